Source: an optimization exercise on an open RTL-to-GDS flow (aim: small area). Production flows keep margins and buffers that such runs may drop.
Where RTL was checked, it was by simulation tests only, not by an equivalence proof against the original.
Runs are listed by start time; runs that overlapped did not see each other's results, and the first one shown may already differ from the original design.
Some runs may be left out. An edit can pass the tests and still lose a function that they never use.
For runs 7 and 8, only the layout was checked, not whether the RTL still works.
The clock cells of runs 6 to 16 and 18 to 22 come from the design's own scripts or RTL, not from TritonCTS.
No driver is modelled on the clock port, so clock power and skew are understated where the tree is cut down; a real chip needs a root buffer or a tree.

<file path="flow/design.v">
module debouncing #(
    parameter integer THRESHOLD = 100
)(
    input  wire clk,
    input  wire reset,
    input  wire btn,
    output reg  transmit
);
    reg ff1, ff2;
    reg [31:0] count;
    always @(posedge clk) begin
        if (reset) begin
            ff1 <= 1'b0;
            ff2 <= 1'b0;
        end else begin
            ff1 <= btn;
            ff2 <= ff1;
        end
    end
    always @(posedge clk) begin
        if (reset) begin
            count <= 0;
            transmit <= 1'b0;
        end else begin
            if (ff2) begin
                if (count < THRESHOLD) count <= count + 1;
            end else begin
                if (count > 0) count <= count - 1;
            end
            if (count >= THRESHOLD) transmit <= 1'b1;
            else transmit <= 1'b0;
        end
    end
endmodule
module transmitter #(
    parameter integer CLK_FREQ  = 1000000,
    parameter integer BAUD_RATE = 9600
)(
    input  wire        clk,
    input  wire        reset,
    input  wire [7:0]  data_in,
    input  wire        transmit,
    output reg         txd,
    output reg         tx_done
);
    localparam integer BAUD_COUNT = CLK_FREQ / BAUD_RATE;
    reg state;
    reg [15:0] baudcnt;
    reg [3:0] bits_sent;
    reg [9:0] shift_reg;
    always @(posedge clk) begin
        if (reset) begin
            state <= 0;
            baudcnt <= 0;
            bits_sent <= 0;
            shift_reg <= 10'h3FF;
            txd <= 1'b1;
            tx_done <= 1'b0;
        end else begin
            tx_done <= 1'b0;
            if (state == 1'b0) begin
                if (transmit) begin
                    baudcnt <= 0;
                    bits_sent <= 0;
                    shift_reg <= {1'b1, data_in, 1'b0};
                    state <= 1'b1;
                end
            end else begin
                if (baudcnt < BAUD_COUNT - 1)
                    baudcnt <= baudcnt + 1;
                else begin
                    baudcnt <= 0;
                    txd <= shift_reg[0];
                    shift_reg <= {1'b1, shift_reg[9:1]};
                    bits_sent <= bits_sent + 1;
                    if (bits_sent + 1 >= 10) begin
                        tx_done <= 1'b1;
                        state <= 1'b0;
                        txd <= 1'b1;
                    end
                end
            end
        end
    end
endmodule
module receiver #(
    parameter integer CLK_FREQ   = 1000000,
    parameter integer BAUD_RATE  = 9600,
    parameter integer DIV_SAMPLE = 4
)(
    input  wire       clk,
    input  wire       rst,
    input  wire       rxd,
    output wire [7:0] rxddata,
    output reg        data_ready
);
    localparam integer DIV_COUNTER = CLK_FREQ / (BAUD_RATE * DIV_SAMPLE);
    localparam integer MID_SAMPLE  = DIV_SAMPLE / 2;
    localparam integer DIV_BIT     = 10;
    reg [13:0] baudcnt;
    reg [1:0] samplecnt;
    reg [3:0] bitcnt;
    reg [9:0] rxshift;
    reg state;
    assign rxddata = rxshift[8:1];
    always @(posedge clk) begin
        if (rst) begin
            state <= 1'b0;
            baudcnt <= 0;
            samplecnt <= 0;
            bitcnt <= 0;
            rxshift <= 10'h3FF;
            data_ready <= 1'b0;
        end else begin
            data_ready <= 1'b0;
            if (baudcnt < DIV_COUNTER - 1) begin
                baudcnt <= baudcnt + 1;
            end else begin
                baudcnt <= 0;
                if (state == 1'b0) begin
                    samplecnt <= 0;
                    bitcnt <= 0;
                    if (~rxd) begin
                        state <= 1'b1;
                    end
                end else begin
                    if (samplecnt == MID_SAMPLE - 1) begin
                        rxshift <= {rxd, rxshift[9:1]};
                    end
                    if (samplecnt < DIV_SAMPLE - 1) begin
                        samplecnt <= samplecnt + 1;
                    end else begin
                        samplecnt <= 0;
                        bitcnt <= bitcnt + 1;
                        if (bitcnt + 1 >= DIV_BIT) begin
                            data_ready <= 1'b1;
                            state <= 1'b0;
                        end
                    end
                end
            end
        end
    end
endmodule
module shared_mem #(
    parameter integer WIDTH = 8,
    parameter integer DEPTH = 16,
    parameter integer ADDR_WIDTH = 4
)(
    input  wire clk,
    input  wire we,
    input  wire [ADDR_WIDTH-1:0] waddr,
    input  wire [WIDTH-1:0] wdata,
    input  wire re,
    input  wire [ADDR_WIDTH-1:0] raddr,
    output reg  [WIDTH-1:0] rdata
);
    reg [WIDTH-1:0] mem [0:DEPTH-1];
    always @(posedge clk) begin
        if (we) mem[waddr] <= wdata;
        if (re) rdata <= mem[raddr];
    end
endmodule
module topmodule #(
    parameter integer CLK_FREQ = 1000000,
    parameter integer BAUD_RATE = 9600,
    parameter integer DB_THRES = 100
)(
    input  wire [7:0] data_in,
    input  wire clk,
    input  wire btn,
    input  wire reset,
    output wire txd,
    output wire [7:0] mem_out_data,
    output wire [3:0] mem_wr_addr,
    output wire tx_done_dbg,
    output wire rx_ready_dbg,
    output wire [7:0] rx_byte_dbg
);
    wire transmit_db;
    wire tx_done;
    wire [7:0] rx_byte;
    wire rx_ready;
    reg [3:0] write_addr;
    reg mem_we, mem_re;
    wire [7:0] mem_rdata;
    debouncing #(.THRESHOLD(DB_THRES)) DB (
        .clk(clk), .reset(reset), .btn(btn), .transmit(transmit_db)
    );
    transmitter #(.CLK_FREQ(CLK_FREQ), .BAUD_RATE(BAUD_RATE)) TX (
        .clk(clk), .reset(reset), .data_in(data_in),
        .transmit(transmit_db), .txd(txd), .tx_done(tx_done)
    );
    receiver #(.CLK_FREQ(CLK_FREQ), .BAUD_RATE(BAUD_RATE)) RX (
        .clk(clk), .rst(reset), .rxd(txd), .rxddata(rx_byte), .data_ready(rx_ready)
    );
    shared_mem #(.WIDTH(8), .DEPTH(16), .ADDR_WIDTH(4)) MEM (
        .clk(clk), .we(mem_we), .waddr(write_addr), .wdata(data_in),
        .re(mem_re), .raddr(write_addr), .rdata(mem_rdata)
    );
    always @(posedge clk) begin
        if (reset) begin
            write_addr <= 0;
            mem_we <= 1'b0;
            mem_re <= 1'b0;
        end else begin
            mem_we <= 1'b0;
            mem_re <= 1'b0;
            if (tx_done) begin
                mem_we <= 1'b1;
                write_addr <= write_addr + 1;
            end
            if (rx_ready) begin
                mem_re <= 1'b1;
            end
        end
    end
    assign mem_out_data = mem_rdata;
    assign mem_wr_addr = write_addr;
    assign tx_done_dbg = tx_done;
    assign rx_ready_dbg = rx_ready;
    assign rx_byte_dbg = rx_byte;
endmodule
</file>
<file path="flow/run.sh">
#!/bin/bash
# synth_recipe.tcl (not shown) runs the flow's synth.tcl, then flattens the netlist and writes it again
# the make line also repeats each setting of config.mk as NAME=value (left out here)
make -C /OpenROAD-flow-scripts/flow DESIGN_CONFIG=/design/flow/config.mk WORK_HOME=/design/flow/orfs CLKGATE_MAP_FILE= SYNTH_SCRIPT=/design/flow/synth_recipe.tcl finish
</file>
<file path="flow/config.mk">
export PLATFORM = sky130hd
export DESIGN_NAME = topmodule
export DESIGN_NICKNAME = topmodule
export VERILOG_FILES = /design/flow/design.v
export SDC_FILE = /design/flow/constraint.sdc
export NUM_CORES = 4
export LEC_CHECK = 0
export CAP_MARGIN = 20
export CORE_MARGIN = 2
export CORE_UTILIZATION = 40
export SLEW_MARGIN = 20
</file>
<file path="flow/constraint.sdc">
create_clock -name core_clock -period 10.0 [get_ports {clk}]
set_input_delay 2.0000 -clock core_clock [delete_from_list [all_inputs] [get_ports {clk}]]
set_output_delay 2.0000 -clock core_clock [all_outputs]
set_load 0.01 [all_outputs]
</file>
==> flow_summary.json, run 1 <==
{
  "ios": 34,
  "via_per_inst": 5.43,
  "skew_ns": 0.00870,
  "clkLatencyLatePin_ns": 0.52,
  "ctsHoldBuffers": 0,
  "synth_top_family_by_area": "simple AND/OR/NAND/NOR gates",
  "wl_um": 22300,
  "htree_levels": 1,
  "period_share_pct": 41.2,
  "fill_cells": 2417,
  "post_cts_buffers": 0,
  "drv_slew": 0,
  "fin_nets": 996,
  "synth_top_area_share_pct": 37.4,
  "cts_max_path_buffers": 3,
  "cts_resized": 0,
  "synth_mux_area_share_pct": 10.0,
  "final.setup.worst_slack_ns": 5.88,
  "relSlewSlack_pct": 38.8,
  "multiInputGateArea_um2": 4500,
  "critPathBufInv": 1,
  "synth_top_area_cell": "edfxtp_1",
  "avgSynthCellArea_um2": 12.0,
  "grt_pass1_vias": 6906,
  "tns_ns": 0,
  "yosys-top-cells-area": "edfxtp_1 (37%), dfxtp_1 (19%), mux4_2 (8.2%)",
  "start_kind": "flip-flop",
  "netlist_area_um2": 10900,
  "largest_reg_flops": 128,
  "path_max_fanout": 17,
  "synth_compound_area_share_pct": 10.2,
  "path_clk_slew_ns": 0.06,
  "max_freq_ghz": 0.243,
  "hpwl_um": 14400,
  "start_util_pct": 40.7,
  "cts_made_buffers": 25,
  "synth.most_common_cell": "edfxtp_1",
  "numPortBuffers": 33,
  "synth_cells": 910,
  "rsz0062_at_grt": "no",
  "row_count": 60,
  "hp-class": "reg -> reg",
  "critPathMaxStageDelay_ns": 0.91,
  "tightest_slew_ns": 0.917,
  "ys_seq_area_share_pct": 56.4,
  "critPathRequiredTime_ns": 8.00,
  "worstSetupPathType": "reg -> out",
  "setup_viol": 0,
  "fin_util_pct": 46.3,
  "synth_edf_count": 136,
  "dieWidth_um": 169,
  "ys_types": 65,
  "core_area_um2": 26900,
  "post-place-ws_ns": 6.04,
  "critPathSlowestCell": "dfxtp_1",
  "grt_max_degree": 61,
  "dr_total_vias": 7054,
  "die_y_um": 169,
  "place.gp.congestion": 0.823,
  "seqCellArea_um2": 6170,
  "grt.overflow.total": 0,
  "drc": 0,
  "endpoint_kind": "output port",
  "clock_sinks": 240,
  "fin_crit_ns": 4.12,
  "ys_ff_latch": 240,
  "ant_nets": 0,
  "crit_arrival_ns": 2.12,
  "synthAdderAreaFrac_pct": 5.11,
  "wire_per_inst_um": 17.1,
  "synth_ff_type": "edfxtp_1",
  "largest-register": "MEM.mem",
  "antenna_found_initial": 0,
  "detailedRoute.firstPassIterationCount": 5,
  "async_reset_ff_share_pct": 0,
  "cts_tree": "built",
  "hold_viol": 0,
  "dieArea_um2": 28700,
  "reg_top3": "MEM.mem x128, DB.count x32, TX.baudcnt x16",
  "cpLargestDelayFamily": "flip-flops",
  "root_buffer": "clkbuf_16",
  "final_layout_size_suffix_gt1_share_pct": 10.5,
  "drtIter0Drc": 435,
  "grt_pass1_wl_um": 36800,
  "outcome": "no timing/DRC/antenna violations",
  "area_delta_synth_final_pct": 13.8,
  "yosysWarningCount": 5,
  "ys_top_cells_by_count": "edfxtp_1 (136), dfxtp_1 (104), nor2_1 (85)",
  "synthSimpleGateAreaFrac_pct": 13.8,
  "path_cells": "clkdlybuf4s50_1",
  "synth_xor_area_share_pct": 1.76,
  "grt_usage_pct": 15.9,
  "antennaDiodeCount": 0,
  "drv_cap": 0
}
-- logic make-up after synthesis --
group                    count (synthesis)
AND/OR/NAND/NOR                        304
flip-flops                             240
AO/OA/AOI/OAI                          170
buffers and inverters                   70
multiplexers                            59
adder cells (fa/ha/maj)                 44
XOR/XNOR                                22
other                                    1
-- stage by stage --
step / cell area [um2] / cells / hold slack [ns]
2_1_floorplan: 11000 / 918 / 0.414
3_3_place_gp: 11600 / 1255 / 0.442
3_5_place_dp: 11600 / 1255 / 0.452
4_1_cts: 12400 / 1300 / 0.467
5_1_grt: 12400 / 1300 / 0.481
6_report: 12400 / 1300 / 0.464
-- layer usage --
| metal | global-route usage (%) | vias up | share of wire [%] |
|---|---|---|---|
| met4 | 3.83 | 0 | 1.7 |
| li1 | - | 3474 | - |
| met1 | 22.2 | 3438 | 48 |
| met3 | 2.36 | 31 | 3.8 |
| met2 | 26.2 | 111 | 47 |
| met5 | 0 | - | 0 |
-- worst paths after layout --
kind / startpoint / endpoint / slack, ns / cells after the start
setup / recovery: write_addr[3] / mem_wr_addr[3] / 5.88 / 1
hold / removal: DB.ff1 / DB.ff2 / 0.46 / 1
setup reg to reg: DB.ff2 / DB.count[26] / 6.40 / 10
hold reg to reg: DB.ff1 / DB.ff2 / 0.46 / 1
-- layout by cell type (no fill, tap or decap), drive strengths merged, types with 6 or more instances in the layout --
master           n
xor2             9
ha              43
edfxtp         136
nand2           70
dfxtp          104
and2            12
xnor2           13
a21oi           57
nor2b           10
nor3            23
buf             12
o21ai           21
conb             9
nand2b           6
a21o            15
clkbuf          30
o31ai            8
mux2i           18
inv             23
nor4            11
clkinv           8
nor2            85
clkdlybuf4s50   32
mux4            40
nand3           30
or3              7
and3            19
o211ai          12
o21a             8
-- layout make-up --
type	instances	share of cell area [%]
clock buffer	30	5.34
clock inverter	15	1.49
inverter	22	0.664
multi-input combinational	608	36.2
sequential	240	49.6
tap	341	3.43
timing repair buffer	44	3.28
Power of run 1 is not shown: the default activity estimate is doubtful for this run.
==> run 2: changes to the inputs <==
==> flow/design.v (replaced) <==
module debouncing #(
    parameter integer THRESHOLD = 100
)(
    input  wire clk,
    input  wire reset,
    input  wire btn,
    output reg  transmit
);
    reg ff1, ff2;
    reg [6:0] count;
    wire at_top = (count == THRESHOLD[6:0]);
    wire at_bot = (count == 7'd0);
    always @(posedge clk) begin
        if (reset) begin
            ff1 <= 1'b0;
            ff2 <= 1'b0;
            count <= 7'd0;
            transmit <= 1'b0;
        end else begin
            ff1 <= btn;
            ff2 <= ff1;
            if (ff2) begin
                if (!at_top) count <= count + 7'd1;
            end else begin
                if (!at_bot) count <= count - 7'd1;
            end
            transmit <= at_top;
        end
    end
endmodule
module transmitter #(
    parameter integer CLK_FREQ  = 1000000,
    parameter integer BAUD_RATE = 9600
)(
    input  wire        clk,
    input  wire        reset,
    input  wire [7:0]  data_in,
    input  wire        transmit,
    output wire        txd,
    output wire        tx_done,
    output wire        mem_we      
);
    localparam integer BAUD_COUNT = CLK_FREQ / BAUD_RATE;
    localparam [3:0] S_DONE = 4'd0, S_IDLE_WE = 4'd1, S_IDLE = 4'd2,
                     S_PRE_WE = 4'd5, S_PRE = 4'd6, S_START = 4'd7;
    reg [3:0] st;
    reg [6:0] baudcnt;
    reg [7:0] data;
    wire active  = st[3] | st[2];
    wire baud_end = (baudcnt == BAUD_COUNT - 1);
    wire idle    = ~st[3] & ~st[2];
    always @(posedge clk) begin
        baudcnt <= (active & ~baud_end) ? baudcnt + 7'd1 : 7'd0;
        if (idle & transmit) data <= data_in;
    end
    always @(posedge clk) begin
        if (reset) begin
            st <= S_IDLE;
        end else begin
            if (idle) begin
                if (st == S_DONE) st <= transmit ? S_PRE_WE : S_IDLE_WE;
                else              st <= transmit ? S_PRE    : S_IDLE;
            end else if (st == S_PRE_WE || baud_end) begin
                st <= st + 4'd1;
            end
        end
    end
    assign txd     = st[3] ? data[st[2:0]] : (st != S_START);
    assign tx_done = (st == S_DONE);
    assign mem_we  = (st == S_IDLE_WE) | (st == S_PRE_WE);
endmodule
module receiver #(
    parameter integer CLK_FREQ   = 1000000,
    parameter integer BAUD_RATE  = 9600,
    parameter integer DIV_SAMPLE = 4
)(
    input  wire       clk,
    input  wire       rst,
    input  wire       rxd,
    output wire [7:0] rxddata,
    output wire       data_ready,
    output wire       mem_re       
);
    localparam integer DIV_COUNTER = CLK_FREQ / (BAUD_RATE * DIV_SAMPLE);
    localparam [5:0] S_READY = 6'd40, S_RE = 6'd41, S_IDLE = 6'd63;
    reg [4:0] baudcnt;
    reg [5:0] st;
    reg [9:1] rxshift;
    wire tick   = (baudcnt == DIV_COUNTER - 1);
    wire idle   = (st == S_IDLE);
    wire active = (st < 6'd40);
    assign rxddata = rxshift[8:1];
    always @(posedge clk) begin
        if (rst) begin
            baudcnt <= 5'd0;
            st <= S_IDLE;
            rxshift <= 9'h1FF;
        end else begin
            baudcnt <= tick ? 5'd0 : baudcnt + 5'd1;
            if (st == S_RE)
                st <= S_IDLE;
            else if (st == S_READY || (tick & active) || (tick & idle & ~rxd))
                st <= st + 6'd1;
            if (tick & active & (st[1:0] == 2'd1))
                rxshift <= {rxd, rxshift[9:2]};
        end
    end
    assign data_ready = (st == S_READY);
    assign mem_re     = (st == S_RE);
endmodule
module shared_mem #(
    parameter integer WIDTH = 8
)(
    input  wire clk,
    input  wire we,
    input  wire [WIDTH-1:0] wdata,
    input  wire re,
    output reg  [WIDTH-1:0] rdata
);
    reg [WIDTH-1:0] last;
    always @(posedge clk) begin
        if (we) last <= wdata;
        if (re) rdata <= last;
    end
endmodule
module topmodule #(
    parameter integer CLK_FREQ = 1000000,
    parameter integer BAUD_RATE = 9600,
    parameter integer DB_THRES = 100
)(
    input  wire [7:0] data_in,
    input  wire clk,
    input  wire btn,
    input  wire reset,
    output wire txd,
    output wire [7:0] mem_out_data,
    output wire [3:0] mem_wr_addr,
    output wire tx_done_dbg,
    output wire rx_ready_dbg,
    output wire [7:0] rx_byte_dbg
);
    wire transmit_db;
    wire tx_done;
    wire rx_ready;
    wire mem_we, mem_re;
    reg [3:0] write_addr;
    debouncing #(.THRESHOLD(DB_THRES)) DB (
        .clk(clk), .reset(reset), .btn(btn), .transmit(transmit_db)
    );
    transmitter #(.CLK_FREQ(CLK_FREQ), .BAUD_RATE(BAUD_RATE)) TX (
        .clk(clk), .reset(reset), .data_in(data_in),
        .transmit(transmit_db), .txd(txd), .tx_done(tx_done), .mem_we(mem_we)
    );
    receiver #(.CLK_FREQ(CLK_FREQ), .BAUD_RATE(BAUD_RATE)) RX (
        .clk(clk), .rst(reset), .rxd(txd), .rxddata(rx_byte_dbg),
        .data_ready(rx_ready), .mem_re(mem_re)
    );
    shared_mem #(.WIDTH(8)) MEM (
        .clk(clk), .we(mem_we), .wdata(data_in), .re(mem_re), .rdata(mem_out_data)
    );
    always @(posedge clk) begin
        if (reset) write_addr <= 4'd0;
        else if (tx_done) write_addr <= write_addr + 4'd1;
    end
    assign mem_wr_addr = write_addr;
    assign tx_done_dbg = tx_done;
    assign rx_ready_dbg = rx_ready;
endmodule
==> flow_summary.json, run 2 <==
{
  "rsz0062_at_grt": "no",
  "max_freq_ghz": 0.235,
  "drv_slew": 0,
  "final_common_cell": "dfxtp_1",
  "post-place-ws_ns": 6.09,
  "critPathBufInv": 1,
  "tightest_slew_ns": 0.839,
  "hp-class": "reg -> reg",
  "drtIter0Drc": 106,
  "place.gp.congestion": 0.766,
  "tns_ns": 0,
  "path_clk_slew_ns": 0.08,
  "use_met1_pct": 17.1,
  "relSlewSlack_pct": 43.9,
  "async_reset_ff_share_pct": 0,
  "grt_use_met2_pct": 20.6,
  "drv_cap": 0,
  "dieWidth_um": 91.8,
  "synth_edf_count": 24,
  "path_max_fanout": 10,
  "synth.most_common_cell": "dfxtp_1",
  "grt.met3_usage_pct": 4.52,
  "synth_cells": 291,
  "grt_pass1_wl_um": 8950,
  "grt_max_degree": 33,
  "root_buffer": "clkbuf_8",
  "outcome": "no timing/DRC/antenna violations",
  "ctsHoldBuffers": 0,
  "numPortBuffers": 33,
  "seqCellArea_um2": 1620,
  "worstSetupPathType": "reg -> out",
  "fin_crit_ns": 4.26,
  "via_per_inst": 4.89,
  "final.setup.worst_slack_ns": 5.74,
  "netlist_area_um2": 3080,
  "setup_viol": 0,
  "die_y_um": 91.8,
  "critPathMaxStageDelay_ns": 0.58,
  "wl_um": 5110,
  "largest_reg_flops": 9,
  "ios": 34,
  "wire_per_inst_um": 11.9,
  "critPathRequiredTime_ns": 8.00,
  "area_delta_synth_final_pct": 18.3,
  "ys_seq_area_share_pct": 52.6,
  "clock_sinks": 69,
  "skew_ns": 0.00900,
  "clkLatencyLatePin_ns": 0.34,
  "cts_resized": 0,
  "final_layout_size_suffix_gt1_share_pct": 8.28,
  "grt_usage_pct": 13.5,
  "start_kind": "flip-flop",
  "post_cts_buffers": 0,
  "largest-register": "RX.rxshift",
  "grt.overflow.total": 0,
  "drc": 0,
  "crit_arrival_ns": 2.26,
  "hpwl_um": 3560,
  "synth_ff_type": "dfxtp_1",
  "antennaDiodeCount": 0,
  "ant_nets": 0,
  "critPathSlowestCell": "dfxtp_1",
  "final_cells": 428,
  "yosys-top-cells-area": "dfxtp_1 (29%), edfxtp_1 (23%), ha_1 (6.1%)",
  "hold_slack_ns": 0.414,
  "avgSynthCellArea_um2": 10.6,
  "antenna_found_initial": 0,
  "hold_viol": 0,
  "fill_cells": 720,
  "yosysWarningCount": 5,
  "row_count": 32,
  "synth_top_area_cell": "dfxtp_1",
  "detailedRoute.firstPassIterationCount": 4,
  "dp.cells": 412,
  "ys_ff_latch": 69,
  "dr_total_vias": 2091,
  "synth_top_area_share_pct": 29.2,
  "start_util_pct": 40.5,
  "htree_levels": 3,
  "endpoint_kind": "output port",
  "grt_pass1_vias": 1973,
  "layout_common_cells": "dfxtp_1 (45), nor2_1 (36), clkdlybuf4s50_1 (33)",
  "core_area_um2": 7610,
  "cts_made_buffers": 9,
  "cts_tree": "built",
  "cts_max_path_buffers": 2,
  "dieArea_um2": 8430,
  "cpLargestDelayFamily": "flip-flops",
  "ys_top_cells_by_count": "dfxtp_1 (45), nor2_1 (36), edfxtp_1 (24)",
  "multiInputGateArea_um2": 1300,
  "ys_types": 47,
  "grt-busiest-layer": "met2",
  "period_share_pct": 42.6,
  "fin_nets": 348,
  "path_cells": "mux2i_1, a22oi_1, nand3_1, a21oi_1, clkdlybuf4s50_1"
}
[run 2: cell count changes after synthesis, moves of 15 or more]
cell	delta
edfxtp_1	-112
mux4_2	-40
nand2_1	-66
ha_1	-28
nor3_1	-16
a21oi_1	-47
clkbuf_1	-28
nor2_1	-49
and3_1	-15
dfxtp_1	-59
[run 2: cells by family after synthesis]
group | count (synthesis) | share of synthesized area [%]
and+or+nand+nor | 97 | 16.3
DFF | 69 | 52.6
buffers and inverters | 33 | 5.19
muxes | 11 | 3.61
adders and majority gates | 16 | 6.74
AOI/OAI and AO/OA | 52 | 11.9
xor gates and xnor gates | 13 | 3.69
[run 2: final timing paths]
| kind | startpoint | end | slack [ns] | cells after the start |
|---|---|---|---|---|
| max | TX.st[2] | txd | 5.74 | 5 |
| min | MEM.last[3] | MEM.rdata[3] | 0.41 | 0 |
| max reg2reg | DB.ff2 | DB.count[6] | 7.74 | 7 |
| min reg2reg | MEM.last[3] | MEM.rdata[3] | 0.41 | 0 |
[run 2: routing by layer]
metal  vias up  part of all wire [%]
li1       1080                     -
met1       970                    49
met2        33                    45
met3         8                   4.0
met4         0                   2.0
met5         -                     0
[run 2: per-stage QoR]
step	utilization [%]	cell area, um2
2_1_floorplan	-	3080
3_3_place_gp	45.4	3460
3_5_place_dp	45.4	3460
4_1_cts	47.9	3650
5_1_grt	47.9	3650
6_report	47.9	3650
[run 2: cell type report]
type | instances | area share, %
Timing Repair Buffer | 34 | 9.26
Inverter | 18 | 1.85
Tap cell | 102 | 3.50
Clock inverter | 6 | 1.75
Multi-Input combinational cell | 189 | 35.7
Sequential cell | 69 | 44.5
Clock buffer | 10 | 3.50
Power of run 2 is not shown: the default activity estimate is doubtful for this run.
==> run 3: changes to the inputs <==
==> flow/flow/run.sh (new file) <==
#!/bin/bash
# Standard ORFS layout, with smaller port buffers and no CTS dummy loads.
cp standard.sh standard_sh_copy.txt
export BUFFER_PORTS_ARGS="-buffer_cell sky130_fd_sc_hd__buf_1"
export CTS_ARGS="-sink_clustering_enable -repair_clock_nets -dont_use_dummy_load"
bash standard.sh > standard.log 2>&1
==> flow/standard.sh (new file) <==
#!/bin/bash
# synth_recipe.tcl (not shown) runs the flow's synth.tcl, then flattens the netlist and writes it again
# the make line also repeats each setting of config.mk as NAME=value (left out here)
make -C /OpenROAD-flow-scripts/flow DESIGN_CONFIG=/design/flow/config.mk WORK_HOME=/design/flow/orfs CLKGATE_MAP_FILE= SYNTH_SCRIPT=/design/flow/synth_recipe.tcl "${@:-finish}"
removed: flow/run.sh
==> flow_summary.json, run 3 <==
{
  "numPortBuffers": 33,
  "synth_cells": 291,
  "critPathBufInv": 1,
  "grt_pass1_wl_um": 8670,
  "synth.most_common_cell": "dfxtp_1",
  "hp-class": "reg -> reg",
  "via_per_inst": 4.90,
  "rsz0062_at_grt": "no",
  "ys_top_cells_by_count": "dfxtp_1 (45), nor2_1 (36), edfxtp_1 (24)",
  "synth_top_area_cell": "dfxtp_1",
  "largest_reg_flops": 9,
  "tightest_slew_ns": 0.936,
  "async_reset_ff_share_pct": 0,
  "min-delay-start": "MEM.last[0]",
  "clkLatencyLatePin_ns": 0.35,
  "ys_ff_latch": 69,
  "startpoint": "TX.st[2]",
  "final_layout_size_suffix_gt1_share_pct": 6.58,
  "ios": 34,
  "drv_slew": 0,
  "cts_tree": "built",
  "synth_ff_type": "dfxtp_1",
  "path_clk_slew_ns": 0.08,
  "netlist_area_um2": 3080,
  "outcome": "no timing/DRC/antenna violations",
  "crit_arrival_ns": 1.87,
  "dr_total_vias": 2063,
  "yosysWarningCount": 5,
  "endpoint_kind": "output port",
  "layout_common_cells": "dfxtp_1 (45), nor2_1 (36), buf_1 (33)",
  "fin_util_pct": 44.3,
  "setup_viol": 0,
  "max_freq_ghz": 0.259,
  "rr_endpoint": "DB.count[6]",
  "hpwl_um": 3500,
  "path_max_fanout": 10,
  "hold_viol": 0,
  "die_y_um": 91.8,
  "critPathRequiredTime_ns": 8.00,
  "antennaDiodeCount": 0,
  "htree_levels": 3,
  "row_count": 32,
  "ant_nets": 0,
  "synth_top_area_share_pct": 29.2,
  "ys_seq_area_share_pct": 52.6,
  "period_share_pct": 38.7,
  "skew_ns": 0.0216,
  "critPathSlowestCell": "dfxtp_1",
  "r2r_start": "DB.ff2",
  "cts_made_buffers": 9,
  "drv_cap": 0,
  "regToRegSetupSlack_ns": 7.73,
  "grt_pass1_vias": 1998,
  "antenna_found_initial": 0,
  "core_area_um2": 7610,
  "wire_per_inst_um": 11.8,
  "place.gp.congestion": 0.773,
  "dieArea_um2": 8430,
  "rr_worst_depth": 7,
  "grt_usage_pct": 13.0,
  "largest-register": "RX.rxshift",
  "critPathMaxStageDelay_ns": 0.59,
  "cts_resized": 0,
  "fin_nets": 348,
  "area_delta_synth_final_pct": 9.42,
  "wl_um": 4970,
  "drtIter0Drc": 117,
  "grt.overflow.total": 0,
  "detailedRoute.firstPassIterationCount": 4,
  "cts_max_path_buffers": 2,
  "worstSetupPathType": "reg -> out",
  "clock_sinks": 69,
  "cpLargestDelayFamily": "flip-flops",
  "start_kind": "flip-flop",
  "ys_types": 47,
  "grt_max_degree": 33,
  "path_cells": "mux2i_1, a22oi_1, nand3_1, a21oi_1, buf_1",
  "yosys-top-cells-area": "dfxtp_1 (29%), edfxtp_1 (23%), ha_1 (6.1%)",
  "relSlewSlack_pct": 37.5,
  "root_buffer": "clkbuf_8",
  "dieWidth_um": 91.8,
  "final_common_cell": "dfxtp_1",
  "synth_edf_count": 24,
  "avgSynthCellArea_um2": 10.6,
  "start_util_pct": 40.5,
  "min_delay_worst_endpoint": "MEM.rdata[0]",
  "post_cts_buffers": 0,
  "fin_crit_ns": 3.87,
  "ctsHoldBuffers": 0,
  "drc": 0,
  "tns_ns": 0,
  "hold_depth": 0
}
-- run 3: cell counts after synthesis --
Identical to the previous run, type by type.
-- run 3: layout make-up --
type	count	area [um2]
inverters	18	67.6
fillers	737	4230
well taps	102	128
repair buffers	34	131
clock buffers	9	124
multi-input cells	189	1300
flip-flops and latches	69	1620
-- run 3: kinds of logic after synthesis --
family	share of synthesized area, %
AO/OA/AOI/OAI	11.9
XOR/XNOR	3.69
adder cells (fa/ha/maj)	6.74
buffers and inverters	5.19
flip-flops	52.6
multiplexers	3.61
AND/OR/NAND/NOR	16.3
-- run 3: per-stage QoR --
step | cell area, um2 | instances | hold WS, ns | setup slack, ns
2_1_floorplan | 3080 | 291 | 0.400 | 6.84
3_3_place_gp | 3250 | 412 | 0.401 | 6.52
3_5_place_dp | 3250 | 412 | 0.405 | 6.50
4_1_cts | 3370 | 421 | 0.422 | 6.12
5_1_grt | 3370 | 421 | 0.433 | 6.00
6_report | 3370 | 421 | 0.421 | 6.13
-- run 3: worst max path at each step --
stage / to / slack (ns) / cells past startpoint
3_3_place_gp: txd / 6.52 / 5
3_5_place_dp: txd / 6.50 / 5
5_1_grt: txd / 6.00 / 5
6_report: txd / 6.13 / 5
4_1_cts: txd / 6.12 / 5
2_1_floorplan: txd / 6.84 / 5
-- run 3: layer usage --
layer | wire (um) | vias up | GRT usage (%) | share of wire (%)
li1 | - | 1074 | - | -
met1 | 2360 | 944 | 15.3 | 47
met5 | 0 | - | 0 | 0
met2 | 2300 | 35 | 21.3 | 46
met4 | 108 | 0 | 6.84 | 2.2
met3 | 206 | 10 | 4.03 | 4.1
Power of run 3 is not shown: the default activity estimate is doubtful for this run.
==> run 4: changes to the inputs <==
==> flow/flow/run.sh (replaced) <==
#!/bin/bash
export BUFFER_PORTS_ARGS="-buffer_cell sky130_fd_sc_hd__buf_1"
export CTS_ARGS="-sink_clustering_enable -repair_clock_nets -dont_use_dummy_load -sink_clustering_size 100 -sink_clustering_max_diameter 500 -buf_list sky130_fd_sc_hd__clkbuf_16 -root_buf sky130_fd_sc_hd__clkbuf_16"
bash standard.sh > standard.log 2>&1
==> flow_summary.json, run 4 <==
{
  "outcome": "no timing/DRC/antenna violations",
  "grt.overflow.total": 0,
  "hold_depth": 0,
  "clock_sinks": 69,
  "path_clk_slew_ns": 0.06,
  "largest_reg_flops": 9,
  "drc": 0,
  "final_layout_size_suffix_gt1_share_pct": 6.58,
  "layout_common_cells": "dfxtp_1 (45), nor2_1 (36), buf_1 (33)",
  "drv_cap": 0,
  "regToRegSetupSlack_ns": 7.73,
  "worstSetupPathType": "reg -> out",
  "start_kind": "flip-flop",
  "cts_resized": 0,
  "rr_endpoint": "DB.count[6]",
  "rsz0062_at_grt": "no",
  "rr_worst_depth": 7,
  "ys_seq_area_share_pct": 52.6,
  "post_cts_buffers": 0,
  "setup_viol": 0,
  "grt_usage_pct": 13.1,
  "dieArea_um2": 8430,
  "yosysWarningCount": 5,
  "synth_cells": 291,
  "dieWidth_um": 91.8,
  "antennaDiodeCount": 0,
  "fin_crit_ns": 3.84,
  "hp-class": "reg -> reg",
  "critPathRequiredTime_ns": 8.00,
  "wire_per_inst_um": 11.8,
  "core_area_um2": 7610,
  "hold_viol": 0,
  "period_share_pct": 38.4,
  "htree_levels": 3,
  "row_count": 32,
  "via_per_inst": 4.90,
  "critPathSlowestCell": "dfxtp_1",
  "die_y_um": 91.8,
  "stdcell_area_um2": 3470,
  "min-delay-start": "MEM.last[0]",
  "dr_total_vias": 2063,
  "synth_ff_type": "dfxtp_1",
  "crit_arrival_ns": 1.84,
  "yosys-top-cells-area": "dfxtp_1 (29%), edfxtp_1 (23%), ha_1 (6.1%)",
  "synth_top_area_cell": "dfxtp_1",
  "drv_slew": 0,
  "grt_pass1_wl_um": 8710,
  "final_common_cell": "dfxtp_1",
  "netlist_area_um2": 3080,
  "max_freq_ghz": 0.260,
  "critPathBufInv": 1,
  "async_reset_ff_share_pct": 0,
  "skew_ns": 0.0156,
  "final_cells": 421,
  "drtIter0Drc": 137,
  "area_delta_synth_final_pct": 12.7,
  "grt_max_degree": 33,
  "place.gp.congestion": 0.773,
  "clkLatencyLatePin_ns": 0.33,
  "start_util_pct": 40.5,
  "r2r_start": "DB.ff2",
  "ant_nets": 0,
  "cpLargestDelayFamily": "flip-flops",
  "ys_ff_latch": 69,
  "cts_made_buffers": 9,
  "dpl_cell_area_um2": 3250,
  "path_cells": "mux2i_1, a22oi_1, nand3_1, a21oi_1, buf_1",
  "tns_ns": 0,
  "hpwl_um": 3500,
  "relSlewSlack_pct": 36.1,
  "tightest_slew_ns": 0.956,
  "detailedRoute.firstPassIterationCount": 4,
  "dp.cells": 412,
  "fin_nets": 348,
  "synth_top_area_share_pct": 29.2,
  "ys_top_cells_by_count": "dfxtp_1 (45), nor2_1 (36), edfxtp_1 (24)",
  "grt_pass1_vias": 2012,
  "cts_tree": "built",
  "root_buffer": "clkbuf_16",
  "critPathMaxStageDelay_ns": 0.58,
  "min_delay_worst_endpoint": "MEM.rdata[0]",
  "ys_types": 47,
  "synth_edf_count": 24,
  "largest-register": "RX.rxshift",
  "path_max_fanout": 10,
  "wl_um": 4970,
  "cts_max_path_buffers": 2,
  "antenna_found_initial": 0,
  "avgSynthCellArea_um2": 10.6,
  "ios": 34,
  "synth.most_common_cell": "dfxtp_1",
  "ctsHoldBuffers": 0,
  "endpoint_kind": "output port",
  "numPortBuffers": 33
}
[run 4: cell counts after synthesis]
Identical to the previous run, type by type.
[run 4: worst max-delay path by stage]
stage / end / slack (ns) / cells after the start / start
after floorplan: txd / 6.84 / 5 / TX.st[2]
after global placement: txd / 6.52 / 5 / TX.st[2]
after detailed placement: txd / 6.50 / 5 / TX.st[2]
after CTS: txd / 6.14 / 5 / TX.st[2]
after global routing: txd / 6.03 / 5 / TX.st[2]
final: txd / 6.16 / 5 / TX.st[2]
[run 4: routing by layer]
| metal | track usage (%) | vias to the layer above | share of wire, % |
|---|---|---|---|
| met2 | 21.4 | 33 | 47 |
| met1 | 15.7 | 949 | 47 |
| li1 | - | 1072 | - |
| met5 | 0 | - | 0 |
| met4 | 6.72 | 0 | 1.9 |
| met3 | 3.78 | 9 | 3.8 |
[run 4: cell type report]
type	count	area, um2
Fill cell	729	4130
Sequential cell	69	1620
Multi-Input combinational cell	189	1300
Clock buffer	9	225
Timing Repair Buffer	34	131
Tap cell	102	128
Inverter	18	67.6
[run 4: kinds of logic after synthesis]
group           share of synthesized area [%]
simple gates                             16.3
flops                                    52.6
compound gates                           11.9
buf+inv                                  5.19
fa+ha+maj                                6.74
xor+xnor                                 3.69
mux                                      3.61
[run 4: stage by stage]
stage | util (%) | hold slack (ns) | worst slack, ns
floorplan | - | 0.400 | 6.84
CTS | 45.7 | 0.418 | 6.14
global placement | 42.7 | 0.401 | 6.52
global route | 45.7 | 0.426 | 6.03
finish | 45.7 | 0.418 | 6.16
detailed placement | 42.7 | 0.405 | 6.50
Power of run 4 is not shown: the default activity estimate is doubtful for this run.
==> run 5: changes to the inputs <==
==> flow/flow/run.sh (replaced) <==
#!/bin/bash
export BUFFER_PORTS_ARGS="-buffer_cell sky130_fd_sc_hd__buf_1"
export CTS_ARGS="-sink_clustering_enable -repair_clock_nets -dont_use_dummy_load -sink_clustering_size 100 -sink_clustering_max_diameter 500 -sink_buffer_max_cap_derate 1.0 -buf_list sky130_fd_sc_hd__clkbuf_8 -root_buf sky130_fd_sc_hd__clkbuf_8"
bash standard.sh > standard.log 2>&1
==> flow_summary.json, run 5 <==
{
  "wl_um": 4970,
  "skew_ns": 0.0216,
  "period_share_pct": 38.7,
  "max_freq_ghz": 0.259,
  "ios": 34,
  "tightest_slew_ns": 0.936,
  "start_kind": "flip-flop",
  "cts_resized": 0,
  "grt.overflow.total": 0,
  "htree_levels": 3,
  "endpoint": "txd",
  "grt_usage_pct": 13.0,
  "layout_common_cells": "dfxtp_1 (45), nor2_1 (36), buf_1 (33)",
  "antenna_found_initial": 0,
  "hpwl_um": 3500,
  "die_y_um": 91.8,
  "netlist_area_um2": 3080,
  "ys_types": 47,
  "ys_seq_area_share_pct": 52.6,
  "wire_per_inst_um": 11.8,
  "numPortBuffers": 33,
  "post_cts_buffers": 0,
  "final_layout_size_suffix_gt1_share_pct": 6.58,
  "path_clk_slew_ns": 0.08,
  "rsz0062_at_grt": "no",
  "cts_max_path_buffers": 2,
  "outcome": "no timing/DRC/antenna violations",
  "path_max_fanout": 10,
  "rr_worst_depth": 7,
  "regToRegSetupSlack_ns": 7.73,
  "dr_total_vias": 2063,
  "tns_ns": 0,
  "relSlewSlack_pct": 37.5,
  "grt_pass1_vias": 1998,
  "synth.most_common_cell": "dfxtp_1",
  "synth_ff_type": "dfxtp_1",
  "cts_made_buffers": 9,
  "hp-class": "reg -> reg",
  "via_per_inst": 4.90,
  "worstSetupPathType": "reg -> out",
  "root_buffer": "clkbuf_8",
  "grt_max_degree": 33,
  "largest_reg_flops": 9,
  "ys_ff_latch": 69,
  "setup_viol": 0,
  "start_util_pct": 40.5,
  "synth_cells": 291,
  "synth_edf_count": 24,
  "fin_nets": 348,
  "drv_slew": 0,
  "dieArea_um2": 8430,
  "final_common_cell": "dfxtp_1",
  "async_reset_ff_share_pct": 0,
  "synth_top_area_cell": "dfxtp_1",
  "crit_arrival_ns": 1.87,
  "area_delta_synth_final_pct": 9.42,
  "critPathSlowestCell": "dfxtp_1",
  "antennaDiodeCount": 0,
  "place.gp.congestion": 0.773,
  "drv_cap": 0,
  "cts_tree": "built",
  "avgSynthCellArea_um2": 10.6,
  "dieWidth_um": 91.8,
  "ys_top_cells_by_count": "dfxtp_1 (45), nor2_1 (36), edfxtp_1 (24)",
  "synth_top_area_share_pct": 29.2,
  "clock_sinks": 69,
  "hold_viol": 0,
  "startpoint": "TX.st[2]",
  "yosysWarningCount": 5,
  "core_area_um2": 7610,
  "ant_nets": 0,
  "rr_endpoint": "DB.count[6]",
  "critPathRequiredTime_ns": 8.00,
  "endpoint_kind": "output port",
  "path_cells": "mux2i_1, a22oi_1, nand3_1, a21oi_1, buf_1",
  "r2r_start": "DB.ff2",
  "min-delay-start": "MEM.last[0]",
  "clkLatencyLatePin_ns": 0.35,
  "drc": 0,
  "critPathMaxStageDelay_ns": 0.59,
  "fin_crit_ns": 3.87,
  "ctsHoldBuffers": 0,
  "largest-register": "RX.rxshift",
  "drtIter0Drc": 117,
  "grt_pass1_wl_um": 8670,
  "row_count": 32,
  "detailedRoute.firstPassIterationCount": 4,
  "yosys-top-cells-area": "dfxtp_1 (29%), edfxtp_1 (23%), ha_1 (6.1%)"
}
run 5: through the flow:
stage	cell area [um2]	cells	hold slack (ns)	utilization (%)	worst slack, ns
2_1_floorplan	3080	291	0.400	-	6.84
3_3_place_gp	3250	412	0.401	42.7	6.52
3_5_place_dp	3250	412	0.405	42.7	6.50
4_1_cts	3370	421	0.422	44.3	6.12
5_1_grt	3370	421	0.433	44.3	6.00
6_report	3370	421	0.421	44.3	6.13
run 5: cell type report:
| class | instances | area, um2 |
|---|---|---|
| repair buffers | 34 | 131 |
| fillers | 737 | 4230 |
| well taps | 102 | 128 |
| flip-flops and latches | 69 | 1620 |
| multi-input cells | 189 | 1300 |
| inverters | 18 | 67.6 |
| clock buffers | 9 | 124 |
run 5: kinds of logic (layout without fill, tap and decap cells):
group,count (synthesis),count (layout),share of synthesized area (%)
mux,11,11,3.61
xor+xnor,13,13,3.69
fa+ha+maj,16,16,6.74
buf+inv,33,61,5.19
simple gates,97,97,16.3
compound gates,52,52,11.9
flops,69,69,52.6
run 5: metal layers:
metal	GRT usage, %	routed length, um	up-vias
li1	-	-	1074
met1	15.3	2360	944
met2	21.3	2300	35
met3	4.03	206	10
met4	6.84	108	0
met5	0	0	-
run 5: worst max-delay path, delay by kind of cell (launching register included):
family                 cells  cell delay [ns]
multiplexers               1             0.13
buffers and inverters      1             0.19
flip-flops                 1             0.59
AO/OA/AOI/OAI              2             0.49
AND/OR/NAND/NOR            1             0.14
run 5: worst min-delay path by stage:
stage / end / slack, ns / cells past startpoint
2_1_floorplan: MEM.rdata[0] / 0.40 / 0
3_3_place_gp: MEM.rdata[5] / 0.40 / 0
3_5_place_dp: MEM.rdata[0] / 0.40 / 0
4_1_cts: MEM.rdata[7] / 0.42 / 0
5_1_grt: MEM.rdata[5] / 0.43 / 0
6_report: MEM.rdata[0] / 0.42 / 0
Power of run 5 is not shown: the default activity estimate is doubtful for this run.
==> run 6: changes to the inputs <==
==> flow/flow/run.sh (replaced) <==
#!/bin/bash
# Standard ORFS layout with three changes: 1-um buf_1 cells as the port
# buffers, and the clock tree replaced by a single clock buffer that drives
# every register (see pre_cts.tcl).
set -euo pipefail
here=$(pwd)
export BUFFER_PORTS_ARGS="-buffer_cell sky130_fd_sc_hd__buf_1"
export PRE_CTS_TCL="$here/flow/pre_cts.tcl"
export CLK_BUF_CELL="${CLK_BUF_CELL:-sky130_fd_sc_hd__clkbuf_8}"
export NCLK="${NCLK:-4}"
bash standard.sh > standard.log 2>&1
==> flow/flow/pre_cts.tcl (new file) <==
# Replace TritonCTS's H-tree (9 buffers for ~70 sinks) with one level of
# clock buffers: the clock sinks are split into NCLK groups by position
# (halves in x, then halves in y) and each group gets its own buffer, placed
# at the group's centre and driven by the clock port.
set block [ord::get_db_block]
set dbu [$block getDbUnitsPerMicron]
set clk_net [$block findNet clk]
set sinks {}
foreach it [$clk_net getITerms] {
  set inst [$it getInst]
  set loc [$inst getLocation]
  lappend sinks [list [lindex $loc 0] [lindex $loc 1] "[$inst getName]/[[$it getMTerm] getName]"]
}
proc split_groups {groups axis} {
  set out {}
  foreach g $groups {
    set s [lsort -integer -index $axis $g]
    set h [expr {[llength $s] / 2}]
    lappend out [lrange $s 0 [expr {$h - 1}]] [lrange $s $h end]
  }
  return $out
}
set groups [list $sinks]
set ng $::env(NCLK)
set axis 0
while {[llength $groups] < $ng} {
  set groups [split_groups $groups $axis]
  set axis [expr {1 - $axis}]
}
set i 0
foreach g $groups {
  set sx 0; set sy 0; set pins {}
  foreach s $g {
    set sx [expr {$sx + [lindex $s 0]}]
    set sy [expr {$sy + [lindex $s 1]}]
    lappend pins [get_pins [lindex $s 2]]
  }
  set n [llength $g]
  set cx [expr {double($sx) / $n / $dbu}]
  set cy [expr {double($sy) / $n / $dbu}]
  puts "clock group $i: $n sinks, buffer at $cx $cy"
  insert_buffer -buffer_cell $::env(CLK_BUF_CELL) -net clk -load_pins $pins \
    -location [list $cx $cy] -buffer_name clkbuf_$i -net_name clk_$i
  incr i
}
rename clock_tree_synthesis orig_clock_tree_synthesis
proc clock_tree_synthesis {args} { puts "clock_tree_synthesis skipped: clock buffers inserted by pre_cts.tcl" }
==> flow_summary.json, run 6 <==
{
  "drc": 0,
  "drv_cap": 0,
  "max_freq_ghz": 0.271,
  "dieWidth_um": 91.8,
  "fin_util_pct": 43.4,
  "endpoint_kind": "output port",
  "ctsHoldBuffers": 0,
  "relSlewSlack_pct": 38.0,
  "dieArea_um2": 8430,
  "synth_cells": 291,
  "async_reset_ff_share_pct": 0,
  "cts_resized": 0,
  "layout_common_cells": "dfxtp_1 (45), nor2_1 (36), buf_1 (33)",
  "start_util_pct": 40.5,
  "area_delta_synth_final_pct": 7.18,
  "largest-register": "RX.rxshift",
  "ys_ff_latch": 69,
  "detailedRoute.firstPassIterationCount": 4,
  "synth_ff_type": "dfxtp_1",
  "fin_crit_ns": 3.69,
  "start_kind": "flip-flop",
  "synth.most_common_cell": "dfxtp_1",
  "netlist_area_um2": 3080,
  "numPortBuffers": 33,
  "path_max_fanout": 10,
  "ys_top_cells_by_count": "dfxtp_1 (45), nor2_1 (36), edfxtp_1 (24)",
  "final_common_cell": "dfxtp_1",
  "ant_nets": 0,
  "core_area_um2": 7610,
  "critPathSlowestCell": "dfxtp_1",
  "grt_pass1_vias": 1954,
  "rsz0062_at_grt": "no",
  "skew_ns": 0.0118,
  "path_cells": "mux2i_1, a22oi_1, nand3_1, a21oi_1, buf_1",
  "dr_total_vias": 2031,
  "final_layout_size_suffix_gt1_share_pct": 5.10,
  "drtIter0Drc": 125,
  "via_per_inst": 4.88,
  "antennaDiodeCount": 0,
  "ios": 34,
  "period_share_pct": 36.9,
  "synth_top_area_share_pct": 29.2,
  "outcome": "no timing/DRC/antenna violations",
  "synth_top_area_cell": "dfxtp_1",
  "setup_viol": 0,
  "row_count": 32,
  "place.gp.congestion": 0.773,
  "post_cts_buffers": 0,
  "die_y_um": 91.8,
  "grt_pass1_wl_um": 8490,
  "synth_edf_count": 24,
  "wl_um": 4840,
  "fin_nets": 343,
  "critPathRequiredTime_ns": 8.00,
  "avgSynthCellArea_um2": 10.6,
  "hpwl_um": 3500,
  "grt_usage_pct": 11.6,
  "grt_max_degree": 33,
  "crit_arrival_ns": 1.69,
  "tightest_slew_ns": 0.929,
  "hp-class": "reg -> reg",
  "yosys-top-cells-area": "dfxtp_1 (29%), edfxtp_1 (23%), ha_1 (6.1%)",
  "path_clk_slew_ns": 0.11,
  "antenna_found_initial": 0,
  "worstSetupPathType": "reg -> out",
  "ys_seq_area_share_pct": 52.6,
  "drv_slew": 0,
  "hold_viol": 0,
  "clkLatencyLatePin_ns": 0.16,
  "wire_per_inst_um": 11.6,
  "ys_types": 47,
  "yosysWarningCount": 5,
  "critPathMaxStageDelay_ns": 0.59,
  "largest_reg_flops": 9,
  "grt.overflow.total": 0,
  "tns_ns": 0
}
==> run 6: final cells by class, without the clock buffers <==
class                      instances  area (um2)
tap                              102         128
fill                             744        4300
sequential                        69        1620
multi-input combinational        189        1300
timing repair buffer              34         131
inverter                          18        67.6
==> run 6: metrics by stage <==
stage / area (um2) / std cells / hold slack [ns] / worst slack (ns)
after global routing: 3300 / 416 / 0.438 / 6.17
after global placement: 3250 / 412 / 0.401 / 6.52
after detailed placement: 3250 / 412 / 0.405 / 6.50
final: 3300 / 416 / 0.419 / 6.31
after CTS: 3300 / 416 / 0.405 / 6.50
after floorplan: 3080 / 291 / 0.400 / 6.84
==> run 6: path summary, 6_finish.rpt <==
check         startpoint            to  slack, ns  cells past startpoint
max             TX.st[2]           txd       6.31                      5
min          MEM.last[7]  MEM.rdata[7]       0.42                      0
max reg2reg       DB.ff2   DB.count[6]       7.72                      7
min reg2reg  MEM.last[7]  MEM.rdata[7]       0.42                      0
==> run 6: worst max-delay path: cells and delay by family (launching register included) <==
kind / cells / cell delay, ns
compound gates: 2 / 0.49
flops: 1 / 0.59
buf+inv: 1 / 0.19
simple gates: 1 / 0.14
mux: 1 / 0.13
==> run 6: routing by layer <==
| layer | global-route usage [%] | part of all wire [%] |
|---|---|---|
| met1 | 15.3 | 48 |
| met2 | 21.1 | 47 |
| met3 | 1.15 | 3.8 |
| met4 | 1.37 | 1.5 |
| met5 | 0 | 0 |
==> run 6: cell families (layout without fill, tap and decap cells) <==
logic type      Yosys count  in the layout  synth area share (%)
mux                      11             11                  3.61
xor+xnor                 13             13                  3.69
buf+inv                  33             56                  5.19
fa+ha+maj                16             16                  6.74
compound gates           52             52                  11.9
flops                    69             69                  52.6
simple gates             97             97                  16.3
Power of run 6 is not shown: the default activity estimate is doubtful for this run.
==> run 7: changes to the inputs <==
--- a/flow/design.v
+++ b/flow/design.v
@@ -9,5 +9,10 @@
     reg ff1, ff2;
-    reg [6:0] count;
-    wire at_top = (count == THRESHOLD[6:0]);
-    wire at_bot = (count == 7'd0);
+    reg [6:0] cnt;
+    function automatic h(input [5:0] x);
+        h = ~(x[5] ^ (x[4] & ~(x[1] ^ x[3])));
+    endfunction
+    wire top    = &cnt;                  
+    wire bottom = ~|cnt;                 
+    wire f = (cnt[6] ^ h(cnt[5:0])) | top;
+    wire g = (cnt[0] ^ h(cnt[6:1])) & ~bottom;
     always @(posedge clk) begin
@@ -16,3 +21,3 @@
             ff2 <= 1'b0;
-            count <= 7'd0;
+            cnt <= 7'd0;
             transmit <= 1'b0;
@@ -21,8 +26,4 @@
             ff2 <= ff1;
-            if (ff2) begin
-                if (!at_top) count <= count + 7'd1;
-            end else begin
-                if (!at_bot) count <= count - 7'd1;
-            end
-            transmit <= at_top;
+            cnt <= ff2 ? {cnt[5:0], f} : {g, cnt[6:1]};
+            transmit <= top;
         end
@@ -49,6 +50,6 @@
     wire active  = st[3] | st[2];
-    wire baud_end = (baudcnt == BAUD_COUNT - 1);
+    wire baud_end = ~baudcnt[6] & baudcnt[5] & ~baudcnt[4] & baudcnt[1] & ~baudcnt[0];    
     wire idle    = ~st[3] & ~st[2];
     always @(posedge clk) begin
-        baudcnt <= (active & ~baud_end) ? baudcnt + 7'd1 : 7'd0;
+        baudcnt <= (active & ~baud_end) ? {~baudcnt[5:0], baudcnt[0] ^ baudcnt[6]} : 7'd0;
         if (idle & transmit) data <= data_in;
@@ -88,3 +89,3 @@
     reg [9:1] rxshift;
-    wire tick   = (baudcnt == DIV_COUNTER - 1);
+    wire tick   = baudcnt[4] & baudcnt[2] & baudcnt[0];    
     wire idle   = (st == S_IDLE);
@@ -93,4 +94,7 @@
     always @(posedge clk) begin
+        if (rst | tick) baudcnt <= 5'd0;
+        else            baudcnt <= {~baudcnt[3:0], baudcnt[1] ^ baudcnt[4]};
+    end
+    always @(posedge clk) begin
         if (rst) begin
-            baudcnt <= 5'd0;
             st <= S_IDLE;
@@ -98,3 +102,2 @@
         end else begin
-            baudcnt <= tick ? 5'd0 : baudcnt + 5'd1;
             if (st == S_RE)
==> flow/flow/run.sh (replaced) <==
#!/bin/bash
# Standard ORFS layout (bash standard.sh) with two changes: buf_1 cells as
# the port buffers, and TritonCTS's clock tree replaced by one level of
# clock buffers (see pre_cts.tcl). Tool output goes to standard.log and to
# ORFS's own logs under orfs/logs.
set -euo pipefail
here=$(pwd)
export BUFFER_PORTS_ARGS="-buffer_cell sky130_fd_sc_hd__buf_1"
export PRE_CTS_TCL="$here/flow/pre_cts.tcl"
export CLK_BUF_CELL="${CLK_BUF_CELL:-sky130_fd_sc_hd__clkbuf_8}"
export NCLK="${NCLK:-4}"
bash standard.sh > standard.log 2>&1
--- a/flow/config.mk
+++ b/flow/config.mk
@@ -7,2 +7,3 @@
 export LEC_CHECK = 0
+export ABC_CLOCK_PERIOD_IN_PS = 1000000
 export CAP_MARGIN = 20
==> flow_summary.json, run 7 <==
{
  "largest-register": "RX.rxshift",
  "synth_top_area_cell": "dfxtp_1",
  "synth_top_area_share_pct": 31.4,
  "core_area_um2": 6870,
  "numPortBuffers": 33,
  "ys_top_cells_by_count": "dfxtp_1 (45), nor2_1 (32), edfxtp_1 (24)",
  "critPathBufInv": 1,
  "dieArea_um2": 7870,
  "rsz0062_at_grt": "no",
  "start_kind": "flip-flop",
  "netlist_area_um2": 2870,
  "drv_cap": 0,
  "place.gp.congestion": 0.786,
  "wl_um": 4630,
  "synth_ff_type": "dfxtp_1",
  "antenna_found_initial": 0,
  "synth.most_common_cell": "dfxtp_1",
  "drc": 0,
  "max_freq_ghz": 0.277,
  "relSlewSlack_pct": 35.4,
  "drv_slew": 0,
  "yosysWarningCount": 5,
  "endpoint_kind": "output port",
  "crit_arrival_ns": 1.61,
  "yosys-top-cells-area": "dfxtp_1 (31%), edfxtp_1 (25%), mux2i_1 (7.7%)",
  "final_layout_size_suffix_gt1_share_pct": 5.78,
  "setup_viol": 0,
  "worstSetupPathType": "reg -> out",
  "outcome": "no timing/DRC/antenna violations",
  "drtIter0Drc": 83,
  "async_reset_ff_share_pct": 0,
  "fin_crit_ns": 3.61,
  "path_max_fanout": 9,
  "ys_types": 47,
  "cts_resized": 0,
  "rr_worst_depth": 5,
  "synth_cells": 262,
  "avgSynthCellArea_um2": 11.0,
  "cpLargestDelayFamily": "flip-flops",
  "area_delta_synth_final_pct": 5.88,
  "die_y_um": 88.7,
  "grt_max_degree": 26,
  "final_common_cell": "dfxtp_1",
  "wire_per_inst_um": 12.4,
  "tightest_slew_ns": 0.967,
  "ant_nets": 0,
  "via_per_inst": 4.78,
  "grt.overflow.total": 0,
  "skew_ns": 0.0116,
  "grt_pass1_vias": 1695,
  "ys_seq_area_share_pct": 56.5,
  "dieWidth_um": 88.7,
  "ios": 34,
  "hpwl_um": 3210,
  "post_cts_buffers": 0,
  "ys_ff_latch": 69,
  "critPathMaxStageDelay_ns": 0.60,
  "hp-class": "reg -> reg",
  "dr_total_vias": 1784,
  "largest_reg_flops": 9,
  "path_cells": "mux2i_1, o32ai_1, nand3b_4, buf_1",
  "start_util_pct": 41.8,
  "critPathSlowestCell": "dfxtp_1",
  "fill_cells": 676,
  "detailedRoute.firstPassIterationCount": 4,
  "synth_edf_count": 24,
  "ctsHoldBuffers": 0,
  "tns_ns": 0,
  "cp.depth": 4,
  "critPathRequiredTime_ns": 8.00,
  "grt_usage_pct": 11.8,
  "antennaDiodeCount": 0,
  "hold_depth": 1,
  "hold_viol": 0,
  "grt_pass1_wl_um": 7760,
  "row_count": 30,
  "period_share_pct": 36.1,
  "layout_common_cells": "dfxtp_1 (45), nor2_1 (32), buf_1 (32)",
  "clkLatencyLatePin_ns": 0.16,
  "path_clk_slew_ns": 0.10,
  "fin_nets": 297
}
-- run 7: changes by cell type after synthesis, sizes merged, moves of 6 or more --
cell   previous run  this run
ha               15         7
a211o            10         0
xor2              9         3
nand2             4        22
nand3            16         7
mux2i            10        22
inv              18         8
-- run 7: per-layer routing --
metal / GRT usage, % / share of wire (%) / vias to the layer above
met5: 0 / 0 / -
met4: 2.48 / 1.8 / 0
met3: 0.933 / 2.9 / 9
met2: 20.2 / 46 / 22
met1: 16.3 / 50 / 833
li1: - / - / 920
-- run 7: area by class of cell, without the clock buffers --
cell class / count / area (um2) / area share (%)
Inverter: 8 / 30.0 / 0.988
Tap cell: 96 / 120 / 3.95
Sequential cell: 69 / 1620 / 53.4
Timing Repair Buffer: 33 / 125 / 4.12
Multi-Input combinational cell: 163 / 1090 / 35.8
-- run 7: metrics by stage --
step | instances | hold slack [ns] | utilization (%) | area (um2) | worst slack [ns]
floorplan | 262 | 0.368 | - | 2870 | 6.93
global placement | 369 | 0.374 | 43.4 | 2980 | 6.27
detailed placement | 369 | 0.374 | 43.4 | 2980 | 6.20
CTS | 373 | 0.375 | 44.2 | 3040 | 6.19
global route | 373 | 0.403 | 44.2 | 3040 | 6.21
finish | 373 | 0.388 | 44.2 | 3040 | 6.39
-- run 7: path summary, 6_finish.rpt --
path / slack (ns) / from / end
max: 6.39 / TX.st[0] / txd
min reg2reg: 0.39 / TX.baudcnt[2] / TX.baudcnt[3]
max reg2reg: 7.66 / TX.st[0] / TX.st[3]
min: 0.39 / TX.baudcnt[2] / TX.baudcnt[3]
-- run 7: worst register-to-register path: stages (launching register included) --
cell and delay [ns]:
dfxtp_1 0.60, ha_1 0.21, nor2b_1 0.76, nor2_2 0.19, or3_1 0.39, a21oi_1 0.14
-- run 7: cell families after synthesis --
kind of cell	Yosys count	synth area share, %
buffers and inverters	30	5.62
multiplexers	25	8.98
XOR/XNOR	8	2.44
AND/OR/NAND/NOR	95	16.5
AO/OA/AOI/OAI	28	6.89
flip-flops	69	56.5
adder cells (fa/ha/maj)	7	3.05
Power of run 7 is not shown: the default activity estimate is doubtful for this run.
==> run 8: changes to the inputs <==
--- a/flow/config.mk
+++ b/flow/config.mk
@@ -7,3 +7,2 @@
 export LEC_CHECK = 0
-export ABC_CLOCK_PERIOD_IN_PS = 1000000
 export CAP_MARGIN = 20
==> flow_summary.json, run 8 <==
{
  "yosys-top-cells-area": "dfxtp_1 (31%), edfxtp_1 (25%), mux2i_1 (7.7%)",
  "drv_cap": 0,
  "min-delay-start": "TX.baudcnt[2]",
  "critPathBufInv": 1,
  "synth_edf_count": 24,
  "yosysWarningCount": 5,
  "critPathMaxStageDelay_ns": 0.60,
  "tns_ns": 0,
  "worstSetupPathType": "reg -> out",
  "post-place-ws_ns": 6.20,
  "row_count": 30,
  "hp-class": "reg -> reg",
  "path_max_fanout": 9,
  "cts_resized": 0,
  "final.setup.worst_slack_ns": 6.39,
  "drtIter0Drc": 83,
  "post_cts_buffers": 0,
  "tightest_slew_ns": 0.967,
  "final_layout_size_suffix_gt1_share_pct": 5.78,
  "largest_reg_flops": 9,
  "period_share_pct": 36.1,
  "hold_viol": 0,
  "ys_top_cells_by_count": "dfxtp_1 (45), nor2_1 (32), edfxtp_1 (24)",
  "drc": 0,
  "fin_nets": 297,
  "setup_viol": 0,
  "synth_top_area_share_pct": 31.4,
  "ys_types": 47,
  "ant_nets": 0,
  "rr_worst_depth": 5,
  "synth.most_common_cell": "dfxtp_1",
  "largest-register": "RX.rxshift",
  "detailedRoute.firstPassIterationCount": 4,
  "place.gp.congestion": 0.786,
  "wire_per_inst_um": 12.4,
  "wl_um": 4630,
  "avgSynthCellArea_um2": 11.0,
  "r2r_start": "TX.st[0]",
  "netlist_area_um2": 2870,
  "path_clk_slew_ns": 0.10,
  "ys_seq_area_share_pct": 56.5,
  "regToRegSetupSlack_ns": 7.66,
  "rsz0062_at_grt": "no",
  "dieWidth_um": 88.7,
  "via_per_inst": 4.78,
  "dr_total_vias": 1784,
  "core_area_um2": 6870,
  "synth_cells": 262,
  "grt_pass1_vias": 1695,
  "ctsHoldBuffers": 0,
  "synth_top_area_cell": "dfxtp_1",
  "relSlewSlack_pct": 35.4,
  "fin_util_pct": 44.2,
  "critPathSlowestCell": "dfxtp_1",
  "hold_depth": 1,
  "area_delta_synth_final_pct": 5.88,
  "layout_common_cells": "dfxtp_1 (45), nor2_1 (32), buf_1 (32)",
  "final_common_cell": "dfxtp_1",
  "crit_arrival_ns": 1.61,
  "critPathRequiredTime_ns": 8.00,
  "grt_usage_pct": 11.8,
  "fin_crit_ns": 3.61,
  "numPortBuffers": 33,
  "skew_ns": 0.0116,
  "synth_ff_type": "dfxtp_1",
  "grt_max_degree": 26,
  "antenna_found_initial": 0,
  "ys_ff_latch": 69,
  "outcome": "no timing/DRC/antenna violations",
  "start_kind": "flip-flop",
  "drv_slew": 0,
  "rr_endpoint": "TX.st[3]",
  "ios": 34,
  "start_util_pct": 41.8,
  "max_freq_ghz": 0.277,
  "grt.overflow.total": 0,
  "clkLatencyLatePin_ns": 0.16,
  "min_delay_worst_endpoint": "TX.baudcnt[3]",
  "endpoint_kind": "output port",
  "path_cells": "mux2i_1, o32ai_1, nand3b_4, buf_1",
  "dieArea_um2": 7870,
  "antennaDiodeCount": 0,
  "die_y_um": 88.7,
  "grt_pass1_wl_um": 7760,
  "hpwl_um": 3210,
  "async_reset_ff_share_pct": 0,
  "cpLargestDelayFamily": "flip-flops"
}
-- run 8: cell counts after synthesis --
No cell type changed its count.
-- run 8: kinds of logic (layout without fill, tap and decap cells) --
kind of cell	count (synthesis)	after routing	share of synthesized area, %
simple gates	95	95	16.5
flops	69	69	56.5
buf+inv	30	45	5.62
compound gates	28	28	6.89
mux	25	25	8.98
xor+xnor	8	8	2.44
fa+ha+maj	7	7	3.05
-- run 8: cell type report, without the clock buffers --
cell class | count | area [um2]
timing repair buffer | 33 | 125
fill | 676 | 3830
sequential | 69 | 1620
tap | 96 | 120
inverter | 8 | 30.0
multi-input combinational | 163 | 1090
-- run 8: layer usage --
metal  GRT usage (%)  up-vias  routed length (um)
met2            20.2       22                2110
met3           0.933        9                 136
li1                -      920                   -
met5               0        -                   0
met4            2.48        0                  82
met1            16.3      833                2300
-- run 8: how the worst max path moves through the flow --
| stage | start | slack, ns | depth (start not counted) | end |
|---|---|---|---|---|
| floorplan | TX.st[0] | 6.93 | 4 | txd |
| global placement | reset | 6.27 | 4 | DB.cnt[0] |
| detailed placement | reset | 6.20 | 4 | DB.cnt[0] |
| CTS | reset | 6.19 | 4 | DB.cnt[0] |
| global route | TX.st[0] | 6.21 | 4 | txd |
| finish | TX.st[0] | 6.39 | 4 | txd |
-- run 8: per-stage QoR --
stage               hold slack (ns)  instance area, um2  instances
floorplan                     0.368                2870        262
global placement              0.374                2980        369
detailed placement            0.374                2980        369
CTS                           0.375                3040        373
global route                  0.403                3040        373
finish                        0.388                3040        373
Power of run 8 is not shown: the default activity estimate is doubtful for this run.
==> run 9: changes to the inputs <==
--- a/flow/design.v
+++ b/flow/design.v
@@ -84,11 +84,4 @@
 );
-    localparam integer DIV_COUNTER = CLK_FREQ / (BAUD_RATE * DIV_SAMPLE);
-    localparam [5:0] S_READY = 6'd40, S_RE = 6'd41, S_IDLE = 6'd63;
     reg [4:0] baudcnt;
-    reg [5:0] st;
-    reg [9:1] rxshift;
-    wire tick   = baudcnt[4] & baudcnt[2] & baudcnt[0];    
-    wire idle   = (st == S_IDLE);
-    wire active = (st < 6'd40);
-    assign rxddata = rxshift[8:1];
+    wire tick = baudcnt[4] & baudcnt[2] & baudcnt[0];    
     always @(posedge clk) begin
@@ -97,17 +90,30 @@
     end
+    reg [1:0] sc;
+    reg [3:0] bc;
+    reg [9:1] rxshift;
+    wire idle   = bc[3] & bc[2];
+    wire active = ~bc[3] | (~bc[2] & ~bc[1]);
+    wire ready  = bc[3] & bc[1] & ~bc[0] & ~bc[2];
+    wire re     = bc[3] & ~bc[2] & bc[1] & bc[0];
+    wire sc_last   = sc[1] & ~sc[0];       
+    wire sc_sample = ~sc[1] & sc[0];       
+    assign rxddata = rxshift[8:1];
     always @(posedge clk) begin
         if (rst) begin
-            st <= S_IDLE;
+            sc <= 2'b00;
+            bc <= 4'hF;
             rxshift <= 9'h1FF;
         end else begin
-            if (st == S_RE)
-                st <= S_IDLE;
-            else if (st == S_READY || (tick & active) || (tick & idle & ~rxd))
-                st <= st + 6'd1;
-            if (tick & active & (st[1:0] == 2'd1))
-                rxshift <= {rxd, rxshift[9:2]};
+            if (tick & active) begin
+                sc <= {sc[0], ~sc[1]};
+                if (sc_sample) rxshift <= {rxd, rxshift[9:2]};
+            end
+            if (re)
+                bc <= 4'hF;
+            else if (ready | (tick & ((active & sc_last) | (idle & ~rxd))))
+                bc <= bc + 4'd1;
         end
     end
-    assign data_ready = (st == S_READY);
-    assign mem_re     = (st == S_RE);
+    assign data_ready = ready;
+    assign mem_re     = re;
 endmodule
==> flow_summary.json, run 9 <==
{
  "endpoint_kind": "output port",
  "hold_slack_ns": 0.390,
  "grt.overflow.total": 0,
  "wire_per_inst_um": 11.7,
  "critPathMaxStageDelay_ns": 0.60,
  "drtIter0Drc": 81,
  "largest-register": "RX.rxshift",
  "critPathRequiredTime_ns": 8.00,
  "hp-class": "reg -> reg",
  "setup_viol": 0,
  "r2r_start": "TX.st[0]",
  "relSlewSlack_pct": 50.5,
  "grt_pass1_wl_um": 7540,
  "final_common_cell": "dfxtp_1",
  "via_per_inst": 4.82,
  "synth_top_area_share_pct": 31.5,
  "place.gp.congestion": 0.732,
  "drv_cap": 0,
  "dieWidth_um": 88.6,
  "path_cells": "mux2_4, or3_4, nand3_1, a21oi_1, buf_1",
  "fill_cells": 639,
  "ys_types": 52,
  "crit_arrival_ns": 1.83,
  "synth_top_area_cell": "dfxtp_1",
  "core_area_um2": 6870,
  "antennaDiodeCount": 0,
  "ios": 34,
  "ys_ff_latch": 69,
  "min-delay-start": "TX.baudcnt[3]",
  "row_count": 30,
  "avgSynthCellArea_um2": 10.8,
  "dr_total_vias": 1811,
  "ant_nets": 0,
  "synth_edf_count": 24,
  "post_cts_buffers": 0,
  "skew_ns": 0.0172,
  "clkLatencyLatePin_ns": 0.17,
  "synth.most_common_cell": "dfxtp_1",
  "dpl_cell_area_um2": 2970,
  "startpoint": "TX.st[0]",
  "tightest_slew_ns": 0.741,
  "yosysWarningCount": 5,
  "max_freq_ghz": 0.261,
  "period_share_pct": 38.3,
  "drc": 0,
  "ys_seq_area_share_pct": 56.6,
  "hold_viol": 0,
  "synth_cells": 264,
  "outcome": "no timing/DRC/antenna violations",
  "start_util_pct": 41.7,
  "grt_pass1_vias": 1681,
  "grt_usage_pct": 11.6,
  "stdcell_area_um2": 3030,
  "grt_max_degree": 30,
  "cts_resized": 0,
  "wl_um": 4390,
  "detailedRoute.firstPassIterationCount": 4,
  "start_kind": "flip-flop",
  "ys_top_cells_by_count": "dfxtp_1 (45), nor2_1 (31), nand2_1 (29)",
  "fin_util_pct": 44.1,
  "yosys-top-cells-area": "dfxtp_1 (31%), edfxtp_1 (25%), nor2_1 (4.1%)",
  "die_y_um": 88.6,
  "synth_ff_type": "dfxtp_1",
  "fin_crit_ns": 3.83,
  "tns_ns": 0,
  "layout_common_cells": "dfxtp_1 (45), buf_1 (33), nor2_1 (31)",
  "fin_nets": 298,
  "antenna_found_initial": 0,
  "worstSetupPathType": "reg -> out",
  "largest_reg_flops": 9,
  "ctsHoldBuffers": 0,
  "numPortBuffers": 33,
  "critPathSlowestCell": "dfxtp_1",
  "final_layout_size_suffix_gt1_share_pct": 6.43,
  "rsz0062_at_grt": "no",
  "area_delta_synth_final_pct": 5.77,
  "path_max_fanout": 10,
  "path_clk_slew_ns": 0.09,
  "async_reset_ff_share_pct": 0,
  "dieArea_um2": 7850,
  "drv_slew": 0,
  "hpwl_um": 3040,
  "netlist_area_um2": 2860
}
[run 9: kinds of logic (layout without fill, tap and decap cells)]
group / Yosys count / count (layout) / share of synthesized area, %
AND/OR/NAND/NOR: 105 / 105 / 17.9
flip-flops: 69 / 69 / 56.6
AO/OA/AOI/OAI: 35 / 35 / 10.1
buffers and inverters: 29 / 45 / 5.86
multiplexers: 13 / 13 / 4.85
XOR/XNOR: 8 / 8 / 2.45
adder cells (fa/ha/maj): 5 / 5 / 2.19
[run 9: layer usage]
metal	track usage [%]	up-vias	part of all wire, %
met5	0	-	0
met4	1.52	0	1.4
met3	1.31	4	3.9
met2	21.0	22	47
met1	15.5	841	48
li1	-	944	-
[run 9: critical path: cells and delay by family, from the launching register on]
family / cells / cell delay [ns]
flops: 1 / 0.60
simple gates: 2 / 0.48
mux: 1 / 0.34
compound gates: 1 / 0.11
buf+inv: 1 / 0.16
[run 9: cell type report, without the clock buffers]
type                       count  area (um2)  share of cell area [%]
tap                           96         120                    3.97
multi-input combinational    166        1070                    35.5
inverter                       7        26.3                   0.868
timing repair buffer          34         131                    4.34
sequential                    69        1620                    53.6
[run 9: final timing paths]
| path | end | slack, ns | depth (start not counted) |
|---|---|---|---|
| worst min register to register | TX.baudcnt[4] | 0.39 | 1 |
| worst max register to register | RX.bc[1] | 8.14 | 5 |
| worst max-delay path | txd | 6.17 | 5 |
| worst min-delay path | TX.baudcnt[4] | 0.39 | 1 |
[run 9: metrics by stage]
| step | setup WS [ns] | instances |
|---|---|---|
| 2_1_floorplan | 6.66 | 264 |
| 3_5_place_dp | 6.33 | 372 |
| 6_report | 6.17 | 376 |
| 5_1_grt | 6.04 | 376 |
| 3_3_place_gp | 6.38 | 372 |
| 4_1_cts | 6.34 | 376 |
Power of run 9 is not shown: the default activity estimate is doubtful for this run.
==> run 10: changes to the inputs <==
--- a/flow/flow/run.sh
+++ b/flow/flow/run.sh
@@ -1,3 +1,3 @@
 #!/bin/bash
-# Standard ORFS layout (bash standard.sh) with two changes: buf_1 cells as
+# Standard ORFS layout (bash standard.sh) with three changes: gates downsized after synthesis (post_floorplan.tcl), buf_1 cells as
 # the port buffers, and TritonCTS's clock tree replaced by one level of
@@ -9,2 +9,3 @@
 export PRE_CTS_TCL="$here/flow/pre_cts.tcl"
+export POST_FLOORPLAN_TCL="$here/flow/post_floorplan.tcl"
 export CLK_BUF_CELL="${CLK_BUF_CELL:-sky130_fd_sc_hd__clkbuf_8}"
==> flow/flow/post_floorplan.tcl (new file) <==
# Synthesis (ABC) upsizes some gates for speed that the 10 ns clock does not
# need. Swap every combinational cell for the smallest cell of the same
# family (same function and pins, e.g. o2bb2ai_4 -> o2bb2ai_1); the later
# repair steps size up again wherever slew, capacitance or timing need it.
set db [ord::get_db]
set block [ord::get_db_block]
set dont_use [split $::env(DONT_USE_CELLS)]
set swapped 0
foreach inst [$block getInsts] {
  set master [$inst getMaster]
  set name [$master getName]
  if {![regexp {^(sky130_fd_sc_hd__)([a-z0-9]+)_([0-9]+)$} $name -> pfx base drive]} { continue }
  if {[$master isSequential]} { continue }
  if {[string match "df*" $base] || [string match "edf*" $base] || [string match "sdf*" $base] ||
      [string match "dl*" $base] || [string match "clk*" $base] || [string match "conb" $base] ||
      [string match "tap*" $base] || [string match "fill*" $base] || [string match "decap*" $base]} { continue }
  set best $master
  set best_area [expr {[$master getWidth] * [$master getHeight]}]
  foreach d {0 1 2} {
    set cand_name "${pfx}${base}_$d"
    if {$cand_name eq $name || [lsearch -exact $dont_use $cand_name] >= 0} { continue }
    set cand [$db findMaster $cand_name]
    if {$cand eq "NULL" || $cand eq ""} { continue }
    set a [expr {[$cand getWidth] * [$cand getHeight]}]
    if {$a < $best_area} { set best $cand; set best_area $a }
  }
  if {$best ne $master} {
    puts "downsize [$inst getName]: $name -> [$best getName]"
    $inst swapMaster $best
    incr swapped
  }
}
puts "downsized $swapped cells"
==> flow_summary.json, run 10 <==
{
  "outcome": "no timing/DRC/antenna violations",
  "grt_max_degree": 30,
  "clkLatencyLatePin_ns": 0.16,
  "dieArea_um2": 7850,
  "drc": 0,
  "skew_ns": 0.0139,
  "numPortBuffers": 33,
  "place.gp.congestion": 0.766,
  "synth_ff_type": "dfxtp_1",
  "synth_cells": 264,
  "yosysWarningCount": 5,
  "drv_slew": 0,
  "die_y_um": 88.6,
  "hold_slack_ns": 0.389,
  "avgSynthCellArea_um2": 10.8,
  "synth_edf_count": 24,
  "dr_total_vias": 1806,
  "path_clk_slew_ns": 0.10,
  "max_freq_ghz": 0.262,
  "hold_viol": 0,
  "rsz0062_at_grt": "no",
  "cts_resized": 0,
  "start_kind": "flip-flop",
  "ios": 34,
  "post_cts_buffers": 0,
  "largest-register": "RX.rxshift",
  "fin_util_pct": 43.2,
  "antennaDiodeCount": 0,
  "ys_types": 52,
  "dieWidth_um": 88.6,
  "detailedRoute.firstPassIterationCount": 4,
  "grt.overflow.total": 0,
  "grt_pass1_wl_um": 7510,
  "via_per_inst": 4.80,
  "row_count": 30,
  "crit_arrival_ns": 1.81,
  "final_layout_size_suffix_gt1_share_pct": 3.57,
  "relSlewSlack_pct": 36.9,
  "synth_top_area_cell": "dfxtp_1",
  "tns_ns": 0,
  "antenna_found_initial": 0,
  "synth_top_area_share_pct": 31.5,
  "wire_per_inst_um": 12.2,
  "path_max_fanout": 10,
  "layout_common_cells": "dfxtp_1 (45), buf_1 (33), nor2_1 (31)",
  "hp-class": "reg -> reg",
  "ant_nets": 0,
  "grt_pass1_vias": 1642,
  "worstSetupPathType": "reg -> out",
  "final_common_cell": "dfxtp_1",
  "drv_cap": 0,
  "start_util_pct": 41.7,
  "synth.most_common_cell": "dfxtp_1",
  "ctsHoldBuffers": 0,
  "critPathRequiredTime_ns": 8.00,
  "ys_ff_latch": 69,
  "fin_crit_ns": 3.81,
  "ys_top_cells_by_count": "dfxtp_1 (45), nor2_1 (31), nand2_1 (29)",
  "netlist_area_um2": 2860,
  "grt_usage_pct": 11.5,
  "core_area_um2": 6870,
  "fin_nets": 298,
  "largest_reg_flops": 9,
  "yosys-top-cells-area": "dfxtp_1 (31%), edfxtp_1 (25%), nor2_1 (4.1%)",
  "hpwl_um": 3140,
  "tightest_slew_ns": 0.944,
  "setup_viol": 0,
  "drtIter0Drc": 73,
  "endpoint_kind": "output port",
  "async_reset_ff_share_pct": 0,
  "area_delta_synth_final_pct": 3.72,
  "wl_um": 4580,
  "ys_seq_area_share_pct": 56.6,
  "period_share_pct": 38.1
}
==> run 10: kinds of logic after synthesis <==
| family | Yosys count | share of synthesized area (%) |
|---|---|---|
| buf+inv | 29 | 5.86 |
| fa+ha+maj | 5 | 2.19 |
| compound gates | 35 | 10.1 |
| mux | 13 | 4.85 |
| simple gates | 105 | 17.9 |
| xor+xnor | 8 | 2.45 |
| flops | 69 | 56.6 |
==> run 10: final timing paths <==
check	start	to	slack (ns)	depth (start not counted)
worst max-delay path	TX.st[0]	txd	6.19	5
worst min-delay path	TX.baudcnt[2]	TX.baudcnt[3]	0.39	1
worst max register to register	TX.st[0]	RX.bc[1]	7.87	5
worst min register to register	TX.baudcnt[2]	TX.baudcnt[3]	0.39	1
==> run 10: per-stage QoR <==
| stage | instances | setup slack (ns) | cell area (um2) |
|---|---|---|---|
| 6_report | 376 | 6.19 | 2970 |
| 5_1_grt | 376 | 6.09 | 2970 |
| 4_1_cts | 376 | 6.37 | 2970 |
| 3_5_place_dp | 372 | 6.37 | 2910 |
| 3_3_place_gp | 372 | 6.40 | 2910 |
| 2_1_floorplan | 264 | 6.66 | 2860 |
==> run 10: layer usage <==
metal / GRT usage (%) / vias up / part of all wire (%)
met2: 19.6 / 24 / 46
li1: - / 940 / -
met4: 1.24 / 0 / 1.3
met5: 0 / - / 0
met3: 1.40 / 5 / 4.4
met1: 16.4 / 837 / 48
==> run 10: layout make-up, without the clock buffers <==
cell class	instances	area (um2)
tap	96	120
inverter	7	26.3
multi-input combinational	166	1010
fill	672	3900
timing repair buffer	34	131
sequential	69	1620
==> run 10: worst max-delay path: stages (launching register included) <==
cell	delay [ns]
dfxtp_1	0.58
mux2_1	0.37
or3_1	0.33
nand3_1	0.12
a21oi_1	0.10
buf_1	0.16
Power of run 10 is not shown: the default activity estimate is doubtful for this run.
==> run 11: changes to the inputs <==
--- a/flow/config.mk
+++ b/flow/config.mk
@@ -7,2 +7,3 @@
 export LEC_CHECK = 0
+export ABC_AREA = 1
 export CAP_MARGIN = 20
==> flow_summary.json, run 11 <==
{
  "path_max_fanout": 8,
  "startpoint": "TX.st[0]",
  "antennaDiodeCount": 0,
  "synth_cells": 283,
  "post-place-ws_ns": 6.71,
  "period_share_pct": 34.1,
  "hpwl_um": 3180,
  "die_y_um": 86.1,
  "synth_edf_count": 24,
  "final_layout_size_suffix_gt1_share_pct": 3.26,
  "drv_cap": 0,
  "wire_per_inst_um": 11.4,
  "path_clk_slew_ns": 0.10,
  "clkLatencyLatePin_ns": 0.16,
  "critPathSlowestCell": "dfxtp_1",
  "async_reset_ff_share_pct": 0,
  "drv_slew": 0,
  "endpoint_kind": "output port",
  "synth_top_area_cell": "dfxtp_1",
  "setup_viol": 0,
  "largest_reg_flops": 9,
  "skew_ns": 0.00757,
  "core_area_um2": 6420,
  "max_freq_ghz": 0.293,
  "final.setup.worst_slack_ns": 6.59,
  "final_cells": 384,
  "rsz0062_at_grt": "no",
  "wl_um": 4370,
  "synth_ff_type": "dfxtp_1",
  "worstSetupPathType": "reg -> out",
  "dr_total_vias": 1830,
  "start_util_pct": 42.0,
  "netlist_area_um2": 2700,
  "post_cts_buffers": 0,
  "regToRegSetupSlack_ns": 8.20,
  "row_count": 29,
  "rr_endpoint": "RX.rxshift[9]",
  "via_per_inst": 4.77,
  "ys_seq_area_share_pct": 60.1,
  "r2r_start": "RX.bc[1]",
  "path_cells": "inv_2, nand2_1, nand3_1, nand3_1, nand2_1, nand2_1, nand2_1, buf_1",
  "dieArea_um2": 7420,
  "cts_resized": 0,
  "numPortBuffers": 33,
  "yosysWarningCount": 5,
  "ys_types": 31,
  "fin_nets": 325,
  "yosys-top-cells-area": "dfxtp_1 (33%), edfxtp_1 (27%), nand2_1 (6.8%)",
  "ys_ff_latch": 69,
  "cp_common_cell": "nand2_1",
  "drc": 0,
  "relSlewSlack_pct": 46.0,
  "start_kind": "flip-flop",
  "grt_usage_pct": 11.8,
  "hold_depth": 1,
  "crit_arrival_ns": 1.41,
  "tns_ns": 0,
  "hold_viol": 0,
  "ctsHoldBuffers": 0,
  "hp-class": "reg -> reg",
  "layout_common_cells": "nand2_1 (50), dfxtp_1 (45), buf_1 (33)",
  "final_common_cell": "nand2_1",
  "place.gp.congestion": 0.850,
  "area_delta_synth_final_pct": 5.75,
  "synth_top_area_share_pct": 33.4,
  "ys_top_cells_by_count": "nand2_1 (49), dfxtp_1 (45), nor2_1 (28)",
  "drtIter0Drc": 93,
  "largest-register": "RX.rxshift",
  "detailedRoute.firstPassIterationCount": 4,
  "avgSynthCellArea_um2": 9.54,
  "dieWidth_um": 86.1,
  "ios": 34,
  "fin_crit_ns": 3.41,
  "fill_cells": 640,
  "grt.overflow.total": 0,
  "critPathBufInv": 2,
  "critPathRequiredTime_ns": 8.00,
  "grt_pass1_vias": 1643,
  "tightest_slew_ns": 0.808,
  "min_delay_worst_endpoint": "TX.baudcnt[3]",
  "ant_nets": 0,
  "outcome": "no timing/DRC/antenna violations",
  "rr_worst_depth": 8,
  "grt_max_degree": 24,
  "min-delay-start": "TX.baudcnt[2]",
  "cpLargestDelayFamily": "flip-flops",
  "synth.most_common_cell": "nand2_1",
  "seqCellArea_um2": 1620,
  "dp.cells": 380,
  "grt_pass1_wl_um": 7420,
  "antenna_found_initial": 0,
  "multiInputGateArea_um2": 836,
  "critPathMaxStageDelay_ns": 0.50
}
==> run 11: changes by cell type after synthesis, sizes merged, moves of 5 or more <==
| cell | delta |
|---|---|
| a21oi | +9 |
| nor2b | -6 |
| nand2 | +21 |
| mux2i | -9 |
| o21ai | +12 |
| inv | +23 |
| clkbuf | -5 |
| nand3 | +16 |
==> run 11: worst max-delay path by stage <==
stage                     depth (start not counted)       end
final                                             8       txd
after global routing                              8       txd
after CTS                                         5  RX.bc[2]
after detailed placement                          5  RX.bc[2]
after global placement                            5  RX.bc[3]
after floorplan                                   7       txd
==> run 11: cell type report, without the clock buffers <==
type	count	area share (%)
Multi-Input combinational cell	170	29.3
Sequential cell	69	56.8
Inverter	31	4.25
Tap cell	77	3.38
Timing Repair Buffer	33	4.34
==> run 11: routing by layer <==
layer	vias to the layer above	GRT usage [%]	routed length, um
li1	974	-	-
met1	824	16.8	2140
met2	25	19.8	1990
met3	7	0.962	134
met4	0	2.45	102
met5	-	0	0
==> run 11: logic make-up after synthesis <==
logic type	count (synthesis)	share of synthesized area (%)
AOI/OAI and AO/OA	37	7.70
DFF	69	60.1
buffers and inverters	44	7.70
xor gates and xnor gates	7	2.27
and+or+nand+nor	121	19.9
adders and majority gates	5	2.32
==> run 11: through the flow <==
| step | area [um2] | hold slack, ns | utilization, % |
|---|---|---|---|
| CTS | 2850 | 0.377 | 44.4 |
| detailed placement | 2800 | 0.376 | 43.6 |
| floorplan | 2700 | 0.368 | - |
| finish | 2850 | 0.389 | 44.4 |
| global placement | 2800 | 0.372 | 43.6 |
| global route | 2850 | 0.397 | 44.4 |
Power of run 11 is not shown: the default activity estimate is doubtful for this run.
==> run 12: changes to the inputs <==
==> flow/flow/run.sh (replaced) <==
#!/bin/bash
# Standard ORFS layout (bash standard.sh), with these changes:
#  - after the standard synthesis, the gates between the registers are
#    re-mapped by ABC for area (resyn.tcl); registers keep names and cells;
#  - gates downsized after floorplan (post_floorplan.tcl);
#  - buf_1 cells as the port buffers;
#  - TritonCTS's clock tree replaced by one level of clock buffers
#    (pre_cts.tcl).
# Each tool's output goes to its own log here and to ORFS's logs in orfs/logs.
set -euo pipefail
here=$(pwd)
export BUFFER_PORTS_ARGS="-buffer_cell sky130_fd_sc_hd__buf_1"
export PRE_CTS_TCL="$here/flow/pre_cts.tcl"
export POST_FLOORPLAN_TCL="$here/flow/post_floorplan.tcl"
export CLK_BUF_CELL="${CLK_BUF_CELL:-sky130_fd_sc_hd__clkbuf_8}"
export NCLK="${NCLK:-4}"
bash standard.sh synth > synth.log 2>&1
res=$here/orfs/results/$FLOW_PLATFORM/topmodule/base
cp $res/1_2_yosys.v $here/standard_synth.v
YOSYS=yosys
[ -x "$FLOW_HOME/../tools/install/yosys/bin/yosys" ] && YOSYS="$FLOW_HOME/../tools/install/yosys/bin/yosys"
RESYN_LIB=$FLOW_HOME/platforms/$FLOW_PLATFORM/lib/sky130_fd_sc_hd__tt_025C_1v80.lib \
RESYN_NETLIST=$res/1_2_yosys.v RESYN_ABC=$here/flow/resyn.abc RESYN_DIR=$here \
  $YOSYS -c $here/flow/resyn.tcl > resyn.log 2>&1
bash standard.sh do-1_synth > synth_odb.log 2>&1
bash standard.sh > standard.log 2>&1
==> flow/flow/resyn.abc (new file) <==
strash
dc2
dch -f
amap
==> flow/flow/resyn.tcl (new file) <==
# Re-map the combinational logic of the standard synthesis netlist for area.
# The registers (dfxtp/edfxtp instances) are kept as they are, with their
# names and cell types; only the gates between them are re-mapped by ABC.
yosys -import
set lib $::env(RESYN_LIB)
set net $::env(RESYN_NETLIST)
read_liberty -ignore_miss_func $lib
read_verilog $net
hierarchy -top $::env(FLOW_TOP)
set seq {}
foreach c {dfxtp_1 dfxtp_2 dfxtp_4 edfxtp_1 dfrtp_1 dfstp_1 dfxbp_1 dfrbp_1 sdfxtp_1 dlxtp_1} { lappend seq sky130_fd_sc_hd__$c }
blackbox {*}$seq
flatten
opt_clean -purge
tee -o $::env(RESYN_DIR)/before.stat stat -liberty $lib
abc -liberty $lib -dont_use sky130_fd_sc_hd__lpflow_* -dont_use sky130_fd_sc_hd__probe* -script $::env(RESYN_ABC)
opt_clean -purge
splitnets
opt_clean -purge
hilomap -singleton -hicell sky130_fd_sc_hd__conb_1 HI -locell sky130_fd_sc_hd__conb_1 LO
insbuf -buf sky130_fd_sc_hd__buf_4 A X
tee -o $::env(RESYN_DIR)/after.stat stat -liberty $lib
write_verilog -noattr -nohex -nodec $net
--- a/flow/config.mk
+++ b/flow/config.mk
@@ -7,3 +7,2 @@
 export LEC_CHECK = 0
-export ABC_AREA = 1
 export CAP_MARGIN = 20
==> flow_summary.json, run 12 <==
{
  "period_share_pct": 36.5,
  "area_delta_synth_final_pct": 7.33,
  "row_count": 28,
  "wire_per_inst_um": 12.6,
  "hpwl_um": 3110,
  "antennaDiodeCount": 0,
  "cts_resized": 0,
  "relSlewSlack_pct": 33.6,
  "grt.overflow.total": 0,
  "cpLargestDelayFamily": "buffers and inverters",
  "setup_viol": 0,
  "outcome": "no timing/DRC/antenna violations",
  "rr_worst_depth": 6,
  "skew_ns": 0.0117,
  "drv_cap": 0,
  "rsz0062_at_grt": "no",
  "worstSetupPathType": "in -> reg",
  "path_clk_slew_ns": 0.10,
  "max_freq_ghz": 0.274,
  "fin_util_pct": 44.9,
  "final_common_cell": "dfxtp_1",
  "grt_pass1_wl_um": 7350,
  "fin_crit_ns": 3.65,
  "hold_depth": 1,
  "clkLatencyLatePin_ns": 0.16,
  "dp.cells": 335,
  "critPathRequiredTime_ns": 10.05,
  "layout_common_cells": "dfxtp_1 (45), nor2_1 (41), buf_1 (33)",
  "start_kind": "primary input",
  "hp-class": "reg -> reg",
  "dieWidth_um": 82.9,
  "path_max_fanout": 18,
  "antenna_found_initial": 0,
  "detailedRoute.firstPassIterationCount": 4,
  "fill_cells": 587,
  "final_cells": 339,
  "ios": 34,
  "critPathMaxStageDelay_ns": 0.61,
  "critPathBufInv": 2,
  "drtIter0Drc": 136,
  "largest-register": "RX.rxshift",
  "start_util_pct": 41.8,
  "die_y_um": 82.9,
  "crit_arrival_ns": 3.69,
  "ant_nets": 0,
  "ctsHoldBuffers": 0,
  "hold_viol": 0,
  "multiInputGateArea_um2": 686,
  "synth_cells": 239,
  "grt_max_degree": 19,
  "critPathSlowestCell": "clkinv_1",
  "endpoint_kind": "flip-flop",
  "post_cts_buffers": 0,
  "avgSynthCellArea_um2": 10.4,
  "dieArea_um2": 6870,
  "via_per_inst": 5.04,
  "drv_slew": 0,
  "fin_nets": 277,
  "dr_total_vias": 1707,
  "yosysWarningCount": 5,
  "cp.depth": 4,
  "wl_um": 4280,
  "largest_reg_flops": 9,
  "final_layout_size_suffix_gt1_share_pct": 1.52,
  "netlist_area_um2": 2490,
  "tightest_slew_ns": 0.988,
  "grt_pass1_vias": 1509,
  "core_area_um2": 5960,
  "drc": 0,
  "numPortBuffers": 33,
  "seqCellArea_um2": 1620,
  "grt_usage_pct": 12.3,
  "path_cells": "buf_1, clkinv_1, nand2_1, o32ai_1",
  "tns_ns": 0,
  "place.gp.congestion": 0.815
}
-- run 12: stage by stage --
step                      setup slack (ns)  area, um2  hold slack (ns)
after floorplan                       6.83       2490            0.368
after global placement                6.18       2620            0.370
after detailed placement              6.12       2620            0.376
final                                 6.35       2670            0.387
after CTS                             6.13       2670            0.378
after global routing                  6.08       2670            0.401
-- run 12: worst paths after layout --
path,start,endpoint,slack (ns)
worst min register to register,RX.baudcnt[3],RX.baudcnt[4],0.39
worst max register to register,RX.baudcnt[4],RX.rxshift[9],7.08
worst max-delay path,reset,DB.cnt[0],6.35
worst min-delay path,RX.baudcnt[3],RX.baudcnt[4],0.39
-- run 12: layout make-up, without the clock buffers --
| type | count | area share, % |
|---|---|---|
| Inverter | 25 | 3.51 |
| Sequential cell | 69 | 60.6 |
| Tap cell | 75 | 3.51 |
| Multi-Input combinational cell | 133 | 25.6 |
| Timing Repair Buffer | 33 | 4.63 |
-- run 12: metal layers --
metal	global-route usage, %	share of wire (%)	wire [um]
met2	19.9	45	1910
met3	1.29	4.0	173
met4	1.04	1.1	45
met1	18.6	50	2150
met5	0	0	0
Power of run 12 is not shown: the default activity estimate is doubtful for this run.
==> run 13: changes to the inputs <==
--- a/flow/design.v
+++ b/flow/design.v
@@ -11,3 +11,3 @@
     function automatic h(input [5:0] x);
-        h = ~(x[5] ^ (x[4] & ~(x[1] ^ x[3])));
+        h = ~(x[3] ^ (x[1] | (x[0] & x[2])));
     endfunction
==> flow_summary.json, run 13 <==
{
  "critPathSlowestCell": "dfxtp_1",
  "final_cells": 333,
  "max_freq_ghz": 0.268,
  "dr_total_vias": 1645,
  "fin_nets": 271,
  "antenna_found_initial": 0,
  "endpoint_kind": "output port",
  "tightest_slew_ns": 0.643,
  "netlist_area_um2": 2460,
  "area_delta_synth_final_pct": 8.04,
  "core_area_um2": 5920,
  "path_max_fanout": 9,
  "ant_nets": 0,
  "drc": 0,
  "antennaDiodeCount": 0,
  "final_layout_size_suffix_gt1_share_pct": 2.33,
  "drv_slew": 0,
  "start_kind": "flip-flop",
  "critPathMaxStageDelay_ns": 0.46,
  "drv_cap": 0,
  "fin_util_pct": 44.9,
  "post_cts_buffers": 0,
  "ios": 34,
  "period_share_pct": 37.3,
  "avgSynthCellArea_um2": 10.6,
  "final.setup.worst_slack_ns": 6.27,
  "wl_um": 3900,
  "wire_per_inst_um": 11.7,
  "grt_pass1_wl_um": 6460,
  "critPathRequiredTime_ns": 8.00,
  "post-place-ws_ns": 6.44,
  "largest_reg_flops": 9,
  "ctsHoldBuffers": 0,
  "setup_viol": 0,
  "grt.overflow.total": 0,
  "dieArea_um2": 6790,
  "skew_ns": 0.0119,
  "hold_viol": 0,
  "detailedRoute.firstPassIterationCount": 4,
  "fin_crit_ns": 3.73,
  "die_y_um": 82.4,
  "relSlewSlack_pct": 57.0,
  "row_count": 28,
  "yosysWarningCount": 5,
  "path_cells": "clkinv_1, o22ai_1, a22o_1, o221ai_1, and2_0, buf_1",
  "worstSetupPathType": "reg -> out",
  "synth_cells": 231,
  "path_clk_slew_ns": 0.10,
  "place.gp.congestion": 0.780,
  "tns_ns": 0,
  "via_per_inst": 4.94,
  "fill_cells": 575,
  "start_util_pct": 41.5,
  "layout_common_cells": "dfxtp_1 (45), nor2_1 (41), buf_1 (33)",
  "rsz0062_at_grt": "no",
  "grt_usage_pct": 11.7,
  "numPortBuffers": 33,
  "clkLatencyLatePin_ns": 0.16,
  "grt_pass1_vias": 1411,
  "crit_arrival_ns": 1.73,
  "dieWidth_um": 82.4,
  "cts_resized": 0,
  "final_common_cell": "dfxtp_1",
  "outcome": "no timing/DRC/antenna violations",
  "hp-class": "reg -> reg",
  "drtIter0Drc": 109,
  "hpwl_um": 2770,
  "grt_max_degree": 23,
  "dp.cells": 329,
  "largest-register": "RX.rxshift"
}
-- run 13: routing by layer --
layer / vias up / global-route usage, % / share of wire, %
li1: 872 / - / -
met1: 744 / 17.6 / 50
met2: 27 / 18.9 / 45
met3: 2 / 1.30 / 4.6
met4: 0 / 1.33 / 0.54
met5: - / 0 / 0
-- run 13: path summary, 6_finish.rpt --
| kind | from | end | slack, ns | cells past startpoint |
|---|---|---|---|---|
| max | TX.st[0] | txd | 6.27 | 6 |
| min | TX.baudcnt[2] | TX.baudcnt[3] | 0.39 | 1 |
| max reg2reg | RX.baudcnt[4] | RX.rxshift[9] | 7.47 | 6 |
| min reg2reg | TX.baudcnt[2] | TX.baudcnt[3] | 0.39 | 1 |
-- run 13: critical path, delay by kind of cell (launching register included) --
family | cells | cell delay, ns
flops | 1 | 0.46
buf+inv | 2 | 0.40
simple gates | 1 | 0.23
compound gates | 3 | 0.50
-- run 13: stage by stage --
stage | area [um2] | hold WS [ns]
2_1_floorplan | 2460 | 0.368
3_3_place_gp | 2600 | 0.370
3_5_place_dp | 2600 | 0.376
4_1_cts | 2660 | 0.376
5_1_grt | 2660 | 0.402
6_report | 2660 | 0.387
-- run 13: area by class of cell, without the clock buffers --
class | count | area (um2) | share of cell area (%)
timing repair buffer | 35 | 139 | 5.23
tap | 75 | 93.8 | 3.53
inverter | 16 | 60.1 | 2.26
sequential | 69 | 1620 | 61.0
multi-input combinational | 134 | 688 | 25.9
Power of run 13 is not shown: the default activity estimate is doubtful for this run.
==> run 14: changes to the inputs <==
--- a/flow/flow/run.sh
+++ b/flow/flow/run.sh
@@ -3,3 +3,3 @@
 #  - after the standard synthesis, the gates between the registers are
-#    re-mapped by ABC for area (resyn.tcl); registers keep names and cells;
+#    re-mapped by ABC for area (resyn.tcl, several ABC scripts, smallest kept); registers keep names and cells;
 #  - gates downsized after floorplan (post_floorplan.tcl);
@@ -21,5 +21,17 @@
 [ -x "$FLOW_HOME/../tools/install/yosys/bin/yosys" ] && YOSYS="$FLOW_HOME/../tools/install/yosys/bin/yosys"
-RESYN_LIB=$FLOW_HOME/platforms/$FLOW_PLATFORM/lib/sky130_fd_sc_hd__tt_025C_1v80.lib \
-RESYN_NETLIST=$res/1_2_yosys.v RESYN_ABC=$here/flow/resyn.abc RESYN_DIR=$here \
-  $YOSYS -c $here/flow/resyn.tcl > resyn.log 2>&1
+# Re-map with several ABC scripts and keep the smallest netlist.
+mkdir -p $here/resyn
+best=""; best_area=""
+for abc in $here/flow/abc_*.abc; do
+  name=$(basename $abc .abc)
+  if RESYN_LIB=$FLOW_HOME/platforms/$FLOW_PLATFORM/lib/sky130_fd_sc_hd__tt_025C_1v80.lib \
+     RESYN_IN=$here/standard_synth.v RESYN_OUT=$here/resyn/$name.v RESYN_ABC=$abc \
+     $YOSYS -c $here/flow/resyn.tcl > $here/resyn/$name.log 2>&1; then
+    area=$(grep -m1 "Chip area" $here/resyn/$name.v.stat | awk '{print $NF}')
+    echo "$name $area" >> $here/resyn/areas.txt
+    if [[ -z "$best" ]] || awk "BEGIN{exit !($area < $best_area)}"; then best=$name; best_area=$area; fi
+  fi
+done
+echo "best $best $best_area" >> $here/resyn/areas.txt
+if [[ -n "$best" ]]; then cp $here/resyn/$best.v $res/1_2_yosys.v; fi
 bash standard.sh do-1_synth > synth_odb.log 2>&1
==> flow/flow/abc_amap.abc (new file) <==
strash
dc2
dch -f
amap
==> flow/flow/abc_map.abc (new file) <==
strash
dch -f
map -a
==> flow/flow/abc_nf.abc (new file) <==
strash
&get -n
&dch -f
&nf -R 1000
&put
==> flow/flow/abc_nfa.abc (new file) <==
strash
dc2
&get -n
&dch -f
&nf -a -R 1000
&put
==> flow/flow/abc_syn2nf.abc (new file) <==
strash
&get -n
&st
&syn2
&dch -f
&nf -a -R 1000
&put
--- a/flow/flow/resyn.tcl
+++ b/flow/flow/resyn.tcl
@@ -1,2 +1,3 @@
-# Re-map the combinational logic of the standard synthesis netlist for area.
+# Re-map the combinational logic of the standard synthesis netlist for area
+# with the ABC script RESYN_ABC, writing RESYN_OUT.
 # The registers (dfxtp/edfxtp instances) are kept as they are, with their
@@ -5,3 +6,3 @@
 set lib $::env(RESYN_LIB)
-set net $::env(RESYN_NETLIST)
+set net $::env(RESYN_IN)
 read_liberty -ignore_miss_func $lib
@@ -14,3 +15,3 @@
 opt_clean -purge
-tee -o $::env(RESYN_DIR)/before.stat stat -liberty $lib
+tee -o $::env(RESYN_OUT).before.stat stat -liberty $lib
 abc -liberty $lib -dont_use sky130_fd_sc_hd__lpflow_* -dont_use sky130_fd_sc_hd__probe* -script $::env(RESYN_ABC)
@@ -21,3 +22,3 @@
 insbuf -buf sky130_fd_sc_hd__buf_4 A X
-tee -o $::env(RESYN_DIR)/after.stat stat -liberty $lib
-write_verilog -noattr -nohex -nodec $net
+tee -o $::env(RESYN_OUT).stat stat -liberty $lib
+write_verilog -noattr -nohex -nodec $::env(RESYN_OUT)
removed: flow/flow/resyn.abc
==> flow_summary.json, run 14 <==
{
  "tns_ns": 0,
  "endpoint_kind": "output port",
  "via_per_inst": 4.94,
  "grt_max_degree": 23,
  "ctsHoldBuffers": 0,
  "dieArea_um2": 6790,
  "worstSetupPathType": "reg -> out",
  "tightest_slew_ns": 0.643,
  "critPathSlowestCell": "dfxtp_1",
  "skew_ns": 0.0119,
  "drv_cap": 0,
  "rr_worst_depth": 6,
  "numPortBuffers": 33,
  "drc": 0,
  "hold_viol": 0,
  "drv_slew": 0,
  "critPathBufInv": 2,
  "path_max_fanout": 9,
  "crit_arrival_ns": 1.73,
  "ant_nets": 0,
  "largest-register": "RX.rxshift",
  "hold_depth": 1,
  "row_count": 28,
  "antennaDiodeCount": 0,
  "grt_pass1_vias": 1411,
  "regToRegSetupSlack_ns": 7.47,
  "hp-class": "reg -> reg",
  "place.gp.congestion": 0.780,
  "drtIter0Drc": 109,
  "netlist_area_um2": 2460,
  "cp.depth": 6,
  "die_y_um": 82.4,
  "synth_cells": 231,
  "wire_per_inst_um": 11.7,
  "setup_viol": 0,
  "fin_nets": 271,
  "core_area_um2": 5920,
  "grt_usage_pct": 11.7,
  "detailedRoute.firstPassIterationCount": 4,
  "area_delta_synth_final_pct": 8.04,
  "wl_um": 3900,
  "fin_crit_ns": 3.73,
  "rsz0062_at_grt": "no",
  "path_clk_slew_ns": 0.10,
  "clkLatencyLatePin_ns": 0.16,
  "final_layout_size_suffix_gt1_share_pct": 2.33,
  "hpwl_um": 2770,
  "max_freq_ghz": 0.268,
  "grt_pass1_wl_um": 6460,
  "critPathRequiredTime_ns": 8.00,
  "layout_common_cells": "dfxtp_1 (45), nor2_1 (41), buf_1 (33)",
  "start_util_pct": 41.5,
  "antenna_found_initial": 0,
  "grt.overflow.total": 0,
  "outcome": "no timing/DRC/antenna violations",
  "final_common_cell": "dfxtp_1",
  "path_cells": "clkinv_1, o22ai_1, a22o_1, o221ai_1, and2_0, buf_1",
  "critPathMaxStageDelay_ns": 0.46,
  "period_share_pct": 37.3,
  "start_kind": "flip-flop",
  "yosysWarningCount": 5,
  "cts_resized": 0,
  "largest_reg_flops": 9,
  "fill_cells": 575,
  "ios": 34,
  "dr_total_vias": 1645,
  "dieWidth_um": 82.4,
  "avgSynthCellArea_um2": 10.6,
  "cpLargestDelayFamily": "compound AO/OA/AOI/OAI gates",
  "post_cts_buffers": 0,
  "relSlewSlack_pct": 57.0
}
==> run 14: worst paths after layout <==
path	start	endpoint
hold reg to reg	TX.baudcnt[2]	TX.baudcnt[3]
hold / removal	TX.baudcnt[2]	TX.baudcnt[3]
setup reg to reg	RX.baudcnt[4]	RX.rxshift[9]
setup / recovery	TX.st[0]	txd
==> run 14: layout make-up, without the clock buffers <==
cell class,instances,area [um2],share of cell area [%]
Inverter,16,60.1,2.26
Sequential cell,69,1620,61.0
Multi-Input combinational cell,134,688,25.9
Timing Repair Buffer,35,139,5.23
Tap cell,75,93.8,3.53
==> run 14: through the flow <==
| stage | util (%) | cell area [um2] | setup slack, ns | hold WS [ns] | cells |
|---|---|---|---|---|---|
| global route | 44.9 | 2660 | 6.10 | 0.402 | 333 |
| CTS | 44.9 | 2660 | 6.44 | 0.376 | 333 |
| global placement | 44.0 | 2600 | 6.49 | 0.370 | 329 |
| floorplan | - | 2460 | 6.73 | 0.368 | 231 |
| detailed placement | 44.0 | 2600 | 6.44 | 0.376 | 329 |
| finish | 44.9 | 2660 | 6.27 | 0.387 | 333 |
==> run 14: metal layers <==
metal,global-route usage [%],up-vias,routed length (um)
li1,-,872,-
met1,17.6,744,1960
met2,18.9,27,1740
met3,1.30,2,181
met4,1.33,0,21
met5,0,-,0
Power of run 14 is not shown: the default activity estimate is doubtful for this run.
==> run 15: changes to the inputs <==
--- a/flow/flow/run.sh
+++ b/flow/flow/run.sh
@@ -15,3 +15,3 @@
 export CLK_BUF_CELL="${CLK_BUF_CELL:-sky130_fd_sc_hd__clkbuf_8}"
-export NCLK="${NCLK:-4}"
+export NCLK="${NCLK:-3}"
 bash standard.sh synth > synth.log 2>&1
==> flow/flow/abc_amap2.abc (new file) <==
strash
dc2
dch -f
amap
strash
dch -f
amap
==> flow/flow/abc_amapm.abc (new file) <==
strash
dc2
dc2
dch -f
amap -m
==> flow/flow/abc_famap.abc (new file) <==
strash
fraig
dc2
dch -f
amap
--- a/flow/flow/pre_cts.tcl
+++ b/flow/flow/pre_cts.tcl
@@ -2,3 +2,3 @@
 # clock buffers: the clock sinks are split into NCLK groups by position
-# (halves in x, then halves in y) and each group gets its own buffer, placed
+# (halves in x, then halves in y; strips in x when NCLK is not a power of two) and each group gets its own buffer, placed
 # at the group's centre and driven by the clock port.
@@ -22,8 +22,18 @@
 }
-set groups [list $sinks]
 set ng $::env(NCLK)
-set axis 0
-while {[llength $groups] < $ng} {
-  set groups [split_groups $groups $axis]
-  set axis [expr {1 - $axis}]
+if {($ng & ($ng - 1)) == 0} {
+  set groups [list $sinks]
+  set axis 0
+  while {[llength $groups] < $ng} {
+    set groups [split_groups $groups $axis]
+    set axis [expr {1 - $axis}]
+  }
+} else {
+  # not a power of two: NCLK strips of equal sink count along x
+  set s [lsort -integer -index 0 $sinks]
+  set groups {}
+  set n [llength $s]
+  for {set k 0} {$k < $ng} {incr k} {
+    lappend groups [lrange $s [expr {$k * $n / $ng}] [expr {($k + 1) * $n / $ng - 1}]]
+  }
 }
==> flow_summary.json, run 15 <==
{
  "outcome": "no timing/DRC/antenna violations",
  "row_count": 28,
  "fin_crit_ns": 3.73,
  "numPortBuffers": 33,
  "final_cells": 334,
  "avgSynthCellArea_um2": 10.5,
  "core_area_um2": 5920,
  "drv_slew": 0,
  "crit_arrival_ns": 1.73,
  "wl_um": 3840,
  "layout_common_cells": "dfxtp_1 (45), nor2_1 (38), buf_1 (33)",
  "dr_total_vias": 1679,
  "dp.cells": 331,
  "tightest_slew_ns": 0.848,
  "seqCellArea_um2": 1620,
  "skew_ns": 0.00329,
  "post_cts_buffers": 0,
  "relSlewSlack_pct": 42.8,
  "grt_pass1_vias": 1454,
  "critPathRequiredTime_ns": 8.00,
  "fin_nets": 272,
  "hp-class": "reg -> reg",
  "start_util_pct": 41.4,
  "ctsHoldBuffers": 0,
  "start_kind": "flip-flop",
  "grt_max_degree": 24,
  "place.gp.congestion": 0.783,
  "yosysWarningCount": 5,
  "ios": 34,
  "multiInputGateArea_um2": 676,
  "clkLatencyLatePin_ns": 0.18,
  "path_clk_slew_ns": 0.12,
  "final_layout_size_suffix_gt1_share_pct": 1.93,
  "hpwl_um": 2820,
  "drc": 0,
  "grt.overflow.total": 0,
  "endpoint_kind": "output port",
  "via_per_inst": 5.03,
  "drtIter0Drc": 38,
  "antennaDiodeCount": 0,
  "period_share_pct": 37.3,
  "antenna_found_initial": 0,
  "die_y_um": 82.3,
  "detailedRoute.firstPassIterationCount": 4,
  "area_delta_synth_final_pct": 7.50,
  "path_max_fanout": 8,
  "synth_cells": 233,
  "setup_viol": 0,
  "final_common_cell": "dfxtp_1",
  "grt_usage_pct": 11.3,
  "worstSetupPathType": "reg -> out",
  "rsz0062_at_grt": "no",
  "max_freq_ghz": 0.268,
  "tns_ns": 0,
  "drv_cap": 0,
  "cts_resized": 0,
  "fill_cells": 579,
  "dieArea_um2": 6770,
  "wire_per_inst_um": 11.5,
  "hold_viol": 0,
  "largest_reg_flops": 9,
  "netlist_area_um2": 2450,
  "ant_nets": 0,
  "dieWidth_um": 82.3,
  "grt_pass1_wl_um": 6310,
  "largest-register": "RX.rxshift"
}
[run 15: cell types whose count changed in the layout (fill, tap and decap cells not counted), moves of 2 or more]
cell      delta
nor3_1       +8
a211oi_1     -3
nand3_1      +3
nor2_1       -3
a221oi_1     +2
a22o_1       -2
a31oi_1      +2
and3_1       -2
nor4_1       -2
o21ai_0      +2
or2_0        +2
[run 15: layer usage]
| metal | track usage [%] | up-vias | share of wire (%) |
|---|---|---|---|
| li1 | - | 865 | - |
| met1 | 15.5 | 782 | 48 |
| met2 | 20.4 | 27 | 47 |
| met3 | 0.761 | 5 | 4.0 |
| met4 | 1.00 | 0 | 1.0 |
| met5 | 0 | - | 0 |
[run 15: worst max-delay path, cell delays in order (launching register included)]
cell	delay, ns
dfxtp_1	0.48
clkinv_1	0.24
o22ai_1	0.23
a221oi_1	0.11
nor3_1	0.26
nor2_1	0.10
buf_1	0.14
[run 15: worst paths after layout]
kind,from,end,slack [ns],cells past startpoint
hold reg to reg,TX.baudcnt[3],TX.baudcnt[4],0.39,1
setup reg to reg,RX.baudcnt[4],RX.rxshift[9],7.54,6
hold / removal,TX.baudcnt[3],TX.baudcnt[4],0.39,1
setup / recovery,TX.st[0],txd,6.27,6
[run 15: metrics by stage]
step | cell area, um2 | utilization (%) | setup WS (ns) | hold slack (ns)
finish | 2640 | 44.5 | 6.27 | 0.390
detailed placement | 2590 | 43.8 | 6.47 | 0.376
global placement | 2590 | 43.8 | 6.53 | 0.372
global route | 2640 | 44.5 | 6.07 | 0.404
floorplan | 2450 | - | 6.80 | 0.368
CTS | 2640 | 44.5 | 6.47 | 0.376
[run 15: final cells by class, without the clock buffers]
class                   instances  area share [%]
inverters                      17            2.42
multi-input cells             135            25.6
well taps                      75            3.56
flip-flops and latches         69            61.5
repair buffers                 35            5.27
Power of run 15 is not shown: the default activity estimate is doubtful for this run.
==> run 16: changes to the inputs <==
--- a/flow/flow/resyn.tcl
+++ b/flow/flow/resyn.tcl
@@ -21,3 +21,2 @@
 hilomap -singleton -hicell sky130_fd_sc_hd__conb_1 HI -locell sky130_fd_sc_hd__conb_1 LO
-insbuf -buf sky130_fd_sc_hd__buf_4 A X
 tee -o $::env(RESYN_OUT).stat stat -liberty $lib
--- a/flow/config.mk
+++ b/flow/config.mk
@@ -10,2 +10,3 @@
 export CORE_UTILIZATION = 40
+export GPL_TIMING_DRIVEN = 0
 export SLEW_MARGIN = 20
==> flow_summary.json, run 16 <==
{
  "path_cells": "clkinv_1, o22ai_1, a221oi_1, nor3_1, nor2_1, buf_1",
  "path_max_fanout": 8,
  "largest_reg_flops": 9,
  "fin_nets": 270,
  "row_count": 27,
  "startpoint": "TX.st[0]",
  "drv_slew": 0,
  "tns_ns": 0,
  "fill_cells": 563,
  "start_util_pct": 42.1,
  "setup_viol": 0,
  "critPathSlowestCell": "dfxtp_1",
  "start_kind": "flip-flop",
  "critPathMaxStageDelay_ns": 0.50,
  "antenna_found_initial": 0,
  "endpoint": "txd",
  "grt_usage_pct": 12.2,
  "hp-class": "reg -> reg",
  "r2r_start": "RX.baudcnt[4]",
  "layout_common_cells": "dfxtp_1 (45), nor2_1 (38), buf_1 (32)",
  "max_freq_ghz": 0.257,
  "final_common_cell": "dfxtp_1",
  "dr_total_vias": 1648,
  "relSlewSlack_pct": 43.8,
  "grt_pass1_vias": 1471,
  "stdcell_area_um2": 2620,
  "worstSetupPathType": "reg -> out",
  "multiInputGateArea_um2": 681,
  "skew_ns": 0.00374,
  "drtIter0Drc": 93,
  "wire_per_inst_um": 11.8,
  "rr_worst_depth": 6,
  "synth_cells": 221,
  "yosysWarningCount": 5,
  "hold_viol": 0,
  "path_clk_slew_ns": 0.12,
  "outcome": "no timing/DRC/antenna violations",
  "largest-register": "RX.rxshift",
  "via_per_inst": 5.01,
  "core_area_um2": 5610,
  "ctsHoldBuffers": 0,
  "crit_arrival_ns": 1.90,
  "die_y_um": 80.8,
  "dpl_cell_area_um2": 2580,
  "avgSynthCellArea_um2": 10.7,
  "rr_endpoint": "RX.rxshift[9]",
  "critPathRequiredTime_ns": 8.00,
  "final_layout_size_suffix_gt1_share_pct": 1.95,
  "grt.overflow.total": 0,
  "drv_cap": 0,
  "clkLatencyLatePin_ns": 0.18,
  "drc": 0,
  "endpoint_kind": "output port",
  "regToRegSetupSlack_ns": 7.60,
  "cts_resized": 0,
  "ant_nets": 0,
  "tightest_slew_ns": 0.834,
  "area_delta_synth_final_pct": 11.1,
  "rsz0062_at_grt": "no",
  "seqCellArea_um2": 1620,
  "numPortBuffers": 33,
  "netlist_area_um2": 2360,
  "dieArea_um2": 6530,
  "detailedRoute.firstPassIterationCount": 4,
  "wl_um": 3890,
  "hpwl_um": 2760,
  "dieWidth_um": 80.8,
  "grt_pass1_wl_um": 6690,
  "ios": 34,
  "antennaDiodeCount": 0,
  "period_share_pct": 39.0,
  "grt_max_degree": 24,
  "post_cts_buffers": 0,
  "place.gp.congestion": 0.758,
  "fin_crit_ns": 3.90
}
## run 16: worst max-delay path, delay by kind of cell, from the launching register on
kind | cells | cell delay, ns
AO/OA/AOI/OAI | 2 | 0.36
AND/OR/NAND/NOR | 2 | 0.44
buffers and inverters | 2 | 0.42
flip-flops | 1 | 0.50
## run 16: per-layer routing
layer  up-vias  global-route usage (%)  part of all wire [%]  wire [um]
met1       761                    17.3                    49       1900
li1        864                       -                     -          -
met4         0                    1.19                   1.0         40
met5         -                       0                     0          0
met2        19                    21.5                    47       1840
met3         4                   0.889                   2.8        109
## run 16: metrics by stage
| step | std cells | setup slack, ns | utilization (%) | hold WS [ns] |
|---|---|---|---|---|
| after CTS | 329 | 6.00 | 46.7 | 0.374 |
| final | 329 | 6.10 | 46.8 | 0.391 |
| after global placement | 326 | 6.01 | 45.9 | 0.370 |
| after floorplan | 221 | 6.80 | - | 0.368 |
| after detailed placement | 326 | 5.98 | 46.0 | 0.373 |
| after global routing | 329 | 5.89 | 46.8 | 0.394 |
## run 16: worst min-delay path by stage
stage	startpoint	to	slack [ns]	cells after the start
floorplan	RX.baudcnt[3]	RX.baudcnt[4]	0.37	1
global placement	RX.baudcnt[3]	RX.baudcnt[4]	0.37	1
detailed placement	TX.baudcnt[2]	TX.baudcnt[3]	0.37	1
CTS	TX.baudcnt[2]	TX.baudcnt[3]	0.37	1
global route	TX.baudcnt[2]	TX.baudcnt[3]	0.39	1
finish	TX.baudcnt[2]	TX.baudcnt[3]	0.39	1
## run 16: final cells by class, without the clock buffers
| class | count | share of cell area, % |
|---|---|---|
| flip-flops and latches | 69 | 61.8 |
| well taps | 72 | 3.44 |
| inverters | 17 | 2.43 |
| repair buffers | 33 | 4.77 |
| multi-input cells | 135 | 26.0 |
Power of run 16 is not shown: the default activity estimate is doubtful for this run.
==> run 17: changes to the inputs <==
--- a/flow/flow/run.sh
+++ b/flow/flow/run.sh
@@ -16,2 +16,3 @@
 export NCLK="${NCLK:-3}"
+export CLK_SLEW_GUARD="${CLK_SLEW_GUARD:-0.122}"
 bash standard.sh synth > synth.log 2>&1
--- a/flow/flow/pre_cts.tcl
+++ b/flow/flow/pre_cts.tcl
@@ -55,2 +55,27 @@
 }
+set_propagated_clock [all_clocks]
+estimate_parasitics -placement
+set guard $::env(CLK_SLEW_GUARD)
+set sizes {sky130_fd_sc_hd__clkbuf_4 sky130_fd_sc_hd__clkbuf_8 sky130_fd_sc_hd__clkbuf_16}
+for {set k 0} {$k < $i} {incr k} {
+  set inst [$block findInst clkbuf_$k]
+  while {1} {
+    set worst 0.0
+    foreach it [[$block findNet clk_$k] getITerms] {
+      if {[$it isInputSignal] || [[$it getMTerm] getName] eq "CLK"} {
+        set pin [get_pins "[[$it getInst] getName]/[[$it getMTerm] getName]"]
+        foreach p {slew_max_rise slew_max_fall} {
+          set sl [get_property $pin $p]
+          if {$sl > $worst} { set worst $sl }
+        }
+      }
+    }
+    set cur [[$inst getMaster] getName]
+    set idx [lsearch -exact $sizes $cur]
+    puts "clock group $k: $cur, estimated worst sink slew $worst"
+    if {$worst <= $guard || $idx < 0 || $idx >= [llength $sizes] - 1} { break }
+    $inst swapMaster [[ord::get_db] findMaster [lindex $sizes [expr {$idx + 1}]]]
+    estimate_parasitics -placement
+  }
+}
 rename clock_tree_synthesis orig_clock_tree_synthesis
==> flow_summary.json, run 17 <==
{
  "start_util_pct": 42.1,
  "netlist_area_um2": 2360,
  "synth_cells": 221,
  "stop_stage": "clock tree synthesis (4_1_cts)",
  "dieWidth_um": 80.8,
  "firstError": "Error: cts.tcl, 6 invalid command name \"NULL\"",
  "avgSynthCellArea_um2": 10.7,
  "yosysWarningCount": 5,
  "hpwl_um": 2760,
  "die_y_um": 80.8,
  "ios": 34,
  "row_count": 27,
  "place.gp.congestion": 0.758,
  "numPortBuffers": 33,
  "outcome": "aborted with a tool error",
  "post-place-ws_ns": 5.98
}
## run 17: through the flow
stage	hold slack [ns]	instances	instance area, um2	utilization [%]
detailed placement	0.373	326	2580	46.0
global placement	0.370	326	2570	45.9
floorplan	0.368	221	2360	-
## run 17: worst max path at each step
stage	endpoint	slack, ns	depth (start not counted)
detailed placement	RX.baudcnt[0]	5.98	4
global placement	RX.baudcnt[0]	6.01	4
floorplan	txd	6.80	5
==> run 18: changes to the inputs <==
--- a/flow/flow/pre_cts.tcl
+++ b/flow/flow/pre_cts.tcl
@@ -59,8 +59,12 @@
 set sizes {sky130_fd_sc_hd__clkbuf_4 sky130_fd_sc_hd__clkbuf_8 sky130_fd_sc_hd__clkbuf_16}
-for {set k 0} {$k < $i} {incr k} {
-  set inst [$block findInst clkbuf_$k]
+set k 0
+foreach bit [$clk_net getITerms] {
+  set inst [$bit getInst]
+  set onet ""
+  foreach it [$inst getITerms] { if {[$it isOutputSignal]} { set onet [$it getNet] } }
+  if {$onet eq "" || $onet eq "NULL"} { continue }
   while {1} {
     set worst 0.0
-    foreach it [[$block findNet clk_$k] getITerms] {
-      if {[$it isInputSignal] || [[$it getMTerm] getName] eq "CLK"} {
+    foreach it [$onet getITerms] {
+      if {[$it isInputSignal]} {
         set pin [get_pins "[[$it getInst] getName]/[[$it getMTerm] getName]"]
@@ -74,3 +78,3 @@
     set idx [lsearch -exact $sizes $cur]
-    puts "clock group $k: $cur, estimated worst sink slew $worst"
+    puts "clock buffer [$inst getName]: $cur, estimated worst sink slew $worst"
     if {$worst <= $guard || $idx < 0 || $idx >= [llength $sizes] - 1} { break }
@@ -79,2 +83,3 @@
   }
+  incr k
 }
==> flow_summary.json, run 18 <==
{
  "outcome": "no timing/DRC/antenna violations",
  "antennaDiodeCount": 0,
  "via_per_inst": 5.00,
  "critPathBufInv": 2,
  "max_freq_ghz": 0.260,
  "regToRegSetupSlack_ns": 7.60,
  "relSlewSlack_pct": 43.2,
  "grt_max_degree": 24,
  "start_util_pct": 42.1,
  "endpoint_kind": "output port",
  "largest_reg_flops": 9,
  "ios": 34,
  "core_area_um2": 5610,
  "r2r_start": "RX.baudcnt[4]",
  "place.gp.congestion": 0.758,
  "numPortBuffers": 33,
  "avgSynthCellArea_um2": 10.7,
  "startpoint": "TX.st[0]",
  "wl_um": 3890,
  "yosysWarningCount": 5,
  "grt_pass1_vias": 1480,
  "drv_cap": 0,
  "multiInputGateArea_um2": 681,
  "largest-register": "RX.rxshift",
  "final_common_cell": "dfxtp_1",
  "detailedRoute.firstPassIterationCount": 4,
  "hpwl_um": 2760,
  "wire_per_inst_um": 11.8,
  "endpoint": "txd",
  "grt_usage_pct": 12.4,
  "die_y_um": 80.8,
  "drtIter0Drc": 86,
  "post-place-ws_ns": 5.98,
  "synth_cells": 221,
  "tns_ns": 0,
  "crit_arrival_ns": 1.84,
  "cp.depth": 6,
  "dieArea_um2": 6530,
  "worstSetupPathType": "reg -> out",
  "critPathRequiredTime_ns": 8.00,
  "area_delta_synth_final_pct": 12.5,
  "skew_ns": 0.00475,
  "seqCellArea_um2": 1620,
  "fill_cells": 559,
  "fin_crit_ns": 3.84,
  "tightest_slew_ns": 0.842,
  "hp-class": "reg -> reg",
  "dieWidth_um": 80.8,
  "cpLargestDelayFamily": "flip-flops",
  "rr_endpoint": "RX.rxshift[9]",
  "dr_total_vias": 1645,
  "setup_viol": 0,
  "dp.cells": 326,
  "path_clk_slew_ns": 0.09,
  "drc": 0,
  "ant_nets": 0,
  "critPathMaxStageDelay_ns": 0.49,
  "row_count": 27,
  "layout_common_cells": "dfxtp_1 (45), nor2_1 (38), buf_1 (32)",
  "drv_slew": 0,
  "rr_worst_depth": 6,
  "antenna_found_initial": 0,
  "final.setup.worst_slack_ns": 6.16,
  "cts_resized": 0,
  "final_cells": 329,
  "grt_pass1_wl_um": 6730,
  "hold_viol": 0,
  "path_max_fanout": 8,
  "post_cts_buffers": 0,
  "period_share_pct": 38.4,
  "grt.overflow.total": 0,
  "critPathSlowestCell": "dfxtp_1",
  "rsz0062_at_grt": "no",
  "fin_util_pct": 47.4,
  "fin_nets": 270,
  "ctsHoldBuffers": 0,
  "netlist_area_um2": 2360,
  "path_cells": "clkinv_1, o22ai_1, a221oi_1, nor3_1, nor2_1, buf_1",
  "clkLatencyLatePin_ns": 0.15,
  "final_layout_size_suffix_gt1_share_pct": 1.95,
  "start_kind": "flip-flop"
}
run 18: area by class of cell, without the clock buffers:
class / count / share of cell area, %
sequential: 69 / 61.0
multi-input combinational: 135 / 25.6
timing repair buffer: 33 / 4.71
tap: 72 / 3.39
inverter: 17 / 2.40
run 18: how the worst min path moves through the flow:
| stage | start | to | slack [ns] | cells past startpoint |
|---|---|---|---|---|
| 6_report | TX.baudcnt[3] | TX.baudcnt[4] | 0.39 | 1 |
| 2_1_floorplan | RX.baudcnt[3] | RX.baudcnt[4] | 0.37 | 1 |
| 3_5_place_dp | TX.baudcnt[2] | TX.baudcnt[3] | 0.37 | 1 |
| 4_1_cts | TX.baudcnt[2] | TX.baudcnt[3] | 0.39 | 1 |
| 5_1_grt | TX.baudcnt[2] | TX.baudcnt[3] | 0.39 | 1 |
| 3_3_place_gp | RX.baudcnt[3] | RX.baudcnt[4] | 0.37 | 1 |
run 18: metrics by stage:
step	hold slack [ns]	cell area, um2
after floorplan	0.368	2360
after global placement	0.370	2570
after detailed placement	0.373	2580
after CTS	0.387	2660
after global routing	0.388	2660
final	0.386	2660
run 18: routing by layer:
layer | wire length (um) | share of wire, % | GRT usage, %
met1 | 1890 | 49 | 17.5
met2 | 1850 | 48 | 21.7
met3 | 116 | 3.0 | 0.889
met4 | 34 | 0.88 | 1.02
met5 | 0 | 0 | 0
Power of run 18 is not shown: the default activity estimate is doubtful for this run.
==> run 19: changes to the inputs <==
--- a/flow/config.mk
+++ b/flow/config.mk
@@ -9,3 +9,3 @@
 export CORE_MARGIN = 2
-export CORE_UTILIZATION = 40
+export CORE_UTILIZATION = 65
 export GPL_TIMING_DRIVEN = 0
==> flow_summary.json, run 19 <==
{
  "outcome": "no timing/DRC/antenna violations",
  "crit_arrival_ns": 1.91,
  "largest_reg_flops": 9,
  "drv_cap": 0,
  "multiInputGateArea_um2": 681,
  "post-place-ws_ns": 6.13,
  "critPathSlowestCell": "dfxtp_1",
  "hold_depth": 1,
  "tns_ns": 0,
  "area_delta_synth_final_pct": 10.6,
  "regToRegSetupSlack_ns": 7.45,
  "min_delay_worst_endpoint": "TX.baudcnt[4]",
  "numPortBuffers": 33,
  "skew_ns": 0.0270,
  "rr_endpoint": "RX.rxshift[9]",
  "hpwl_um": 2910,
  "grt_pass1_wl_um": 6610,
  "ios": 34,
  "final.setup.worst_slack_ns": 6.09,
  "grt_max_degree": 24,
  "worstSetupPathType": "reg -> out",
  "seqCellArea_um2": 1620,
  "startpoint": "TX.st[0]",
  "hp-class": "reg -> reg",
  "core_area_um2": 3420,
  "synth_cells": 221,
  "layout_common_cells": "dfxtp_1 (45), nor2_1 (38), buf_1 (33)",
  "final_cells": 303,
  "r2r_start": "RX.baudcnt[4]",
  "relSlewSlack_pct": 32.5,
  "critPathMaxStageDelay_ns": 0.52,
  "final_common_cell": "dfxtp_1",
  "fill_cells": 239,
  "drtIter0Drc": 112,
  "cts_resized": 0,
  "setup_viol": 0,
  "drc": 0,
  "rsz0062_at_grt": "no",
  "max_freq_ghz": 0.256,
  "start_kind": "flip-flop",
  "detailedRoute.firstPassIterationCount": 4,
  "final_layout_size_suffix_gt1_share_pct": 1.56,
  "ant_nets": 0,
  "dieArea_um2": 4130,
  "grt_pass1_vias": 1529,
  "drv_slew": 0,
  "avgSynthCellArea_um2": 10.7,
  "wl_um": 3990,
  "fin_nets": 270,
  "die_y_um": 64.3,
  "place.gp.congestion": 0.827,
  "start_util_pct": 69.1,
  "period_share_pct": 39.1,
  "ctsHoldBuffers": 0,
  "via_per_inst": 5.67,
  "rr_worst_depth": 6,
  "clkLatencyLatePin_ns": 0.17,
  "largest-register": "RX.rxshift",
  "wire_per_inst_um": 13.2,
  "fin_crit_ns": 3.91,
  "endpoint_kind": "output port",
  "dp.cells": 300,
  "path_cells": "clkinv_1, o22ai_1, a221oi_1, nor3_1, nor2_1, buf_1",
  "hold_viol": 0,
  "min-delay-start": "TX.baudcnt[3]",
  "critPathRequiredTime_ns": 8.00,
  "tightest_slew_ns": 1.01,
  "dieWidth_um": 64.3,
  "hold_slack_ns": 0.397,
  "antennaDiodeCount": 0,
  "grt_usage_pct": 19.5,
  "antenna_found_initial": 0,
  "dr_total_vias": 1717,
  "yosysWarningCount": 5,
  "path_clk_slew_ns": 0.12,
  "grt.overflow.total": 0,
  "path_max_fanout": 8,
  "post_cts_buffers": 0,
  "netlist_area_um2": 2360,
  "row_count": 21
}
run 19: cell count changes in the layout (fill, tap and decap cells not counted), sizes merged:
cell	delta
buf	+1
clkbuf	-1
run 19: area by class of cell, without the clock buffers:
type,count,share of cell area (%)
Inverter,17,2.44
Multi-Input combinational cell,135,26.1
Sequential cell,69,62.1
Tap cell,46,2.20
Timing Repair Buffer,33,4.74
run 19: metrics by stage:
stage	utilization (%)	area, um2
after floorplan	-	2360
after global placement	74.4	2540
after detailed placement	74.6	2550
after CTS	76.4	2610
after global routing	76.4	2610
final	76.4	2610
run 19: how the worst max path moves through the flow:
stage / slack (ns) / endpoint / cells past startpoint
2_1_floorplan: 6.80 / txd / 5
3_3_place_gp: 6.11 / RX.baudcnt[0] / 4
3_5_place_dp: 6.13 / RX.baudcnt[0] / 4
4_1_cts: 6.06 / txd / 6
5_1_grt: 5.93 / txd / 6
6_report: 6.09 / txd / 6
run 19: critical path: cells and delay by family (launching register included):
family	cells	cell delay, ns
buffers and inverters	2	0.43
flip-flops	1	0.52
AO/OA/AOI/OAI	2	0.38
AND/OR/NAND/NOR	2	0.40
run 19: layer usage:
metal / track usage [%] / vias up / routed length, um
met5: 0 / - / 0
met4: 0.798 / 0 / 16
met3: 1.58 / 2 / 179
met2: 35.4 / 39 / 1940
met1: 27.2 / 811 / 1850
li1: - / 865 / -
Power of run 19 is not shown: the default activity estimate is doubtful for this run.
==> run 20: changes to the inputs <==
--- a/flow/flow/run.sh
+++ b/flow/flow/run.sh
@@ -15,3 +15,3 @@
 export CLK_BUF_CELL="${CLK_BUF_CELL:-sky130_fd_sc_hd__clkbuf_8}"
-export NCLK="${NCLK:-3}"
+export NCLK="${NCLK:-4}"
 export CLK_SLEW_GUARD="${CLK_SLEW_GUARD:-0.122}"
--- a/flow/config.mk
+++ b/flow/config.mk
@@ -9,3 +9,3 @@
 export CORE_MARGIN = 2
-export CORE_UTILIZATION = 65
+export CORE_UTILIZATION = 40
 export GPL_TIMING_DRIVEN = 0
==> flow_summary.json, run 20 <==
{
  "grt.overflow.total": 0,
  "setup_viol": 0,
  "outcome": "no timing/DRC/antenna violations",
  "via_per_inst": 5.00,
  "netlist_area_um2": 2360,
  "dpl_cell_area_um2": 2580,
  "relSlewSlack_pct": 43.7,
  "path_cells": "clkinv_1, o22ai_1, a221oi_1, nor3_1, nor2_1, buf_1",
  "critPathBufInv": 2,
  "dieWidth_um": 80.8,
  "dieArea_um2": 6530,
  "layout_common_cells": "dfxtp_1 (45), nor2_1 (38), buf_1 (32)",
  "start_util_pct": 42.1,
  "row_count": 27,
  "hold_viol": 0,
  "drtIter0Drc": 68,
  "skew_ns": 0.00869,
  "rsz0062_at_grt": "no",
  "final.setup.worst_slack_ns": 6.13,
  "stdcell_area_um2": 2640,
  "critPathRequiredTime_ns": 8.00,
  "cts_resized": 0,
  "multiInputGateArea_um2": 681,
  "post_cts_buffers": 0,
  "largest-register": "RX.rxshift",
  "final_common_cell": "dfxtp_1",
  "seqCellArea_um2": 1620,
  "path_clk_slew_ns": 0.10,
  "path_max_fanout": 8,
  "endpoint_kind": "output port",
  "dr_total_vias": 1650,
  "hp-class": "reg -> reg",
  "period_share_pct": 38.7,
  "tightest_slew_ns": 0.836,
  "place.gp.congestion": 0.758,
  "r2r_start": "RX.baudcnt[4]",
  "hold_slack_ns": 0.385,
  "critPathSlowestCell": "dfxtp_1",
  "rr_worst_depth": 6,
  "grt_pass1_wl_um": 6680,
  "clkLatencyLatePin_ns": 0.16,
  "area_delta_synth_final_pct": 11.7,
  "wire_per_inst_um": 11.8,
  "drv_cap": 0,
  "wl_um": 3900,
  "rr_endpoint": "RX.rxshift[9]",
  "antenna_found_initial": 0,
  "antennaDiodeCount": 0,
  "ios": 34,
  "final_layout_size_suffix_gt1_share_pct": 2.33,
  "largest_reg_flops": 9,
  "startpoint": "TX.st[0]",
  "drv_slew": 0,
  "avgSynthCellArea_um2": 10.7,
  "ctsHoldBuffers": 0,
  "grt_max_degree": 24,
  "synth_cells": 221,
  "ant_nets": 0,
  "yosysWarningCount": 5,
  "fin_nets": 271,
  "worstSetupPathType": "reg -> out",
  "cpLargestDelayFamily": "flip-flops",
  "start_kind": "flip-flop",
  "endpoint": "txd",
  "critPathMaxStageDelay_ns": 0.49,
  "regToRegSetupSlack_ns": 7.60,
  "cp.depth": 6,
  "die_y_um": 80.8,
  "numPortBuffers": 33,
  "detailedRoute.firstPassIterationCount": 4,
  "tns_ns": 0,
  "core_area_um2": 5610,
  "hpwl_um": 2760,
  "fill_cells": 565,
  "drc": 0,
  "post-place-ws_ns": 5.98,
  "grt_usage_pct": 12.2,
  "crit_arrival_ns": 1.87,
  "grt_pass1_vias": 1479,
  "max_freq_ghz": 0.258,
  "fin_crit_ns": 3.87
}
## run 20: through the flow
stage / utilization, % / std cells
final: 47.0 / 330
after CTS: 47.0 / 330
after detailed placement: 46.0 / 326
after global placement: 45.9 / 326
after floorplan: - / 221
after global routing: 47.0 / 330
## run 20: final cells by class, without the clock buffers
type / count / share of cell area (%)
multi-input cells: 135 / 25.8
flip-flops and latches: 69 / 61.5
well taps: 72 / 3.42
inverters: 17 / 2.42
repair buffers: 33 / 4.75
## run 20: layer usage
layer / routed length (um) / track usage [%] / up-vias
met5: 0 / 0 / -
met4: 71 / 2.03 / 0
met3: 113 / 0.889 / 6
met2: 1800 / 20.7 / 20
met1: 1920 / 17.5 / 762
li1: - / - / 862
## run 20: worst min-delay path by stage
| stage | startpoint | end | slack (ns) | cells after the start |
|---|---|---|---|---|
| floorplan | RX.baudcnt[3] | RX.baudcnt[4] | 0.37 | 1 |
| global placement | RX.baudcnt[3] | RX.baudcnt[4] | 0.37 | 1 |
| detailed placement | TX.baudcnt[2] | TX.baudcnt[3] | 0.37 | 1 |
| CTS | RX.baudcnt[3] | RX.baudcnt[4] | 0.38 | 1 |
| global route | TX.baudcnt[2] | TX.baudcnt[3] | 0.39 | 1 |
| finish | RX.baudcnt[3] | RX.baudcnt[4] | 0.38 | 1 |
Power of run 20 is not shown: the default activity estimate is doubtful for this run.
==> run 21: changes to the inputs <==
--- a/flow/design.v
+++ b/flow/design.v
@@ -13,6 +13,7 @@
     endfunction
-    wire top    = &cnt;                  
-    wire bottom = ~|cnt;                 
-    wire f = (cnt[6] ^ h(cnt[5:0])) | top;
-    wire g = (cnt[0] ^ h(cnt[6:1])) & ~bottom;
+    wire near_top = cnt[5] & cnt[4] & cnt[3] & cnt[1] & cnt[0];
+    wire near_bot = ~(cnt[5] | cnt[3] | cnt[2] | cnt[1] | cnt[0]);
+    wire top = near_top & cnt[6];        
+    wire f = (cnt[6] ^ h(cnt[5:0])) | near_top;
+    wire g = (cnt[0] ^ h(cnt[6:1])) & ~near_bot;
     always @(posedge clk) begin
==> flow_summary.json, run 21 <==
{
  "startpoint": "TX.st[1]",
  "grt_max_degree": 25,
  "critPathRequiredTime_ns": 8.00,
  "grt_pass1_vias": 1489,
  "rsz0062_at_grt": "no",
  "yosysWarningCount": 5,
  "clkLatencyLatePin_ns": 0.16,
  "tightest_slew_ns": 0.839,
  "dr_total_vias": 1647,
  "start_kind": "flip-flop",
  "skew_ns": 0.00628,
  "antenna_found_initial": 0,
  "hpwl_um": 2690,
  "worstSetupPathType": "reg -> out",
  "wl_um": 3840,
  "grt_usage_pct": 12.2,
  "ios": 34,
  "final_layout_size_suffix_gt1_share_pct": 1.96,
  "fin_nets": 268,
  "synth_cells": 218,
  "post_cts_buffers": 0,
  "r2r_start": "TX.st[1]",
  "netlist_area_um2": 2360,
  "drtIter0Drc": 111,
  "ctsHoldBuffers": 0,
  "min-delay-start": "RX.baudcnt[3]",
  "final_common_cell": "dfxtp_1",
  "path_cells": "clkinv_1, nand2_1, nor2_1, a2111oi_0, nor3_1, nor2_1, buf_1",
  "hold_depth": 1,
  "numPortBuffers": 33,
  "crit_arrival_ns": 1.87,
  "drv_slew": 0,
  "area_delta_synth_final_pct": 11.5,
  "cts_resized": 0,
  "path_clk_slew_ns": 0.09,
  "grt_pass1_wl_um": 6650,
  "tns_ns": 0,
  "endpoint_kind": "output port",
  "outcome": "no timing/DRC/antenna violations",
  "antennaDiodeCount": 0,
  "cp_common_cell": "nor2_1",
  "via_per_inst": 5.04,
  "min_delay_worst_endpoint": "RX.baudcnt[4]",
  "core_area_um2": 5610,
  "place.gp.congestion": 0.809,
  "row_count": 27,
  "largest_reg_flops": 9,
  "wire_per_inst_um": 11.7,
  "rr_worst_depth": 9,
  "rr_endpoint": "RX.bc[3]",
  "relSlewSlack_pct": 43.5,
  "grt.overflow.total": 0,
  "start_util_pct": 42.1,
  "drc": 0,
  "period_share_pct": 38.7,
  "regToRegSetupSlack_ns": 7.92,
  "setup_viol": 0,
  "path_max_fanout": 6,
  "avgSynthCellArea_um2": 10.8,
  "critPathMaxStageDelay_ns": 0.43,
  "max_freq_ghz": 0.258,
  "die_y_um": 80.8,
  "layout_common_cells": "dfxtp_1 (45), nor2_1 (40), buf_1 (32)",
  "dieArea_um2": 6530,
  "hp-class": "reg -> reg",
  "drv_cap": 0,
  "dieWidth_um": 80.8,
  "critPathSlowestCell": "dfxtp_1",
  "hold_viol": 0,
  "detailedRoute.firstPassIterationCount": 4,
  "fin_crit_ns": 3.87,
  "largest-register": "RX.rxshift",
  "ant_nets": 0
}
[run 21: stage by stage]
stage	hold WS, ns	cell area (um2)	instances	util (%)	setup WS [ns]
6_report	0.387	2630	327	46.9	6.13
5_1_grt	0.408	2630	327	46.9	5.96
4_1_cts	0.388	2630	327	46.9	6.12
3_5_place_dp	0.372	2570	323	45.9	6.01
3_3_place_gp	0.370	2570	323	45.9	6.02
2_1_floorplan	0.368	2360	218	-	6.69
[run 21: critical path: cells and delay by family (launching register included)]
| family | cells | cell delay [ns] |
|---|---|---|
| AOI/OAI and AO/OA | 1 | 0.38 |
| and+or+nand+nor | 4 | 0.51 |
| buffers and inverters | 2 | 0.40 |
| DFF | 1 | 0.43 |
[run 21: per-layer routing]
metal | wire length [um] | GRT usage [%]
met5 | 0 | 0
met4 | 78 | 2.20
met3 | 170 | 1.33
met2 | 1740 | 21.0
met1 | 1850 | 16.8
[run 21: layout make-up, without the clock buffers]
class / count / area, um2
sequential: 69 / 1620
fill: 549 / 2980
inverter: 20 / 75.1
tap: 72 / 90.1
multi-input combinational: 129 / 663
timing repair buffer: 33 / 125
[run 21: how the worst max path moves through the flow]
stage	endpoint	slack, ns	cells past startpoint
final	txd	6.13	7
after global routing	txd	5.96	7
after CTS	txd	6.12	7
after detailed placement	DB.transmit	6.01	3
after global placement	DB.transmit	6.02	3
after floorplan	txd	6.69	6
Power of run 21 is not shown: the default activity estimate is doubtful for this run.
==> run 22: changes to the inputs <==
==> flow/flow/abc_deepsyn.abc (new file) <==
strash
&get -n
&deepsyn -I 20 -J 50
&put
dch -f
amap
==> flow_summary.json, run 22 <==
{
  "outcome": "no timing/DRC/antenna violations",
  "row_count": 27,
  "yosysWarningCount": 5,
  "core_area_um2": 5570,
  "worstSetupPathType": "in -> reg",
  "avgSynthCellArea_um2": 11.1,
  "start_kind": "primary input",
  "grt_max_degree": 19,
  "hpwl_um": 2730,
  "final_common_cell": "dfxtp_1",
  "largest_reg_flops": 9,
  "critPathRequiredTime_ns": 10.06,
  "clkLatencyLatePin_ns": 0.16,
  "hp-class": "reg -> reg",
  "path_max_fanout": 18,
  "netlist_area_um2": 2330,
  "wire_per_inst_um": 11.9,
  "grt_usage_pct": 12.0,
  "final_layout_size_suffix_gt1_share_pct": 1.62,
  "rsz0062_at_grt": "no",
  "ctsHoldBuffers": 0,
  "crit_arrival_ns": 3.92,
  "area_delta_synth_final_pct": 11.5,
  "regToRegSetupSlack_ns": 7.44,
  "tightest_slew_ns": 0.806,
  "antenna_found_initial": 0,
  "die_y_um": 80.3,
  "dieArea_um2": 6450,
  "cts_resized": 0,
  "fin_crit_ns": 3.86,
  "grt.overflow.total": 0,
  "ios": 34,
  "drv_slew": 0,
  "dr_total_vias": 1594,
  "seqCellArea_um2": 1620,
  "fin_nets": 260,
  "grt_pass1_wl_um": 6470,
  "drtIter0Drc": 87,
  "largest-register": "RX.rxshift",
  "drv_cap": 0,
  "relSlewSlack_pct": 46.1,
  "skew_ns": 0.00320,
  "period_share_pct": 38.6,
  "path_clk_slew_ns": 0.10,
  "multiInputGateArea_um2": 622,
  "setup_viol": 0,
  "fin_util_pct": 46.6,
  "dieWidth_um": 80.3,
  "drc": 0,
  "max_freq_ghz": 0.259,
  "grt_pass1_vias": 1444,
  "ant_nets": 0,
  "post_cts_buffers": 0,
  "tns_ns": 0,
  "numPortBuffers": 33,
  "endpoint_kind": "flip-flop",
  "fill_cells": 536,
  "hold_viol": 0,
  "detailedRoute.firstPassIterationCount": 6,
  "via_per_inst": 5.00,
  "place.gp.congestion": 0.805,
  "antennaDiodeCount": 0,
  "layout_common_cells": "dfxtp_1 (45), nor2_1 (39), buf_1 (33)",
  "synth_cells": 210,
  "wl_um": 3810,
  "start_util_pct": 41.8
}
==> run 22: layout make-up, without the clock buffers <==
cell class | count | area share (%)
repair buffers | 33 | 4.77
inverters | 23 | 3.32
well taps | 72 | 3.47
flip-flops and latches | 69 | 62.4
multi-input cells | 118 | 23.9
==> run 22: metrics by stage <==
step | area (um2) | std cells | setup slack [ns] | hold slack, ns
final | 2600 | 319 | 6.14 | 0.387
after CTS | 2600 | 319 | 6.06 | 0.388
after detailed placement | 2540 | 315 | 5.88 | 0.372
after floorplan | 2330 | 210 | 6.74 | 0.368
after global placement | 2540 | 315 | 5.92 | 0.373
after global routing | 2600 | 319 | 5.89 | 0.407
==> run 22: path summary, 6_finish.rpt <==
kind,start,end,cells past startpoint
worst max-delay path,reset,RX.rxshift[8],7
worst min-delay path,RX.baudcnt[3],RX.baudcnt[4],1
worst max register to register,TX.st[0],RX.bc[2],10
worst min register to register,RX.baudcnt[3],RX.baudcnt[4],1
==> run 22: worst max-delay path: stages <==
cell,delay [ns]
buf_1,0.56
clkinv_1,0.44
o21ai_0,0.21
nor3_1,0.09
clkinv_1,0.17
nand2_1,0.22
o22a_1,0.22
==> run 22: metal layers <==
metal	up-vias	global-route usage (%)	part of all wire, %
met5	-	0	0
met4	0	1.69	1.4
met3	5	0.787	3.5
met2	31	21.2	46
met1	737	16.6	49
li1	821	-	-
Power of run 22 is not shown: the default activity estimate is doubtful for this run.

re-timing with driven ports:
In the flow no input, the clock included, has a driving cell. The finished layouts below were timed again as built, in two steps.
Step 1 (the two cells are an assumption about what drives the block):
set clk [get_ports {clk}]
set_driving_cell -lib_cell sky130_fd_sc_hd__clkbuf_16 $clk
set_driving_cell -lib_cell sky130_fd_sc_hd__buf_2 [delete_from_list [all_inputs] $clk]
Step 2 adds t to the input delays and takes it off the output delays; t is the mean of the earliest and latest rising clock arrival at the registers after step 1. Input paths then give back, and output paths get back, about the clock's delay inside the block.
Slacks: ideal / step 1 / step 2; pairs: ideal / step 1.
| run | t, ns | setup WS [ns] | hold WS [ns] | latest minus earliest clock arrival (ns) |
|---|---|---|---|---|
| run 1 | 0.567 | 5.883 / 5.832 / 6.087 | 0.464 / 0.464 / 0.464 | 0.010 / 0.010 |
| run 2 | 0.369 | 5.738 / 5.708 / 6.077 | 0.414 / 0.414 / 0.414 | 0.009 / 0.009 |
| run 3 | 0.360 | 6.132 / 6.101 / 6.462 | 0.421 / 0.421 / 0.421 | 0.030 / 0.031 |
| run 4 | 0.355 | 6.156 / 6.123 / 6.478 | 0.418 / 0.418 / 0.418 | 0.021 / 0.021 |
| run 5 | 0.360 | 6.132 / 6.101 / 6.462 | 0.421 / 0.421 / 0.421 | 0.030 / 0.031 |
| run 6 | 0.219 | 6.309 / 6.247 / 6.466 | 0.419 / 0.418 / 0.418 | 0.012 / 0.012 |
| run 7 | 0.215 | 6.391 / 6.335 / 6.550 | 0.388 / 0.388 / 0.388 | 0.012 / 0.012 |
| run 8 | 0.215 | 6.391 / 6.335 / 6.550 | 0.388 / 0.388 / 0.388 | 0.012 / 0.012 |
| run 9 | 0.217 | 6.166 / 6.109 / 6.326 | 0.390 / 0.390 / 0.390 | 0.017 / 0.017 |
| run 10 | 0.214 | 6.188 / 6.130 / 6.344 | 0.389 / 0.389 / 0.389 | 0.014 / 0.014 |
| run 11 | 0.214 | 6.587 / 6.528 / 6.742 | 0.389 / 0.389 / 0.389 | 0.008 / 0.008 |
| run 12 | 0.212 | 6.352 / 6.308 / 6.169 | 0.387 / 0.387 / 0.387 | 0.012 / 0.012 |
| run 13 | 0.211 | 6.266 / 6.212 / 6.423 | 0.387 / 0.387 / 0.387 | 0.012 / 0.012 |
| run 14 | 0.211 | 6.266 / 6.212 / 6.423 | 0.387 / 0.387 / 0.387 | 0.012 / 0.012 |
| run 15 | 0.221 | 6.267 / 6.220 / 6.441 | 0.390 / 0.390 / 0.390 | 0.003 / 0.004 |
| run 16 | 0.221 | 6.103 / 6.057 / 6.278 | 0.391 / 0.391 / 0.391 | 0.004 / 0.004 |
| run 18 | 0.204 | 6.156 / 6.100 / 6.304 | 0.386 / 0.386 / 0.386 | 0.006 / 0.006 |
| run 19 | 0.207 | 6.092 / 6.043 / 6.115 | 0.397 / 0.397 / 0.397 | 0.027 / 0.027 |
| run 20 | 0.210 | 6.131 / 6.077 / 6.287 | 0.385 / 0.385 / 0.385 | 0.010 / 0.010 |
| run 21 | 0.210 | 6.129 / 6.072 / 6.282 | 0.387 / 0.387 / 0.387 | 0.006 / 0.006 |
| run 22 | 0.207 | 6.142 / 6.169 / 5.962 | 0.387 / 0.387 / 0.387 | 0.005 / 0.004 |
After both steps every run listed still meets setup and hold. For run 12, which loses most, drivers alone change the setup slack by -0.044 ns; drivers and shift together by -0.183 ns.
